This design comes from an exercise in tuning for small area on the open sky130 flow, not from production work. RTL that was checked went through simulation tests only; none was proved equivalent to the original. Order is by start time. A run may have started before the one above it ended, and the first run may already hold edits. Not every run is shown, and edits may drop behaviour that the tests do not exercise. The RTL of run 7 was laid out without a check of its function. No activity file was given, so power comes from the tool's default toggle rates.

==> flow/design.v <==
module box(data, enable, reset, clock, value);
	input enable, clock, reset;
	input [3:0] data;
	output reg [3:0] value;
	always @(posedge clock) 
	begin
		if(reset == 1'b1)
		begin
			value <= 4'b0000;
		end
		else if(enable)
		begin
			value <= data;
		end
	end
endmodule
module variable_counter(reset, CLOCK_50, outvalue);
    input reset;
    input CLOCK_50;
    output [3:0] outvalue;
    t_ff T0(  
       .enable(1'b1), 
       .clock(CLOCK_50), 
       .reset(reset),
       .q(outvalue)
       );
endmodule
module t_ff(enable, clock, reset, q);
    input enable, clock, reset;
    output reg [3:0] q;
    always @(posedge clock)
    begin
        if(reset == 1'b1)  
        begin
            q <= 4'b0000;
        end
        else if(q > 4'b1111)  
            q <= 0;
        else if(enable == 1'b1)  
            q <= q + 4'b0001;
    end
endmodule
module move (po1,po2,po3,po4,po5,po6,po7,po8,po9,po10,po11,po12,po13,po14,po15,po16,pq1,pq2,pq3,pq4,pq5,pq6,pq7,pq8,pq9,pq10,pq11,pq12,pq13,pq14,pq15,pq16, clock_inere, real_movemente, real_movemen_te, random_number_ine);
	input [3:0] po1,po2,po3,po4,po5,po6,po7,po8,po9,po10,po11,po12,po13,po14,po15,po16;
	input clock_inere;
	input [1:0] real_movemente;
	input real_movemen_te;
	input [3:0] random_number_ine;
	output [3:0] pq1,pq2,pq3,pq4,pq5,pq6,pq7,pq8,pq9,pq10,pq11,pq12,pq13,pq14,pq15,pq16;
	move_below mer1(po1,po2,po3,po4,po5,po6,po7,po8,po9,po10,po11,po12,po13,po14,po15,
	po16,pq1,pq2,pq3,pq4,pq5,pq6,pq7,pq8,pq9,pq10,pq11,pq12,pq13,pq14,pq15,pq16, clock_inere, real_movemente[1:0],real_movemen_te ,random_number_ine);
endmodule
module move_below(o1,o2,o3,o4,o5,o6,o7,o8,o9,o10,o11,o12,o13,o14,o15,o16,NSQ1,NSQ2,NSQ3,NSQ4,NSQ5,NSQ6,NSQ7,NSQ8,NSQ9,NSQ10,NSQ11,NSQ12,NSQ13,NSQ14,NSQ15,NSQ16, clock_iner, real_movement, real_movemen_t, random_number_in);
	input [3:0] o1,o2,o3,o4,o5,o6,o7,o8,o9,o10,o11,o12,o13,o14,o15,o16;
	wire [3:0] qt1,qt2,qt3,qt4,qt5,qt6,qt7,qt8,qt9,qt10,qt11,qt12,qt13,qt14,qt15,qt16;
	wire [3:0] q1,q2,q3,q4,q5,q6,q7,q8,q9,q10,q11,q12,q13,q14,q15,q16;
	reg [3:0] onu1, onu2, onu3, onu4, onu5, onu6, onu7, onu8, onu9, onu10, onu11, onu12, onu13, onu14, onu15, onu16;	
	output [3:0] NSQ1,NSQ2,NSQ3,NSQ4,NSQ5,NSQ6,NSQ7,NSQ8,NSQ9,NSQ10,NSQ11,NSQ12,NSQ13,NSQ14,NSQ15,NSQ16;
	input clock_iner;
	input [1:0] real_movement;
	input real_movemen_t;
	wire [1:0] muxer;
	input [3:0] random_number_in;
	move_final m1(o1,o2,o3,o4,o5,o6,o7,o8,o9,o10,o11,o12,o13,o14,o15,
	o16,qt1,qt2,qt3,qt4,qt5,qt6,qt7,qt8,qt9,qt10,qt11,qt12,qt13,qt14,qt15,qt16, clock_iner,real_movemen_t, real_movement[1:0]);
	state_final s1(.CLOCK_IN(clock_iner), .randomnumber_generated(random_number_in),.CONTROL(real_movemen_t), .SQ1(qt1), .SQ2(qt2),.SQ3(qt3),.SQ4(qt4),.SQ5(qt5),.SQ6(qt6),.SQ7(qt7),.SQ8(qt8),.SQ9(qt9),.SQ10(qt10),.SQ11(qt11),.SQ12(qt12),.SQ13(qt13),.SQ14(qt14),.SQ15(qt15),.SQ16(qt16), .NSQ1(q1),.NSQ2(q2),.NSQ3(q3),.NSQ4(q4),.NSQ5(q5),.NSQ6(q6),.NSQ7(q7),.NSQ8(q8),.NSQ9(q9),.NSQ10(q10),.NSQ11(q11),.NSQ12(q12),.NSQ13(q13),.NSQ14(q14),.NSQ15(q15),.NSQ16(q16), .mux_ind(muxer));
	always @(*)
		begin
			case(real_movemen_t)
				0:begin
					onu1 <= o1;
					onu2 <= o2;
					onu3 <= o3;
					onu4 <= o4;
					onu5 <= o5;
					onu6 <= o6;
					onu7 <= o7;
					onu8 <= o8;
					onu9 <= o9;
					onu10 <= o10;
					onu11 <= o11;
					onu12 <= o12;
					onu13 <= o13;
					onu14 <= o14;
					onu15 <= o15;
					onu16 <= o16;
					end
				1:begin
					onu1 <= q1;
					onu2 <= q2;
					onu3 <= q3;
					onu4 <= q4;
					onu5 <= q5;
					onu6 <= q6;
					onu7 <= q7;
					onu8 <= q8;
					onu9 <= q9;
					onu10 <= q10;
					onu11 <= q11;
					onu12 <= q12;
					onu13 <= q13;
					onu14 <= q14;
					onu15 <= q15;
					onu16 <= q16;
					end
				endcase
		end
	assign NSQ1= onu1;
	assign NSQ2 = onu2;
	assign NSQ3 = onu3;
	assign NSQ4 = onu4;
	assign NSQ5 = onu5;
	assign NSQ6 = onu6;
	assign NSQ7 = onu7;
	assign NSQ8= onu8;
	assign NSQ9= onu9;
	assign NSQ10= onu10;
	assign NSQ11= onu11;
	assign NSQ12= onu12;
	assign NSQ13= onu13;
	assign NSQ14= onu14;
	assign NSQ15= onu15;
	assign NSQ16= onu16;
endmodule
module move_final (SQ1, SQ2,SQ3,SQ4,SQ5,SQ6,SQ7,SQ8,SQ9,SQ10,SQ11,SQ12,SQ13,SQ14,SQ15,SQ16, NSQ1,NSQ2,NSQ3,NSQ4,NSQ5,NSQ6,NSQ7,NSQ8,NSQ9,NSQ10,NSQ11,NSQ12,NSQ13,NSQ14,NSQ15,NSQ16, CLOCK_IN, CONTROL,MOVER);
	input [3:0] SQ1, SQ2,SQ3,SQ4,SQ5,SQ6,SQ7,SQ8,SQ9,SQ10,SQ11,SQ12,SQ13,SQ14,SQ15,SQ16;
	wire [3:0] S1,S2,S3,S4,S5,S6,S7,S8,S9,S10,S11,S12,S13,S14,S15,S16;
	reg [3:0] onu1, onu2, onu3, onu4, onu5, onu6, onu7, onu8, onu9, onu10, onu11, onu12, onu13, onu14, onu15, onu16;
	output [3:0] NSQ1,NSQ2,NSQ3,NSQ4,NSQ5,NSQ6,NSQ7,NSQ8,NSQ9,NSQ10,NSQ11,NSQ12,NSQ13,NSQ14,NSQ15,NSQ16;
	input CONTROL;
	input CLOCK_IN;
	input [1:0]MOVER;
	move_up m1(.old_box1(SQ1),.old_box2(SQ2),.old_box3(SQ3),.old_box4(SQ4),.old_box5(SQ5),.old_box6(SQ6),.old_box7(SQ7),.old_box8(SQ8),.old_box9(SQ9),.old_box10(SQ10),.old_box11(SQ11),.old_box12(SQ12),.old_box13(SQ13),.old_box14(SQ14),.old_box15(SQ15),
	.old_box16(SQ16),.newbox1(S1), .newbox2(S2),.newbox3(S3),.newbox4(S4),.newbox5(S5),.newbox6(S6),.newbox7(S7),.newbox8(S8),.newbox9(S9),.newbox10(S10),.newbox11(S11),.newbox12(S12),.newbox13(S13),.newbox14(S14),.newbox15(S15),.newbox16(S16), .clock_in(CLOCK_IN), .movement(MOVER));
	always @(*)
		begin
			case(CONTROL)
				0:begin
					onu1 <= SQ1;
					onu2 <= SQ2;
					onu3 <= SQ3;
					onu4 <= SQ4;
					onu5 <= SQ5;
					onu6 <= SQ6;
					onu7 <= SQ7;
					onu8 <= SQ8;
					onu9 <= SQ9;
					onu10 <= SQ10;
					onu11 <= SQ11;
					onu12 <= SQ12;
					onu13 <= SQ13;
					onu14 <= SQ14;
					onu15 <= SQ15;
					onu16 <= SQ16;
					end
				1:begin
					onu1 <= S1;
					onu2 <= S2;
					onu3 <= S3;
					onu4 <= S4;
					onu5 <= S5;
					onu6 <= S6;
					onu7 <= S7;
					onu8 <= S8;
					onu9 <= S9;
					onu10 <= S10;
					onu11 <= S11;
					onu12 <= S12;
					onu13 <= S13;
					onu14 <= S14;
					onu15 <= S15;
					onu16 <= S16;
					end
				endcase
		end
	assign NSQ1= onu1;
	assign NSQ2 = onu2;
	assign NSQ3 = onu3;
	assign NSQ4 = onu4;
	assign NSQ5 = onu5;
	assign NSQ6 = onu6;
	assign NSQ7 = onu7;
	assign NSQ8= onu8;
	assign NSQ9= onu9;
	assign NSQ10= onu10;
	assign NSQ11= onu11;
	assign NSQ12= onu12;
	assign NSQ13= onu13;
	assign NSQ14= onu14;
	assign NSQ15= onu15;
	assign NSQ16= onu16;
endmodule
module move_up(old_box1,old_box2,old_box3,old_box4,old_box5,old_box6,old_box7,old_box8,old_box9,old_box10,old_box11,old_box12,old_box13,old_box14,old_box15,
	old_box16,newbox1, newbox2,newbox3,newbox4,newbox5,newbox6,newbox7,newbox8,newbox9,newbox10,newbox11,newbox12,newbox13,newbox14,newbox15,newbox16, clock_in, movement);
	input [3:0] old_box1,old_box2,old_box3,old_box4,old_box5,old_box6,old_box7,old_box8,old_box9,old_box10,old_box11,old_box12,old_box13,old_box14,old_box15,
	old_box16;
	input clock_in;
	input [1:0] movement;
	reg [3:0] newbo1, newbo2,newbo3,newbo4,newbo5,newbo6,newbo7,newbo8,newbo9,newbo10,newbo11,newbo12,newbo13,newbo14,newbo15,newbo16;
	output [3:0] newbox1, newbox2,newbox3,newbox4,newbox5,newbox6,newbox7,newbox8,newbox9,newbox10,newbox11,newbox12,newbox13,newbox14,newbox15,newbox16;
	wire [3:0] up1,up2,up3,up4,up5,up6,up7,up8,up9,up10,up11,up12,up13,up14,up15,up16, d1,d2, d3, d4, d5, d6, d7, d8, d9, d10,d11,d12,d13,d14,d15,d16,rt1,rt2,rt3,rt4,rt5,rt6,rt7,rt8,rt9,rt10;
	wire [3:0] rt11,rt12,rt13,rt14,rt15,rt16,l1,l2,l3,l4,l5,l6,l7,l8,l9,l10,l11,l12,l13,l14,l15,l16;
	wire [3:0] up_temp1,up_temp2,up_temp3,up_temp4,up_temp5,up_temp6,up_temp7,up_temp8,up_temp9,up_temp10,up_temp11,up_temp12,up_temp13,up_temp14,up_temp15,up_temp16;
	wire [3:0] d_temp1,d_temp2, d_temp3, d_temp4, d_temp5, d_temp6, d_temp7, d_temp8, d_temp9, d_temp10,d_temp11,d_temp12,d_temp13,d_temp14,d_temp15,d_temp16;
	wire [3:0] r_temp1,r_temp2,r_temp3,r_temp4,r_temp5,r_temp6,r_temp7,r_temp8,r_temp9,r_temp10;
	wire [3:0] r_temp11,r_temp12,r_temp13,r_temp14,r_temp15,r_temp16,l_temp1,l_temp2,l_temp3,l_temp4,l_temp5,l_temp6,l_temp7,l_temp8,l_temp9,l_temp10;
	wire [3:0] l_temp11,l_temp12,l_temp13,l_temp14,l_temp15,l_temp16;
	block_shifter firstrow_shift(.r1(old_box1), .r2(old_box2), .r3(old_box3), .r4(old_box4), .clock(clock_in), .b1(l1), .b2(l2),.b3(l3), .b4(l4));
	block_shifter secondrow_shift(.r1(old_box5), .r2(old_box6), .r3(old_box7), .r4(old_box8), .clock(clock_in), .b1(l5), .b2(l6),.b3(l7), .b4(l8));
	block_shifter thirdrow_shift(.r1(old_box9), .r2(old_box10), .r3(old_box11), .r4(old_box12), .clock(clock_in), .b1(l9), .b2(l10),.b3(l11), .b4(l12));
	block_shifter fourthrow_shift(.r1(old_box13), .r2(old_box14), .r3(old_box15), .r4(old_box16), .clock(clock_in), .b1(l13), .b2(l14),.b3(l15), .b4(l16));
	block_adder firstrow_adder(.r1(l1), .r2(l2), .r3(l3), .r4(l4),.clock(clock_in), .b1(l_temp1), .b2(l_temp2), .b3(l_temp3), .b4(l_temp4));
	block_adder secondrow_adder(.r1(l5), .r2(l6), .r3(l7), .r4(l8),.clock(clock_in), .b1(l_temp5), .b2(l_temp6), .b3(l_temp7), .b4(l_temp8));
	block_adder thirdrow_adder(.r1(l9), .r2(l10), .r3(l11), .r4(l12),.clock(clock_in), .b1(l_temp9), .b2(l_temp10), .b3(l_temp11), .b4(l_temp12));
	block_adder fourthrow_adder(.r1(l13), .r2(l14), .r3(l15), .r4(l16),.clock(clock_in), .b1(l_temp13), .b2(l_temp14), .b3(l_temp15), .b4(l_temp16));
	block_shifter firstrow_shift0(.r1(old_box4), .r2(old_box3), .r3(old_box2), .r4(old_box1), .clock(clock_in), .b1(rt1), .b2(rt2),.b3(rt3), .b4(rt4));
	block_shifter secondrow_shift1(.r1(old_box8), .r2(old_box7), .r3(old_box6), .r4(old_box5), .clock(clock_in), .b1(rt5), .b2(rt6),.b3(rt7), .b4(rt8));
	block_shifter thirdrow_shift2(.r1(old_box12), .r2(old_box11), .r3(old_box10), .r4(old_box9), .clock(clock_in), .b1(rt9), .b2(rt10),.b3(rt11), .b4(rt12));
	block_shifter fourthrow_shift3(.r1(old_box16), .r2(old_box15), .r3(old_box14), .r4(old_box13), .clock(clock_in), .b1(rt13), .b2(rt14),.b3(rt15), .b4(rt16));
	block_adder firstrow_adder0(.r1(rt1), .r2(rt2), .r3(rt3), .r4(rt4),.clock(clock_in), .b1(r_temp1), .b2(r_temp2), .b3(r_temp3), .b4(r_temp4));
	block_adder secondrow_adder1(.r1(rt5), .r2(rt6), .r3(rt7), .r4(rt8),.clock(clock_in), .b1(r_temp5), .b2(r_temp6), .b3(r_temp7), .b4(r_temp8));
	block_adder thirdrow_adder2(.r1(rt9), .r2(rt10), .r3(rt11), .r4(rt12),.clock(clock_in), .b1(r_temp9), .b2(r_temp10), .b3(r_temp11), .b4(r_temp12));
	block_adder fourthrow_adder3(.r1(rt13), .r2(rt14), .r3(rt15), .r4(rt16),.clock(clock_in), .b1(r_temp13), .b2(r_temp14), .b3(r_temp15), .b4(r_temp16));	
	block_shifter firstrow_shift4(.r1(old_box13), .r2(old_box9), .r3(old_box5), .r4(old_box1), .clock(clock_in), .b1(d1), .b2(d2),.b3(d3), .b4(d4));
	block_shifter secondrow_shift5(.r1(old_box14), .r2(old_box10), .r3(old_box6), .r4(old_box2), .clock(clock_in), .b1(d5), .b2(d6),.b3(d7), .b4(d8));
	block_shifter thirdrow_shift6(.r1(old_box15), .r2(old_box11), .r3(old_box7), .r4(old_box3), .clock(clock_in), .b1(d9), .b2(d10),.b3(d11), .b4(d12));
	block_shifter fourthrow_shift7(.r1(old_box16), .r2(old_box12), .r3(old_box8), .r4(old_box4), .clock(clock_in), .b1(d13), .b2(d14),.b3(d15), .b4(d16));
	block_adder firstrow_adder4(.r1(d1), .r2(d2), .r3(d3), .r4(d4),.clock(clock_in), .b1(d_temp1), .b2(d_temp2), .b3(d_temp3), .b4(d_temp4));
	block_adder secondrow_adder5(.r1(d5), .r2(d6), .r3(d7), .r4(d8),.clock(clock_in), .b1(d_temp5), .b2(d_temp6), .b3(d_temp7), .b4(d_temp8));
	block_adder thirdrow_adder6(.r1(d9), .r2(d10), .r3(d11), .r4(d12),.clock(clock_in), .b1(d_temp9), .b2(d_temp10), .b3(d_temp11), .b4(d_temp12));
	block_adder fourthrow_adder7(.r1(d13), .r2(d14), .r3(d15), .r4(d16),.clock(clock_in), .b1(d_temp13), .b2(d_temp14), .b3(d_temp15), .b4(d_temp16));	
	block_shifter firstrow_shift8(.r1(old_box1), .r2(old_box5), .r3(old_box9), .r4(old_box13), .clock(clock_in), .b1(up1), .b2(up2),.b3(up3), .b4(up4));
	block_shifter secondrow_shif9(.r1(old_box2), .r2(old_box6), .r3(old_box10), .r4(old_box14), .clock(clock_in), .b1(up5), .b2(up6),.b3(up7), .b4(up8));
	block_shifter thirdrow_shift10(.r1(old_box3), .r2(old_box7), .r3(old_box11), .r4(old_box15), .clock(clock_in), .b1(up9), .b2(up10),.b3(up11), .b4(up12));
	block_shifter fourthrow_shift11(.r1(old_box4), .r2(old_box8), .r3(old_box12), .r4(old_box16), .clock(clock_in), .b1(up13), .b2(up14),.b3(up15), .b4(up16));
	block_adder firstrow_adder8(.r1(up1), .r2(up2), .r3(up3), .r4(up4),.clock(clock_in), .b1(up_temp1), .b2(up_temp2), .b3(up_temp3), .b4(up_temp4));
	block_adder secondrow_adder9(.r1(up5), .r2(up6), .r3(up7), .r4(up8),.clock(clock_in), .b1(up_temp5), .b2(up_temp6), .b3(up_temp7), .b4(up_temp8));
	block_adder thirdrow_adder10(.r1(up9), .r2(up10), .r3(up11), .r4(up12),.clock(clock_in), .b1(up_temp9), .b2(up_temp10), .b3(up_temp11), .b4(up_temp12));
	block_adder fourthrow_adder11(.r1(up13), .r2(up14), .r3(up15), .r4(up16),.clock(clock_in), .b1(up_temp13), .b2(up_temp14), .b3(up_temp15), .b4(up_temp16));
	always @(*)
	begin
		case(movement)
			0: begin
				newbo1 <= l_temp1;
				newbo2 <= l_temp2;
				newbo3 <= l_temp3;
				newbo4 <= l_temp4;
				newbo5 <= l_temp5;
				newbo6 <= l_temp6;
				newbo7 <= l_temp7;
				newbo8 <= l_temp8;
				newbo9 <= l_temp9;
				newbo10 <= l_temp10;
				newbo11 <= l_temp11;
				newbo12 <= l_temp12;
				newbo13 <= l_temp13;
				newbo14 <= l_temp14;
				newbo15 <= l_temp15;
				newbo16 <= l_temp16;
				end
			1: begin
				newbo1<= r_temp4;
				newbo2 <= r_temp3;
				newbo3 <= r_temp2;
				newbo4 <= r_temp1;
				newbo5 <= r_temp8;
				newbo6 <= r_temp7;
				newbo7 <= r_temp6;
				newbo8 <= r_temp5;
				newbo9 <= r_temp12;
				newbo10 <= r_temp11;
				newbo11 <= r_temp10;
				newbo12 <= r_temp9;
				newbo13 <= r_temp16;
				newbo14 <= r_temp15;
				newbo15<= r_temp14;
				newbo16 <= r_temp13;
				end
			2: begin
				newbo13 <= d_temp1;
				newbo9 <= d_temp2;
				newbo5 <= d_temp3;
				newbo1 <= d_temp4;
				newbo14 <= d_temp5;
				newbo10 <= d_temp6;
				newbo6 <= d_temp7;
				newbo2 <= d_temp8;
				newbo15 <= d_temp9;
				newbo11 <= d_temp10;
				newbo7 <= d_temp11;
				newbo3 <= d_temp12;
				newbo16 <= d_temp13;
				newbo12 <= d_temp14;
				newbo8 <= d_temp15;
				newbo4 <= d_temp16;
				end
			3: begin
				newbo1 <= up_temp1;
				newbo2 <= up_temp5;
				newbo3 <= up_temp9;
				newbo4 <= up_temp13;
				newbo5 <= up_temp2;
				newbo6 <= up_temp6;
				newbo7 <= up_temp10;
				newbo8 <= up_temp14;
				newbo9 <= up_temp3;
				newbo10 <= up_temp7;
				newbo11 <= up_temp11;
				newbo12 <= up_temp15;
				newbo13 <= up_temp4;
				newbo14 <= up_temp8;
				newbo15 <= up_temp12;
				newbo16 <= up_temp16;
				end
		endcase
	end
	assign newbox1 = newbo1; 
	assign newbox2 = newbo2; 
	assign newbox3 = newbo3; 
	assign newbox4 = newbo4; 
	assign newbox5 = newbo5; 
	assign newbox6 = newbo6; 
	assign newbox7 = newbo7; 
	assign newbox8 = newbo8; 
	assign newbox9 = newbo9; 
	assign newbox10 = newbo10; 
	assign newbox11 = newbo11; 
	assign newbox12 = newbo12; 
	assign newbox13 = newbo13; 
	assign newbox14 = newbo14; 
	assign newbox15 = newbo15; 
	assign newbox16 = newbo16;
endmodule	
module block_shifter(r1, r2, r3, r4,clock, b1, b2, b3, b4);
	input [3:0] r1, r2, r3, r4;
	input clock;
	reg [3:0] new_box1, new_box2, new_box3, new_box4;
	output [3:0] b1, b2, b3, b4;
	always@(*)
		begin
			new_box1 <= r1;
			new_box2 <= r2;
			new_box3 <= r3;
			new_box4 <= r4;
			if ((r1 != 4'b0000 & r2 != 4'b0000 & r3 != 4'b0000 & r4 != 4'b0000)  
				| (r1 != 4'b0000 & r2 != 4'b0000 & r3 != 4'b0000 & r4 == 4'b0000)  
				| (r1 != 4'b0000 & r2 != 4'b0000 & r3 == 4'b0000 & r4 == 4'b0000)  
				| (r1 != 4'b0000 & r2 == 4'b0000 & r3 == 4'b0000 & r4 == 4'b0000)  
				| (r1 == 4'b0000 & r2 == 4'b0000 & r3 == 4'b0000 & r4 == 4'b0000)  
				)
				begin
				new_box1 <= r1;
				new_box2 <= r2;
				new_box3 <= r3;
				new_box4 <= r4;
				end
			else if (r1 == 4'b0000 & r2 == 4'b0000 & r3 == 4'b0000 & r4 != 4'b0000)  
				begin
				new_box1<= r4;
				new_box2<= 4'b0000;
				new_box3<= 4'b0000;
				new_box4<= 4'b0000;
				end
			else if (r1 == 4'b0000 & r2 == 4'b0000 & r3 != 4'b0000 & r4 == 4'b0000)  
				begin
				new_box1<= r3;
				new_box2<= 4'b0000;
				new_box3<= 4'b0000;
				new_box4<= 4'b0000;
				end
			else if (r1 == 4'b0000 & r2 == 4'b0000 & r3 != 4'b0000 & r4 != 4'b0000)  
				begin
				new_box1<= r3;
				new_box2<= r4;
				new_box3<= 4'b0000;
				new_box4<= 4'b0000;
				end
			else if (r1 == 4'b0000 & r2 != 4'b0000 & r3 == 4'b0000 & r4 == 4'b0000)  
				begin
				new_box1<= r2;
				new_box2<= 4'b0000;
				new_box3<= 4'b0000;
				new_box4<= 4'b0000;
				end
			else if (r1 == 4'b0000 & r2 != 4'b0000 & r3 == 4'b0000 & r4 != 4'b0000)  
				begin
				new_box1<= r2;
				new_box2<= r4;
				new_box3<= 4'b0000;
				new_box4<= 4'b0000;
				end	
			else if (r1 == 4'b0000 & r2 != 4'b0000 & r3 != 4'b0000 & r4 == 4'b0000)  
				begin
				new_box1<= r2;
				new_box2<= r3;
				new_box3<= 4'b0000;
				new_box4<= 4'b0000;
				end
			else if (r1 == 4'b0000 & r2 != 4'b0000 & r3 != 4'b0000 & r4 != 4'b0000)  
				begin
				new_box1<= r2;
				new_box2<= r3;
				new_box3<= r4;
				new_box4<= 4'b0000;
				end
			else if (r1 != 4'b0000 & r2 == 4'b0000 & r3 == 4'b0000 & r4 != 4'b0000)  
				begin
				new_box1<= r1;
				new_box2<= r4;
				new_box3<= 4'b0000;
				new_box4<= 4'b0000;
				end
			else if (r1 != 4'b0000 & r2 == 4'b0000 & r3 != 4'b0000 & r4 == 4'b0000)  
				begin
				new_box1<= r1;
				new_box2<= r3;
				new_box3<= 4'b0000;
				new_box4<= 4'b0000;
				end	
			else if (r1 != 4'b0000 & r2 == 4'b0000 & r3 != 4'b0000 & r4 != 4'b0000)  
				begin
				new_box1<= r1;
				new_box2<= r3;
				new_box3<= r4;
				new_box4<= 4'b0000;
				end
			else if (r1 != 4'b0000 & r2 != 4'b0000 & r3 == 4'b0000 & r4 != 4'b0000)  
				begin
				new_box1<= r1;
				new_box2<= r2;
				new_box3<= r4;
				new_box4<= 4'b0000;
				end
		end
		assign b1= new_box1;
		assign b2= new_box2;
		assign b3= new_box3;
		assign b4= new_box4;
endmodule
module block_adder(r1, r2, r3, r4,clock, b1, b2, b3, b4);
	input [3:0] r1, r2, r3, r4;
	input clock;
	reg [3:0] new_box1, new_box2, new_box3, new_box4;
	output [3:0] b1, b2, b3, b4;
	always@(*)
		begin
			new_box1 <= r1;
			new_box2 <= r2;
			new_box3 <= r3;
			new_box4 <= r4;
			if (r1 != 4'b0000 & r2 != 4'b0000 & r3 != 4'b0000 & r4 != 4'b0000)  
			begin
				if (r1==r2 & r3 == r4)   
					begin
					new_box1 <= r1+4'b0001;
					new_box2 <= r3+4'b0001;
					new_box3 <= 4'b0000;
					new_box4 <= 4'b0000;
					end
				else if (r1==r2 & r3!=r4)  
					begin
					new_box1 <= r1+4'b0001;
					new_box2 <= r3;
					new_box3 <= r4;
					new_box4 <= 4'b0000;
					end
				else if (r1!=r2 & r2!=r3 & r3!=r4 )  
					begin
					new_box1 <= r1;
					new_box2 <= r2;
					new_box3 <= r3;
					new_box4 <= r4;
					end
				else if (r1!=r2 & r2==r3)  
					begin
					new_box1 <= r1;
					new_box2 <= r2+4'b0001;
					new_box3 <= r4;
					new_box4 <= 4'b0000;
					end
				else if (r1!=r2 & r2!=r3 & r3==r4)  
					begin
					new_box1 <= r1;
					new_box2 <= r2;
					new_box3 <= r3+4'b0001;
					new_box4 <= 4'b0000;
					end
			end
			else if (r1 != 4'b0000 & r2 != 4'b0000 & r3 != 4'b0000 & r4 == 4'b0000)
			begin
				if (r1 == r2)  
					begin
					new_box1 <= r1+4'b0001;
					new_box2 <= r3;
					new_box3 <= 4'b0000;
					new_box4 <= 4'b0000;
					end
				else if (r1!=r2 & r2==r3)  
					begin
					new_box1 <= r1;
					new_box2 <= r2+4'b0001;
					new_box3 <= 4'b0000;
					new_box4 <= 4'b0000;
					end
				else if (r1!=r2 & r2!=r3)  
					begin
					new_box1 <= r1;
					new_box2 <= r2;
					new_box3 <= r3;
					new_box4 <= 4'b0000;
					end
			end
			else if (r1 != 4'b0000 & r2 != 4'b0000 & r3 == 4'b0000 & r4 == 4'b0000)
			begin
				if (r1 == r2)  
					begin
					new_box1 <= r1+4'b0001;
					new_box2 <= 4'b0000;
					new_box3 <= 4'b0000;
					new_box4 <= 4'b0000;
					end
				if (r1 != r2)  
					begin
					new_box1 <= r1;
					new_box2 <= r2;
					new_box3 <= 4'b0000;
					new_box4 <= 4'b0000;
					end
			end
			else if (r1 != 4'b0000 & r2 == 4'b0000 & r3 == 4'b0000 & r4 == 4'b0000)
			begin
				new_box1 <= r1;
				new_box2 <= 4'b0000;
				new_box3 <= 4'b0000;
				new_box4 <= 4'b0000;
			end
			else if (r1 == 4'b0000 & r2 == 4'b0000 & r3 == 4'b0000 & r4 == 4'b0000)
			begin
				new_box1 <= 4'b0000;
				new_box2 <= 4'b0000;
				new_box3 <= 4'b0000;
				new_box4 <= 4'b0000;
			end
		end
		assign b1= new_box1;
		assign b2= new_box2;
		assign b3= new_box3;
		assign b4= new_box4;
endmodule
module state_final (CLOCK_IN, randomnumber_generated,CONTROL, SQ1, SQ2,SQ3,SQ4,SQ5,SQ6,SQ7,SQ8,SQ9,SQ10,SQ11,SQ12,SQ13,SQ14,SQ15,SQ16, NSQ1,NSQ2,NSQ3,NSQ4,NSQ5,NSQ6,NSQ7,NSQ8,NSQ9,NSQ10,NSQ11,NSQ12,NSQ13,NSQ14,NSQ15,NSQ16, mux_ind);
	input [3:0] SQ1, SQ2,SQ3,SQ4,SQ5,SQ6,SQ7,SQ8,SQ9,SQ10,SQ11,SQ12,SQ13,SQ14,SQ15,SQ16;
	wire [3:0] S1,S2,S3,S4,S5,S6,S7,S8,S9,S10,S11,S12,S13,S14,S15,S16;
	reg [3:0] onu1, onu2, onu3, onu4, onu5, onu6, onu7, onu8, onu9, onu10, onu11, onu12, onu13, onu14, onu15, onu16;
	output [3:0] NSQ1,NSQ2,NSQ3,NSQ4,NSQ5,NSQ6,NSQ7,NSQ8,NSQ9,NSQ10,NSQ11,NSQ12,NSQ13,NSQ14,NSQ15,NSQ16;
	input CONTROL;
	input [3:0] randomnumber_generated;
	output [1:0] mux_ind;
	input CLOCK_IN;
	state_below statbel(.outvalue(randomnumber_generated), .b1(SQ1), .b2(SQ2),.b3(SQ3),.b4(SQ4),
	.b5(SQ5),.b6(SQ6),.b7(SQ7),.b8(SQ8),.b9(SQ9),.b10(SQ10),.b11(SQ11),.b12(SQ12),.b13(SQ13),.b14(SQ14),.b15(SQ15),
	.b16(SQ16),.bart1(S1), .bart2(S2),.bart3(S3),.bart4(S4),.bart5(S5),.bart6(S6),
	.bart7(S7),.bart8(S8),.bart9(S9),.bart10(S10),.bart11(S11),.bart12(S12),.bart13(S13),.bart14(S14),.bart15(S15),.bart16(S16), .select(mux_ind), .clock_inner(CLOCK_IN));
	always @(*)
		begin
			case(CONTROL)
				0:begin
					onu1 <= SQ1;
					onu2 <= SQ2;
					onu3 <= SQ3;
					onu4 <= SQ4;
					onu5 <= SQ5;
					onu6 <= SQ6;
					onu7 <= SQ7;
					onu8 <= SQ8;
					onu9 <= SQ9;
					onu10 <= SQ10;
					onu11 <= SQ11;
					onu12 <= SQ12;
					onu13 <= SQ13;
					onu14 <= SQ14;
					onu15 <= SQ15;
					onu16 <= SQ16;
					end
				1:begin
					onu1 <= S1;
					onu2 <= S2;
					onu3 <= S3;
					onu4 <= S4;
					onu5 <= S5;
					onu6 <= S6;
					onu7 <= S7;
					onu8 <= S8;
					onu9 <= S9;
					onu10 <= S10;
					onu11 <= S11;
					onu12 <= S12;
					onu13 <= S13;
					onu14 <= S14;
					onu15 <= S15;
					onu16 <= S16;
					end
				endcase
		end
	assign NSQ1= onu1;
	assign NSQ2 = onu2;
	assign NSQ3 = onu3;
	assign NSQ4 = onu4;
	assign NSQ5 = onu5;
	assign NSQ6 = onu6;
	assign NSQ7 = onu7;
	assign NSQ8= onu8;
	assign NSQ9= onu9;
	assign NSQ10= onu10;
	assign NSQ11= onu11;
	assign NSQ12= onu12;
	assign NSQ13= onu13;
	assign NSQ14= onu14;
	assign NSQ15= onu15;
	assign NSQ16= onu16;
endmodule
module state_below(clock_inner, outvalue, b1, b2, b3,b4,b5,b6,b7,b8,b9,b10,b11,b12,b13,b14, b15, b16,bart1, bart2,bart3,bart4,bart5,bart6,bart7,bart8,bart9,bart10,bart11,bart12,bart13,bart14,bart15,bart16, select);
	input [3:0] b1, b2, b3,b4,b5,b6,b7,b8,b9,b10,b11,b12,b13,b14, b15, b16;	
	wire [3:0] k1, k2, k3,k4,k5,k6,k7,k8,k9,k10,k11,k12,k13,k14, k15, k16;	
	wire [3:0] kr1, kr2, kr3,kr4,kr5,kr6,kr7,kr8,kr9,kr10,kr11,kr12,kr13,kr14, kr15, kr16;	
	wire mux_rand;
	wire mux_other;
	output [1:0] select;
	input [3:0] outvalue;
	reg [3:0] ror1, ror2,ror3,ror4,ror5,ror6,ror7,ror8,ror9,ror10,ror11,ror12,ror13,ror14,ror15,ror16;
	output [3:0] bart1, bart2,bart3,bart4,bart5,bart6,bart7,bart8,bart9,bart10,bart11,bart12,bart13,bart14,bart15,bart16;
	input clock_inner;
	random_number_grabber r0(.clock(clock_inner),.randombox(outvalue), .box1(b1), .box2(b2), .box3(b3),.box4(b4),.box5(b5),.box6(b6),.box7(b7),.box8(b8),.box9(b9),
	.box10(b10),.box11(b11),.box12(b12),.box13(b13),.box14(b14), .box15(b15), .box16(b16),.q1(k1),.q2(k2),.q3(k3),.q4(k4),.q5(k5),.q6(k6),.q7(k7),.q8(k8),.q9(k9),.q10(k10),.q11(k11),.q12(k12),.q13(k13),.q14(k14),.q15(k15),.q16(k16), .muxy(mux_rand));
	other_checker r1(.clock(clock_inner),.box1(b1), .box2(b2), .box3(b3),.box4(b4),.box5(b5),.box6(b6),.box7(b7),.box8(b8),.box9(b9),
	.box10(b10),.box11(b11),.box12(b12),.box13(b13),.box14(b14), .box15(b15), .box16(b16),.boxy1(kr1),.boxy2(kr2),.boxy3(kr3),.boxy4(kr4),.boxy5(kr5),.boxy6(kr6),.boxy7(kr7),.boxy8(kr8),.boxy9(kr9),.boxy10(kr10),.boxy11(kr11),.boxy12(kr12),.boxy13(kr13),.boxy14(kr14),.boxy15(kr15),.boxy16(kr16), .mux_other(mux_other));
	assign select = {mux_other, mux_rand};
	always@(*)
	begin
		case(select)
			0: begin
				ror1 <= b1;
				ror2 <= b2;
				ror3 <= b3;
				ror4 <= b4;
				ror5 <= b5;
				ror6 <= b6;
				ror7 <= b7;
				ror8 <= b8;
				ror9 <= b9;
				ror10 <= b10;
				ror11 <= b11;
				ror12 <= b12;
				ror13 <= b13;
				ror14 <= b14;
				ror15 <= b15;
				ror16 <= b16;
				end
			1: begin
				ror1 <= b1;
				ror2 <= b2;
				ror3 <= b3;
				ror4 <= b4;
				ror5 <= b5;
				ror6 <= b6;
				ror7 <= b7;
				ror8 <= b8;
				ror9 <= b9;
				ror10 <= b10;
				ror11 <= b11;
				ror12 <= b12;
				ror13 <= b13;
				ror14 <= b14;
				ror15 <= b15;
				ror16 <= b16;
				end
			2: begin
				ror1 <= kr1;
				ror2 <= kr2;
				ror3 <= kr3;
				ror4 <= kr4;
				ror5 <= kr5;
				ror6 <= kr6;
				ror7 <= kr7;
				ror8 <= kr8;
				ror9 <= kr9;
				ror10 <= kr10;
				ror11 <= kr11;
				ror12 <= kr12;
				ror13 <= kr13;
				ror14 <= kr14;
				ror15 <= kr15;
				ror16 <= kr16;
				end
			3: begin
				ror1 <= k1;
				ror2 <= k2;
				ror3 <= k3;
				ror4 <= k4;
				ror5 <= k5;
				ror6 <= k6;
				ror7 <= k7;
				ror8 <= k8;
				ror9 <= k9;
				ror10 <= k10;
				ror11 <= k11;
				ror12 <= k12;
				ror13 <= k13;
				ror14 <= k14;
				ror15 <= k15;
				ror16 <= k16;
				end
		endcase
	end
	assign bart1 = ror1;
	assign bart2 = ror2;
	assign bart3 = ror3;
	assign bart4 = ror4;
	assign bart5 = ror5;
	assign bart6 = ror6;
	assign bart7 = ror7;
	assign bart8 = ror8;
	assign bart9 = ror9;
	assign bart10 = ror10;
	assign bart11 = ror11;
	assign bart12 = ror12;
	assign bart13 = ror13;
	assign bart14 = ror14;
	assign bart15 = ror15;
	assign bart16 = ror16;
endmodule	
module random_number_grabber(clock, randombox,box1, box2, box3,box4,box5,box6,box7,box8,box9,box10,box11,box12,box13,box14, box15, box16, q1,q2,q3,q4,q5,q6,q7,q8,q9,q10,q11,q12,q13,q14,q15,q16, muxy);
	input [3:0] box1, box2, box3,box4,box5,box6,box7,box8,box9,box10,box11,box12,box13,box14, box15, box16;
	reg [3:0] qt1,qt2,qt3,qt4,qt5,qt6,qt7,qt8,qt9,qt10,qt11,qt12,qt13,qt14,qt15,qt16;
	output [3:0] q1,q2,q3,q4,q5,q6,q7,q8,q9,q10,q11,q12,q13,q14,q15,q16;
	reg q;
	input [3:0] randombox;
	output muxy;
	input clock;
	always@(*)
		begin
			case(randombox)
				0: begin
						if (box1 == 4'b0000)
						begin
							q = 1'b1;
							qt1 <= 4'b0001;
							qt2 <= box2;
							qt3 <= box3;
							qt4 <= box4;
							qt5 <= box5;
							qt6 <= box6;
							qt7 <= box7;
							qt8 <= box8;
							qt9 <= box9;
							qt10 <= box10;
							qt11 <= box11;
							qt12 <= box12;
							qt13 <= box13;
							qt14 <= box14;
							qt15 <= box15;
							qt16 <= box16;
						end
						else
						begin
						q <= 1'b0;
						qt1 <= box1;
						qt2 <= box2;
						qt3 <= box3;
						qt4 <= box4;
						qt5 <= box5;
						qt6 <= box6;
						qt7 <= box7;
						qt8 <= box8;
						qt9 <= box9;
						qt10 <= box10;
						qt11 <= box11;
						qt12 <= box12;
						qt13 <= box13;
						qt14 <= box14;
						qt15 <= box15;
						qt16 <= box16;
						end
					end
				1: begin
						if (box2 == 4'b0000)
						begin
							q <= 1'b1;
							qt1 <= box1;
							qt2 <= 4'b0001;
							qt3 <= box3;
							qt4 <= box4;
							qt5 <= box5;
							qt6 <= box6;
							qt7 <= box7;
							qt8 <= box8;
							qt9 <= box9;
							qt10 <= box10;
							qt11 <= box11;
							qt12 <= box12;
							qt13 <= box13;
							qt14 <= box14;
							qt15 <= box15;
							qt16 <= box16;
						end
						else
						begin
						q <= 1'b0;
						qt1 <= box1;
						qt2 <= box2;
						qt3 <= box3;
						qt4 <= box4;
						qt5 <= box5;
						qt6 <= box6;
						qt7 <= box7;
						qt8 <= box8;
						qt9 <= box9;
						qt10 <= box10;
						qt11 <= box11;
						qt12 <= box12;
						qt13 <= box13;
						qt14 <= box14;
						qt15 <= box15;
						qt16 <= box16;
						end
					end
				2: begin
						if (box3 == 4'b0000)
						begin
							q <= 1'b1;
							qt1 <= box1;
							qt2 <= box2;
							qt3 <= 4'b0001;
							qt4 <= box4;
							qt5 <= box5;
							qt6 <= box6;
							qt7 <= box7;
							qt8 <= box8;
							qt9 <= box9;
							qt10 <= box10;
							qt11 <= box11;
							qt12 <= box12;
							qt13 <= box13;
							qt14 <= box14;
							qt15 <= box15;
							qt16 <= box16;							
						end
						else
						begin
						q <= 1'b0;
						qt1 <= box1;
						qt2 <= box2;
						qt3 <= box3;
						qt4 <= box4;
						qt5 <= box5;
						qt6 <= box6;
						qt7 <= box7;
						qt8 <= box8;
						qt9 <= box9;
						qt10 <= box10;
						qt11 <= box11;
						qt12 <= box12;
						qt13 <= box13;
						qt14 <= box14;
						qt15 <= box15;
						qt16 <= box16;
						end
					end
				3: begin
						if (box4 == 4'b0000)
						begin
							q <= 1'b1;
							qt1 <= box1;
							qt2 <= box2;
							qt3 <= box3;
							qt4 <= 4'b0001;
							qt5 <= box5;
							qt6 <= box6;
							qt7 <= box7;
							qt8 <= box8;
							qt9 <= box9;
							qt10 <= box10;
							qt11 <= box11;
							qt12 <= box12;
							qt13 <= box13;
							qt14 <= box14;
							qt15 <= box15;
							qt16 <= box16;
						end
						else
						begin
						q <= 1'b0;
						qt1 <= box1;
						qt2 <= box2;
						qt3 <= box3;
						qt4 <= box4;
						qt5 <= box5;
						qt6 <= box6;
						qt7 <= box7;
						qt8 <= box8;
						qt9 <= box9;
						qt10 <= box10;
						qt11 <= box11;
						qt12 <= box12;
						qt13 <= box13;
						qt14 <= box14;
						qt15 <= box15;
						qt16 <= box16;
						end
					end
				4: begin
						if (box5 == 4'b0000)
						begin
							q <= 1'b1;
							qt1 <= box1;
							qt2 <= box2;
							qt3 <= box3;
							qt4 <= box4;
							qt5 <= 4'b0001;
							qt6 <= box6;
							qt7 <= box7;
							qt8 <= box8;
							qt9 <= box9;
							qt10 <= box10;
							qt11 <= box11;
							qt12 <= box12;
							qt13 <= box13;
							qt14 <= box14;
							qt15 <= box15;
							qt16 <= box16;
						end
						else
						begin
						q <= 1'b0;
						qt1 <= box1;
						qt2 <= box2;
						qt3 <= box3;
						qt4 <= box4;
						qt5 <= box5;
						qt6 <= box6;
						qt7 <= box7;
						qt8 <= box8;
						qt9 <= box9;
						qt10 <= box10;
						qt11 <= box11;
						qt12 <= box12;
						qt13 <= box13;
						qt14 <= box14;
						qt15 <= box15;
						qt16 <= box16;
						end
					end
				5: begin
						if (box6 == 4'b0000)
						begin
							q <= 1'b1;
							qt1 <= box1;
							qt2 <= box2;
							qt3 <= box3;
							qt4 <= box4;
							qt5 <= box5;
							qt6 <= 4'b0001;
							qt7 <= box7;
							qt8 <= box8;
							qt9 <= box9;
							qt10 <= box10;
							qt11 <= box11;
							qt12 <= box12;
							qt13 <= box13;
							qt14 <= box14;
							qt15 <= box15;
							qt16 <= box16;
						end
						else
						begin
						q <= 1'b0;
						qt1 <= box1;
						qt2 <= box2;
						qt3 <= box3;
						qt4 <= box4;
						qt5 <= box5;
						qt6 <= box6;
						qt7 <= box7;
						qt8 <= box8;
						qt9 <= box9;
						qt10 <= box10;
						qt11 <= box11;
						qt12 <= box12;
						qt13 <= box13;
						qt14 <= box14;
						qt15 <= box15;
						qt16 <= box16;
						end
					end
				6: begin
						if (box7 == 4'b0000)
						begin
							q <= 1'b1;
							qt1 <= box1;
							qt2 <= box2;
							qt3 <= box3;
							qt4 <= box4;
							qt5 <= box5;
							qt6 <= box6;
							qt7 <= 4'b0001;
							qt8 <= box8;
							qt9 <= box9;
							qt10 <= box10;
							qt11 <= box11;
							qt12 <= box12;
							qt13 <= box13;
							qt14 <= box14;
							qt15 <= box15;
							qt16 <= box16;
						end
						else
						begin
						q <= 1'b0;
						qt1 <= box1;
						qt2 <= box2;
						qt3 <= box3;
						qt4 <= box4;
						qt5 <= box5;
						qt6 <= box6;
						qt7 <= box7;
						qt8 <= box8;
						qt9 <= box9;
						qt10 <= box10;
						qt11 <= box11;
						qt12 <= box12;
						qt13 <= box13;
						qt14 <= box14;
						qt15 <= box15;
						qt16 <= box16;
						end
					end
				7: begin
						if (box8 == 4'b0000)
						begin
							q <= 1'b1;
							qt1 <= box1;
							qt2 <= box2;
							qt3 <= box3;
							qt4 <= box4;
							qt5 <= box5;
							qt6 <= box6;
							qt7 <= box7;
							qt8 <= 4'b0001;
							qt9 <= box9;
							qt10 <= box10;
							qt11 <= box11;
							qt12 <= box12;
							qt13 <= box13;
							qt14 <= box14;
							qt15 <= box15;
							qt16 <= box16;
						end
						else
						begin
						q <= 1'b0;
						qt1 <= box1;
						qt2 <= box2;
						qt3 <= box3;
						qt4 <= box4;
						qt5 <= box5;
						qt6 <= box6;
						qt7 <= box7;
						qt8 <= box8;
						qt9 <= box9;
						qt10 <= box10;
						qt11 <= box11;
						qt12 <= box12;
						qt13 <= box13;
						qt14 <= box14;
						qt15 <= box15;
						qt16 <= box16;
						end
					end
				8: begin
						if (box9 == 4'b0000)
						begin
							q <= 1'b1;
							qt1 <= box1;
							qt2 <= box2;
							qt3 <= box3;
							qt4 <= box4;
							qt5 <= box5;
							qt6 <= box6;
							qt7 <= box7;
							qt8 <= box8;
							qt9 <= 4'b0001;
							qt10 <= box10;
							qt11 <= box11;
							qt12 <= box12;
							qt13 <= box13;
							qt14 <= box14;
							qt15 <= box15;
							qt16 <= box16;
						end
						else
						begin
						q <= 1'b0;
						qt1 <= box1;
						qt2 <= box2;
						qt3 <= box3;
						qt4 <= box4;
						qt5 <= box5;
						qt6 <= box6;
						qt7 <= box7;
						qt8 <= box8;
						qt9 <= box9;
						qt10 <= box10;
						qt11 <= box11;
						qt12 <= box12;
						qt13 <= box13;
						qt14 <= box14;
						qt15 <= box15;
						qt16 <= box16;
						end
					end
				9: begin
						if (box10 == 4'b0000)
						begin
							q <= 1'b1;
							qt1 <= box1;
							qt2 <= box2;
							qt3 <= box3;
							qt4 <= box4;
							qt5 <= box5;
							qt6 <= box6;
							qt7 <= box7;
							qt8 <= box8;
							qt9 <= box9;
							qt10 <= 4'b0001;
							qt11 <= box11;
							qt12 <= box12;
							qt13 <= box13;
							qt14 <= box14;
							qt15 <= box15;
							qt16 <= box16;
						end
						else
						begin
						q <= 1'b0;
						qt1 <= box1;
						qt2 <= box2;
						qt3 <= box3;
						qt4 <= box4;
						qt5 <= box5;
						qt6 <= box6;
						qt7 <= box7;
						qt8 <= box8;
						qt9 <= box9;
						qt10 <= box10;
						qt11 <= box11;
						qt12 <= box12;
						qt13 <= box13;
						qt14 <= box14;
						qt15 <= box15;
						qt16 <= box16;
						end
					end
				10: begin
						if (box11 == 4'b0000)
						begin
							q <= 1'b1;
							qt1 <= box1;
							qt2 <= box2;
							qt3 <= box3;
							qt4 <= box4;
							qt5 <= box5;
							qt6 <= box6;
							qt7 <= box7;
							qt8 <= box8;
							qt9 <= box9;
							qt10 <= box10;
							qt11 <= 4'b0001;
							qt12 <= box12;
							qt13 <= box13;
							qt14 <= box14;
							qt15 <= box15;
							qt16 <= box16;
						end
						else
						begin
						q <= 1'b0;
						qt1 <= box1;
						qt2 <= box2;
						qt3 <= box3;
						qt4 <= box4;
						qt5 <= box5;
						qt6 <= box6;
						qt7 <= box7;
						qt8 <= box8;
						qt9 <= box9;
						qt10 <= box10;
						qt11 <= box11;
						qt12 <= box12;
						qt13 <= box13;
						qt14 <= box14;
						qt15 <= box15;
						qt16 <= box16;
						end
					end
				11: begin
						if (box12 == 4'b0000)
						begin
							q <= 1'b1;
							qt1 <= box1;
							qt2 <= box2;
							qt3 <= box3;
							qt4 <= box4;
							qt5 <= box5;
							qt6 <= box6;
							qt7 <= box7;
							qt8 <= box8;
							qt9 <= box9;
							qt10 <= box10;
							qt11 <= box11;
							qt12 <= 4'b0001;
							qt13 <= box13;
							qt14 <= box14;
							qt15 <= box15;
							qt16 <= box16;
						end
						else
						begin
						q <= 1'b0;
						qt1 <= box1;
						qt2 <= box2;
						qt3 <= box3;
						qt4 <= box4;
						qt5 <= box5;
						qt6 <= box6;
						qt7 <= box7;
						qt8 <= box8;
						qt9 <= box9;
						qt10 <= box10;
						qt11 <= box11;
						qt12 <= box12;
						qt13 <= box13;
						qt14 <= box14;
						qt15 <= box15;
						qt16 <= box16;
						end
					end
				12: begin
						if (box13 == 4'b0000)
						begin
							q <= 1'b1;
							qt1 <= box1;
							qt2 <= box2;
							qt3 <= box3;
							qt4 <= box4;
							qt5 <= box5;
							qt6 <= box6;
							qt7 <= box7;
							qt8 <= box8;
							qt9 <= box9;
							qt10 <= box10;
							qt11 <= box11;
							qt12 <= box12;
							qt13 <= 4'b0001;
							qt14 <= box14;
							qt15 <= box15;
							qt16 <= box16;
						end
						else
						begin
						q <= 1'b0;
						qt1 <= box1;
						qt2 <= box2;
						qt3 <= box3;
						qt4 <= box4;
						qt5 <= box5;
						qt6 <= box6;
						qt7 <= box7;
						qt8 <= box8;
						qt9 <= box9;
						qt10 <= box10;
						qt11 <= box11;
						qt12 <= box12;
						qt13 <= box13;
						qt14 <= box14;
						qt15 <= box15;
						qt16 <= box16;
						end
					end
				13: begin
						if (box14 == 4'b0000)
						begin
							q <= 1'b1;
							qt1 <= box1;
							qt2 <= box2;
							qt3 <= box3;
							qt4 <= box4;
							qt5 <= box5;
							qt6 <= box6;
							qt7 <= box7;
							qt8 <= box8;
							qt9 <= box9;
							qt10 <= box10;
							qt11 <= box11;
							qt12 <= box12;
							qt13 <= box13;
							qt14 <= 4'b0001;
							qt15 <= box15;
							qt16 <= box16;
						end
						else
						begin
						q <= 1'b0;
						qt1 <= box1;
						qt2 <= box2;
						qt3 <= box3;
						qt4 <= box4;
						qt5 <= box5;
						qt6 <= box6;
						qt7 <= box7;
						qt8 <= box8;
						qt9 <= box9;
						qt10 <= box10;
						qt11 <= box11;
						qt12 <= box12;
						qt13 <= box13;
						qt14 <= box14;
						qt15 <= box15;
						qt16 <= box16;
						end
					end
				14: begin
						if (box15 == 4'b0000)
						begin
							q <= 1'b1;
							qt1 <= box1;
							qt2 <= box2;
							qt3 <= box3;
							qt4 <= box4;
							qt5 <= box5;
							qt6 <= box6;
							qt7 <= box7;
							qt8 <= box8;
							qt9 <= box9;
							qt10 <= box10;
							qt11 <= box11;
							qt12 <= box12;
							qt13 <= box13;
							qt14 <= box14;
							qt15 <= 4'b0001;
							qt16 <= box16;
						end
						else
						begin
						q <= 1'b0;
						qt1 <= box1;
						qt2 <= box2;
						qt3 <= box3;
						qt4 <= box4;
						qt5 <= box5;
						qt6 <= box6;
						qt7 <= box7;
						qt8 <= box8;
						qt9 <= box9;
						qt10 <= box10;
						qt11 <= box11;
						qt12 <= box12;
						qt13 <= box13;
						qt14 <= box14;
						qt15 <= box15;
						qt16 <= box16;
						end
					end
				15: begin
						if (box16 == 4'b0000)
						begin
							q <= 1'b1;
							qt1 <= box1;
							qt2 <= box2;
							qt3 <= box3;
							qt4 <= box4;
							qt5 <= box5;
							qt6 <= box6;
							qt7 <= box7;
							qt8 <= box8;
							qt9 <= box9;
							qt10 <= box10;
							qt11 <= box11;
							qt12 <= box12;
							qt13 <= box13;
							qt14 <= box14;
							qt15 <= box15;
							qt16 <= 4'b0001;
						end
						else
						begin
						q <= 1'b0;
						qt1 <= box1;
						qt2 <= box2;
						qt3 <= box3;
						qt4 <= box4;
						qt5 <= box5;
						qt6 <= box6;
						qt7 <= box7;
						qt8 <= box8;
						qt9 <= box9;
						qt10 <= box10;
						qt11 <= box11;
						qt12 <= box12;
						qt13 <= box13;
						qt14 <= box14;
						qt15 <= box15;
						qt16 <= box16;
						end
					end
			endcase
		end
		assign muxy = q;
		assign q1=qt1;
		assign q2=qt2;
		assign q3=qt3;
		assign q4=qt4;
		assign q5=qt5;
		assign q6=qt6;
		assign q7=qt7;
		assign q8=qt8;
		assign q9=qt9;
		assign q10=qt10;
		assign q11=qt11;
		assign q12=qt12;
		assign q13=qt13;
		assign q14=qt14;
		assign q15=qt15;
		assign q16=qt16;
endmodule
module other_checker (box1,clock, box2, box3,box4,box5,box6,box7,box8,box9,box10,box11,box12,box13,box14, box15, box16,boxy1, boxy2, boxy3,boxy4,boxy5,boxy6,boxy7,boxy8,boxy9,boxy10,boxy11,boxy12,boxy13,boxy14, boxy15, boxy16, mux_other);
	input [3:0] box1, box2, box3,box4,box5,box6,box7,box8,box9,box10,box11,box12,box13,box14, box15, box16;
	reg [3:0] qt1,qt2,qt3,qt4,qt5,qt6,qt7,qt8,qt9,qt10,qt11,qt12,qt13,qt14,qt15,qt16;
	output [3:0] boxy1, boxy2, boxy3,boxy4,boxy5,boxy6,boxy7,boxy8,boxy9,boxy10,boxy11,boxy12,boxy13,boxy14, boxy15, boxy16;
	reg q;
	input clock;
	output mux_other;
	always@(*)
		begin
			if (box1 == 4'b0000)
			begin
				q <= 1'b1;
				qt1 <= 4'b0001;
				qt2 <= box2;
				qt3 <= box3;
				qt4 <= box4;
				qt5 <= box5;
				qt6 <= box6;
				qt7 <= box7;
				qt8 <= box8;
				qt9 <= box9;
				qt10 <= box10;
				qt11 <= box11;
				qt12 <= box12;
				qt13 <= box13;
				qt14 <= box14;
				qt15 <= box15;
				qt16 <= box16;
			end
			else if (box2 == 4'b0000)
			begin
				q <= 1'b1;
				qt1 <= box1;
				qt2 <= 4'b0001;
				qt3 <= box3;
				qt4 <= box4;
				qt5 <= box5;
				qt6 <= box6;
				qt7 <= box7;
				qt8 <= box8;
				qt9 <= box9;
				qt10 <= box10;
				qt11 <= box11;
				qt12 <= box12;
				qt13 <= box13;
				qt14 <= box14;
				qt15 <= box15;
				qt16 <= box16;
			end
			else if (box3 == 4'b0000)
			begin
				q <= 1'b1;
				qt1 <= box1;
				qt2 <= box2;
				qt3 <= 4'b0001;
				qt4 <= box4;
				qt5 <= box5;
				qt6 <= box6;
				qt7 <= box7;
				qt8 <= box8;
				qt9 <= box9;
				qt10 <= box10;
				qt11 <= box11;
				qt12 <= box12;
				qt13 <= box13;
				qt14 <= box14;
				qt15 <= box15;
				qt16 <= box16;
			end
			else if (box4 == 4'b0000)
			begin
				q <= 1'b1;
				qt1 <= box1;
				qt2 <= box2;
				qt3 <= box3;
				qt4 <= 4'b0001;
				qt5 <= box5;
				qt6 <= box6;
				qt7 <= box7;
				qt8 <= box8;
				qt9 <= box9;
				qt10 <= box10;
				qt11 <= box11;
				qt12 <= box12;
				qt13 <= box13;
				qt14 <= box14;
				qt15 <= box15;
				qt16 <= box16;
			end
			else if (box5 == 4'b0000)
			begin
				q <= 1'b1;
				qt1 <= box1;
				qt2 <= box2;
				qt3 <= box3;
				qt4 <= box4;
				qt5 <= 4'b0001;
				qt6 <= box6;
				qt7 <= box7;
				qt8 <= box8;
				qt9 <= box9;
				qt10 <= box10;
				qt11 <= box11;
				qt12 <= box12;
				qt13 <= box13;
				qt14 <= box14;
				qt15 <= box15;
				qt16 <= box16;
			end
			else if (box6 == 4'b0000)
			begin
				q <= 1'b1;
				qt1 <= box1;
				qt2 <= box2;
				qt3 <= box3;
				qt4 <= box4;
				qt5 <= box5;
				qt6 <= 4'b0001;
				qt7 <= box7;
				qt8 <= box8;
				qt9 <= box9;
				qt10 <= box10;
				qt11 <= box11;
				qt12 <= box12;
				qt13 <= box13;
				qt14 <= box14;
				qt15 <= box15;
				qt16 <= box16;
			end
			else if (box7 == 4'b0000)
			begin
				q <= 1'b1;
				qt1 <= box1;
				qt2 <= box2;
				qt3 <= box3;
				qt4 <= box4;
				qt5 <= box5;
				qt6 <= box6;
				qt7 <= 4'b0001;
				qt8 <= box8;
				qt9 <= box9;
				qt10 <= box10;
				qt11 <= box11;
				qt12 <= box12;
				qt13 <= box13;
				qt14 <= box14;
				qt15 <= box15;
				qt16 <= box16;
			end
			else if (box8 == 4'b0000)
			begin
				q <= 1'b1;
				qt1 <= box1;
				qt2 <= box2;
				qt3 <= box3;
				qt4 <= box4;
				qt5 <= box5;
				qt6 <= box6;
				qt7 <= box7;
				qt8 <= 4'b0001;
				qt9 <= box9;
				qt10 <= box10;
				qt11 <= box11;
				qt12 <= box12;
				qt13 <= box13;
				qt14 <= box14;
				qt15 <= box15;
				qt16 <= box16;
			end
			else if (box9 == 4'b0000)
			begin
				q <= 1'b1;
				qt1 <= box1;
				qt2 <= box2;
				qt3 <= box3;
				qt4 <= box4;
				qt5 <= box5;
				qt6 <= box6;
				qt7 <= box7;
				qt8 <= box8;
				qt9 <= 4'b0001;
				qt10 <= box10;
				qt11 <= box11;
				qt12 <= box12;
				qt13 <= box13;
				qt14 <= box14;
				qt15 <= box15;
				qt16 <= box16;
			end
			else if (box10 == 4'b0000)
			begin
				q <= 1'b1;
				qt1 <= box1;
				qt2 <= box2;
				qt3 <= box3;
				qt4 <= box4;
				qt5 <= box5;
				qt6 <= box6;
				qt7 <= box7;
				qt8 <= box8;
				qt9 <= box9;
				qt10 <= 4'b0001;
				qt11 <= box11;
				qt12 <= box12;
				qt13 <= box13;
				qt14 <= box14;
				qt15 <= box15;
				qt16 <= box16;
			end
			else if (box11 == 4'b0000)
			begin
				q <= 1'b1;
				qt1 <= box1;
				qt2 <= box2;
				qt3 <= box3;
				qt4 <= box4;
				qt5 <= box5;
				qt6 <= box6;
				qt7 <= box7;
				qt8 <= box8;
				qt9 <= box9;
				qt10 <= box10;
				qt11 <= 4'b0001;
				qt12 <= box12;
				qt13 <= box13;
				qt14 <= box14;
				qt15 <= box15;
				qt16 <= box16;
			end
			else if (box12 == 4'b0000)
			begin
				q <= 1'b1;
				qt1 <= box1;
				qt2 <= box2;
				qt3 <= box3;
				qt4 <= box4;
				qt5 <= box5;
				qt6 <= box6;
				qt7 <= box7;
				qt8 <= box8;
				qt9 <= box9;
				qt10 <= box10;
				qt11 <= box11;
				qt12 <= 4'b0001;
				qt13 <= box13;
				qt14 <= box14;
				qt15 <= box15;
				qt16 <= box16;
			end
			else if (box13 == 4'b0000)
			begin
				q <= 1'b1;
				qt1 <= box1;
				qt2 <= box2;
				qt3 <= box3;
				qt4 <= box4;
				qt5 <= box5;
				qt6 <= box6;
				qt7 <= box7;
				qt8 <= box8;
				qt9 <= box9;
				qt10 <= box10;
				qt11 <= box11;
				qt12 <= box12;
				qt13 <= 4'b0001;
				qt14 <= box14;
				qt15 <= box15;
				qt16 <= box16;
			end
			else if (box14 == 4'b0000)
			begin
				q <= 1'b1;
				qt1 <= box1;
				qt2 <= box2;
				qt3 <= box3;
				qt4 <= box4;
				qt5 <= box5;
				qt6 <= box6;
				qt7 <= box7;
				qt8 <= box8;
				qt9 <= box9;
				qt10 <= box10;
				qt11 <= box11;
				qt12 <= box12;
				qt13 <= box13;
				qt14 <= 4'b0001;
				qt15 <= box15;
				qt16 <= box16;
			end
			else if (box15 == 4'b0000)
			begin
				q <= 1'b1;
				qt1 <= box1;
				qt2 <= box2;
				qt3 <= box3;
				qt4 <= box4;
				qt5 <= box5;
				qt6 <= box6;
				qt7 <= box7;
				qt8 <= box8;
				qt9 <= box9;
				qt10 <= box10;
				qt11 <= box11;
				qt12 <= box12;
				qt13 <= box13;
				qt14 <= box14;
				qt15 <= 4'b0001;
				qt16 <= box16;
			end
			else if (box16 == 4'b0000)
			begin
				q <= 1'b1;
				qt1 <= box1;
				qt2 <= box2;
				qt3 <= box3;
				qt4 <= box4;
				qt5 <= box5;
				qt6 <= box6;
				qt7 <= box7;
				qt8 <= box8;
				qt9 <= box9;
				qt10 <= box10;
				qt11 <= box11;
				qt12 <= box12;
				qt13 <= box13;
				qt14 <= box14;
				qt15 <= box15;
				qt16 <= 4'b0001;
			end
			else 
			begin
				q <= 1'b0;
				qt1 <= box1;
				qt2 <= box2;
				qt3 <= box3;
				qt4 <= box4;
				qt5 <= box5;
				qt6 <= box6;
				qt7 <= box7;
				qt8 <= box8;
				qt9 <= box9;
				qt10 <= box10;
				qt11 <= box11;
				qt12 <= box12;
				qt13 <= box13;
				qt14 <= box14;
				qt15 <= box15;
				qt16 <= box16;
			end		
		end
		assign mux_other = q;
		assign boxy1=qt1;
		assign boxy2=qt2;
		assign boxy3=qt3;
		assign boxy4=qt4;
		assign boxy5=qt5;
		assign boxy6=qt6;
		assign boxy7=qt7;
		assign boxy8=qt8;
		assign boxy9=qt9;
		assign boxy10=qt10;
		assign boxy11=qt11;
		assign boxy12=qt12;
		assign boxy13=qt13;
		assign boxy14=qt14;
		assign boxy15=qt15;
		assign boxy16=qt16;
endmodule
module control(reset, start, clock, direction, oldvalues, update, newvalues, endstatus, current_state, next_state);
	input start, clock, reset;
	input [3:0] direction;
	input [16 * 4 - 1 : 0] oldvalues;
	output [16 * 4 - 1 : 0] newvalues;
	output update;  
	output reg [1:0] endstatus;  
	reg [3:0]  box1in, box2in, box3in, box4in, box5in, box6in, box7in, box8in, 
				box9in, box10in, box11in, box12in, box13in, box14in, box15in, box16in;
	wire [3:0]  box_move1in, box_move2in, box_move3in, box_move4in, box_move5in, box_move6in, box_move7in, box_move8in, 
				box_move9in, box_move10in, box_move11in, box_move12in, box_move13in, box_move14in, box_move15in, box_move16in; 
	wire [3:0] box1out, box2out, box3out, box4out, box5out, box6out, box7out, box8out, box9out, 
				box10out, box11out, box12out, box13out, box14out, box15out, box16out;  
	wire win, lose, clk;
	reg enable_move, enable_givenum;
	reg update_inside;
	wire [3:0] random1;
	reg [1:0] direction_bi;
	wire dir;
	assign dir = |direction;
	always@(posedge clock)
	begin
		case(direction)
			4'b0001:  
				begin direction_bi <= 2'b00; end
			4'b0010:  
				begin direction_bi <= 2'b01; end
			4'b0100:  
				begin direction_bi <= 2'b10; end
			4'b1000:  
				begin direction_bi <= 2'b11; end
			default:
				begin direction_bi <= 2'b00; end
		endcase
	end
	variable_counter v0(reset, clock, random1);
	assign win = ((box1out == 4'b1011) || (box2out == 4'b1011) || (box3out == 4'b1011 ) || ( box4out == 4'b1011 ) || 
			(box5out == 4'b1011 ) || ( box6out == 4'b1011 ) || ( box7out == 4'b1011 ) || ( box8out == 4'b1011 ) || 
			(box9out == 4'b1011 ) || ( box10out == 4'b1011 ) || ( box11out == 4'b1011 ) || ( box12out == 4'b1011 ) || 
			(box13out == 4'b1011 ) || ( box14out == 4'b1011 ) || ( box15out == 4'b1011 ) || ( box16out == 4'b1011));
	assign lose = ((box1out != 4'b0000) && (box2out != 4'b0000) && (box3out != 4'b0000 ) && ( box4out != 4'b0000 ) && 
			(box5out != 4'b0000 ) && ( box6out != 4'b0000 ) && ( box7out != 4'b0000 ) && ( box8out != 4'b0000 ) && 
			(box9out != 4'b0000 ) && ( box10out != 4'b0000 ) && ( box11out != 4'b0000 ) && ( box12out != 4'b0000 ) && 
			(box13out != 4'b0000 ) && ( box14out != 4'b0000 ) && ( box15out != 4'b0000 ) && ( box16out != 4'b0000) && 
			(box1out != box2out) && (box2out != box3out) && (box3out != box4out) && (box1out != box5out) && (box2out != box6out) &&
			(box3out != box7out) && (box4out != box8out) && (box5out != box6out) && (box6out != box7out) && (box7out != box8out) &&
			(box5out != box9out) && (box6out != box10out) && (box7out != box11out) && (box8out != box12out) && (box9out != box10out) &&
			(box10out != box11out) && (box11out != box12out) && (box9out != box13out) && (box10out != box14out) && (box11out != box15out) &&
			(box12out != box16out) && (box13out != box14out) && (box14out != box15out) && (box15out != box16out)); 
	assign {box1out, box2out, box3out, box4out, box5out, box6out, box7out, box8out, box9out, 
				box10out, box11out, box12out, box13out, box14out, box15out, box16out} = oldvalues;
	assign newvalues = {box1in, box2in, box3in, box4in, box5in, box6in, box7in, box8in, 
				box9in, box10in, box11in, box12in, box13in, box14in, box15in, box16in};
	output reg [2:0] current_state, next_state;  
	localparam  		INIT = 3'b101,
				INIT2 = 3'b001, 
				WAIT = 3'b011,
				MOVE = 3'b010,
				END = 3'b000;	
	always@(*)  
	begin
		casex(current_state)
			INIT: begin next_state = INIT2; end
			INIT2: begin next_state = start? INIT2: WAIT; end
			WAIT: 
			begin
			if(start)
				next_state = INIT2;
			else if(endstatus != 2'b00)
				next_state = END;
			else if(direction != 4'b0000) 
				next_state = MOVE;
			else
				next_state = WAIT;
			end
			MOVE: begin next_state = WAIT; end
			END: begin next_state = start? INIT: END; end
			default: next_state = INIT;
		endcase
	end
	always@(*)  
	begin
		update_inside <= 1'b0;
		enable_givenum <= 1'b0;
		enable_move <= 1'b0;
		box1in <= box1out;
		box2in <= box2out;
		box3in <= box3out;
		box4in <= box4out;
		box5in <= box5out;
		box6in <= box6out;
		box7in <= box7out;
		box8in <= box8out;
		box9in <= box9out;
		box10in <= box10out;
		box11in <= box11out;
		box12in <= box12out;
		box13in <= box13out;
		box14in <= box14out;
		box15in <= box15out;
		box16in <= box16out;
		case(current_state)
			INIT:
				begin
				if(reset | start) begin enable_givenum <= 1'b1; end
				else begin enable_givenum <= 1'b0; end
				box1in <= 4'b0000;
				box2in <= 4'b0000;
				box3in <= 4'b0000;
				box4in <= 4'b0000;
				box5in <= 4'b0000;
				box6in <= 4'b0000;
				box7in <= 4'b0000;
				box8in <= 4'b0000;
				box9in <= 4'b0000;
				box10in <= 4'b0000;
				box11in <= 4'b0000;
				box12in <= 4'b0000;
				box13in <= 4'b0000;
				box14in <= 4'b0000;
				box15in <= 4'b0000;
				box16in <= 4'b0000;
				update_inside <= 1'b1;
				end
			INIT2: 
				begin
				if (random1==4'b0000)
					begin
					enable_givenum <= 1'b1;
					enable_move <= 1'b0;
					box1in <= 4'b0000;
					box2in <= 4'b0000;
					box3in <= 4'b0000;
					box4in <= 4'b0000;
					box5in <= 4'b0001;
					box6in <= 4'b0000;
					box7in <= 4'b0001;
					box8in <= 4'b0000;
					box9in <= 4'b0000;
					box10in <= 4'b0000;
					box11in <= 4'b0000;
					box12in <= 4'b0000;
					box13in <= 4'b0000;
					box14in <= 4'b0000;
					box15in <= 4'b0000;
					box16in <= 4'b0000;
					end
				else if (random1 > 4'b1100)
					begin
					box1in <= 4'b0000;
					box2in <= 4'b0000;
					box3in <= 4'b0000;
					box4in <= 4'b0000;
					box5in <= 4'b0001;
					box6in <= 4'b0000;
					box7in <= 4'b0000;
					box8in <= 4'b0000;
					box9in <= 4'b0000;
					box10in <= 4'b0000;
					box11in <= 4'b0000;
					box12in <= 4'b0000;
					box13in <= 4'b0000;
					box14in <= 4'b0000;
					box15in <= 4'b0001;
					box16in <= 4'b0000;
					end
				else if (random1 > 4'b1010)
					begin
					box1in <= 4'b0000;
					box2in <= 4'b0000;
					box3in <= 4'b0000;
					box4in <= 4'b0000;
					box5in <= 4'b0000;
					box6in <= 4'b0000;
					box7in <= 4'b0000;
					box8in <= 4'b0001;
					box9in <= 4'b0000;
					box10in <= 4'b0000;
					box11in <= 4'b0000;
					box12in <= 4'b0000;
					box13in <= 4'b0000;
					box14in <= 4'b0001;
					box15in <= 4'b0000;
					box16in <= 4'b0000;
					end
				else if (random1 > 4'b1000)
					begin
					box1in <= 4'b0001;
					box2in <= 4'b0000;
					box3in <= 4'b0000;
					box4in <= 4'b0000;
					box5in <= 4'b0000;
					box6in <= 4'b0000;
					box7in <= 4'b0000;
					box8in <= 4'b0000;
					box9in <= 4'b0000;
					box10in <= 4'b0000;
					box11in <= 4'b0000;
					box12in <= 4'b0000;
					box13in <= 4'b0000;
					box14in <= 4'b0000;
					box15in <= 4'b0000;
					box16in <= 4'b0001;
					end
				else if (random1 > 4'b0110)
					begin
					box1in <= 4'b0001;
					box2in <= 4'b0000;
					box3in <= 4'b0000;
					box4in <= 4'b0000;
					box5in <= 4'b0000;
					box6in <= 4'b0000;
					box7in <= 4'b0000;
					box8in <= 4'b0000;
					box9in <= 4'b0000;
					box10in <= 4'b0000;
					box11in <= 4'b0000;
					box12in <= 4'b0000;
					box13in <= 4'b0000;
					box14in <= 4'b0000;
					box15in <= 4'b0000;
					box16in <= 4'b0001;
					end
				else if (random1 > 4'b0100)
					begin
					box1in <= 4'b0000;
					box2in <= 4'b0000;
					box3in <= 4'b0000;
					box4in <= 4'b0000;
					box5in <= 4'b0000;
					box6in <= 4'b0000;
					box7in <= 4'b0000;
					box8in <= 4'b0000;
					box9in <= 4'b0001;
					box10in <= 4'b0000;
					box11in <= 4'b0000;
					box12in <= 4'b0001;
					box13in <= 4'b0000;
					box14in <= 4'b0000;
					box15in <= 4'b0000;
					box16in <= 4'b0000;
					end
				else if (random1 > 4'b0010)
					begin
					box1in <= 4'b0000;
					box2in <= 4'b0001;
					box3in <= 4'b0000;
					box4in <= 4'b0001;
					box5in <= 4'b0000;
					box6in <= 4'b0000;
					box7in <= 4'b0000;
					box8in <= 4'b0000;
					box9in <= 4'b0000;
					box10in <= 4'b0000;
					box11in <= 4'b0000;
					box12in <= 4'b0000;
					box13in <= 4'b0000;
					box14in <= 4'b0000;
					box15in <= 4'b0000;
					box16in <= 4'b0000;
					end
				else
					begin
					box1in <= 4'b0000;
					box2in <= 4'b0000;
					box3in <= 4'b0000;
					box4in <= 4'b0000;
					box5in <= 4'b0000;
					box6in <= 4'b0000;
					box7in <= 4'b0000;
					box8in <= 4'b0001;
					box9in <= 4'b0000;
					box10in <= 4'b0001;
					box11in <= 4'b0000;
					box12in <= 4'b0000;
					box13in <= 4'b0000;
					box14in <= 4'b0000;
					box15in <= 4'b0000;
					box16in <= 4'b0000;
					end
					update_inside <= 1'b1;
				end			
			WAIT:
				begin
				enable_givenum <= 1'b0;
				enable_move <= 1'b0;	
				box1in <= box1out;
				box2in <= box2out;
				box3in <= box3out;
				box4in <= box4out;
				box5in <= box5out;
				box6in <= box6out;
				box7in <= box7out;
				box8in <= box8out;
				box9in <= box9out;
				box10in <= box10out;
				box11in <= box11out;
				box12in <= box12out;
				box13in <= box13out;
				box14in <= box14out;
				box15in <= box15out;
				box16in <= box16out;
				end
			MOVE: 
				begin
				enable_givenum <= 1'b0;
				enable_move <= 1'b1;
				box1in <= box_move1in;
				box2in <= box_move2in;
				box3in <= box_move3in;
				box4in <= box_move4in;
				box5in <= box_move5in;
				box6in <= box_move6in;
				box7in <= box_move7in;
				box8in <= box_move8in;
				box9in <= box_move9in;
				box10in <= box_move10in;
				box11in <= box_move11in;
				box12in <= box_move12in;
				box13in <= box_move13in;
				box14in <= box_move14in;
				box15in <= box_move15in;
				box16in <= box_move16in;
				update_inside <= 1'b1;
				end
		endcase
	end
	assign update = update_inside;
	clockdelay c1(clock, ~reset, 1'b1, clk);
	always@(posedge clock)
	begin
        if(start | reset)
			begin
            current_state <= INIT;
			end
        else
			begin
            current_state <= next_state;
			end
	end
	always@(*)  
	begin 
		if(win)
		begin
			endstatus <= 2'b01;
		end
		else if(lose)
		begin
			endstatus <= 2'b10;
		end
		else
		begin
			endstatus <= 2'b00;
		end
	end
	move mo(box1out, box2out, box3out, box4out, box5out, box6out, box7out, box8out, box9out, 
					box10out, box11out, box12out, box13out, box14out, box15out, box16out, box_move1in, box_move2in, box_move3in, box_move4in, box_move5in, box_move6in, box_move7in, 
					box_move8in, box_move9in, box_move10in, box_move11in, box_move12in, box_move13in, box_move14in, box_move15in, box_move16in, clock, direction_bi, enable_move, random1);
endmodule
module clockdelay(clock, reset_n, enable, clk);
	input clock, reset_n, enable;
	output reg clk;
	reg  	q;
	always @(posedge clock) begin
		if(reset_n == 1'b0)
			q <= 0;
		else if (enable == 1'b1)
		begin
		  if (q == 1)
			  q <= 0;
		  else
			  q <= q + 1'b1;
		end
   end
    always@(*)
    begin
		clk <= (q == 1)? 1'b1: 1'b0;
    end
endmodule
module game2048_core(clk, reset, start, direction, board, endstatus, state);
	input clk, reset, start;
	input [3:0] direction;              
	output [63:0] board;                
	output [1:0] endstatus;             
	output [2:0] state;
	wire reset_boxes, enable;
	wire [16 * 4 - 1 : 0] newvalues;
	wire [16 * 4 - 1 : 0] oldvalues;
	wire [3:0] box1in, box2in, box3in, box4in, box5in, box6in, box7in, box8in, box9in, box10in, box11in, box12in, box13in, box14in, box15in, box16in;
	wire [3:0] box1out, box2out, box3out, box4out, box5out, box6out, box7out, box8out, box9out, box10out, box11out, box12out, box13out, box14out, box15out, box16out;
	wire [2:0] n_state;
	assign reset_boxes = start | reset;
	box	b1(box1in, enable, reset_boxes, clk, box1out);
	box	b2(box2in, enable, reset_boxes, clk, box2out);
	box	b3(box3in, enable, reset_boxes, clk, box3out);
	box	b4(box4in, enable, reset_boxes, clk, box4out);
	box	b5(box5in, enable, reset_boxes, clk, box5out);
	box	b6(box6in, enable, reset_boxes, clk, box6out);
	box	b7(box7in, enable, reset_boxes, clk, box7out);
	box	b8(box8in, enable, reset_boxes, clk, box8out);
	box	b9(box9in, enable, reset_boxes, clk, box9out);
	box	b10(box10in, enable, reset_boxes, clk, box10out);
	box	b11(box11in, enable, reset_boxes, clk, box11out);
	box	b12(box12in, enable, reset_boxes, clk, box12out);
	box	b13(box13in, enable, reset_boxes, clk, box13out);
	box	b14(box14in, enable, reset_boxes, clk, box14out);
	box	b15(box15in, enable, reset_boxes, clk, box15out);
	box	b16(box16in, enable, reset_boxes, clk, box16out);
	assign {box1in, box2in, box3in, box4in, box5in, box6in, box7in, box8in, box9in, box10in, box11in, box12in, box13in, box14in, box15in, box16in} = newvalues;
	assign oldvalues = {box1out, box2out, box3out, box4out, box5out, box6out, box7out, box8out, box9out, box10out, box11out, box12out, box13out, box14out, box15out, box16out};
	control c0(reset, start, clk, direction, oldvalues, enable, newvalues, endstatus, state, n_state);
	assign board = oldvalues;
endmodule
==> flow/run.sh <==
#!/bin/bash
# synth_recipe.tcl (not shown) runs the flow's synth.tcl, then flattens the netlist and writes it again
# the make line also repeats each setting of config.mk as NAME=value (left out here)
make -C /OpenROAD-flow-scripts/flow DESIGN_CONFIG=/design/flow/config.mk WORK_HOME=/design/flow/orfs CLKGATE_MAP_FILE= SYNTH_SCRIPT=/design/flow/synth_recipe.tcl finish
==> flow/config.mk <==
export PLATFORM = sky130hd
export DESIGN_NAME = game2048_core
export DESIGN_NICKNAME = game2048_core
export VERILOG_FILES = /design/flow/design.v
export SDC_FILE = /design/flow/constraint.sdc
export NUM_CORES = 4
export LEC_CHECK = 0
export CAP_MARGIN = 20
export CORE_MARGIN = 2
export CORE_UTILIZATION = 40
export SLEW_MARGIN = 20
==> flow/constraint.sdc <==
create_clock -name core_clock -period 12.0 [get_ports {clk}]
set_input_delay 2.4000 -clock core_clock [delete_from_list [all_inputs] [get_ports {clk}]]
set_output_delay 2.4000 -clock core_clock [all_outputs]
set_load 0.01 [all_outputs]
==> results of run 1 <==
-- worst min path at each step --
stage | to | slack [ns] | cells past startpoint | start
after global placement | c0.current_state[1] | 0.52 | 1 | c0.current_state[0]
after floorplan | c0.current_state[1] | 0.53 | 1 | c0.current_state[0]
final | c0.current_state[1] | 0.55 | 1 | c0.current_state[0]
after global routing | c0.current_state[1] | 0.60 | 1 | c0.current_state[0]
after CTS | c0.current_state[1] | 0.55 | 1 | c0.current_state[0]
after detailed placement | c0.current_state[1] | 0.53 | 1 | c0.current_state[0]
-- per-layer routing --
| metal | global-route usage [%] | part of all wire, % |
|---|---|---|
| met4 | 28.35 | 8.1 |
| met3 | 13.02 | 14 |
| met2 | 61.83 | 40 |
| met1 | 55.14 | 37 |
| met5 | 0.05176 | 0.040 |
-- worst max-delay path, delay by kind of cell (launching register included) --
family | cells | cell delay [ns]
XOR/XNOR | 2 | 0.91
buffers and inverters | 1 | 0.36
AND/OR/NAND/NOR | 10 | 3.69
flip-flops | 1 | 0.70
AO/OA/AOI/OAI | 6 | 3.03
-- per-stage QoR --
step / worst slack, ns / utilization, % / instances / hold slack, ns / power, mW
2_1_floorplan: 6.166 / - / 5513 / 0.5300 / 0.4612
5_1_grt: 3.180 / 42.06 / 6429 / 0.6002 / 0.9568
3_3_place_gp: 3.472 / 41.61 / 6410 / 0.5242 / 0.5981
4_1_cts: 3.660 / 42.02 / 6428 / 0.5472 / 0.9159
6_report: 3.176 / 42.07 / 6433 / 0.5458 / 0.9448
3_5_place_dp: 3.700 / 41.65 / 6412 / 0.5273 / 0.5962
-- registers in the layout, indices dropped and copies added, names as in the netlist --
register and count:
b7.value 4, b1.value 4, b16.value 4, b9.value 4
c0.current_state 3, b14.value 4, b5.value 4, b13.value 4
b6.value 4, b10.value 4, b3.value 4, b15.value 4
b2.value 4, c0.v0.T0.q 4, c0.direction_bi 2, b11.value 4
b12.value 4, b8.value 4, b4.value 4
-- cells in the final DEF (no fill, tap or decap), types with 30 or more instances in the layout --
cell type                           n
sky130_fd_sc_hd__a22oi_1           53
sky130_fd_sc_hd__or3_1             58
sky130_fd_sc_hd__o21ai_0          289
sky130_fd_sc_hd__a31oi_1          123
sky130_fd_sc_hd__o22ai_1           77
sky130_fd_sc_hd__xor2_1            93
sky130_fd_sc_hd__o21a_1            49
sky130_fd_sc_hd__dfxtp_1           69
sky130_fd_sc_hd__o211ai_1         114
sky130_fd_sc_hd__nand4_1          161
sky130_fd_sc_hd__a21o_1            54
sky130_fd_sc_hd__nand2_1          534
sky130_fd_sc_hd__a32oi_1           33
sky130_fd_sc_hd__buf_4            180
sky130_fd_sc_hd__nand3_1          298
sky130_fd_sc_hd__mux2i_1           72
sky130_fd_sc_hd__a221oi_1          30
sky130_fd_sc_hd__nor4_1            92
sky130_fd_sc_hd__o221ai_1          49
sky130_fd_sc_hd__xnor2_1          193
sky130_fd_sc_hd__nor2_1           415
sky130_fd_sc_hd__and3_1            66
sky130_fd_sc_hd__and2_1            46
sky130_fd_sc_hd__a211o_1           37
sky130_fd_sc_hd__inv_1            159
sky130_fd_sc_hd__ha_1             100
sky130_fd_sc_hd__clkdlybuf4s50_1   75
sky130_fd_sc_hd__nor3_1           224
sky130_fd_sc_hd__a21oi_1          382
sky130_fd_sc_hd__o21ai_1           50
sky130_fd_sc_hd__o31ai_1           75
sky130_fd_sc_hd__a211oi_1          90
sky130_fd_sc_hd__o2111ai_1         32
-- kinds of logic (layout without fill, tap and decap cells) --
logic type	Yosys count	count (layout)	synth area share, %
flip-flops	73	73	4.072
AND/OR/NAND/NOR	2174	2174	31.39
XOR/XNOR	289	289	7.116
adder cells (fa/ha/maj)	107	107	3.682
other	0	4	0
buffers and inverters	701	452	9.215
multiplexers	105	105	3.044
AO/OA/AOI/OAI	2064	2064	41.49
-- power breakdown --
| group | internal, mW | total (mW) | switching [mW] |
|---|---|---|---|
| registers | 0.244 | 0.249 | 0.00450 |
| clock network | 0.184 | 0.326 | 0.141 |
| logic | 0.0951 | 0.370 | 0.275 |
-- layout make-up --
class | count | area [µm²]
diodes | 4 | 10.01
clock buffers | 9 | 225.2
clock inverters | 7 | 101.3
fillers | 9645 | 51360
inverters | 180 | 675.6
multi-input cells | 4739 | 31250
flip-flops and latches | 73 | 1466
well taps | 1165 | 1458
repair buffers | 256 | 2107
==> PnR_summary.wiki, run 1 <==
{| class="wikitable"
! Metric !! Value
|-
| Final routed DRC violation total || 0
|-
| Die width || 303.5 µm
|-
| Cells after Synth || 5513
|-
| Count of endpoints failing hold in the final timing report || 0
|-
| Cell taking the most area after synthesis || sky130_fd_sc_hd__nand2_1
|-
| Total of buffers placed on input and output ports || 75
|-
| Vertical extent of the die || 303.5 µm
|-
| DP HPWL || 155000 µm
|-
| Number of synthesized register bits || 73
|-
| Area fraction of the dominant cell type after synthesis || 5.596%
|-
| Sequential cell area fraction in the yosys report || 4.072%
|-
| Fraction of layout cells with a size suffix above 1 || 8.796%
|-
| Most numerous cell in the Yosys netlist || sky130_fd_sc_hd__nand2_1
|-
| Critical path launch point || b7.value[1]
|-
| TritonCTS clock tree || done
|-
| End point of the critical path || b2.value[0]
|-
| Async SR Flop Fraction || 0%
|-
| Antenna violations before repair || 11
|-
| Mean cell area of the mapped netlist || 6.510 µm²
|-
| Warnings from Yosys || 13
|-
| Site Rows || 109
|-
| Remaining antenna violation count after routing || 0
|-
| Clock-pin slew on the worst setup and hold paths || 0.08 ns
|-
| Final critical path time including I/O delays and setup || 8.824 ns
|-
| Number of DRC markers in iteration 0 || 8901
|-
| Standard cell core area || 88650 µm²
|-
| Worst slew margin relative to its limit || 11.70%
|-
| Most frequent cells after synthesis || sky130_fd_sc_hd__nand2_1 (535), sky130_fd_sc_hd__nor2_1 (420), sky130_fd_sc_hd__a21oi_1 (382)
|-
| Total congestion overflow after global routing || 0
|-
| Netlist Area Pre-Place || 35890 µm²
|-
| Post-synthesis net count || 5620
|-
| Floorplan die area || 92130 µm²
|-
| Slowest cell on the critical path || sky130_fd_sc_hd__a21oi_1
|-
| Number of max-capacitance violations reported || 0
|-
| Relative area change from synthesis to final layout || 3.915%
|-
| Arrival time of data at the critical path endpoint || 9.12 ns
|-
| Hold Path Class || reg2reg
|-
| Buffer levels on the longest clock path || 2
|-
| Sum of negative setup slack || 0 ns
|-
| All-layer global routing usage || 43.00%
|-
| Via count of the first global-routing pass || 43750
|-
| Worst reg2reg setup slack || 3.18 ns
|-
| Instance area after placement || 36930 µm²
|-
| Layout Cell Area excl Fill || 37290 µm²
|-
| Number of levels the H-tree was split into || 3
|-
| RePlAce Congestion || 1.091
|-
| Crit Path Max Fanout || 65
|-
| Post-CTS setup buffer count || 0
|-
| Post-synth EDFFs || 0
|-
| Resize count post-CTS || 0
|-
| Wire length of the first global-routing pass || 300900 µm
|-
| Endpoint class of the critical path || register
|-
| Worst vdd ir || 0.07812 mV
|-
| Number of vias in the routed layout || 49210
|-
| Power density of the placed cells || 25.34 nW/µm²
|-
| Total length of routed wires || 208200 µm
|-
| Net count of the finished layout || 5366
|-
| Worst reg2reg endpoint || b2.value[0]
|-
| Total setup violations reported at the end of the flow || 0
|-
| Detailed-route vias per instance || 7.650
|-
| Root buffer cell || sky130_fd_sc_hd__clkbuf_16
|-
| Effective utilization at floorplan || 40.48%
|-
| Critical Path Source Type || register
|-
| Category of the most critical setup path || reg2reg
|-
| Slew @ Worst Pin || 1.308 ns
|-
| Unrepaired setup endpoints after global routing || false
|-
| Cell types with the largest area share after synthesis || sky130_fd_sc_hd__nand2_1 (5.6%), sky130_fd_sc_hd__a21oi_1 (5.3%), sky130_fd_sc_hd__xnor2_1 (4.7%)
|-
| Number of buffers inserted during clock tree synthesis || 9
|-
| Length of the first detailed-routing pass in iterations || 7
|-
| R2r worst-path depth || 19
|-
| Cell variety after synth || 132
|-
| Pin count of the biggest net entering global routing || 68
|-
| Required time of the critical path || 12.29 ns
|-
| Clock sink count || 73
|-
| Routed length per placed instance || 32.36 µm
|-
| Leakage dissipation || 12.75 nW
|-
| Max-slew violation count || 0
|-
| Max Clock Freq || 0.1133 GHz
|-
| Outcome || finished clean
|-
| Clk_skew || 0.01525 ns
|-
| Worst path cell trace || or4_2 -> buf_4 -> xnor2_1 -> a21boi_0 -> o2111ai_2 -> xor2_1 -> a21oi_1 -> nand4_1 -> or3_1 -> and3_1 -> a32oi_1 -> nor3_1 -> a31oi_1 -> nand4bb_1 -> nand4b_4 -> or4_1 -> nand2_1 -> nor2_1 -> a22o_1
|-
| Clock insertion delay at the later pin of the skew report || 0.39 ns
|-
| CTS Hold Buffers Added || 0
|-
| Top Ports || 76
|-
| Delay contributed by the slowest stage of the critical path || 0.88 ns
|-
| Fraction of the cycle the final worst path needs || 73.53%
|-
| Synth Flop Type || sky130_fd_sc_hd__dfxtp_1
|-
| FF-to-FF Start || b7.value[1]
|}
==> run 2: changes to the inputs <==
==> flow/design.v (replaced) <==
module game2048_core(clk, reset, start, direction, board, endstatus, state);
	input clk, reset, start;
	input [3:0] direction;              
	output [63:0] board;                
	output [1:0] endstatus;             
	output [2:0] state;
	localparam INIT = 3'b101, INIT2 = 3'b001, WAIT = 3'b011, MOVE = 3'b010, END = 3'b000;
	reg [63:0] b;
	reg [2:0] st;
	reg [3:0] cnt;
	reg [1:0] dir;
	assign board = b;
	assign state = st;
	wire clr = reset | start;
	wire mv = (st == MOVE);
	function [3:0] tile(input [63:0] x, input integer r, input integer c);
		tile = x[63 - 16 * r - 4 * c -: 4];
	endfunction
	wire gl = ~mv | (dir == 2'd0);
	wire gr = mv & (dir == 2'd1);
	wire gd = mv & (dir == 2'd2);
	wire gu = mv & (dir == 2'd3);
	wire [15:0] lin [0:3];
	wire [15:0] lout [0:3];
	wire [2:0] leq [0:3];
	genvar u, p, r, c;
	generate for (u = 0; u < 4; u = u + 1) begin : g_u
		for (p = 0; p < 4; p = p + 1) begin : g_p
			assign lin[u][15 - 4 * p -: 4] =
				({4{gl}} & tile(b, u, p)) | ({4{gr}} & tile(b, 3 - u, 3 - p)) |
				({4{gu}} & tile(b, p, u)) | ({4{gd}} & tile(b, 3 - p, 3 - u));
		end
		line u_line(.i(lin[u]), .hold(~mv), .o(lout[u]), .eq(leq[u]));
	end endgenerate
	wire sl = ~clr & gl, sr = ~clr & gr, sd = ~clr & gd, su = ~clr & gu;
	wire [3:0] nt [0:15];
	generate for (r = 0; r < 4; r = r + 1) begin : g_r
		for (c = 0; c < 4; c = c + 1) begin : g_c
			assign nt[4 * r + c] =
				({4{sl}} & lout[r][15 - 4 * c -: 4]) | ({4{sr}} & lout[3 - r][15 - 4 * (3 - c) -: 4]) |
				({4{su}} & lout[c][15 - 4 * r -: 4]) | ({4{sd}} & lout[3 - c][15 - 4 * (3 - r) -: 4]);
		end
	end endgenerate
	wire go = mv & ~clr;
	reg [15:0] e, dec, put;
	reg hit, seen;
	integer i;
	always @(*) begin
		for (i = 0; i < 16; i = i + 1) begin
			e[i] = ~|nt[i];
			dec[i] = (cnt == i);
		end
		hit = |(e & dec);
		seen = 1'b0;
		for (i = 0; i < 16; i = i + 1) begin
			put[i] = go & e[i] & (dec[i] | (~hit & ~seen));
			seen = seen | e[i];
		end
	end
	reg [15:0] op;
	always @(*) begin
		op = 16'd0;
		if (cnt == 4'd0) begin op[4] = 1'b1; op[6] = 1'b1; end
		else if (cnt > 4'd12) begin op[4] = 1'b1; op[14] = 1'b1; end
		else if (cnt > 4'd10) begin op[7] = 1'b1; op[13] = 1'b1; end
		else if (cnt > 4'd6) begin op[0] = 1'b1; op[15] = 1'b1; end
		else if (cnt > 4'd4) begin op[8] = 1'b1; op[11] = 1'b1; end
		else if (cnt > 4'd2) begin op[1] = 1'b1; op[3] = 1'b1; end
		else begin op[7] = 1'b1; op[9] = 1'b1; end
	end
	wire ini = (st == INIT2) & ~clr;
	wire [63:0] nb;
	genvar k;
	generate for (k = 0; k < 16; k = k + 1) begin : g_nb
		assign nb[63 - 4 * k -: 4] = {nt[k][3:1], nt[k][0] | put[k] | (ini & op[k])};
	end endgenerate
	reg win, full, pair;
	always @(*) begin
		win = 1'b0;
		full = 1'b1;
		pair = 1'b0;
		for (i = 0; i < 16; i = i + 1) begin
			win = win | (b[63 - 4 * i -: 4] == 4'd11);
			full = full & (b[63 - 4 * i -: 4] != 4'd0);
		end
		for (i = 0; i < 12; i = i + 1)
			pair = pair | (b[63 - 4 * i -: 4] == b[47 - 4 * i -: 4]);
		for (i = 0; i < 4; i = i + 1)
			pair = pair | (|leq[i]);
	end
	assign endstatus = mv ? 2'b00 : win ? 2'b01 : (full & ~pair) ? 2'b10 : 2'b00;
	always @(posedge clk) begin
		cnt <= reset ? 4'd0 : cnt + 4'd1;
		dir[0] <= (direction == 4'b0010) | (direction == 4'b1000);
		dir[1] <= (direction == 4'b0100) | (direction == 4'b1000);
		b <= nb;
		if (clr)
			st <= INIT;
		else case (st)
			INIT: st <= INIT2;
			INIT2: st <= WAIT;
			WAIT: st <= (endstatus != 2'b00) ? END : (direction != 4'b0000) ? MOVE : WAIT;
			MOVE: st <= WAIT;
			END: st <= END;
			default: st <= INIT;
		endcase
	end
endmodule
module line(i, hold, o, eq);
	input [15:0] i;
	input hold;
	output [15:0] o;
	output [2:0] eq;
	wire [3:0] a0 = i[15:12], a1 = i[11:8], a2 = i[7:4], a3 = i[3:0];
	wire z0 = hold | (|a0), z1 = hold | (|a1), z2 = hold | (|a2);
	wire one = (z0 ^ z1 ^ z2) & ~(z0 & z1 & z2);    
	wire all3 = z0 & z1 & z2;
	wire two = ~one & ~all3 & (z0 | z1 | z2);       
	wire [3:0] t0 = z0 ? a0 : z1 ? a1 : z2 ? a2 : a3;
	wire [3:0] t1 = ({4{z0 & z1}} & a1) | ({4{z2 & (z0 ^ z1)}} & a2) | ({4{one}} & a3);
	wire [3:0] t2 = ({4{all3}} & a2) | ({4{two}} & a3);
	wire [3:0] t3 = {4{all3}} & a3;
	assign eq = {t0 == t1, t1 == t2, t2 == t3};
	wire m0 = ~hold & (|t1) & eq[2];
	wire m1 = ~hold & ~m0 & (|t2) & eq[1];
	wire m2 = ~hold & ~m1 & (|t3) & eq[0];
	wire [3:0] o0 = t0 + m0;
	wire [3:0] o1 = (m0 ? t2 : t1) + (m0 ? m2 : m1);
	wire [3:0] o2 = (m0 | m1) ? (m2 ? 4'd0 : t3) : t2 + m2;
	wire [3:0] o3 = (m0 | m1 | m2) ? 4'd0 : t3;
	assign o = {o0, o1, o2, o3};
endmodule
--- a/flow/config.mk
+++ b/flow/config.mk
@@ -7,5 +7,6 @@
 export LEC_CHECK = 0
+export ABC_AREA = 1
 export CAP_MARGIN = 20
 export CORE_MARGIN = 2
-export CORE_UTILIZATION = 40
+export CORE_UTILIZATION = 70
 export SLEW_MARGIN = 20
==> PnR_summary.wiki, run 2 <==
{| class="wikitable"
! Metric !! Value
|-
| Warnings from Yosys || 1
|-
| Final routed DRC violation total || 0
|-
| Fraction of layout cells with a size suffix above 1 || 5.410%
|-
| Relative area change from synthesis to final layout || 8.193%
|-
| Netlist Area Pre-Place || 10710 µm²
|-
| Category of the most critical setup path || reg2out
|-
| Clk_skew || 0.007569 ns
|-
| Net count of the finished layout || 2020
|-
| Top Ports || 76
|-
| Clock sink count || 73
|-
| Total setup violations reported at the end of the flow || 0
|-
| Pin count of the biggest net entering global routing || 81
|-
| Effective utilization at floorplan || 70.95%
|-
| Site Rows || 45
|-
| All-layer global routing usage || 54.27%
|-
| Number of vias in the routed layout || 14320
|-
| Min-Delay Path Depth || 1
|-
| Antenna violations before repair || 2
|-
| Synth Flop Type || sky130_fd_sc_hd__dfxtp_1
|-
| Worst min-delay path endpoint || cnt[0]
|-
| RePlAce Congestion || 1.184
|-
| Worst reg2reg endpoint || b[60]
|-
| Clock insertion delay at the later pin of the skew report || 0.35 ns
|-
| Number of buffers inserted during clock tree synthesis || 9
|-
| Crit Path Max Fanout || 80
|-
| Layout Cell Area excl Fill || 11580 µm²
|-
| FF-to-FF Start || st[2]
|-
| Min-Delay Startpoint || cnt[0]
|-
| Largest register FFs || 64
|-
| Routed length per placed instance || 20.94 µm
|-
| Antenna Cells || 0
|-
| Number of DRC markers in iteration 0 || 3346
|-
| Sequential cell area fraction in the yosys report || 13.65%
|-
| Endpoint class of the critical path || output port
|-
| Vertical extent of the die || 127.7 µm
|-
| Max Clock Freq || 0.1154 GHz
|-
| Total of buffers placed on input and output ports || 75
|-
| Async SR Flop Fraction || 0%
|-
| Hold Path Class || reg2reg
|-
| Total length of routed wires || 45350 µm
|-
| Root buffer cell || sky130_fd_sc_hd__clkbuf_16
|-
| Floorplan die area || 16300 µm²
|-
| Worst slew margin relative to its limit || 22.87%
|-
| Worst reg2reg setup slack || 4.14 ns
|-
| Sum of negative setup slack || 0 ns
|-
| Area fraction of the dominant cell type after synthesis || 19.74%
|-
| Cell taking the most area after synthesis || sky130_fd_sc_hd__nand2_1
|-
| Most frequent cells in the layout || sky130_fd_sc_hd__nand2_1 (563), sky130_fd_sc_hd__nand3_1 (251), sky130_fd_sc_hd__inv_1 (237), sky130_fd_sc_hd__nor2_1 (235), sky130_fd_sc_hd__nand4_1 (78)
|-
| Cells after Synth || 1960
|-
| Slew @ Worst Pin || 1.153 ns
|-
| Post-synth EDFFs || 0
|-
| Number of levels the H-tree was split into || 3
|-
| Power density of the placed cells || 47.78 nW/µm²
|-
| Unrepaired setup endpoints after global routing || false
|-
| Post-CTS setup buffer count || 0
|-
| Largest registers || b (64), cnt (4), st (3)
|-
| Worst vdd ir || 0.06968 mV
|-
| Wire length of the first global-routing pass || 68570 µm
|-
| Total congestion overflow after global routing || 0
|-
| Cell types with the largest area share after synthesis || sky130_fd_sc_hd__nand2_1 (20%), sky130_fd_sc_hd__dfxtp_1 (14%), sky130_fd_sc_hd__nand3_1 (12%)
|-
| Length of the first detailed-routing pass in iterations || 17
|-
| Mean cell area of the mapped netlist || 5.462 µm²
|-
| Via count of the first global-routing pass || 12670
|-
| Resize count post-CTS || 0
|-
| Number of max-capacitance violations reported || 0
|-
| Cell variety after synth || 57
|-
| DP HPWL || 34400 µm
|-
| CTS Hold Buffers Added || 0
|-
| TritonCTS clock tree || done
|-
| Most common library cell in the layout ignoring fill and taps || sky130_fd_sc_hd__nand2_1
|-
| Post-synthesis net count || 2007
|-
| Number of synthesized register bits || 73
|-
| Buffer levels on the longest clock path || 2
|-
| Required time of the critical path || 9.60 ns
|-
| Leakage dissipation || 5.591 nW
|-
| Critical Path Source Type || register
|-
| Most frequent cells after synthesis || sky130_fd_sc_hd__nand2_1 (563), sky130_fd_sc_hd__nand3_1 (251), sky130_fd_sc_hd__inv_1 (237)
|-
| Arrival time of data at the critical path endpoint || 6.27 ns
|-
| R2r worst-path depth || 38
|-
| Standard cell core area || 15090 µm²
|-
| Max-slew violation count || 0
|-
| Register name with the most flops || b
|-
| Detailed-route vias per instance || 6.611
|-
| Remaining antenna violation count after routing || 0
|-
| Fraction of the cycle the final worst path needs || 72.21%
|-
| Most numerous cell in the Yosys netlist || sky130_fd_sc_hd__nand2_1
|-
| Outcome || finished clean
|-
| Instance area after placement || 11310 µm²
|-
| Clock-pin slew on the worst setup and hold paths || 0.06 ns
|-
| Count of endpoints failing hold in the final timing report || 0
|-
| Die width || 127.7 µm
|-
| Final critical path time including I/O delays and setup || 8.666 ns
|}
[run 2: cell count changes after synthesis, moves of 105 or more]
cell / change
sky130_fd_sc_hd__xnor2_1: -141
sky130_fd_sc_hd__o21ai_0: -229
sky130_fd_sc_hd__o211ai_1: -113
sky130_fd_sc_hd__nor2_1: -185
sky130_fd_sc_hd__buf_2: -156
sky130_fd_sc_hd__nor3_1: -211
sky130_fd_sc_hd__a31oi_1: -105
sky130_fd_sc_hd__clkbuf_1: -175
sky130_fd_sc_hd__a21oi_1: -335
[run 2: layer usage]
metal	vias to the layer above	track usage, %	part of all wire (%)
li1	6434	-	-
met1	6160	67.32	34
met2	1346	75.02	38
met3	378	24.33	18
met4	2	36.39	9.6
met5	-	0.6192	0.10
[run 2: worst max-delay path, stage by stage (launching register included)]
cell                              delay, ns
sky130_fd_sc_hd__dfxtp_1               0.35
sky130_fd_sc_hd__inv_2                 0.14
sky130_fd_sc_hd__nand2_2               0.08
sky130_fd_sc_hd__nor2_4                0.14
sky130_fd_sc_hd__buf_4                 0.64
sky130_fd_sc_hd__nand2_1               0.77
sky130_fd_sc_hd__o21ai_0               0.59
sky130_fd_sc_hd__nor2_1                0.15
sky130_fd_sc_hd__nand2_2               0.16
sky130_fd_sc_hd__inv_1                 0.09
sky130_fd_sc_hd__ha_1                  0.30
sky130_fd_sc_hd__ha_1                  0.35
sky130_fd_sc_hd__inv_1                 0.13
sky130_fd_sc_hd__nand4_1               0.17
sky130_fd_sc_hd__nand2_1               0.22
sky130_fd_sc_hd__nand2_1               0.07
sky130_fd_sc_hd__nand2_1               0.06
sky130_fd_sc_hd__nor2_1                0.05
sky130_fd_sc_hd__nand2_1               0.23
sky130_fd_sc_hd__nand2_1               0.10
sky130_fd_sc_hd__a221oi_1              0.29
sky130_fd_sc_hd__nand3_1               0.20
sky130_fd_sc_hd__inv_1                 0.09
sky130_fd_sc_hd__clkdlybuf4s50_1       0.53
[run 2: worst max-delay path by stage]
stage | from | end | slack [ns] | cells after the start
after detailed placement | st[2] | endstatus[1] | 4.07 | 22
after floorplan | st[2] | endstatus[1] | 6.28 | 26
final | st[2] | endstatus[1] | 3.33 | 23
after global placement | st[2] | endstatus[1] | 4.22 | 24
after CTS | st[2] | endstatus[1] | 3.69 | 23
after global routing | st[2] | endstatus[1] | 3.02 | 23
[run 2: report_power, final]
group	leakage [nW]	internal, mW	switching (mW)
combinational	4.87	0.0129	0.0322
clock	0.129	0.141	0.119
sequential	0.589	0.244	0.00489
total	5.59	0.398	0.156
[run 2: per-stage QoR]
stage | total power, mW | worst slack [ns] | util, % | cells | hold WS (ns)
floorplan | 0.2805 | 6.284 | - | 1960 | 0.4523
global placement | 0.2953 | 4.223 | 74.96 | 2150 | 0.5013
detailed placement | 0.2959 | 4.067 | 74.96 | 2150 | 0.5045
CTS | 0.5447 | 3.692 | 76.76 | 2166 | 0.5205
global route | 0.5619 | 3.020 | 76.76 | 2166 | 0.5482
finish | 0.5534 | 3.334 | 76.76 | 2166 | 0.5239
[run 2: layout make-up]
cell class              instances  area (µm²)
clock buffers                  10       229.0
flip-flops and latches         73        1461
fillers                      1269        3507
inverters                     252       947.2
clock inverters                 6       42.54
well taps                     188       235.2
repair buffers                 82       803.3
multi-input cells            1555        7864
[run 2: cell families after synthesis]
logic type | count (synthesis) | share of synthesized area [%]
compound gates | 205 | 11.29
xor+xnor | 64 | 5.236
flops | 73 | 13.65
buf+inv | 332 | 12.89
simple gates | 1246 | 52.26
fa+ha+maj | 40 | 4.675
==> run 3: changes to the inputs <==
--- a/flow/design.v
+++ b/flow/design.v
@@ -25,2 +25,3 @@
 	wire [2:0] leq [0:3];
+	wire [3:0] lfull;
 	genvar u, p, r, c;
@@ -32,3 +33,3 @@
 		end
-		line u_line(.i(lin[u]), .hold(~mv), .o(lout[u]), .eq(leq[u]));
+		line u_line(.i(lin[u]), .hold(~mv), .o(lout[u]), .eq(leq[u]), .full(lfull[u]));
 	end endgenerate
@@ -76,11 +77,8 @@
 	end endgenerate
-	reg win, full, pair;
+	reg win, pair;
 	always @(*) begin
 		win = 1'b0;
-		full = 1'b1;
 		pair = 1'b0;
-		for (i = 0; i < 16; i = i + 1) begin
-			win = win | (b[63 - 4 * i -: 4] == 4'd11);
-			full = full & (b[63 - 4 * i -: 4] != 4'd0);
-		end
+		for (i = 0; i < 16; i = i + 1)
+			win = win | (b[63 - 4 * i] & b[61 - 4 * i] & b[60 - 4 * i]);
 		for (i = 0; i < 12; i = i + 1)
@@ -90,3 +88,3 @@
 	end
-	assign endstatus = mv ? 2'b00 : win ? 2'b01 : (full & ~pair) ? 2'b10 : 2'b00;
+	assign endstatus = mv ? 2'b00 : win ? 2'b01 : ((&lfull) & ~pair) ? 2'b10 : 2'b00;
 	always @(posedge clk) begin
@@ -108,3 +106,3 @@
 endmodule
-module line(i, hold, o, eq);
+module line(i, hold, o, eq, full);
 	input [15:0] i;
@@ -113,19 +111,25 @@
 	output [2:0] eq;
+	output full;
 	wire [3:0] a0 = i[15:12], a1 = i[11:8], a2 = i[7:4], a3 = i[3:0];
-	wire z0 = hold | (|a0), z1 = hold | (|a1), z2 = hold | (|a2);
-	wire one = (z0 ^ z1 ^ z2) & ~(z0 & z1 & z2);    
-	wire all3 = z0 & z1 & z2;
-	wire two = ~one & ~all3 & (z0 | z1 | z2);       
-	wire [3:0] t0 = z0 ? a0 : z1 ? a1 : z2 ? a2 : a3;
-	wire [3:0] t1 = ({4{z0 & z1}} & a1) | ({4{z2 & (z0 ^ z1)}} & a2) | ({4{one}} & a3);
-	wire [3:0] t2 = ({4{all3}} & a2) | ({4{two}} & a3);
-	wire [3:0] t3 = {4{all3}} & a3;
-	assign eq = {t0 == t1, t1 == t2, t2 == t3};
-	wire m0 = ~hold & (|t1) & eq[2];
-	wire m1 = ~hold & ~m0 & (|t2) & eq[1];
-	wire m2 = ~hold & ~m1 & (|t3) & eq[0];
-	wire [3:0] o0 = t0 + m0;
-	wire [3:0] o1 = (m0 ? t2 : t1) + (m0 ? m2 : m1);
-	wire [3:0] o2 = (m0 | m1) ? (m2 ? 4'd0 : t3) : t2 + m2;
-	wire [3:0] o3 = (m0 | m1 | m2) ? 4'd0 : t3;
+	wire z0 = |a0, z1 = |a1, z2 = |a2, z3 = |a3;
+	wire y1 = hold | z1, y2 = hold | z2;
+	wire [3:0] s1 = y1 ? a1 : y2 ? a2 : a3;
+	wire [3:0] s2 = y2 ? a2 : a3;
+	wire E0 = a0 == s1, E1 = a1 == s2, E2 = a2 == a3;
+	assign eq = {E0, E1, E2};
+	assign full = z0 & z1 & z2 & z3;
+	wire h0 = ~hold & z0 & E0;
+	wire h1 = ~hold & z1 & ~h0 & E1;
+	wire c2 = (h0 & ~z1) | h1;
+	wire h2 = ~hold & z2 & ~c2 & E2;
+	wire k0 = hold | z0;
+	wire k1 = hold | (z1 & ~h0);
+	wire k2 = hold | (z2 & ~c2);
+	wire k3 = ~((h0 & ~z1 & ~z2) | (h1 & ~z2) | h2);
+	wire [3:0] v0 = a0 + h0, v1 = a1 + h1, v2 = a2 + h2, v3 = a3;
+	wire [1:0] p1 = k0, p2 = k0 + k1, p3 = k0 + k1 + k2;
+	wire [3:0] o0 = v0 | ({4{~k0}} & v1) | ({4{~k0 & ~k1}} & v2) | ({4{~k0 & ~k1 & ~k2}} & v3);
+	wire [3:0] o1 = ({4{k1 & p1 == 1}} & v1) | ({4{k2 & p2 == 1}} & v2) | ({4{k3 & p3 == 1}} & v3);
+	wire [3:0] o2 = ({4{k2 & p2 == 2}} & v2) | ({4{k3 & p3 == 2}} & v3);
+	wire [3:0] o3 = {4{k3 & p3 == 3}} & v3;
 	assign o = {o0, o1, o2, o3};
==> flow/flow/run.sh (new file) <==
#!/bin/bash
# Layout flow: the standard synthesis with an area-oriented ABC script
# (flow/synth.tcl, flow/area.abc), then the standard flow's own layout (standard.sh)
# from the synthesised netlist to finish, with buf_1 cells as the port
# buffers. Each tool's output goes to a log
# file in the work folder.
set -euo pipefail
W=$(pwd)
export MY_ABC_SCRIPT="$W/flow/area.abc"
# every port still gets its own buffer, a buf_1 (the output load is 0.01 pF)
export BUFFER_PORTS_ARGS="-buffer_cell sky130_fd_sc_hd__buf_1"
make -C "$FLOW_HOME" DESIGN_CONFIG="$W/config.mk" WORK_HOME="$W/orfs" CLKGATE_MAP_FILE= \
  SYNTH_SCRIPT="$W/flow/synth.tcl" synth > "$W/synth.log" 2>&1
bash "$W/standard.sh" > "$W/layout.log" 2>&1
==> flow/flow/area.abc (new file) <==
strash; &get -n; &fraig -x; &put; scorr; dc2; strash; &get -n; &dch -f; &put; amap; topo
==> flow/flow/synth.tcl (new file) <==
# The standard synthesis script (synth_recipe.tcl), except that ABC maps
# the logic with flow/area.abc (an area-oriented script using amap) instead
# of ORFS's script. Every other ABC argument (liberty, dont_use cells,
# constraints) is kept, and the registers are mapped before ABC runs, so they
# are the standard synthesis's.
proc synth {args} { yosys synth -nofsm -noshare {*}$args }
proc abc {args} {
  set out {}
  set skip 0
  foreach a $args {
    if {$skip} { set skip 0; continue }
    if {$a eq "-script"} { set skip 1; continue }
    lappend out $a
  }
  yosys abc -script $::env(MY_ABC_SCRIPT) {*}$out
}
source $::env(SCRIPTS_DIR)/synth.tcl
# left out here: clear keep_hierarchy, flatten, clean up, hide names made inside functions, write 1_2_yosys.v
==> flow/standard.sh (new file) <==
#!/bin/bash
# synth_recipe.tcl (not shown) runs the flow's synth.tcl, then flattens the netlist and writes it again
# the make line also repeats each setting of config.mk as NAME=value (left out here)
make -C /OpenROAD-flow-scripts/flow DESIGN_CONFIG=/design/flow/config.mk WORK_HOME=/design/flow/orfs CLKGATE_MAP_FILE= SYNTH_SCRIPT=/design/flow/synth_recipe.tcl "${@:-finish}"
--- a/flow/config.mk
+++ b/flow/config.mk
@@ -10,3 +10,3 @@
 export CORE_MARGIN = 2
-export CORE_UTILIZATION = 70
+export CORE_UTILIZATION = 45
 export SLEW_MARGIN = 20
removed: flow/run.sh
==> PnR_summary.wiki, run 3 <==
{| class="wikitable"
! Metric !! Value
|-
| Slowest cell on the critical path || sky130_fd_sc_hd__nor4_2
|-
| Floorplan die area || 18160 µm²
|-
| Power density of the placed cells || 64.79 nW/µm²
|-
| Area fraction of the dominant cell type after synthesis || 18.99%
|-
| Buffer levels on the longest clock path || 2
|-
| Sequential cell area fraction in the yosys report || 18.99%
|-
| Critical path launch point || st[1]
|-
| Die width || 134.8 µm
|-
| Number of buffers inserted during clock tree synthesis || 9
|-
| Worst reg2reg setup slack || 0.99 ns
|-
| Most common library cell in the layout ignoring fill and taps || sky130_fd_sc_hd__clkinv_1
|-
| Final critical path time including I/O delays and setup || 11.01 ns
|-
| Top Ports || 76
|-
| Sequential cell area || 1461 µm²
|-
| All-layer global routing usage || 42.49%
|-
| Site Rows || 47
|-
| Routed length per placed instance || 25.87 µm
|-
| Antenna violations before repair || 2
|-
| Effective utilization at floorplan || 46.24%
|-
| Largest register FFs || 64
|-
| Via count of the first global-routing pass || 9485
|-
| Critical Path Source Type || register
|-
| Vertical extent of the die || 134.8 µm
|-
| Max Clock Freq || 0.09087 GHz
|-
| Wire length of the first global-routing pass || 57700 µm
|-
| Async SR Flop Fraction || 0%
|-
| RePlAce Congestion || 1.072
|-
| Max-slew violation count || 0
|-
| Fraction of the core area covered by cells at the end of the flow || 52.84%
|-
| Antenna Cells || 0
|-
| Leakage dissipation || 2.865 nW
|-
| Worst reg2reg endpoint || b[0]
|-
| Number of DRC markers in iteration 0 || 1523
|-
| Fill cell count || 1757
|-
| Root buffer cell || sky130_fd_sc_hd__clkbuf_16
|-
| Largest registers || b (64), cnt (4), st (3)
|-
| TritonCTS clock tree || done
|-
| Post-synth EDFFs || 0
|-
| Clock insertion delay at the later pin of the skew report || 0.36 ns
|-
| Number of max-capacitance violations reported || 0
|-
| Number of levels the H-tree was split into || 3
|-
| Register name with the most flops || b
|-
| End point of the critical path || b[0]
|-
| Crit Path Max Fanout || 24
|-
| Sum of negative setup slack || 0 ns
|-
| Warnings from Yosys || 1
|-
| Total setup violations reported at the end of the flow || 0
|-
| Delay contributed by the slowest stage of the critical path || 0.57 ns
|-
| R2r worst-path depth || 39
|-
| Final routed DRC violation total || 0
|-
| Pin count of the biggest net entering global routing || 33
|-
| Min-Delay Startpoint || cnt[0]
|-
| Fraction of layout cells with a size suffix above 1 || 3.813%
|-
| Worst slew margin relative to its limit || 24.27%
|-
| Category of the most critical setup path || reg2reg
|-
| Relative area change from synthesis to final layout || 14.28%
|-
| Cell taking the most area after synthesis || sky130_fd_sc_hd__dfxtp_1
|-
| Total of buffers placed on input and output ports || 75
|-
| FF-to-FF Start || st[1]
|-
| Length of the first detailed-routing pass in iterations || 18
|-
| Required time of the critical path || 12.26 ns
|-
| Detailed-route vias per instance || 6.934
|-
| Most common cell type on the critical path || sky130_fd_sc_hd__clkinv_1
|-
| Worst vdd ir || 0.06601 mV
|-
| Clock sink count || 73
|-
| Mean cell area of the mapped netlist || 6.588 µm²
|-
| Net count of the finished layout || 1327
|-
| Most frequent cells after synthesis || sky130_fd_sc_hd__clkinv_1 (206), sky130_fd_sc_hd__o22ai_1 (164), sky130_fd_sc_hd__nor2_1 (161)
|-
| Most numerous cell in the Yosys netlist || sky130_fd_sc_hd__clkinv_1
|-
| Count of endpoints failing hold in the final timing report || 0
|-
| Number of vias in the routed layout || 10440
|-
| Area of the multi-input gates || 5497 µm²
|-
| Total congestion overflow after global routing || 0
|-
| Most frequent cells in the layout || sky130_fd_sc_hd__clkinv_1 (206), sky130_fd_sc_hd__o22ai_1 (164), sky130_fd_sc_hd__nor2_1 (159), sky130_fd_sc_hd__o21ai_0 (86), sky130_fd_sc_hd__buf_1 (75)
|-
| Remaining antenna violation count after routing || 0
|-
| Standard cell core area || 16640 µm²
|-
| Unrepaired setup endpoints after global routing || false
|-
| Cells after Synth || 1168
|-
| Fraction of the cycle the final worst path needs || 91.71%
|-
| Synth Flop Type || sky130_fd_sc_hd__dfxtp_1
|-
| DP HPWL || 31710 µm
|-
| Post-synthesis net count || 1215
|-
| Clk_skew || 0.008920 ns
|-
| Endpoint class of the critical path || register
|-
| Slew @ Worst Pin || 1.134 ns
|-
| Arrival time of data at the critical path endpoint || 11.26 ns
|-
| Total length of routed wires || 38940 µm
|-
| Cell variety after synth || 47
|-
| Netlist Area Pre-Place || 7695 µm²
|-
| Hold Path Class || reg2reg
|-
| Clock-pin slew on the worst setup and hold paths || 0.07 ns
|-
| Outcome || finished clean
|-
| Cell types with the largest area share after synthesis || sky130_fd_sc_hd__dfxtp_1 (19%), sky130_fd_sc_hd__o22ai_1 (13%), sky130_fd_sc_hd__clkinv_1 (10%)
|-
| Number of synthesized register bits || 73
|}
run 3: cell count changes after synthesis, moves of 67 or more:
cell                       change
sky130_fd_sc_hd__nand2_1     -510
sky130_fd_sc_hd__nand3_1     -225
sky130_fd_sc_hd__nand4_1      -67
sky130_fd_sc_hd__nor2_1       -74
sky130_fd_sc_hd__o22ai_1     +130
sky130_fd_sc_hd__clkinv_1    +202
sky130_fd_sc_hd__inv_1       -237
run 3: kinds of logic after synthesis:
kind of cell	after synthesis	share of synthesized area (%)
adders and majority gates	40	6.894
AOI/OAI and AO/OA	460	40.02
xor gates and xnor gates	2	0.2277
and+or+nand+nor	387	23.82
DFF	73	18.99
buffers and inverters	206	10.05
run 3: critical path, delay by kind of cell, from the launching register on:
kind                     cells  cell delay, ns
AND/OR/NAND/NOR             18            5.36
AO/OA/AOI/OAI               12            3.20
buffers and inverters        8            1.48
adder cells (fa/ha/maj)      1            0.52
flip-flops                   1            0.35
run 3: worst min-delay path by stage:
stage	end	depth (start not counted)
3_3_place_gp	cnt[0]	1
2_1_floorplan	cnt[0]	1
3_5_place_dp	cnt[0]	1
4_1_cts	cnt[0]	1
5_1_grt	cnt[0]	1
6_report	cnt[0]	1
run 3: where the power goes:
part	internal, mW	switching, mW	leakage, nW
clock network	0.165	0.124	0.146
logic	0.00901	0.0239	2.13
registers	0.244	0.00338	0.589
run 3: what timing repair did:
action | CTS | global route
endpoints found under the hold margin | 0 | 0
endpoints found under the setup margin | 0 | 2
hold buffers | 0 | 0
resized for setup | 0 | 2
buffers inserted | 0 | 0
run 3: per-layer routing:
metal,part of all wire [%],wire length [µm],global-route usage [%],vias up
met5,0.059,23,0,-
met4,7.2,2788,26.49,4
met3,12,4733,11.56,188
met2,43,16580,64.41,795
met1,38,14820,53.39,4705
li1,-,-,-,4743
run 3: stage by stage:
step	hold slack, ns	power (mW)	instance area, µm²	std cells	worst slack (ns)
6_report	0.4618	0.5698	8793	1505	0.9947
5_1_grt	0.4839	0.5848	8793	1505	0.1952
4_1_cts	0.4679	0.5692	8772	1505	0.9863
3_5_place_dp	0.4519	0.2843	8462	1489	1.062
3_3_place_gp	0.4411	0.2844	8457	1489	1.252
2_1_floorplan	0.4212	0.2726	7695	1168	1.258
run 3: final cells by class:
type / instances / share of cell area (%)
Clock buffer: 9 / 2.561
Clock inverter: 7 / 0.9676
Inverter: 206 / 8.793
Multi-Input combinational cell: 889 / 62.51
Sequential cell: 73 / 16.62
Tap cell: 220 / 3.130
Timing Repair Buffer: 101 / 5.421
==> run 4: changes to the inputs <==
--- a/flow/design.v
+++ b/flow/design.v
@@ -112,2 +112,5 @@
 	output full;
+	function [3:0] inc(input [3:0] x, input c);
+		inc = {x[3] | (c & x[2] & x[1] & x[0]), x[2] ^ (c & x[1] & x[0]), x[1] ^ (c & x[0]), x[0] ^ c};
+	endfunction
 	wire [3:0] a0 = i[15:12], a1 = i[11:8], a2 = i[7:4], a3 = i[3:0];
@@ -128,3 +131,3 @@
 	wire k3 = ~((h0 & ~z1 & ~z2) | (h1 & ~z2) | h2);
-	wire [3:0] v0 = a0 + h0, v1 = a1 + h1, v2 = a2 + h2, v3 = a3;
+	wire [3:0] v0 = inc(a0, h0), v1 = inc(a1, h1), v2 = inc(a2, h2), v3 = a3;
 	wire [1:0] p1 = k0, p2 = k0 + k1, p3 = k0 + k1 + k2;
--- a/flow/flow/run.sh
+++ b/flow/flow/run.sh
@@ -4,3 +4,3 @@
 # from the synthesised netlist to finish, with buf_1 cells as the port
-# buffers. Each tool's output goes to a log
+# buffers and a clock tree of clkbuf_8 cells. Each tool's output goes to a log
 # file in the work folder.
@@ -11,2 +11,4 @@
 export BUFFER_PORTS_ARGS="-buffer_cell sky130_fd_sc_hd__buf_1"
+# clock tree of clkbuf_8 cells, without dummy loads
+export CTS_ARGS="-sink_clustering_enable -repair_clock_nets -buf_list sky130_fd_sc_hd__clkbuf_8 -root_buf sky130_fd_sc_hd__clkbuf_8 -dont_use_dummy_load"
 make -C "$FLOW_HOME" DESIGN_CONFIG="$W/config.mk" WORK_HOME="$W/orfs" CLKGATE_MAP_FILE= \
==> PnR_summary.wiki, run 4 <==
{| class="wikitable"
! Metric !! Value
|-
| Clock insertion delay at the later pin of the skew report || 0.36 ns
|-
| CTS Hold Buffers Added || 0
|-
| Wire length of the first global-routing pass || 57930 µm
|-
| Warnings from Yosys || 2
|-
| Clock-pin slew on the worst setup and hold paths || 0.07 ns
|-
| Sum of negative setup slack || 0 ns
|-
| Post-synthesis net count || 1232
|-
| Worst slew margin relative to its limit || 21.30%
|-
| Clk_skew || 0.01939 ns
|-
| Relative area change from synthesis to final layout || 11.01%
|-
| Net count of the finished layout || 1337
|-
| Slew @ Worst Pin || 1.151 ns
|-
| Cells after Synth || 1197
|-
| Power density of the placed cells || 50.54 nW/µm²
|-
| Mean cell area of the mapped netlist || 6.409 µm²
|-
| All-layer global routing usage || 41.98%
|-
| Largest register FFs || 64
|-
| Total setup violations reported at the end of the flow || 0
|-
| Critical Path Source Type || register
|-
| Pin count of the biggest net entering global routing || 33
|-
| Number of standard cells in the final layout excluding fillers || 1520
|-
| Leakage dissipation || 2.563 nW
|-
| Area fraction of the dominant cell type after synthesis || 19.05%
|-
| Most common library cell in the layout ignoring fill and taps || sky130_fd_sc_hd__clkinv_1
|-
| Bufs and invs on worst path || 6
|-
| Final critical path time including I/O delays and setup || 10.60 ns
|-
| Count of endpoints failing hold in the final timing report || 0
|-
| Total length of routed wires || 38860 µm
|-
| Remaining antenna violation count after routing || 0
|-
| Standard cell core area || 16640 µm²
|-
| Number of DRC markers in iteration 0 || 2138
|-
| Antenna Cells || 0
|-
| Buffer levels on the longest clock path || 2
|-
| Fraction of the cycle the final worst path needs || 88.34%
|-
| Root buffer cell || sky130_fd_sc_hd__clkbuf_8
|-
| Multiplexer share of the synthesized area || 0%
|-
| Detailed-routing wirelength on met1 || 14690 µm
|-
| Number of max-capacitance violations reported || 0
|-
| Crit Path Max Fanout || 26
|-
| Die width || 134.6 µm
|-
| Most frequent cells in the layout || sky130_fd_sc_hd__clkinv_1 (209), sky130_fd_sc_hd__o22ai_1 (178), sky130_fd_sc_hd__nor2_1 (168), sky130_fd_sc_hd__o21ai_0 (90), sky130_fd_sc_hd__buf_1 (75)
|-
| Detailed-route vias per instance || 7.164
|-
| Sequential cell area fraction in the yosys report || 19.05%
|-
| Site Rows || 47
|-
| Delay contributed by the slowest stage of the critical path || 0.73 ns
|-
| Final routed DRC violation total || 0
|-
| Number of vias in the routed layout || 10890
|-
| Most frequent cells after synthesis || sky130_fd_sc_hd__clkinv_1 (209), sky130_fd_sc_hd__o22ai_1 (178), sky130_fd_sc_hd__nor2_1 (169)
|-
| Share of synthesized cell area in full adder, half adder and majority cells || 4.958%
|-
| Number of synthesized register bits || 73
|-
| Category of the most critical setup path || reg2reg
|-
| Kind of cell adding the most delay to the critical path || simple AND/OR/NAND/NOR gates
|-
| Total of buffers placed on input and output ports || 75
|-
| Xor and xnor area share after synthesis || 0.2283%
|-
| Largest family of logic cells by synthesized area || compound AO/OA/AOI/OAI gates
|-
| Met2 wire length || 15690 µm
|-
| Number of levels the H-tree was split into || 3
|-
| Fraction of layout cells with a size suffix above 1 || 2.462%
|-
| Max Clock Freq || 0.09433 GHz
|-
| Post-synth EDFFs || 0
|-
| Unrepaired setup endpoints after global routing || false
|-
| Largest registers || b (64), cnt (4), st (3)
|-
| Netlist Area Pre-Place || 7671 µm²
|-
| Effective utilization at floorplan || 46.09%
|-
| Resize count post-CTS || 0
|-
| Cell variety after synth || 45
|-
| Arrival time of data at the critical path endpoint || 10.84 ns
|-
| Number of buffers inserted during clock tree synthesis || 9
|-
| Total congestion overflow after global routing || 0
|-
| Hold Path Class || reg2reg
|-
| Slowest cell on the critical path || sky130_fd_sc_hd__nor4_1
|-
| Post-CTS setup buffer count || 0
|-
| Register name with the most flops || b
|-
| Async SR Flop Fraction || 0%
|-
| Endpoint class of the critical path || register
|-
| Most numerous cell in the Yosys netlist || sky130_fd_sc_hd__clkinv_1
|-
| Antenna violations before repair || 1
|-
| Via count of the first global-routing pass || 9739
|-
| Compound-Gate Fraction of Synth Area || 38.33%
|-
| Vertical extent of the die || 134.6 µm
|-
| Synth Flop Type || sky130_fd_sc_hd__dfxtp_1
|-
| Max-slew violation count || 0
|-
| Worst vdd ir || 0.07023 mV
|-
| Outcome || finished clean
|-
| DP HPWL || 31490 µm
|-
| Routed wl met3 || 5813 µm
|-
| Max Used Layer || met5
|-
| Clock sink count || 73
|-
| Length of the first detailed-routing pass in iterations || 6
|-
| Simple-gate share of the synthesized area || 27.21%
|-
| Post-placement cell count || 1511
|-
| Cell types with the largest area share after synthesis || sky130_fd_sc_hd__dfxtp_1 (19%), sky130_fd_sc_hd__o22ai_1 (15%), sky130_fd_sc_hd__clkinv_1 (10%)
|-
| Top Ports || 76
|-
| Floorplan die area || 18110 µm²
|-
| Required time of the critical path || 12.24 ns
|-
| TritonCTS clock tree || done
|-
| RePlAce Congestion || 1.129
|-
| Routed length per placed instance || 25.57 µm
|-
| Cell taking the most area after synthesis || sky130_fd_sc_hd__dfxtp_1
|}
## run 4: cell types whose count changed after synthesis, moves of 10 or more
cell,before,now
sky130_fd_sc_hd__a21oi_1,49,39
sky130_fd_sc_hd__o22ai_1,164,178
sky130_fd_sc_hd__a222oi_1,15,2
sky130_fd_sc_hd__ha_1,36,24
sky130_fd_sc_hd__nand2_1,53,71
sky130_fd_sc_hd__nor4_1,52,67
sky130_fd_sc_hd__nor3_1,28,51
## run 4: power by group
part           internal [mW]  switching (mW)  total [mW]
Sequential             0.244         0.00346       0.248
Combinational        0.00940          0.0242      0.0336
Clock                 0.0669          0.0821       0.149
Total                  0.321           0.110       0.430
## run 4: area by class of cell
type | count | area [µm²]
Tap cell | 220 | 275.3
Clock buffer | 9 | 123.9
Timing Repair Buffer | 94 | 424.2
Sequential cell | 73 | 1461
Inverter | 209 | 784.5
Multi-Input combinational cell | 915 | 5446
Fill cell | 1763 | 8127
## run 4: path summary, 6_finish.rpt
kind | slack [ns] | cells past startpoint | to | start
setup reg to reg | 1.40 | 38 | b[0] | st[1]
hold / removal | 0.50 | 1 | cnt[0] | cnt[0]
hold reg to reg | 0.50 | 1 | cnt[0] | cnt[0]
setup / recovery | 1.40 | 38 | b[0] | st[1]
## run 4: per-stage QoR
stage	instance area [µm²]	utilization, %	worst slack, ns	total power [mW]	hold slack [ns]
final	8516	51.17	1.399	0.4304	0.5005
after global routing	8516	51.17	0.6155	0.4425	0.5509
after CTS	8509	51.13	1.784	0.4292	0.5071
after detailed placement	8386	50.39	1.850	0.2852	0.4914
after global placement	8378	50.34	1.930	0.2862	0.4750
after floorplan	7671	-	0.9815	0.2731	0.4440
## run 4: routing by layer
layer | GRT usage (%) | up-vias
li1 | - | 4783
met1 | 55.29 | 4922
met2 | 61.79 | 955
met3 | 11.82 | 227
met4 | 23.22 | 2
met5 | 0 | -
## run 4: logic make-up after synthesis
group                    count (synthesis)
AO/OA/AOI/OAI                          445
buffers and inverters                  209
flip-flops                              73
AND/OR/NAND/NOR                        440
adder cells (fa/ha/maj)                 28
XOR/XNOR                                 2
## run 4: worst register-to-register path: cells and delay by family (launching register included)
kind                     cells  cell delay, ns
adder cells (fa/ha/maj)      1            0.50
flip-flops                   1            0.36
AND/OR/NAND/NOR             22            6.50
AO/OA/AOI/OAI                9            1.87
buffers and inverters        6            1.22
==> run 5: changes to the inputs <==
==> flow/flow/area.abc (replaced) <==
strash; &get -n; &fraig -x; &put; scorr; dc2; dc2; dc2; strash; &get -n; &dch -f; &put; amap -F 20 -A 50 -C 1000; topo
==> PnR_summary.wiki, run 5 <==
{| class="wikitable"
! Metric !! Value
|-
| Met2 usage in global routing || 61.20%
|-
| Buffer levels on the longest clock path || 2
|-
| Sum of negative setup slack || 0 ns
|-
| Register name with the most flops || b
|-
| Length of the first detailed-routing pass in iterations || 14
|-
| Effective utilization at floorplan || 46.26%
|-
| Arrival time of data at the critical path endpoint || 11.51 ns
|-
| Final routed DRC violation total || 0
|-
| Number of buffers inserted during clock tree synthesis || 9
|-
| Min-Delay Startpoint || cnt[0]
|-
| Number of levels the H-tree was split into || 3
|-
| FF-to-FF Start || st[1]
|-
| Net count of the finished layout || 1257
|-
| Clk_skew || 0.02073 ns
|-
| Sequential cell area fraction in the yosys report || 19.74%
|-
| Die width || 132.3 µm
|-
| RePlAce Congestion || 1.105
|-
| Most common library cell in the layout ignoring fill and taps || sky130_fd_sc_hd__clkinv_1
|-
| Cell variety after synth || 44
|-
| Relative area change from synthesis to final layout || 12.24%
|-
| Fraction of layout cells with a size suffix above 1 || 3.607%
|-
| Endpoint class of the critical path || register
|-
| Switching power of the nets || 117.9 µW
|-
| Worst-case hold slack || 0.5348 ns
|-
| TritonCTS clock tree || done
|-
| Instance area after placement || 8120 µm²
|-
| Largest registers || b (64), cnt (4), st (3)
|-
| Netlist Area Pre-Place || 7402 µm²
|-
| Clock-pin slew on the worst setup and hold paths || 0.08 ns
|-
| Power density of the placed cells || 52.72 nW/µm²
|-
| Synth Flop Type || sky130_fd_sc_hd__dfxtp_1
|-
| Worst vdd ir || 0.08181 mV
|-
| Worst slew margin relative to its limit || 30.97%
|-
| Required time of the critical path || 12.27 ns
|-
| Layout Cell Area excl Fill || 8308 µm²
|-
| Number of vias in the routed layout || 10480
|-
| Post-placement cell count || 1427
|-
| Vertical extent of the die || 132.3 µm
|-
| Post-CTS setup buffer count || 0
|-
| Total length of routed wires || 38230 µm
|-
| Most frequent cells in the layout || sky130_fd_sc_hd__clkinv_1 (189), sky130_fd_sc_hd__nor2_1 (125), sky130_fd_sc_hd__o21ai_0 (123), sky130_fd_sc_hd__o22ai_1 (109), sky130_fd_sc_hd__buf_1 (75)
|-
| Total of buffers placed on input and output ports || 75
|-
| Worst reg2reg endpoint || b[8]
|-
| Async SR Flop Fraction || 0%
|-
| Min-Delay Path Depth || 1
|-
| Worst reg2reg setup slack || 0.76 ns
|-
| R2r worst-path depth || 43
|-
| Internal Dissipation || 320.1 µW
|-
| Number of DRC markers in iteration 0 || 2320
|-
| Antenna violations before repair || 0
|-
| Sequential cell fraction of total power || 56.5%
|-
| Most common cell type on the critical path || sky130_fd_sc_hd__clkinv_1
|-
| Via count of the first global-routing pass || 9085
|-
| Clock insertion delay at the later pin of the skew report || 0.38 ns
|-
| Worst min-delay path endpoint || cnt[0]
|-
| Most frequent cells after synthesis || sky130_fd_sc_hd__clkinv_1 (190), sky130_fd_sc_hd__o21ai_0 (129), sky130_fd_sc_hd__nor2_1 (128)
|-
| Total setup violations reported at the end of the flow || 0
|-
| Count of endpoints failing hold in the final timing report || 0
|-
| Max-slew violation count || 0
|-
| Delay contributed by the slowest stage of the critical path || 0.53 ns
|-
| Clock sink count || 73
|-
| Floorplan die area || 17490 µm²
|-
| Number of max-capacitance violations reported || 0
|-
| Category of the most critical setup path || reg2reg
|-
| Hold Path Class || reg2reg
|-
| Root buffer cell || sky130_fd_sc_hd__clkbuf_8
|-
| Crit Path Max Fanout || 29
|-
| Remaining antenna violation count after routing || 0
|-
| Max Clock Freq || 0.08893 GHz
|-
| Outcome || finished clean
|-
| Area fraction of the dominant cell type after synthesis || 19.74%
|-
| Total congestion overflow after global routing || 0
|-
| Cell taking the most area after synthesis || sky130_fd_sc_hd__dfxtp_1
|-
| Final critical path time including I/O delays and setup || 11.24 ns
|-
| Routed length per placed instance || 26.62 µm
|-
| Mean cell area of the mapped netlist || 6.639 µm²
|-
| Largest register FFs || 64
|-
| Detailed-route vias per instance || 7.295
|-
| Clk network pwr share || 36.2%
|-
| Fraction of the cycle the final worst path needs || 93.71%
|-
| Most used routing layer in global routing || met2
|-
| Top Ports || 76
|-
| Antenna Cells || 0
|-
| Pin count of the biggest net entering global routing || 30
|-
| Combinational cell fraction of total power || 7.3%
|-
| All-layer global routing usage || 41.88%
|-
| Critical Path Source Type || register
|-
| Unrepaired setup endpoints after global routing || false
|-
| Met1 demand-to-capacity share in global routing || 55.65%
|-
| Slew @ Worst Pin || 1.026 ns
|-
| Standard cell core area || 16000 µm²
|-
| Warnings from Yosys || 2
|-
| DP HPWL || 30530 µm
|-
| Post-synthesis net count || 1150
|-
| Leakage dissipation || 2.524 nW
|-
| Cell types with the largest area share after synthesis || sky130_fd_sc_hd__dfxtp_1 (20%), sky130_fd_sc_hd__a222oi_1 (10%), sky130_fd_sc_hd__clkinv_1 (9.6%)
|-
| Total power || 438.0 µW
|-
| CTS Hold Buffers Added || 0
|-
| Number of synthesized register bits || 73
|-
| Number of standard cells in the final layout excluding fillers || 1436
|-
| Slowest cell on the critical path || sky130_fd_sc_hd__o22ai_1
|-
| Cells after Synth || 1115
|-
| Post-synth EDFFs || 0
|-
| Site Rows || 46
|-
| Wire length of the first global-routing pass || 55850 µm
|-
| GR met3 Demand/Resource || 12.19%
|-
| Most numerous cell in the Yosys netlist || sky130_fd_sc_hd__clkinv_1
|-
| Switching share of power || 26.92%
|}
run 5: changes by cell type after synthesis, sizes merged, moves of 19 or more:
cell    change
o21ai      +39
o22ai      -66
clkinv     -19
o22a       -22
a21oi      +22
a222oi     +72
o221ai     -21
nor3       -22
nor2       -41
run 5: what timing repair did:
item	CTS	global route
endpoints found under the hold margin	0	0
endpoints found under the setup margin	0	5
gates resized for setup	0	17
run 5: worst max-delay path: cells and delay by family (launching register included):
| family | cells | cell delay [ns] |
|---|---|---|
| simple gates | 19 | 4.70 |
| flops | 1 | 0.40 |
| buf+inv | 10 | 1.94 |
| compound gates | 12 | 3.39 |
| fa+ha+maj | 1 | 0.50 |
| xor+xnor | 1 | 0.17 |
run 5: metrics by stage:
stage / utilization (%) / worst slack [ns]
6_report: 51.92 / 0.7550
3_3_place_gp: 50.68 / 0.6798
2_1_floorplan: - / 0.7780
3_5_place_dp: 50.75 / 0.7392
5_1_grt: 51.92 / 0.009343
4_1_cts: 51.52 / 0.6997
run 5: logic make-up after synthesis:
group / share of synthesized area (%)
xor gates and xnor gates: 0.1183
DFF: 19.74
adders and majority gates: 5.139
AOI/OAI and AO/OA: 43.39
and+or+nand+nor: 21.97
buffers and inverters: 9.635
run 5: final cells by class:
cell class	count	area, µm²
fill	1721	7692
clock buffer	9	123.9
multi-input combinational	852	5293
sequential	73	1461
inverter	190	716.9
timing repair buffer	96	442.9
tap	216	270.3
run 5: layer usage:
layer / vias up / routed length, µm
li1: 4609 / -
met1: 4780 / 14760
met2: 899 / 15600
met3: 188 / 5402
met4: 0 / 2459
met5: - / 0
run 5: power by group through the flow:
stage                     Sequential [mW]  Clock (mW)  Combinational [mW]
after floorplan                     0.252           0              0.0198
after global placement              0.253           0              0.0312
after detailed placement            0.253           0              0.0303
after CTS                           0.247       0.158              0.0305
after global routing                0.248       0.167              0.0344
final                               0.247       0.159              0.0320
run 5: how the worst max path moves through the flow:
stage,start,to,slack [ns]
detailed placement,st[2],b[0],0.74
finish,st[1],b[8],0.76
CTS,st[1],b[0],0.70
global route,st[2],b[0],0.009
floorplan,st[1],b[0],0.78
global placement,st[2],b[0],0.68
==> run 6: changes to the inputs <==
--- a/flow/config.mk
+++ b/flow/config.mk
@@ -11,2 +11,3 @@
 export CORE_UTILIZATION = 45
+export GPL_TIMING_DRIVEN = 0
 export SLEW_MARGIN = 20
==> PnR_summary.wiki, run 6 <==
{| class="wikitable"
! Metric !! Value
|-
| Buffer levels on the longest clock path || 2
|-
| Antenna Cells || 0
|-
| Cell taking the most area after synthesis || sky130_fd_sc_hd__dfxtp_1
|-
| Instance area after placement || 8026 µm²
|-
| Endpoint class of the critical path || register
|-
| Max-slew violation count || 0
|-
| Clock sink count || 73
|-
| Critical Path Source Type || register
|-
| Total congestion overflow after global routing || 0
|-
| Wire length of the first global-routing pass || 53760 µm
|-
| Most frequent cells in the layout || sky130_fd_sc_hd__clkinv_1 (188), sky130_fd_sc_hd__nor2_1 (118), sky130_fd_sc_hd__o21ai_0 (116), sky130_fd_sc_hd__o22ai_1 (105), sky130_fd_sc_hd__buf_1 (75)
|-
| Number of synthesized register bits || 73
|-
| Total length of routed wires || 36880 µm
|-
| Internal Dissipation || 320.2 µW
|-
| Total setup violations reported at the end of the flow || 0
|-
| Delay contributed by the slowest stage of the critical path || 0.69 ns
|-
| Relative area change from synthesis to final layout || 13.79%
|-
| Slew @ Worst Pin || 1.165 ns
|-
| Vertical extent of the die || 132.3 µm
|-
| Clock-pin slew on the worst setup and hold paths || 0.08 ns
|-
| Most frequent cells after synthesis || sky130_fd_sc_hd__clkinv_1 (190), sky130_fd_sc_hd__o21ai_0 (129), sky130_fd_sc_hd__nor2_1 (128)
|-
| R2r worst-path depth || 36
|-
| Total of buffers placed on input and output ports || 75
|-
| Number of vias in the routed layout || 10300
|-
| Min-Delay Startpoint || cnt[0]
|-
| Total power || 435.1 µW
|-
| Worst reg2reg setup slack || 0.40 ns
|-
| Cell types with the largest area share after synthesis || sky130_fd_sc_hd__dfxtp_1 (20%), sky130_fd_sc_hd__a222oi_1 (10%), sky130_fd_sc_hd__clkinv_1 (9.6%)
|-
| Netlist Area Pre-Place || 7402 µm²
|-
| Net count of the finished layout || 1251
|-
| Most numerous cell in the Yosys netlist || sky130_fd_sc_hd__clkinv_1
|-
| Fraction of layout cells with a size suffix above 1 || 5.025%
|-
| Switching power of the nets || 114.9 µW
|-
| Layout Cell Area excl Fill || 8423 µm²
|-
| Min-Delay Path Depth || 1
|-
| Number of standard cells in the final layout excluding fillers || 1430
|-
| Clk_skew || 0.02462 ns
|-
| Root buffer cell || sky130_fd_sc_hd__clkbuf_8
|-
| Category of the most critical setup path || reg2reg
|-
| TritonCTS clock tree || done
|-
| Post-synth EDFFs || 0
|-
| Arrival time of data at the critical path endpoint || 11.86 ns
|-
| RePlAce Congestion || 1.042
|-
| Sequential cell area || 1461 µm²
|-
| Clock insertion delay at the later pin of the skew report || 0.38 ns
|-
| Cells after Synth || 1115
|-
| Most common library cell in the layout ignoring fill and taps || sky130_fd_sc_hd__clkinv_1
|-
| Required time of the critical path || 12.27 ns
|-
| Die width || 132.3 µm
|-
| Kind of cell adding the most delay to the critical path || simple AND/OR/NAND/NOR gates
|-
| Register name with the most flops || b
|-
| Max Clock Freq || 0.08624 GHz
|-
| All-layer global routing usage || 40.17%
|-
| Number of buffers inserted during clock tree synthesis || 9
|-
| Synth Flop Type || sky130_fd_sc_hd__dfxtp_1
|-
| Sequential cell area fraction in the yosys report || 19.74%
|-
| Combinational cell fraction of total power || 7.4%
|-
| Crit Path Max Fanout || 13
|-
| Hold Path Class || reg2reg
|-
| Number of DRC markers in iteration 0 || 2104
|-
| Effective utilization at floorplan || 46.26%
|-
| Mean cell area of the mapped netlist || 6.639 µm²
|-
| FF-to-FF Start || dir[1]
|-
| Standard cell core area || 16000 µm²
|-
| Final routed DRC violation total || 0
|-
| Top Ports || 76
|-
| Slowest cell on the critical path || sky130_fd_sc_hd__o21ai_1
|-
| Cell variety after synth || 44
|-
| Largest registers || b (64), cnt (4), st (3)
|-
| Warnings from Yosys || 2
|-
| DP HPWL || 29540 µm
|-
| Worst reg2reg endpoint || b[0]
|-
| Area fraction of the dominant cell type after synthesis || 19.74%
|-
| Count of endpoints failing hold in the final timing report || 0
|-
| Worst slew margin relative to its limit || 21.62%
|-
| Clk network pwr share || 35.6%
|-
| Worst vdd ir || 0.07674 mV
|-
| Largest register FFs || 64
|-
| Floorplan die area || 17490 µm²
|-
| Leakage dissipation || 2.541 nW
|-
| Number of max-capacitance violations reported || 0
|-
| Area of the multi-input gates || 5444 µm²
|-
| Switching share of power || 26.41%
|-
| Number of levels the H-tree was split into || 3
|-
| Routed length per placed instance || 25.79 µm
|-
| Bufs and invs on worst path || 6
|-
| Via count of the first global-routing pass || 8841
|-
| Power density of the placed cells || 51.65 nW/µm²
|-
| Sequential cell fraction of total power || 56.9%
|-
| Length of the first detailed-routing pass in iterations || 14
|-
| Fill cell count || 1722
|-
| Remaining antenna violation count after routing || 0
|-
| Site Rows || 46
|-
| Outcome || finished clean
|-
| Detailed-route vias per instance || 7.203
|-
| Final critical path time including I/O delays and setup || 11.60 ns
|-
| Worst min-delay path endpoint || cnt[0]
|-
| Fraction of the cycle the final worst path needs || 96.63%
|-
| Post-placement cell count || 1410
|-
| Pin count of the biggest net entering global routing || 30
|-
| Post-synthesis net count || 1150
|-
| Async SR Flop Fraction || 0%
|-
| Antenna violations before repair || 0
|-
| Unrepaired setup endpoints after global routing || false
|}
==> run 6: worst max path at each step <==
stage,start,endpoint,cells after the start
floorplan,st[1],b[0],42
global placement,st[2],b[0],42
detailed placement,st[2],b[0],43
CTS,st[1],b[0],41
global route,st[1],b[0],41
finish,dir[1],b[0],36
==> run 6: kinds of logic (layout without fill, tap and decap cells) <==
group	after synthesis	in the layout	share of synthesized area, %
and+or+nand+nor	344	344	21.97
xor gates and xnor gates	1	1	0.1183
buffers and inverters	190	289	9.635
adders and majority gates	28	28	5.139
AOI/OAI and AO/OA	479	479	43.39
DFF	73	73	19.74
==> run 6: final cells by class <==
type / count / share of cell area [%]
Clock buffer: 9 / 1.471
Timing Repair inverter: 1 / 0.04456
Tap cell: 216 / 3.209
Sequential cell: 73 / 17.35
Timing Repair Buffer: 89 / 4.694
Multi-Input combinational cell: 852 / 64.63
Inverter: 190 / 8.601
==> run 6: through the flow <==
step	worst slack [ns]	TNS, ns	utilization [%]	hold WS (ns)
after CTS	0.02857	0	51.91	0.5104
after detailed placement	-3.698	-37.68	50.16	0.4942
after global routing	0.001555	0	52.64	0.5361
after global placement	-3.838	-40.23	49.71	0.4946
after floorplan	0.7780	0	-	0.4554
final	0.4047	0	52.64	0.5062
==> run 6: power groups by stage <==
stage | combinational (mW) | clock (mW) | sequential [mW]
after floorplan | 0.0198 | 0 | 0.252
after global placement | 0.0303 | 0 | 0.253
after detailed placement | 0.0301 | 0 | 0.253
after CTS | 0.0306 | 0.154 | 0.247
after global routing | 0.0350 | 0.165 | 0.248
final | 0.0323 | 0.155 | 0.248
==> run 6: routing by layer <==
layer  vias up  GRT usage (%)  share of wire [%]
met5         -          3.333                  0
met4         0          19.18                5.9
met2       836          58.56                 40
li1       4611              -                  -
met1      4687          51.63                 38
met3       167          15.57                 16
==> run 6: what timing repair did <==
| item | CTS | global route |
|---|---|---|
| pin swaps | 2 | 4 |
| hold buffers | 0 | 0 |
| gates cloned | 1 | 0 |
| resized for setup | 28 | 25 |
| endpoints found under the setup margin | 17 | 8 |
| setup buffers | 3 | 6 |
==> run 7: changes to the inputs <==
--- a/flow/design.v
+++ b/flow/design.v
@@ -45,4 +45,5 @@
 	wire go = mv & ~clr;
-	reg [15:0] e, dec, put;
-	reg hit, seen;
+	reg [15:0] e, dec, put, seen;
+	reg [3:0] rany, rseen;
+	reg hit;
 	integer i;
@@ -54,7 +55,8 @@
 		hit = |(e & dec);
-		seen = 1'b0;
-		for (i = 0; i < 16; i = i + 1) begin
-			put[i] = go & e[i] & (dec[i] | (~hit & ~seen));
-			seen = seen | e[i];
-		end
+		for (i = 0; i < 4; i = i + 1) rany[i] = |e[4 * i +: 4];
+		rseen = {|rany[2:0], |rany[1:0], rany[0], 1'b0};
+		for (i = 0; i < 16; i = i + 1)
+			seen[i] = rseen[i / 4] | ((i % 4 > 0) & e[i - i % 4]) | ((i % 4 > 1) & e[i - i % 4 + 1]) | ((i % 4 > 2) & e[i - i % 4 + 2]);
+		for (i = 0; i < 16; i = i + 1)
+			put[i] = go & e[i] & (dec[i] | (~hit & ~seen[i]));
 	end
--- a/flow/config.mk
+++ b/flow/config.mk
@@ -11,3 +11,2 @@
 export CORE_UTILIZATION = 45
-export GPL_TIMING_DRIVEN = 0
 export SLEW_MARGIN = 20
==> PnR_summary.wiki, run 7 <==
{| class="wikitable"
! Metric !! Value
|-
| Register name with the most flops || b
|-
| Most common cell type on the critical path || sky130_fd_sc_hd__clkinv_1
|-
| Length of the first detailed-routing pass in iterations || 13
|-
| Final critical path time including I/O delays and setup || 11.27 ns
|-
| Leakage dissipation || 2.586 nW
|-
| Net count of the finished layout || 1266
|-
| Standard cell core area || 16410 µm²
|-
| Required time of the critical path || 12.25 ns
|-
| Arrival time of data at the critical path endpoint || 11.52 ns
|-
| Max Clock Freq || 0.08870 GHz
|-
| Hold Path Class || reg2reg
|-
| Total length of routed wires || 39400 µm
|-
| Die width || 132.8 µm
|-
| Number of DRC markers in iteration 0 || 2264
|-
| Root buffer cell || sky130_fd_sc_hd__clkbuf_8
|-
| Antenna Cells || 0
|-
| Most numerous cell in the Yosys netlist || sky130_fd_sc_hd__clkinv_1
|-
| Outcome || finished clean
|-
| Total of buffers placed on input and output ports || 75
|-
| Most frequent cells after synthesis || sky130_fd_sc_hd__clkinv_1 (210), sky130_fd_sc_hd__nor2_1 (123), sky130_fd_sc_hd__o21ai_0 (123)
|-
| Final routed DRC violation total || 0
|-
| Most frequent cells in the layout || sky130_fd_sc_hd__clkinv_1 (209), sky130_fd_sc_hd__o21ai_0 (121), sky130_fd_sc_hd__nor2_1 (113), sky130_fd_sc_hd__o22ai_1 (109), sky130_fd_sc_hd__a222oi_1 (76)
|-
| Number of buffers inserted during clock tree synthesis || 9
|-
| Effective utilization at floorplan || 45.50%
|-
| Category of the most critical setup path || reg2reg
|-
| Fraction of the core area covered by cells at the end of the flow || 52.08%
|-
| Antenna violations before repair || 1
|-
| All-layer global routing usage || 42.86%
|-
| Wire length of the first global-routing pass || 57070 µm
|-
| Critical Path Source Type || register
|-
| Buffer levels on the longest clock path || 2
|-
| Detailed-route vias per instance || 7.214
|-
| Routed length per placed instance || 27.19 µm
|-
| Clock insertion delay at the later pin of the skew report || 0.38 ns
|-
| Clk_skew || 0.04260 ns
|-
| Kind of cell adding the most delay to the critical path || simple AND/OR/NAND/NOR gates
|-
| Largest register FFs || 64
|-
| Sequential cell area fraction in the yosys report || 19.58%
|-
| Fraction of the cycle the final worst path needs || 93.95%
|-
| Async SR Flop Fraction || 0%
|-
| Most common library cell in the layout ignoring fill and taps || sky130_fd_sc_hd__clkinv_1
|-
| Mean cell area of the mapped netlist || 6.653 µm²
|-
| Endpoint class of the critical path || register
|-
| DP HPWL || 31500 µm
|-
| Via count of the first global-routing pass || 9121
|-
| Area fraction of the dominant cell type after synthesis || 19.58%
|-
| Number of levels the H-tree was split into || 3
|-
| Relative area change from synthesis to final layout || 14.47%
|-
| Clock-pin slew on the worst setup and hold paths || 0.07 ns
|-
| Slew @ Worst Pin || 1.194 ns
|-
| Max-slew violation count || 0
|-
| Synth Flop Type || sky130_fd_sc_hd__dfxtp_1
|-
| Remaining antenna violation count after routing || 0
|-
| Sum of negative setup slack || 0 ns
|-
| Instance area after placement || 8177 µm²
|-
| Number of synthesized register bits || 73
|-
| Top Ports || 76
|-
| Cell taking the most area after synthesis || sky130_fd_sc_hd__dfxtp_1
|-
| Vertical extent of the die || 132.8 µm
|-
| Cells after Synth || 1122
|-
| Count of endpoints failing hold in the final timing report || 0
|-
| RePlAce Congestion || 1.100
|-
| CTS Hold Buffers Added || 0
|-
| Layout Cell Area excl Fill || 8544 µm²
|-
| Delay contributed by the slowest stage of the critical path || 1.00 ns
|-
| Number of max-capacitance violations reported || 0
|-
| Largest registers || b (64), cnt (4), st (3)
|-
| Cell variety after synth || 48
|-
| Clock sink count || 73
|-
| Fill cell count || 1692
|-
| Crit Path Max Fanout || 17
|-
| Worst slew margin relative to its limit || 20.42%
|-
| Post-synth EDFFs || 0
|-
| Netlist Area Pre-Place || 7465 µm²
|-
| Bufs and invs on worst path || 12
|-
| Warnings from Yosys || 2
|-
| Power density of the placed cells || 50.62 nW/µm²
|-
| Post-synthesis net count || 1157
|-
| Total setup violations reported at the end of the flow || 0
|-
| Slowest cell on the critical path || sky130_fd_sc_hd__nor4_1
|-
| Fraction of layout cells with a size suffix above 1 || 5.370%
|-
| Site Rows || 47
|-
| Total congestion overflow after global routing || 0
|-
| Total power || 432.5 µW
|-
| Pin count of the biggest net entering global routing || 33
|-
| Floorplan die area || 17630 µm²
|-
| TritonCTS clock tree || done
|-
| Number of vias in the routed layout || 10450
|-
| Cell types with the largest area share after synthesis || sky130_fd_sc_hd__dfxtp_1 (20%), sky130_fd_sc_hd__clkinv_1 (11%), sky130_fd_sc_hd__a222oi_1 (10%)
|-
| Worst vdd ir || 0.05234 mV
|}
## run 7: cell types whose count changed after synthesis, moves of 3 or more
cell	before	now
sky130_fd_sc_hd__a221o_1	4	1
sky130_fd_sc_hd__nor4_1	53	45
sky130_fd_sc_hd__a32o_1	0	3
sky130_fd_sc_hd__o21ai_0	129	123
sky130_fd_sc_hd__o22ai_1	112	118
sky130_fd_sc_hd__a311oi_1	0	3
sky130_fd_sc_hd__a221oi_1	8	11
sky130_fd_sc_hd__clkinv_1	190	210
sky130_fd_sc_hd__a21oi_1	61	48
sky130_fd_sc_hd__nor2_1	128	123
sky130_fd_sc_hd__or3_1	10	7
sky130_fd_sc_hd__or4_1	5	10
## run 7: final timing paths
path / start / endpoint / slack [ns] / cells past startpoint
setup / recovery: st[2] / b[0] / 0.73 / 45
hold / removal: cnt[2] / cnt[2] / 0.54 / 1
setup reg to reg: st[2] / b[0] / 0.73 / 45
hold reg to reg: cnt[2] / cnt[2] / 0.54 / 1
## run 7: cell type report
type                       count  area [µm²]  share of cell area (%)
clock buffer                   9       123.9                   1.450
timing repair buffer          98       466.7                   5.462
inverter                     210       792.0                   9.269
multi-input combinational    839        5425                   63.49
tap                          220       275.3                   3.222
sequential                    73        1461                   17.10
## run 7: timing repair
action / in CTS / in global routing
setup buffers: 0 / 3
gates resized for setup: 0 / 41
endpoints found under the setup margin: 0 / 5
## run 7: layer usage
| metal | up-vias | global-route usage, % | routed length (µm) |
|---|---|---|---|
| li1 | 4642 | - | - |
| met1 | 4802 | 57.35 | 15020 |
| met2 | 851 | 62.98 | 16180 |
| met3 | 158 | 11.34 | 5712 |
| met4 | 0 | 22.64 | 2485 |
| met5 | - | 0 | 0 |
## run 7: per-stage QoR
| step | cells | setup WS (ns) | hold slack, ns |
|---|---|---|---|
| 5_1_grt | 1449 | -0.008135 | 0.5769 |
| 3_5_place_dp | 1437 | 0.5399 | 0.5326 |
| 2_1_floorplan | 1122 | 0.8236 | 0.4801 |
| 4_1_cts | 1446 | 0.4773 | 0.5457 |
| 6_report | 1449 | 0.7255 | 0.5447 |
| 3_3_place_gp | 1437 | 0.5647 | 0.5265 |
## run 7: worst reg2reg max path, delay by kind of cell, from the launching register on
| family | cells | cell delay (ns) |
|---|---|---|
| compound gates | 12 | 2.75 |
| buf+inv | 12 | 2.42 |
| fa+ha+maj | 1 | 0.49 |
| simple gates | 20 | 5.22 |
| flops | 1 | 0.31 |
## run 7: cells by family after synthesis
family / after synthesis / synth area share, %
buffers and inverters: 210 / 10.56
DFF: 73 / 19.58
adders and majority gates: 28 / 5.096
and+or+nand+nor: 336 / 21.40
AOI/OAI and AO/OA: 475 / 43.36
## run 7: where the power goes
group          switching (mW)  internal (mW)  leakage (nW)
logic                  0.0240         0.0104          1.93
clock network          0.0836         0.0668        0.0647
registers             0.00336          0.244         0.589
total                   0.111          0.322          2.59
==> run 8: changes to the inputs <==
--- a/flow/design.v
+++ b/flow/design.v
@@ -45,5 +45,4 @@
 	wire go = mv & ~clr;
-	reg [15:0] e, dec, put, seen;
-	reg [3:0] rany, rseen;
-	reg hit;
+	reg [15:0] e, dec, put;
+	reg hit, seen;
 	integer i;
@@ -55,8 +54,7 @@
 		hit = |(e & dec);
-		for (i = 0; i < 4; i = i + 1) rany[i] = |e[4 * i +: 4];
-		rseen = {|rany[2:0], |rany[1:0], rany[0], 1'b0};
-		for (i = 0; i < 16; i = i + 1)
-			seen[i] = rseen[i / 4] | ((i % 4 > 0) & e[i - i % 4]) | ((i % 4 > 1) & e[i - i % 4 + 1]) | ((i % 4 > 2) & e[i - i % 4 + 2]);
-		for (i = 0; i < 16; i = i + 1)
-			put[i] = go & e[i] & (dec[i] | (~hit & ~seen[i]));
+		seen = 1'b0;
+		for (i = 0; i < 16; i = i + 1) begin
+			put[i] = go & e[i] & (dec[i] | (~hit & ~seen));
+			seen = seen | e[i];
+		end
 	end
--- a/flow/config.mk
+++ b/flow/config.mk
@@ -8,5 +8,5 @@
 export ABC_AREA = 1
-export CAP_MARGIN = 20
+export CAP_MARGIN = 5
 export CORE_MARGIN = 2
 export CORE_UTILIZATION = 45
-export SLEW_MARGIN = 20
+export SLEW_MARGIN = 5
==> PnR_summary.wiki, run 8 <==
{| class="wikitable"
! Metric !! Value
|-
| Cell taking the most area after synthesis || sky130_fd_sc_hd__dfxtp_1
|-
| Cell types with the largest area share after synthesis || sky130_fd_sc_hd__dfxtp_1 (20%), sky130_fd_sc_hd__a222oi_1 (10%), sky130_fd_sc_hd__clkinv_1 (9.6%)
|-
| Most frequent cells in the layout || sky130_fd_sc_hd__clkinv_1 (189), sky130_fd_sc_hd__nor2_1 (126), sky130_fd_sc_hd__o21ai_0 (124), sky130_fd_sc_hd__o22ai_1 (105), sky130_fd_sc_hd__buf_1 (75)
|-
| Simple-gate share of the synthesized area || 21.97%
|-
| Relative area change from synthesis to final layout || 12.78%
|-
| Largest family of logic cells by synthesized area || compound AO/OA/AOI/OAI gates
|-
| Async SR Flop Fraction || 0%
|-
| GR met3 Demand/Resource || 12.34%
|-
| Register name with the most flops || b
|-
| Most numerous cell in the Yosys netlist || sky130_fd_sc_hd__clkinv_1
|-
| Switching power of the nets || 115.9 µW
|-
| Die width || 132.3 µm
|-
| Mean cell area of the mapped netlist || 6.639 µm²
|-
| TritonCTS clock tree || done
|-
| Cell variety after synth || 44
|-
| Most used routing layer in global routing || met2
|-
| Final routed DRC violation total || 0
|-
| Sequential cell fraction of total power || 56.7%
|-
| Post-synthesis net count || 1150
|-
| Slowest cell on the critical path || sky130_fd_sc_hd__fa_1
|-
| Number of DRC markers in iteration 0 || 2350
|-
| Most common cell type on the critical path || sky130_fd_sc_hd__clkinv_1
|-
| Outcome || finished clean
|-
| All-layer global routing usage || 41.68%
|-
| Worst reg2reg setup slack || 0.69 ns
|-
| Fraction of the cycle the final worst path needs || 94.22%
|-
| Standard cell core area || 16000 µm²
|-
| Total setup violations reported at the end of the flow || 0
|-
| Multiplexer share of the synthesized area || 0%
|-
| Wire length of the first global-routing pass || 55960 µm
|-
| Synth Flop Type || sky130_fd_sc_hd__dfxtp_1
|-
| Clk_skew || 0.02113 ns
|-
| Internal Dissipation || 320.1 µW
|-
| Site Rows || 46
|-
| Critical Path Source Type || register
|-
| Total power || 436.0 µW
|-
| Clock sink count || 73
|-
| Detailed-route vias per instance || 7.208
|-
| Via count of the first global-routing pass || 9082
|-
| Number of buffers inserted during clock tree synthesis || 9
|-
| Number of levels the H-tree was split into || 3
|-
| Worst slew margin relative to its limit || 11.68%
|-
| Length of the first detailed-routing pass in iterations || 13
|-
| Slew @ Worst Pin || 1.320 ns
|-
| Fraction of layout cells with a size suffix above 1 || 3.928%
|-
| Cells after Synth || 1115
|-
| Pin count of the biggest net entering global routing || 30
|-
| Max-slew violation count || 0
|-
| Met1 demand-to-capacity share in global routing || 55.29%
|-
| Clock insertion delay at the later pin of the skew report || 0.37 ns
|-
| Total length of routed wires || 38120 µm
|-
| DP HPWL || 30470 µm
|-
| Most common library cell in the layout ignoring fill and taps || sky130_fd_sc_hd__clkinv_1
|-
| Arrival time of data at the critical path endpoint || 11.57 ns
|-
| Delay contributed by the slowest stage of the critical path || 0.58 ns
|-
| Worst vdd ir || 0.06855 mV
|-
| Number of max-capacitance violations reported || 0
|-
| Largest register FFs || 64
|-
| Crit Path Max Fanout || 16
|-
| Clk network pwr share || 35.9%
|-
| Total congestion overflow after global routing || 0
|-
| Count of endpoints failing hold in the final timing report || 0
|-
| Number of synthesized register bits || 73
|-
| Hold Path Class || reg2reg
|-
| Routed length per placed instance || 26.49 µm
|-
| Most frequent cells after synthesis || sky130_fd_sc_hd__clkinv_1 (190), sky130_fd_sc_hd__o21ai_0 (129), sky130_fd_sc_hd__nor2_1 (128)
|-
| Floorplan die area || 17490 µm²
|-
| Sequential cell area fraction in the yosys report || 19.74%
|-
| Fraction of the core area covered by cells at the end of the flow || 52.17%
|-
| Required time of the critical path || 12.27 ns
|-
| CTS Hold Buffers Added || 0
|-
| Total of buffers placed on input and output ports || 75
|-
| Buffer levels on the longest clock path || 2
|-
| Netlist Area Pre-Place || 7402 µm²
|-
| Antenna violations before repair || 0
|-
| Vertical extent of the die || 132.3 µm
|-
| Largest registers || b (64), cnt (4), st (3)
|-
| Area fraction of the dominant cell type after synthesis || 19.74%
|-
| Top Ports || 76
|-
| Met2 usage in global routing || 60.27%
|-
| Net count of the finished layout || 1259
|-
| Power density of the placed cells || 52.23 nW/µm²
|-
| Share of synthesized cell area in full adder, half adder and majority cells || 5.139%
|-
| Root buffer cell || sky130_fd_sc_hd__clkbuf_8
|-
| RePlAce Congestion || 1.105
|-
| Combinational cell fraction of total power || 7.4%
|-
| Endpoint class of the critical path || register
|-
| Category of the most critical setup path || reg2reg
|-
| Compound-Gate Fraction of Synth Area || 43.39%
|-
| Xor and xnor area share after synthesis || 0.1183%
|-
| Post-synth EDFFs || 0
|-
| Warnings from Yosys || 2
|-
| Sum of negative setup slack || 0 ns
|-
| Switching share of power || 26.59%
|-
| Final critical path time including I/O delays and setup || 11.31 ns
|-
| Leakage dissipation || 2.535 nW
|-
| Max Clock Freq || 0.08844 GHz
|-
| Remaining antenna violation count after routing || 0
|-
| Clock-pin slew on the worst setup and hold paths || 0.08 ns
|-
| Number of vias in the routed layout || 10370
|-
| Effective utilization at floorplan || 46.26%
|}
-- run 8: changes by cell type after synthesis, moves of 5 or more --
cell                       change
sky130_fd_sc_hd__o22ai_1       -6
sky130_fd_sc_hd__nor2_1        +5
sky130_fd_sc_hd__clkinv_1     -20
sky130_fd_sc_hd__a21oi_1      +13
sky130_fd_sc_hd__nor4_1        +8
sky130_fd_sc_hd__or4_1         -5
sky130_fd_sc_hd__o21ai_0       +6
-- run 8: power by group through the flow --
stage | clock network, mW | logic, mW | registers (mW)
after floorplan | 0 | 0.0198 | 0.252
after global placement | 0 | 0.0312 | 0.253
after detailed placement | 0 | 0.0304 | 0.253
after CTS | 0.157 | 0.0306 | 0.247
after global routing | 0.165 | 0.0344 | 0.247
final | 0.157 | 0.0321 | 0.247
-- run 8: final cells by class --
class / instances / area [µm²]
fill: 1734 / 7652
multi-input combinational: 852 / 5319
sequential: 73 / 1461
inverter: 190 / 716.9
timing repair buffer: 98 / 454.2
tap: 216 / 270.3
clock buffer: 9 / 123.9
antenna: 1 / 2.502
-- run 8: what timing repair did --
| item | 4_1_cts | 5_1_grt |
|---|---|---|
| resized for setup | 0 | 21 |
| endpoints found under the setup margin | 0 | 5 |
| setup buffers | 0 | 3 |
-- run 8: cell families (layout without fill, tap and decap cells) --
kind of cell	count (synthesis)	in the layout
xor+xnor	1	1
flops	73	73
compound gates	479	479
fa+ha+maj	28	28
buf+inv	190	297
other cells	0	1
simple gates	344	344
-- run 8: worst max-delay path: cells and delay by family, from the launching register on --
kind                     cells  cell delay, ns
flip-flops                   1            0.40
buffers and inverters        9            1.99
AND/OR/NAND/NOR             18            4.91
adder cells (fa/ha/maj)      1            0.58
AO/OA/AOI/OAI               13            3.32
-- run 8: worst paths after layout --
check,endpoint,startpoint,cells after the start
max,b[0],st[1],41
max reg2reg,b[0],st[1],41
min,cnt[0],cnt[0],1
min reg2reg,cnt[0],cnt[0],1
-- run 8: metal layers --
layer	vias up	wire [µm]
li1	4623	-
met1	4639	14270
met2	932	15470
met3	178	5916
met4	0	2466
met5	-	0
-- run 8: per-stage QoR --
step / hold slack, ns / setup WS (ns) / cell area, µm² / instances
final: 0.5222 / 0.6933 / 8348 / 1439
after global routing: 0.5613 / -0.01777 / 8346 / 1438
after CTS: 0.5296 / 0.5925 / 8233 / 1435
after detailed placement: 0.5141 / 0.6630 / 8109 / 1426
after global placement: 0.4991 / 0.6798 / 8109 / 1426
after floorplan: 0.4554 / 0.7780 / 7402 / 1115
==> run 9: changes to the inputs <==
--- a/flow/flow/run.sh
+++ b/flow/flow/run.sh
@@ -12,3 +12,3 @@
 # clock tree of clkbuf_8 cells, without dummy loads
-export CTS_ARGS="-sink_clustering_enable -repair_clock_nets -buf_list sky130_fd_sc_hd__clkbuf_8 -root_buf sky130_fd_sc_hd__clkbuf_8 -dont_use_dummy_load"
+export CTS_ARGS="-sink_clustering_enable -repair_clock_nets -buf_list sky130_fd_sc_hd__clkbuf_8 -root_buf sky130_fd_sc_hd__clkbuf_8 -dont_use_dummy_load -sink_clustering_size 30 -sink_clustering_max_diameter 300"
 make -C "$FLOW_HOME" DESIGN_CONFIG="$W/config.mk" WORK_HOME="$W/orfs" CLKGATE_MAP_FILE= \
--- a/flow/config.mk
+++ b/flow/config.mk
@@ -8,5 +8,5 @@
 export ABC_AREA = 1
-export CAP_MARGIN = 5
+export CAP_MARGIN = 20
 export CORE_MARGIN = 2
 export CORE_UTILIZATION = 45
-export SLEW_MARGIN = 5
+export SLEW_MARGIN = 20
==> PnR_summary.wiki, run 9 <==
{| class="wikitable"
! Metric !! Value
|-
| Most numerous cell in the Yosys netlist || sky130_fd_sc_hd__clkinv_1
|-
| Slowest cell on the critical path || sky130_fd_sc_hd__o22ai_1
|-
| Required time of the critical path || 12.27 ns
|-
| Post-synth EDFFs || 0
|-
| Clock sink count || 73
|-
| Final routed DRC violation total || 0
|-
| Most frequent cells after synthesis || sky130_fd_sc_hd__clkinv_1 (190), sky130_fd_sc_hd__o21ai_0 (129), sky130_fd_sc_hd__nor2_1 (128)
|-
| Outcome || finished clean
|-
| Number of levels the H-tree was split into || 3
|-
| Delay contributed by the slowest stage of the critical path || 0.53 ns
|-
| Number of max-capacitance violations reported || 0
|-
| Cells after Synth || 1115
|-
| Category of the most critical setup path || reg2reg
|-
| Number of buffers inserted during clock tree synthesis || 9
|-
| Worst slew margin relative to its limit || 30.97%
|-
| RePlAce Congestion || 1.105
|-
| Most common cell type on the critical path || sky130_fd_sc_hd__clkinv_1
|-
| Unrepaired setup endpoints after global routing || false
|-
| Via count of the first global-routing pass || 9085
|-
| Crit Path Max Fanout || 29
|-
| Detailed-route vias per instance || 7.295
|-
| Effective utilization at floorplan || 46.26%
|-
| Site Rows || 46
|-
| Clock insertion delay at the later pin of the skew report || 0.38 ns
|-
| Floorplan die area || 17490 µm²
|-
| Critical Path Source Type || register
|-
| Worst min-delay path endpoint || cnt[0]
|-
| Layout Cell Area excl Fill || 8308 µm²
|-
| Min-Delay Path Depth || 1
|-
| Length of the first detailed-routing pass in iterations || 14
|-
| Final worst-path setup slack || 0.7550 ns
|-
| Die width || 132.3 µm
|-
| Count of endpoints failing hold in the final timing report || 0
|-
| Netlist Area Pre-Place || 7402 µm²
|-
| Clk_skew || 0.02073 ns
|-
| Antenna violations before repair || 0
|-
| DP HPWL || 30530 µm
|-
| Buffer levels on the longest clock path || 2
|-
| Clk network pwr share || 36.2%
|-
| Sequential cell area fraction in the yosys report || 19.74%
|-
| Worst vdd ir || 0.08181 mV
|-
| Async SR Flop Fraction || 0%
|-
| Register name with the most flops || b
|-
| Power density of the placed cells || 52.72 nW/µm²
|-
| FF-to-FF Start || st[1]
|-
| Arrival time of data at the critical path endpoint || 11.51 ns
|-
| Total congestion overflow after global routing || 0
|-
| R2r worst-path depth || 43
|-
| Antenna Cells || 0
|-
| Root buffer cell || sky130_fd_sc_hd__clkbuf_8
|-
| Relative area change from synthesis to final layout || 12.24%
|-
| Endpoint class of the critical path || register
|-
| Number of synthesized register bits || 73
|-
| Hold Path Class || reg2reg
|-
| Pre-CTS worst setup slack || 0.7392 ns
|-
| Warnings from Yosys || 2
|-
| Vertical extent of the die || 132.3 µm
|-
| Worst-case hold slack || 0.5348 ns
|-
| Largest register FFs || 64
|-
| Fraction of layout cells with a size suffix above 1 || 3.607%
|-
| Sequential cell fraction of total power || 56.5%
|-
| Synth Flop Type || sky130_fd_sc_hd__dfxtp_1
|-
| Cell variety after synth || 44
|-
| Wire length of the first global-routing pass || 55850 µm
|-
| Net count of the finished layout || 1257
|-
| Min-Delay Startpoint || cnt[0]
|-
| Instance area after placement || 8120 µm²
|-
| Remaining antenna violation count after routing || 0
|-
| Max Clock Freq || 0.08893 GHz
|-
| Max-slew violation count || 0
|-
| Post-synthesis net count || 1150
|-
| Total setup violations reported at the end of the flow || 0
|-
| Top Ports || 76
|-
| Sum of negative setup slack || 0 ns
|-
| Combinational cell fraction of total power || 7.3%
|-
| Pin count of the biggest net entering global routing || 30
|-
| Worst reg2reg endpoint || b[8]
|-
| Cell types with the largest area share after synthesis || sky130_fd_sc_hd__dfxtp_1 (20%), sky130_fd_sc_hd__a222oi_1 (10%), sky130_fd_sc_hd__clkinv_1 (9.6%)
|-
| Mean cell area of the mapped netlist || 6.639 µm²
|-
| Worst reg2reg setup slack || 0.76 ns
|-
| Most frequent cells in the layout || sky130_fd_sc_hd__clkinv_1 (189), sky130_fd_sc_hd__nor2_1 (125), sky130_fd_sc_hd__o21ai_0 (123), sky130_fd_sc_hd__o22ai_1 (109), sky130_fd_sc_hd__buf_1 (75)
|-
| Cell taking the most area after synthesis || sky130_fd_sc_hd__dfxtp_1
|-
| Most common library cell in the layout ignoring fill and taps || sky130_fd_sc_hd__clkinv_1
|-
| Total power || 438.0 µW
|-
| Total length of routed wires || 38230 µm
|-
| Switching power of the nets || 117.9 µW
|-
| Final critical path time including I/O delays and setup || 11.24 ns
|-
| Number of DRC markers in iteration 0 || 2320
|-
| Total of buffers placed on input and output ports || 75
|-
| Standard cell core area || 16000 µm²
|-
| Leakage dissipation || 2.524 nW
|-
| Routed length per placed instance || 26.62 µm
|-
| Number of vias in the routed layout || 10480
|-
| Area fraction of the dominant cell type after synthesis || 19.74%
|-
| Slew @ Worst Pin || 1.026 ns
|-
| All-layer global routing usage || 41.88%
|-
| Largest registers || b (64), cnt (4), st (3)
|-
| Switching share of power || 26.92%
|-
| Clock-pin slew on the worst setup and hold paths || 0.08 ns
|-
| Fraction of the cycle the final worst path needs || 93.71%
|-
| Internal Dissipation || 320.1 µW
|-
| TritonCTS clock tree || done
|}
[run 9: critical path: cells and delay by family, from the launching register on]
family	cells	cell delay [ns]
buf+inv	10	1.94
xor+xnor	1	0.17
flops	1	0.40
simple gates	19	4.70
fa+ha+maj	1	0.50
compound gates	12	3.39
[run 9: through the flow]
step / std cells / util [%]
2_1_floorplan: 1115 / -
3_3_place_gp: 1426 / 50.68
3_5_place_dp: 1427 / 50.75
4_1_cts: 1436 / 51.52
5_1_grt: 1436 / 51.92
6_report: 1436 / 51.92
[run 9: how the worst max path moves through the flow]
stage	start	endpoint	slack (ns)	depth (start not counted)
finish	st[1]	b[8]	0.76	43
global route	st[2]	b[0]	0.009	42
CTS	st[1]	b[0]	0.70	44
detailed placement	st[2]	b[0]	0.74	45
global placement	st[2]	b[0]	0.68	42
floorplan	st[1]	b[0]	0.78	42
[run 9: cell families after synthesis]
kind of cell | count (synthesis) | synth area share [%]
AOI/OAI and AO/OA | 479 | 43.39
xor gates and xnor gates | 1 | 0.1183
adders and majority gates | 28 | 5.139
buffers and inverters | 190 | 9.635
DFF | 73 | 19.74
and+or+nand+nor | 344 | 21.97
[run 9: power by group through the flow]
stage               Clock [mW]  Combinational [mW]  Sequential [mW]
global placement             0              0.0312            0.253
CTS                      0.158              0.0305            0.247
finish                   0.159              0.0320            0.247
detailed placement           0              0.0303            0.253
floorplan                    0              0.0198            0.252
global route             0.167              0.0344            0.248
[run 9: repair_timing]
item / in CTS / in global routing
setup endpoints to repair: 0 / 5
gates resized for setup: 0 / 17
hold buffers: 0 / 0
buffers inserted: 0 / 0
[run 9: layout make-up]
cell class / instances / area (µm²)
fill: 1721 / 7692
multi-input combinational: 852 / 5293
sequential: 73 / 1461
inverter: 190 / 716.9
timing repair buffer: 96 / 442.9
tap: 216 / 270.3
clock buffer: 9 / 123.9
[run 9: routing by layer]
layer  global-route usage, %  part of all wire [%]  up-vias
li1                        -                     -     4609
met1                   55.65                    39     4780
met2                   61.20                    41      899
met3                   12.19                    14      188
met4                   22.10                   6.4        0
met5                       0                     0        -
==> run 10: changes to the inputs <==
==> flow/flow/run.sh (replaced) <==
#!/bin/bash
# Layout flow: the standard synthesis with an area-oriented ABC script
# (flow/synth.tcl, flow/area.abc), then the standard flow's own layout (standard.sh)
# from the synthesised netlist to finish, with buf_1 cells as the port
# buffers and a small clock tree (clkbuf_4 cells under a clkbuf_8 root). Each tool's output goes to a log
# file in the work folder.
set -euo pipefail
W=$(pwd)
export MY_ABC_SCRIPT="$W/flow/area.abc"
# every port still gets its own buffer, a buf_1 (the output load is 0.01 pF)
export BUFFER_PORTS_ARGS="-buffer_cell sky130_fd_sc_hd__buf_1"
# clock tree of clkbuf_4 cells under a clkbuf_8 root, without dummy loads
export CTS_ARGS="-sink_clustering_enable -repair_clock_nets -buf_list sky130_fd_sc_hd__clkbuf_4 -root_buf sky130_fd_sc_hd__clkbuf_8 -dont_use_dummy_load"
make -C "$FLOW_HOME" DESIGN_CONFIG="$W/config.mk" WORK_HOME="$W/orfs" CLKGATE_MAP_FILE= \
  SYNTH_SCRIPT="$W/flow/synth.tcl" synth > "$W/synth.log" 2>&1
bash "$W/standard.sh" > "$W/layout.log" 2>&1
--- a/flow/config.mk
+++ b/flow/config.mk
@@ -10,3 +10,3 @@
 export CORE_MARGIN = 2
-export CORE_UTILIZATION = 45
+export CORE_UTILIZATION = 38
 export SLEW_MARGIN = 20
==> PnR_summary.wiki, run 10 <==
{| class="wikitable"
! Metric !! Value
|-
| Post-synthesis net count || 1150
|-
| Sequential cell area fraction in the yosys report || 19.74%
|-
| RePlAce Congestion || 1.101
|-
| Largest registers || b (64), cnt (4), st (3)
|-
| Most common library cell in the layout ignoring fill and taps || sky130_fd_sc_hd__clkinv_1
|-
| Critical Path Source Type || register
|-
| Worst vdd ir || 0.05012 mV
|-
| Most frequent cells in the layout || sky130_fd_sc_hd__clkinv_1 (189), sky130_fd_sc_hd__nor2_1 (125), sky130_fd_sc_hd__o21ai_0 (125), sky130_fd_sc_hd__o22ai_1 (106), sky130_fd_sc_hd__buf_1 (75)
|-
| Total length of routed wires || 39880 µm
|-
| Number of DRC markers in iteration 0 || 2662
|-
| R2r worst-path depth || 44
|-
| Top Ports || 76
|-
| Clk_skew || 0.02735 ns
|-
| Leakage dissipation || 2.580 nW
|-
| Register name with the most flops || b
|-
| Category of the most critical setup path || reg2reg
|-
| Hold Path Class || reg2reg
|-
| Mean cell area of the mapped netlist || 6.639 µm²
|-
| Largest family of logic cells by synthesized area || compound AO/OA/AOI/OAI gates
|-
| Total congestion overflow after global routing || 0
|-
| Effective utilization at floorplan || 38.41%
|-
| Cell types with the largest area share after synthesis || sky130_fd_sc_hd__dfxtp_1 (20%), sky130_fd_sc_hd__a222oi_1 (10%), sky130_fd_sc_hd__clkinv_1 (9.6%)
|-
| Clock insertion delay at the later pin of the skew report || 0.37 ns
|-
| Sequential cell area || 1461 µm²
|-
| GR met3 Demand/Resource || 8.764%
|-
| Number of buffers inserted during clock tree synthesis || 9
|-
| Synth Flop Type || sky130_fd_sc_hd__dfxtp_1
|-
| Simple-gate share of the synthesized area || 21.97%
|-
| Sequential cell fraction of total power || 56.7%
|-
| End point of the critical path || b[0]
|-
| Total setup violations reported at the end of the flow || 0
|-
| Number of synthesized register bits || 73
|-
| Post-synth EDFFs || 0
|-
| Arrival time of data at the critical path endpoint || 11.41 ns
|-
| Number of max-capacitance violations reported || 0
|-
| Unrepaired setup endpoints after global routing || false
|-
| TritonCTS clock tree || done
|-
| Fraction of the cycle the final worst path needs || 93.01%
|-
| Most used routing layer in global routing || met2
|-
| Compound-Gate Fraction of Synth Area || 43.39%
|-
| Cell taking the most area after synthesis || sky130_fd_sc_hd__dfxtp_1
|-
| DP HPWL || 32230 µm
|-
| Internal Dissipation || 320.9 µW
|-
| Relative area change from synthesis to final layout || 14.64%
|-
| Most numerous cell in the Yosys netlist || sky130_fd_sc_hd__clkinv_1
|-
| Number of vias in the routed layout || 10410
|-
| Worst reg2reg setup slack || 0.84 ns
|-
| Standard cell core area || 19270 µm²
|-
| Antenna violations before repair || 1
|-
| All-layer global routing usage || 37.61%
|-
| Async SR Flop Fraction || 0%
|-
| Worst slew margin relative to its limit || 23.36%
|-
| FF-to-FF Start || st[2]
|-
| Clock sink count || 73
|-
| Count of endpoints failing hold in the final timing report || 0
|-
| Pin count of the biggest net entering global routing || 29
|-
| Share of synthesized cell area in full adder, half adder and majority cells || 5.139%
|-
| Largest register FFs || 64
|-
| Switching share of power || 26.52%
|-
| Met2 usage in global routing || 56.17%
|-
| Area fraction of the dominant cell type after synthesis || 19.74%
|-
| Slowest cell on the critical path || sky130_fd_sc_hd__nor4_4
|-
| Multiplexer share of the synthesized area || 0%
|-
| Total of buffers placed on input and output ports || 75
|-
| Worst reg2reg endpoint || b[0]
|-
| Fraction of the core area covered by cells at the end of the flow || 44.03%
|-
| Fraction of layout cells with a size suffix above 1 || 4.645%
|-
| Sum of negative setup slack || 0 ns
|-
| Cells after Synth || 1115
|-
| Number of levels the H-tree was split into || 3
|-
| Required time of the critical path || 12.25 ns
|-
| Final critical path time including I/O delays and setup || 11.16 ns
|-
| Slew @ Worst Pin || 1.150 ns
|-
| Delay contributed by the slowest stage of the critical path || 0.49 ns
|-
| Buffer levels on the longest clock path || 2
|-
| Floorplan die area || 20610 µm²
|-
| Max-slew violation count || 0
|-
| Most frequent cells after synthesis || sky130_fd_sc_hd__clkinv_1 (190), sky130_fd_sc_hd__o21ai_0 (129), sky130_fd_sc_hd__nor2_1 (128)
|-
| Fill cell count || 2065
|-
| Combinational cell fraction of total power || 7.7%
|-
| Netlist Area Pre-Place || 7402 µm²
|-
| Root buffer cell || sky130_fd_sc_hd__clkbuf_8
|-
| Via count of the first global-routing pass || 9140
|-
| Die width || 143.6 µm
|-
| Warnings from Yosys || 2
|-
| Vertical extent of the die || 143.6 µm
|-
| Xor and xnor area share after synthesis || 0.1183%
|-
| Crit Path Max Fanout || 23
|-
| Length of the first detailed-routing pass in iterations || 13
|-
| Clock-pin slew on the worst setup and hold paths || 0.07 ns
|-
| Net count of the finished layout || 1264
|-
| Final routed DRC violation total || 0
|-
| Clk network pwr share || 35.6%
|-
| Cell variety after synth || 44
|-
| Min-Delay Path Depth || 1
|-
| Power density of the placed cells || 51.46 nW/µm²
|-
| Remaining antenna violation count after routing || 0
|-
| Area of the multi-input gates || 5354 µm²
|-
| Site Rows || 51
|-
| Met1 demand-to-capacity share in global routing || 50.90%
|-
| Outcome || finished clean
|-
| Critical path launch point || st[2]
|-
| Routed length per placed instance || 26.71 µm
|-
| Endpoint class of the critical path || register
|-
| Detailed-route vias per instance || 6.974
|-
| Wire length of the first global-routing pass || 57520 µm
|-
| Switching power of the nets || 115.8 µW
|-
| Max Clock Freq || 0.08959 GHz
|}
run 10: cell counts after synthesis:
Identical to the previous run, type by type.
run 10: critical path, delay by kind of cell (launching register included):
family / cells / cell delay [ns]
flops: 1 / 0.32
compound gates: 13 / 3.22
buf+inv: 8 / 1.45
simple gates: 22 / 5.59
fa+ha+maj: 1 / 0.49
run 10: final cells by class:
cell class	count	share of cell area, %
diodes	1	0.02949
clock buffers	9	1.460
inverters	190	8.449
multi-input cells	852	63.09
flip-flops and latches	73	17.22
well taps	265	3.907
repair buffers	103	5.839
run 10: cells by family after synthesis:
logic type / count (synthesis)
buffers and inverters: 190
AND/OR/NAND/NOR: 344
AO/OA/AOI/OAI: 479
XOR/XNOR: 1
flip-flops: 73
adder cells (fa/ha/maj): 28
run 10: metal layers:
layer	part of all wire (%)	vias to the layer above	routed length, µm
met3	14	169	5527
met2	42	860	16710
met1	39	4745	15440
met5	0	-	0
met4	5.5	0	2197
li1	-	4638	-
run 10: power groups by stage:
| stage | Clock (mW) | Sequential [mW] | Combinational [mW] |
|---|---|---|---|
| after floorplan | 0 | 0.252 | 0.0198 |
| after global placement | 0 | 0.253 | 0.0318 |
| after detailed placement | 0 | 0.253 | 0.0315 |
| after CTS | 0.155 | 0.247 | 0.0317 |
| after global routing | 0.163 | 0.248 | 0.0362 |
| final | 0.156 | 0.248 | 0.0336 |
run 10: how the worst min path moves through the flow:
stage / startpoint / to / slack (ns)
floorplan: cnt[0] / cnt[0] / 0.46
global route: cnt[0] / cnt[0] / 0.56
CTS: cnt[0] / cnt[0] / 0.51
detailed placement: cnt[0] / cnt[0] / 0.50
global placement: cnt[0] / cnt[0] / 0.49
finish: cnt[0] / cnt[0] / 0.51
run 10: what timing repair did:
action | in CTS | in global routing
resized for setup | 0 | 27
buffers inserted | 0 | 3
hold buffers | 0 | 0
endpoints found under the setup margin | 0 | 7
run 10: stage by stage:
stage / worst slack [ns] / total power, mW / area, µm² / std cells / hold slack (ns)
2_1_floorplan: 0.7780 / 0.2718 / 7402 / 1115 / 0.4554
3_3_place_gp: 0.5654 / 0.2846 / 8200 / 1479 / 0.4925
3_5_place_dp: 0.5809 / 0.2843 / 8214 / 1480 / 0.4953
4_1_cts: 0.4845 / 0.4338 / 8338 / 1489 / 0.5107
5_1_grt: 0.07327 / 0.4470 / 8483 / 1492 / 0.5618
6_report: 0.8385 / 0.4367 / 8486 / 1493 / 0.5093
==> run 11: changes to the inputs <==
--- a/flow/design.v
+++ b/flow/design.v
@@ -90,3 +90,3 @@
 	always @(posedge clk) begin
-		cnt <= reset ? 4'd0 : cnt + 4'd1;
+		cnt <= reset ? 4'd0 : {cnt[3] ^ (&cnt[2:0]), cnt[2] ^ (&cnt[1:0]), cnt[1] ^ cnt[0], ~cnt[0]};
 		dir[0] <= (direction == 4'b0010) | (direction == 4'b1000);
@@ -132,7 +132,8 @@
 	wire [3:0] v0 = inc(a0, h0), v1 = inc(a1, h1), v2 = inc(a2, h2), v3 = a3;
-	wire [1:0] p1 = k0, p2 = k0 + k1, p3 = k0 + k1 + k2;
+	wire b2o = k0 ^ k1, b2t = k0 & k1;
+	wire b3o = (b2o & ~k2) | (~k0 & ~k1 & k2), b3t = (b2t & ~k2) | (b2o & k2), b3h = b2t & k2;
 	wire [3:0] o0 = v0 | ({4{~k0}} & v1) | ({4{~k0 & ~k1}} & v2) | ({4{~k0 & ~k1 & ~k2}} & v3);
-	wire [3:0] o1 = ({4{k1 & p1 == 1}} & v1) | ({4{k2 & p2 == 1}} & v2) | ({4{k3 & p3 == 1}} & v3);
-	wire [3:0] o2 = ({4{k2 & p2 == 2}} & v2) | ({4{k3 & p3 == 2}} & v3);
-	wire [3:0] o3 = {4{k3 & p3 == 3}} & v3;
+	wire [3:0] o1 = ({4{k1 & k0}} & v1) | ({4{k2 & b2o}} & v2) | ({4{k3 & b3o}} & v3);
+	wire [3:0] o2 = ({4{k2 & b2t}} & v2) | ({4{k3 & b3t}} & v3);
+	wire [3:0] o3 = {4{k3 & b3h}} & v3;
 	assign o = {o0, o1, o2, o3};
==> flow/flow/run.sh (replaced) <==
#!/bin/bash
# Layout flow: the standard synthesis with an area-oriented ABC script
# (flow/synth.tcl, flow/area.abc), then the standard flow's own layout (standard.sh)
# from the synthesised netlist to finish, with buf_1 cells as the port
# buffers and a clock tree of clkbuf_8 cells. Each tool's output goes to a log
# file in the work folder.
set -euo pipefail
W=$(pwd)
export MY_ABC_SCRIPT="$W/flow/area.abc"
# every port still gets its own buffer, a buf_1 (the output load is 0.01 pF)
export BUFFER_PORTS_ARGS="-buffer_cell sky130_fd_sc_hd__buf_1"
# clock tree of clkbuf_8 cells, without dummy loads
export CTS_ARGS="-sink_clustering_enable -repair_clock_nets -buf_list sky130_fd_sc_hd__clkbuf_8 -root_buf sky130_fd_sc_hd__clkbuf_8 -dont_use_dummy_load"
# ADDER_MAP_FILE is left empty so that ABC maps the adders' logic too
make -C "$FLOW_HOME" DESIGN_CONFIG="$W/config.mk" WORK_HOME="$W/orfs" CLKGATE_MAP_FILE= \
  ADDER_MAP_FILE= SYNTH_SCRIPT="$W/flow/synth.tcl" synth > "$W/synth.log" 2>&1
bash "$W/standard.sh" > "$W/layout.log" 2>&1
==> flow/flow/area.abc (replaced) <==
strash; &get -n; &fraig -x; &put; scorr; dc2; dc2; dc2; strash; &get -n; &dch -f; &put; amap -F 20 -A 50 -C 1000; topo; strash; dch -f; amap -F 20 -A 50 -C 1000; topo
--- a/flow/config.mk
+++ b/flow/config.mk
@@ -10,3 +10,3 @@
 export CORE_MARGIN = 2
-export CORE_UTILIZATION = 38
+export CORE_UTILIZATION = 40
 export SLEW_MARGIN = 20
==> PnR_summary.wiki, run 11 <==
{| class="wikitable"
! Metric !! Value
|-
| Outcome || finished clean
|-
| Count of endpoints failing hold in the final timing report || 0
|-
| Cells after Synth || 1122
|-
| Cell taking the most area after synthesis || sky130_fd_sc_hd__dfxtp_1
|-
| Most frequent cells after synthesis || sky130_fd_sc_hd__clkinv_1 (185), sky130_fd_sc_hd__o21ai_0 (145), sky130_fd_sc_hd__nor2_1 (132)
|-
| Area fraction of the dominant cell type after synthesis || 20.49%
|-
| Number of synthesized register bits || 73
|-
| Routed length per placed instance || 27.38 µm
|-
| R2r worst-path depth || 42
|-
| Final routed DRC violation total || 0
|-
| Worst reg2reg endpoint || b[0]
|-
| Most frequent cells in the layout || sky130_fd_sc_hd__clkinv_1 (185), sky130_fd_sc_hd__o21ai_0 (145), sky130_fd_sc_hd__nor2_1 (130), sky130_fd_sc_hd__o22ai_1 (127), sky130_fd_sc_hd__nand2_1 (90)
|-
| Total length of routed wires || 40060 µm
|-
| Worst reg2reg setup slack || 0.73 ns
|-
| Worst min-delay path endpoint || cnt[0]
|-
| CTS Hold Buffers Added || 0
|-
| Number of max-capacitance violations reported || 0
|-
| Clock insertion delay at the later pin of the skew report || 0.35 ns
|-
| Mean cell area of the mapped netlist || 6.357 µm²
|-
| Sum of negative setup slack || 0 ns
|-
| Detailed-route vias per instance || 7.171
|-
| Die width || 137.5 µm
|-
| Via count of the first global-routing pass || 9119
|-
| Hold Path Class || reg2reg
|-
| Remaining antenna violation count after routing || 0
|-
| Fill cell count || 1886
|-
| Wire length of the first global-routing pass || 57820 µm
|-
| TritonCTS clock tree || done
|-
| Pre-CTS worst setup slack || 1.009 ns
|-
| Root buffer cell || sky130_fd_sc_hd__clkbuf_8
|-
| Min-Delay Startpoint || cnt[0]
|-
| Antenna Cells || 0
|-
| Sequential cell area fraction in the yosys report || 20.49%
|-
| Total congestion overflow after global routing || 0
|-
| Pin count of the biggest net entering global routing || 36
|-
| Warnings from Yosys || 2
|-
| Synth Flop Type || sky130_fd_sc_hd__dfxtp_1
|-
| Most common library cell in the layout ignoring fill and taps || sky130_fd_sc_hd__clkinv_1
|-
| Cell variety after synth || 41
|-
| Max-slew violation count || 0
|-
| Top Ports || 76
|-
| Category of the most critical setup path || reg2reg
|-
| FF-to-FF Start || st[2]
|-
| Worst-case hold slack || 0.4488 ns
|-
| Number of buffers inserted during clock tree synthesis || 9
|-
| Site Rows || 48
|-
| Clock-pin slew on the worst setup and hold paths || 0.07 ns
|-
| Required time of the critical path || 12.24 ns
|-
| Clk_skew || 0.01941 ns
|-
| Total of buffers placed on input and output ports || 75
|-
| Max Clock Freq || 0.08871 GHz
|-
| Leakage dissipation || 2.423 nW
|-
| Buffer levels on the longest clock path || 2
|-
| Delay contributed by the slowest stage of the critical path || 0.81 ns
|-
| DP HPWL || 32190 µm
|-
| Relative area change from synthesis to final layout || 13.40%
|-
| Post-synthesis net count || 1129
|-
| Final critical path time including I/O delays and setup || 11.27 ns
|-
| Net count of the finished layout || 1247
|-
| Critical Path Source Type || register
|-
| Effective utilization at floorplan || 41.10%
|-
| Power density of the placed cells || 52.94 nW/µm²
|-
| Fraction of the cycle the final worst path needs || 93.94%
|-
| Length of the first detailed-routing pass in iterations || 14
|-
| Cell types with the largest area share after synthesis || sky130_fd_sc_hd__dfxtp_1 (20%), sky130_fd_sc_hd__o22ai_1 (11%), sky130_fd_sc_hd__a222oi_1 (10%)
|-
| All-layer global routing usage || 41.67%
|-
| Most numerous cell in the Yosys netlist || sky130_fd_sc_hd__clkinv_1
|-
| Min-Delay Path Depth || 1
|-
| Most common cell type on the critical path || sky130_fd_sc_hd__clkinv_1
|-
| Number of levels the H-tree was split into || 3
|-
| Worst vdd ir || 0.05448 mV
|-
| Slowest cell on the critical path || sky130_fd_sc_hd__nor3_2
|-
| Slew @ Worst Pin || 1.171 ns
|-
| Async SR Flop Fraction || 0%
|-
| Number of vias in the routed layout || 10490
|-
| Register name with the most flops || b
|-
| Standard cell core area || 17360 µm²
|-
| Endpoint class of the critical path || register
|-
| Netlist Area Pre-Place || 7133 µm²
|-
| Post-CTS setup buffer count || 0
|-
| Antenna violations before repair || 0
|-
| Floorplan die area || 18920 µm²
|-
| Number of DRC markers in iteration 0 || 2219
|-
| Post-synth EDFFs || 0
|-
| Total setup violations reported at the end of the flow || 0
|-
| Fraction of layout cells with a size suffix above 1 || 3.796%
|-
| Clock sink count || 73
|-
| Arrival time of data at the critical path endpoint || 11.52 ns
|-
| Final worst-path setup slack || 0.7276 ns
|-
| Unrepaired setup endpoints after global routing || false
|-
| Worst slew margin relative to its limit || 21.92%
|-
| Crit Path Max Fanout || 16
|-
| Vertical extent of the die || 137.5 µm
|-
| Largest registers || b (64), cnt (4), st (3)
|-
| RePlAce Congestion || 1.112
|-
| Largest register FFs || 64
|}
-- run 11: power by group --
group / switching [mW] / internal [mW] / total [mW] / leakage, nW
clock network: 0.0829 / 0.0670 / 0.150 / 0.0647
registers: 0.00345 / 0.244 / 0.248 / 0.589
logic: 0.0222 / 0.00853 / 0.0307 / 1.77
-- run 11: repair_timing --
item	CTS	global route
resized for setup	0	2
setup endpoints to repair	0	3
endpoints found under the hold margin	0	0
-- run 11: area by class of cell --
type                            instances  area, µm²  share of cell area, %
Clock buffer                            9      123.9                  1.531
Inverter                              185      694.4                  8.585
Multi-Input combinational cell        864       5006                  61.89
Sequential cell                        73       1461                  18.07
Tap cell                              225      281.5                  3.480
Timing Repair Buffer                  107      521.8                  6.450
-- run 11: routing by layer --
| layer | up-vias | wire length (µm) | GRT usage, % |
|---|---|---|---|
| met3 | 176 | 5534 | 11.37 |
| met2 | 870 | 16620 | 61.42 |
| li1 | 4657 | - | - |
| met4 | 0 | 2457 | 20.90 |
| met5 | - | 0 | 0 |
| met1 | 4788 | 15450 | 55.63 |
-- run 11: how the worst max path moves through the flow --
stage           from   end  slack, ns
2_1_floorplan  st[1]  b[0]       1.11
3_3_place_gp   st[2]  b[0]        1.0
3_5_place_dp   st[2]  b[0]       1.01
4_1_cts        st[2]  b[0]       0.93
5_1_grt        st[2]  b[0]      0.001
6_report       st[2]  b[0]       0.73
-- run 11: through the flow --
stage	power (mW)	std cells	cell area, µm²	util [%]
2_1_floorplan	0.2703	1122	7133	-
3_3_place_gp	0.2826	1454	7941	45.75
3_5_place_dp	0.2822	1454	7948	45.79
4_1_cts	0.4296	1463	8071	46.50
5_1_grt	0.4409	1463	8089	46.60
6_report	0.4282	1463	8089	46.60
-- run 11: cell families after synthesis --
| group | after synthesis | synth area share (%) |
|---|---|---|
| and+or+nand+nor | 385 | 25.21 |
| buffers and inverters | 185 | 9.735 |
| AOI/OAI and AO/OA | 477 | 44.33 |
| xor gates and xnor gates | 2 | 0.2456 |
| DFF | 73 | 20.49 |
-- run 11: worst max-delay path: cells and delay by family, from the launching register on --
kind / cells / cell delay, ns
DFF: 1 / 0.34
and+or+nand+nor: 23 / 6.13
buffers and inverters: 7 / 1.53
AOI/OAI and AO/OA: 12 / 3.16
==> run 12: changes to the inputs <==
==> flow/flow/area.abc (replaced) <==
strash; &get -n; &fraig -x; &put; scorr; dc2; dc2; dc2; strash; &get -n; &dch -f; &put; amap -F 20 -A 50 -C 1000; topo; strash; dch -f; amap -F 20 -A 50 -C 1000 -Q 0.05; topo
==> PnR_summary.wiki, run 12 <==
{| class="wikitable"
! Metric !! Value
|-
| Number of vias in the routed layout || 10110
|-
| Detailed-route vias per instance || 7.315
|-
| Layout Cell Area excl Fill || 8109 µm²
|-
| Clock sink count || 73
|-
| Most numerous cell in the Yosys netlist || sky130_fd_sc_hd__clkinv_1
|-
| Switching power of the nets || 112.6 µW
|-
| Post-synth EDFFs || 0
|-
| Critical Path Source Type || register
|-
| Warnings from Yosys || 2
|-
| Clk network pwr share || 35.8%
|-
| Category of the most critical setup path || reg2reg
|-
| Area fraction of the dominant cell type after synthesis || 20.43%
|-
| Worst slew margin relative to its limit || 23.70%
|-
| Cell types with the largest area share after synthesis || sky130_fd_sc_hd__dfxtp_1 (20%), sky130_fd_sc_hd__o22ai_1 (10%), sky130_fd_sc_hd__clkinv_1 (9.6%)
|-
| Root buffer cell || sky130_fd_sc_hd__clkbuf_8
|-
| Min-Delay Startpoint || cnt[0]
|-
| Switching share of power || 26.05%
|-
| Slew @ Worst Pin || 1.134 ns
|-
| Vertical extent of the die || 137.7 µm
|-
| Largest registers || b (64), cnt (4), st (3)
|-
| Delay contributed by the slowest stage of the critical path || 0.72 ns
|-
| TritonCTS clock tree || done
|-
| Power density of the placed cells || 53.30 nW/µm²
|-
| Clk_skew || 0.03213 ns
|-
| Max Clock Freq || 0.09142 GHz
|-
| Antenna Cells || 0
|-
| Wire length of the first global-routing pass || 57160 µm
|-
| All-layer global routing usage || 41.34%
|-
| Final critical path time including I/O delays and setup || 10.94 ns
|-
| RePlAce Congestion || 1.098
|-
| Instance area after placement || 7921 µm²
|-
| Total setup violations reported at the end of the flow || 0
|-
| Fraction of layout cells with a size suffix above 1 || 4.062%
|-
| Antenna violations before repair || 1
|-
| Pin count of the biggest net entering global routing || 34
|-
| Pre-CTS worst setup slack || 0.6297 ns
|-
| Most frequent cells in the layout || sky130_fd_sc_hd__clkinv_1 (182), sky130_fd_sc_hd__o22ai_1 (115), sky130_fd_sc_hd__o21ai_0 (110), sky130_fd_sc_hd__nor2_1 (80), sky130_fd_sc_hd__buf_1 (75)
|-
| Routed length per placed instance || 28.62 µm
|-
| Number of buffers inserted during clock tree synthesis || 9
|-
| Total of buffers placed on input and output ports || 75
|-
| Count of endpoints failing hold in the final timing report || 0
|-
| Relative area change from synthesis to final layout || 13.36%
|-
| CTS Hold Buffers Added || 0
|-
| Sequential cell area fraction in the yosys report || 20.43%
|-
| Post-synthesis net count || 1054
|-
| Floorplan die area || 18970 µm²
|-
| Cell variety after synth || 46
|-
| Post-placement cell count || 1372
|-
| Combinational cell fraction of total power || 7.1%
|-
| Clock-pin slew on the worst setup and hold paths || 0.09 ns
|-
| Number of DRC markers in iteration 0 || 1871
|-
| Effective utilization at floorplan || 41.07%
|-
| FF-to-FF Start || st[2]
|-
| Hold Path Class || reg2reg
|-
| Leakage dissipation || 2.323 nW
|-
| Endpoint class of the critical path || register
|-
| Final routed DRC violation total || 0
|-
| Total congestion overflow after global routing || 0
|-
| Worst vdd ir || 0.06049 mV
|-
| Top Ports || 76
|-
| Via count of the first global-routing pass || 9070
|-
| Slowest cell on the critical path || sky130_fd_sc_hd__a2111oi_1
|-
| Total length of routed wires || 39550 µm
|-
| Unrepaired setup endpoints after global routing || false
|-
| Fraction of the core area covered by cells at the end of the flow || 46.56%
|-
| Internal Dissipation || 319.6 µW
|-
| Number of standard cells in the final layout excluding fillers || 1382
|-
| Die width || 137.7 µm
|-
| Cell taking the most area after synthesis || sky130_fd_sc_hd__dfxtp_1
|-
| Length of the first detailed-routing pass in iterations || 12
|-
| Fraction of the cycle the final worst path needs || 91.16%
|-
| Resize count post-CTS || 0
|-
| Number of max-capacitance violations reported || 0
|-
| Mean cell area of the mapped netlist || 6.832 µm²
|-
| Register name with the most flops || b
|-
| Net count of the finished layout || 1166
|-
| Crit Path Max Fanout || 16
|-
| Buffer levels on the longest clock path || 2
|-
| Fill cell count || 1854
|-
| Site Rows || 48
|-
| Critical path launch point || st[2]
|-
| Arrival time of data at the critical path endpoint || 11.20 ns
|-
| Cells after Synth || 1047
|-
| Synth Flop Type || sky130_fd_sc_hd__dfxtp_1
|-
| Required time of the critical path || 12.26 ns
|-
| Sequential cell fraction of total power || 57.1%
|-
| Remaining antenna violation count after routing || 0
|-
| DP HPWL || 31940 µm
|-
| Sum of negative setup slack || 0 ns
|-
| Clock insertion delay at the later pin of the skew report || 0.38 ns
|-
| Number of levels the H-tree was split into || 3
|-
| Largest register FFs || 64
|-
| Netlist Area Pre-Place || 7153 µm²
|-
| Most frequent cells after synthesis || sky130_fd_sc_hd__clkinv_1 (182), sky130_fd_sc_hd__o22ai_1 (117), sky130_fd_sc_hd__o21ai_0 (113)
|-
| Max-slew violation count || 0
|-
| Post-CTS setup buffer count || 0
|-
| Number of synthesized register bits || 73
|-
| Final worst-path setup slack || 1.061 ns
|-
| Standard cell core area || 17420 µm²
|-
| Outcome || finished clean
|-
| Most common library cell in the layout ignoring fill and taps || sky130_fd_sc_hd__clkinv_1
|-
| Async SR Flop Fraction || 0%
|}
-- run 12: routing by layer --
layer	vias to the layer above	wire (µm)	track usage [%]	part of all wire, %
met5	-	0	0	0
met4	0	2512	22.90	6.4
li1	4473	-	-	-
met2	804	16330	61.06	41
met1	4673	15170	54.80	38
met3	159	5532	10.34	14
-- run 12: power groups by stage --
stage	registers [mW]	clock network [mW]	logic, mW
2_1_floorplan	0.252	0	0.0186
3_3_place_gp	0.252	0	0.0297
3_5_place_dp	0.252	0	0.0295
4_1_cts	0.247	0.154	0.0296
5_1_grt	0.247	0.164	0.0331
6_report	0.247	0.155	0.0309
-- run 12: worst paths after layout --
check	to	slack (ns)	cells past startpoint
worst max-delay path	b[0]	1.06	41
worst max register to register	b[0]	1.06	41
worst min register to register	cnt[0]	0.45	1
worst min-delay path	cnt[0]	0.45	1
-- run 12: kinds of logic after synthesis --
kind of cell,after synthesis,synth area share [%]
compound gates,471,46.84
simple gates,301,20.73
buf+inv,182,9.551
flops,73,20.43
xor+xnor,20,2.449
-- run 12: critical path: cells and delay by family (launching register included) --
kind / cells / cell delay (ns)
buffers and inverters: 6 / 1.40
AOI/OAI and AO/OA: 13 / 3.75
and+or+nand+nor: 22 / 5.36
DFF: 1 / 0.32
-- run 12: stage by stage --
step           total power, mW  hold WS, ns
3_5_place_dp            0.2816       0.4353
2_1_floorplan           0.2703       0.4143
3_3_place_gp            0.2819       0.4279
5_1_grt                 0.4439       0.4835
4_1_cts                 0.4303       0.4561
6_report                0.4322       0.4504
-- run 12: area by class of cell --
type | count | area [µm²] | area share [%]
clock buffers | 9 | 123.9 | 1.528
inverters | 182 | 683.2 | 8.425
multi-input cells | 792 | 5082 | 62.68
flip-flops and latches | 73 | 1461 | 18.02
well taps | 225 | 281.5 | 3.472
repair buffers | 101 | 476.7 | 5.879

==> separate check: timing with driven ports <==
In the flow no input, the clock included, has a driving cell. The finished layouts below were timed again as built, in two steps. Step 1: set_driving_cell puts a clkbuf_16 on clk and a buf_2 on each other input, an assumption about the parent block. Step 2 moves the port delays by t, midway between the first and last clock arrival at a register: inputs arrive t later, outputs are due t later. That takes back most of the time a late clock gives input paths. a / b / c = ideal / step 1 / step 2; a / b = the first two.
run | t (ns) | slack for setup (ns) | worst hold slack (ns) | worst register clock-pin slew, ns | worst data-port slew with drivers (ns)
run 1 | 0.440 | 3.176 / 3.176 / 3.176 | 0.546 / 0.546 / 0.546 | 0.08 / 0.08 | 0.03
run 2 | 0.393 | 3.334 / 3.288 / 3.681 | 0.524 / 0.524 / 0.524 | 0.06 / 0.06 | 0.04
run 3 | 0.397 | 0.995 / 0.995 / 0.995 | 0.462 / 0.462 / 0.462 | 0.07 / 0.07 | 0.03
run 4 | 0.388 | 1.399 / 1.399 / 1.399 | 0.501 / 0.501 / 0.501 | 0.08 / 0.08 | 0.03
run 5 | 0.410 | 0.755 / 0.755 / 0.755 | 0.535 / 0.535 / 0.535 | 0.08 / 0.08 | 0.03
run 6 | 0.402 | 0.405 / 0.405 / 0.405 | 0.506 / 0.506 / 0.506 | 0.08 / 0.08 | 0.03
run 7 | 0.392 | 0.726 / 0.726 / 0.726 | 0.545 / 0.545 / 0.545 | 0.10 / 0.10 | 0.03
run 8 | 0.398 | 0.693 / 0.693 / 0.693 | 0.522 / 0.522 / 0.522 | 0.08 / 0.08 | 0.03
run 9 | 0.410 | 0.755 / 0.755 / 0.755 | 0.535 / 0.535 / 0.535 | 0.08 / 0.08 | 0.03
run 10 | 0.392 | 0.838 / 0.838 / 0.838 | 0.509 / 0.509 / 0.509 | 0.09 / 0.09 | 0.04
run 11 | 0.382 | 0.728 / 0.728 / 0.728 | 0.449 / 0.449 / 0.449 | 0.08 / 0.08 | 0.04
run 12 | 0.395 | 1.061 / 1.061 / 1.061 | 0.450 / 0.450 / 0.450 | 0.09 / 0.09 | 0.03
After both steps setup and hold are still met in every run listed.
